From an optimization exercise on the open Yosys and OpenROAD flow, aimed at small area, a short achievable clock period and few clock cycles per item; shortcuts taken in it are not production practice.
The RTL was checked by simulation tests, not by an equivalence proof against the original design.
Runs are listed by start time; runs that overlapped did not see each other's results, and the first one shown may already differ from the original design.
Some runs may be left out. An edit can pass the tests and still lose a function that they never use.
Power figures rest on the tool's default switching activity, not on a simulated workload.

**flow/design.v**
```verilog
`timescale 1ns / 1ps
module mmult(
  input  clk,                  
  input  reset_n,              
  input  enable,               
  input  [0:9*8-1] A_mat,      
  input  [0:9*8-1] B_mat,      
  output valid,                
  output reg [0:9*17-1] C_mat  
);
reg [1:0] row;    
reg       done;
wire busy = enable & ~done;
always @(posedge clk or negedge reset_n)
begin
    if (!reset_n) begin
        row  <= 2'd0;
        done <= 1'b0;
    end else if (busy) begin
        row  <= row + 2'd1;
        if (row == 2'd2) done <= 1'b1;
    end
end
wire [0:23] a_row = (row == 2'd0) ? A_mat[0:23] :
                    (row == 2'd1) ? A_mat[24:47] : A_mat[48:71];
reg [16:0] c_row [0:2];
integer c, k;
always @(*) begin
    for (c = 0; c < 3; c = c + 1) begin
        c_row[c] = 17'd0;
        for (k = 0; k < 3; k = k + 1)
            c_row[c] = c_row[c] + a_row[8*k +: 8] * B_mat[24*k + 8*c +: 8];
    end
end
integer r, j;
always @(posedge clk)
begin
    for (r = 0; r < 3; r = r + 1)
        if (busy && row == r)
            for (j = 0; j < 3; j = j + 1)
                C_mat[51*r + 17*j +: 17] <= c_row[j];
end
assign valid = done;
endmodule
```
**flow/config.mk**
```make
export PLATFORM = sky130hd
export DESIGN_NAME = mmult
export DESIGN_NICKNAME = mmult
export VERILOG_FILES = /design/flow/design.v
export SDC_FILE = /design/flow/constraint.sdc
export NUM_CORES = 4
export LEC_CHECK = 0
export CAP_MARGIN = 20
export CORE_MARGIN = 2
export CORE_UTILIZATION = 20
export PLACE_DENSITY = 0.35
export SLEW_MARGIN = 20
```
**flow/run.sh**
```bash
#!/bin/bash
# synth_recipe.tcl (not shown) runs the flow's synth.tcl, then flattens the netlist and writes it again
# the make line also repeats each setting of config.mk as NAME=value (left out here)
make -C /OpenROAD-flow-scripts/flow DESIGN_CONFIG=/design/flow/config.mk WORK_HOME=/design/flow/orfs CLKGATE_MAP_FILE= SYNTH_SCRIPT=/design/flow/synth_recipe.tcl finish
```
**flow/constraint.sdc**
```tcl
create_clock -name core_clock -period 90.0 [get_ports {clk}]
set_input_delay 18.0000 -clock core_clock [delete_from_list [all_inputs] [get_ports {clk}]]
set_output_delay 18.0000 -clock core_clock [all_outputs]
set_load 0.01 [all_outputs]
```
==> results of run 1 <==
==> kinds of logic after synthesis <==
kind of cell	Yosys count	share of synthesized area, %
adders and majority gates	774	51.0
buffers and inverters	758	11.2
and+or+nand+nor	688	14.1
DFF	156	17.9
AOI/OAI and AO/OA	126	3.49
xor gates and xnor gates	38	1.28
muxes	26	1.00
==> final timing paths <==
kind	to	cells past startpoint	slack, ns	start
min	done	1	0.52	done
min in group asynchronous	row[0]	1	17.69	reset_n
max in group asynchronous	done	1	72.11	reset_n
max reg2reg	C_mat[86]	24	81.98	row[0]
max	C_mat[122]	21	65.25	A_mat[24]
min reg2reg	done	1	0.52	done
==> registers in the layout (all words and copies together), names as in the netlist <==
signal / flops
row: 2
done: 1
C_mat: 153
==> through the flow <==
step	area [um2]	setup slack (ns)
3_3_place_gp	31200	64.68
5_1_grt	31800	64.84
4_1_cts	31800	65.22
3_5_place_dp	31200	64.64
6_report	31800	65.25
2_1_floorplan	26000	66.15
==> Yosys cell counts, types with 2 or more instances <==
cell type	n
nor2_1	22
a211o_1	2
ha_1	294
edfxtp_1	153
o221a_2	2
a311oi_1	2
o21ai_2	20
and2_1	334
o21bai_1	2
a21boi_0	3
a221o_1	2
fa_1	480
or2_2	3
dfrtp_1	3
a2111oi_0	4
nand3_1	7
nand2_1	238
buf_1	4
mux2i_1	26
nor3_1	7
nand2b_1	11
o211ai_1	6
o2111ai_1	3
a31oi_1	5
o21ai_0	12
nor2b_1	53
or3_1	2
a211oi_1	3
inv_1	692
xor2_1	9
o21a_1	7
a21oi_1	27
xnor2_1	29
a21oi_2	3
o21ai_1	3
buf_2	26
clkbuf_1	31
buf_6	4
nor4b_1	3
a21o_1	9
o31a_1	2
==> metal layers <==
layer,wire (um),vias to the layer above,global-route usage (%)
met3,4230,43,2.51
met2,39500,370,21.7
met1,39600,8986,18.2
li1,-,8235,-
met5,64,-,0
met4,912,10,2.80
==> cell type report <==
class                   instances  share of cell area [%]
multi-input cells            1652                    58.3
flip-flops and latches        156                    14.7
repair buffers                325                    10.0
inverters                     692                    8.18
well taps                    1742                    6.86
clock buffers                  17                    1.34
clock inverters                15                   0.532
diodes                          4                  0.0315
==> summary.txt, run 1 <==
Status
  • Status: finished clean

GRT
  • First-pass GRT wire length: 129000 um
  • Number of global-route vias before repair: 19.6k
  • Largest net degree at the start of global routing: 50
  • Initial antenna violation count: 15
  • Grt ovf: 0
  • Overall routing resource usage: 13.3%

Layout
  • Most common cell after layout, fill and taps aside: inv_1
  • Nets: 3765
  • Commonest non-fill, non-tap cells in the layout: inv_1 (692), fa_1 (480), and2_1 (331)
  • Util after Layout: 24.6%
  • Final cell count without fillers: 4603
  • Area growth from synthesis to layout: 22.0%
  • Share of post-route cells with drive strength above 1: 3.36%
  • Multi-input logic area: 18500 um2
  • Filler cells: 14.1k
  • Storage cell area: 4670 um2

CTS
  • Clock latency (worst-skew pair): 0.53 ns
  • Hold buffers post-CTS: 0
  • Clock-pin slew on the worst setup and hold paths: 0.07 ns
  • Clock Path Buffers: 2
  • Setup bufs post-CTS: 0
  • Clk sinks: 156
  • Root Buffer: clkbuf_16
  • Post-CTS sizing: 0
  • TritonCTS Buffers: 17
  • H-tree depth: 4
  • CTS tree: done

Worst setup path
  • Critical Path End Type: flip-flop
  • CP max stage delay: 0.80 ns
  • Critical Path Source Type: primary input
  • CP top delay family: adder cells
  • CP bufs+invs: 5
  • CP dominant cell by count: fa_1
  • Max FO, Critical Path: 24
  • Req. time, crit path: 90.23 ns
  • Kind of critical path: primary input to flip-flop
  • Critical path's slowest cell: o21ai_4
  • Critical path, cell by cell: clkdlybuf4s50_1 > mux2i_1 > o21ai_4 > and2_1 > fa_1 > fa_1 > inv_1 > fa_1 > fa_1 > inv_1 > fa_1 > fa_1 > inv_1 > fa_1 > inv_1 > ha_1 > o21a_1 > o31a_1 > o221a_2 > nor2_1 > o311ai_0
  • Crit path DAT: 24.98 ns

Placed design
  • Placed cell count: 4567
  • Port Buf Inserts: 300
  • DPL Wire Length: 68500 um
  • GPL Wtd Cong: 0.772

Detailed routing
  • Initial DRC count: 684
  • DRC viols: 0
  • Vias: 17.6k
  • Vias per cell: 3.83
  • Antenna-violating nets left: 0
  • DRT Pass-1 Iters: 5
  • Total Wirelength: 84400 um
  • Average wire per standard cell: 18.3 um

Floorplan
  • I/O pin cnt: 301
  • Core Region: 129000 um2
  • DIE HEIGHT: 365 um
  • Full die area: 133000 um2
  • # rows: 132
  • DIE WIDTH: 365 um
  • Starting density of the core: 20.1%

Timing
  • Final slew viol count: 0
  • Max-slew headroom: 32.0%
  • Setup TNS Final: 0 ns
  • Final setup skew: 0.0184 ns
  • Final Hold Fails: 0
  • Final setup viols: 0
  • Worst-margin pin slew: 1.02 ns
  • Fin crit share: 27.5%
  • RSZ-0062 raised after global routing: no
  • Hold_ws: 0.516 ns
  • Final Critical Period: 24.75 ns
  • FMAX: 40.4 MHz

Logic synthesis
  • Yosys reg bits: 156
  • Top cells by area, synth: fa_1 (37%), edfxtp_1 (18%), ha_1 (14%), inv_1 (10%), and2_1 (8.0%)
  • Async S/R FF share, synth: 1.92%
  • EDFF count, synth: 153
  • Main synth FF type: edfxtp_1
  • Post-Syn Instances: 2566
  • Area leader, netlist: fa_1
  • YS warnings: 2
  • Mapped Area: 26000 um2
  • Post-synth top area share: 36.9%
  • Post-synthesis cell type count: 59
  • Sequential share of the synthesized area: 17.9%
  • Syn avg cell area: 10.1 um2

Worst hold path
  • Worst min path class: flip-flop to flip-flop

Run
  • Max-cap violations: 0
Testbench counts, summed over its fixed seeds: cycles 1,600, mults 320.
Power of run 1 is not shown: default switching activity piles up to over one toggle a cycle in this logic, so the estimate is an artifact.
## Run 2: large edit since run 1, in outline
flow/design.v: 44 -> 1654 lines; modules unchanged: 0
  mmult: edited, 43 -> 1649 lines, shown in part
  fa: new, 4 lines
==> module mmult, changes in run 2, first 54 of 1643 lines <==
@@ -22,22 +22,1628 @@
 end
 wire [0:23] a_row = (row == 2'd0) ? A_mat[0:23] :
                     (row == 2'd1) ? A_mat[24:47] : A_mat[48:71];
-reg [16:0] c_row [0:2];
-integer c, k;
-always @(*) begin
-    for (c = 0; c < 3; c = c + 1) begin
-        c_row[c] = 17'd0;
-        for (k = 0; k < 3; k = k + 1)
-            c_row[c] = c_row[c] + a_row[8*k +: 8] * B_mat[24*k + 8*c +: 8];
-    end
-end
-integer r, j;
+wire [7:0] a0 = a_row[0:7];
+wire [7:0] b00 = B_mat[0:7];
+wire [7:0] b01 = B_mat[8:15];
+wire [7:0] b02 = B_mat[16:23];
+wire [7:0] a1 = a_row[8:15];
+wire [7:0] b10 = B_mat[24:31];
+wire [7:0] b11 = B_mat[32:39];
+wire [7:0] b12 = B_mat[40:47];
+wire [7:0] a2 = a_row[16:23];
+wire [7:0] b20 = B_mat[48:55];
+wire [7:0] b21 = B_mat[56:63];
+wire [7:0] b22 = B_mat[64:71];
+wire p0_0_0_0 = ~(a0[0] & b00[0]);
+wire p0_0_0_1 = ~(a0[0] & b00[1]);
+wire p0_0_0_2 = ~(a0[0] & b00[2]);
+wire p0_0_0_3 = ~(a0[0] & b00[3]);
+wire p0_0_0_4 = ~(a0[0] & b00[4]);
+wire p0_0_0_5 = ~(a0[0] & b00[5]);
+wire p0_0_0_6 = ~(a0[0] & b00[6]);
+wire p0_0_0_7 = ~(a0[0] & b00[7]);
+wire p0_0_1_0 = ~(a0[1] & b00[0]);
+wire p0_0_1_1 = ~(a0[1] & b00[1]);
+wire p0_0_1_2 = ~(a0[1] & b00[2]);
+wire p0_0_1_3 = ~(a0[1] & b00[3]);
+wire p0_0_1_4 = ~(a0[1] & b00[4]);
+wire p0_0_1_5 = ~(a0[1] & b00[5]);
+wire p0_0_1_6 = ~(a0[1] & b00[6]);
+wire p0_0_1_7 = ~(a0[1] & b00[7]);
+wire p0_0_2_0 = ~(a0[2] & b00[0]);
+wire p0_0_2_1 = ~(a0[2] & b00[1]);
+wire p0_0_2_2 = ~(a0[2] & b00[2]);
+wire p0_0_2_3 = ~(a0[2] & b00[3]);
+wire p0_0_2_4 = ~(a0[2] & b00[4]);
+wire p0_0_2_5 = ~(a0[2] & b00[5]);
+wire p0_0_2_6 = ~(a0[2] & b00[6]);
+wire p0_0_2_7 = ~(a0[2] & b00[7]);
+wire p0_0_3_0 = ~(a0[3] & b00[0]);
+wire p0_0_3_1 = ~(a0[3] & b00[1]);
+wire p0_0_3_2 = ~(a0[3] & b00[2]);
+wire p0_0_3_3 = ~(a0[3] & b00[3]);
==> module fa as of run 2 <==
module fa(input a, input b, input c, output s, output co);
assign s  = a ^ b ^ c;
assign co = (a & b) | (a & c) | (b & c);
endmodule
--- a/flow/config.mk
+++ b/flow/config.mk
@@ -10,3 +10,5 @@
 export CORE_UTILIZATION = 20
 export PLACE_DENSITY = 0.35
 export SLEW_MARGIN = 20
+export SYNTH_HIERARCHICAL = 1
+export SYNTH_MINIMUM_KEEP_SIZE = 0
==> run 2 against run 1 <==
Against the previous run: cell area down 19%; highest routed layer unchanged; still clean; cell count down 26%; register-to-register slack worse by 0.13 ns.
==> summary.txt, run 2 <==
Timing
  • FMAX: 40.6 MHz
  • Final setup margin: 65.35 ns
  • Max-slew headroom: 29.8%
  • Setup TNS Final: 0 ns
  • Worst-margin pin slew: 1.05 ns
  • Final slew viol count: 0
  • RSZ-0062 raised after global routing: no
  • Final setup viols: 0
  • Final Critical Period: 24.65 ns
  • Final setup skew: 0.0227 ns
  • Final Hold Fails: 0
  • Fin crit share: 27.4%

GRT
  • First-pass GRT wire length: 111000 um
  • Number of global-route vias before repair: 16.6k
  • Initial antenna violation count: 14
  • Grt ovf: 0
  • Largest net degree at the start of global routing: 53
  • Overall routing resource usage: 14.9%

Worst setup path
  • CP bufs+invs: 2
  • Critical path's slowest cell: fa_1
  • CP top delay family: adder cells
  • Req. time, crit path: 90.29 ns
  • Critical Path End Type: flip-flop
  • CP dominant cell by count: fa_1
  • Kind of critical path: primary input to flip-flop
  • Reg2reg setup slack: 81.85 ns
  • CP max stage delay: 0.60 ns
  • Crit path DAT: 24.94 ns
  • Critical path, cell by cell: clkdlybuf4s50_1 > mux2i_1 > o21ai_2 > buf_4 > nand2_1 > fa_1 > fa_1 > fa_1 > fa_1 > fa_1 > fa_1 > fa_1 > ha_1 > nand2_1 > a2bb2oi_1 > nor2b_1 > a2bb2oi_1 > o311ai_1 > a21oi_1 > xor2_1
  • RR Endpoint: C_mat[120]
  • FF-to-FF Start: row[1]
  • Max FO, Critical Path: 24
  • Critical Path Source Type: primary input
  • R2R depth: 22

Logic synthesis
  • Top cells by area, synth: fa_1 (50%), edfxtp_1 (22%), nand2_1 (11%), ha_1 (3.1%), buf_1 (1.4%)
  • Yosys reg bits: 156
  • Main synth FF type: edfxtp_1
  • Most common cell in the netlist: nand2_1
  • YS warnings: 7
  • Area leader, netlist: fa_1
  • Syn avg cell area: 11.6 um2
  • Commonest cells post-synth: nand2_1 (625), fa_1 (513), edfxtp_1 (153), buf_1 (75), ha_1 (51)
  • Mapped Area: 20400 um2
  • Post-synth top area share: 50.3%
  • Sequential share of the synthesized area: 22.9%
  • EDFF count, synth: 153
  • Post-Syn Instances: 1765
  • Async S/R FF share, synth: 1.92%
  • Post-synthesis cell type count: 57

Layout
  • Util after Layout: 25.2%
  • Nets: 2725
  • Most flops, register: C_mat
  • Share of post-route cells with drive strength above 1: 4.89%
  • Commonest non-fill, non-tap cells in the layout: nand2_1 (625), fa_1 (513), clkdlybuf4s50_1 (300)
  • Max reg flops: 153
  • Regs by FF count: C_mat x153, row x2, done x1
  • Area growth from synthesis to layout: 25.5%
  • Most common cell after layout, fill and taps aside: nand2_1

Floorplan
  • # rows: 117
  • Core Region: 102000 um2
  • Starting density of the core: 20.1%
  • DIE WIDTH: 324 um
  • I/O pin cnt: 301
  • DIE HEIGHT: 324 um
  • Full die area: 105000 um2

Detailed routing
  • DRT Pass-1 Iters: 5
  • Total Wirelength: 75500 um
  • Initial DRC count: 682
  • Average wire per standard cell: 22.2 um
  • Vias per cell: 4.19
  • Antenna-violating nets left: 0
  • DRC viols: 0
  • Vias: 14.2k

CTS
  • TritonCTS Buffers: 17
  • Setup bufs post-CTS: 0
  • Clock-pin slew on the worst setup and hold paths: 0.07 ns
  • Clk sinks: 156
  • Clock Path Buffers: 2
  • Clock latency (worst-skew pair): 0.51 ns
  • Post-CTS sizing: 0
  • H-tree depth: 4
  • Hold buffers post-CTS: 0
  • CTS tree: done
  • Root Buffer: clkbuf_16

Run
  • Max-cap violations: 0

Placed design
  • DP Worst Slack: 64.84 ns
  • GPL Wtd Cong: 0.800
  • Port Buf Inserts: 300
  • DPL Wire Length: 59100 um

Worst hold path
  • Worst min path class: flip-flop to flip-flop
  • Hold path start: done
  • WHS Endpoint: done
  • Worst hold path cell count: 1

Status
  • Status: finished clean
## run 2: logic make-up (layout without fill, tap and decap cells)
family | after synthesis | in the layout | synth area share [%]
flops | 156 | 156 | 22.9
simple gates | 705 | 705 | 13.7
other cells | 1 | 34 | 0.0184
fa+ha+maj | 564 | 564 | 53.4
compound gates | 126 | 126 | 4.11
buf+inv | 149 | 378 | 2.99
mux | 25 | 25 | 1.23
xor+xnor | 39 | 39 | 1.67
## run 2: Yosys stat by module (local to each module, per instance)
| module | cell area [um2] | cells inside | flops+latches |
|---|---|---|---|
| mmult | 10200 | 1255 | 156 |
| fa | 20.0 | 1 | 0 |
## run 2: worst max-delay path by stage
stage / from / endpoint / slack, ns / cells after the start
2_1_floorplan: A_mat[24] / C_mat[105] / 65.94 / 18
3_3_place_gp: A_mat[53] / C_mat[120] / 64.92 / 20
3_5_place_dp: A_mat[53] / C_mat[120] / 64.84 / 20
4_1_cts: A_mat[53] / C_mat[120] / 65.36 / 20
5_1_grt: A_mat[53] / C_mat[120] / 64.98 / 20
6_report: A_mat[53] / C_mat[120] / 65.35 / 20
## run 2: stage by stage
step	hold WS, ns	std cells	cell area, um2
floorplan	0.533	1797	20500
global route	0.549	3395	25600
CTS	0.529	3394	25600
global placement	0.495	3363	25000
finish	0.525	3395	25600
detailed placement	0.498	3363	25000
## run 2: layout make-up
cell class              count  area [um2]
well taps                1368        1710
diodes                      1        2.50
repair buffers            328        3210
clock inverters            14         168
fillers                 10800       76000
inverters                  19        71.3
multi-input cells        1492       15400
flip-flops and latches    156        4670
clock buffers              17         425
## run 2: metal layers
layer | track usage (%) | routed length, um | up-vias | share of wire [%]
met5 | 0 | 88 | - | 0.12
met4 | 4.25 | 1450 | 16 | 1.9
met3 | 3.32 | 4570 | 89 | 6.1
met2 | 26.1 | 38400 | 480 | 51
met1 | 18.3 | 30900 | 7584 | 41
li1 | - | - | 6071 | -
Testbench counts for the RTL of run 2, summed over its fixed seeds: cycles 1,600, mults 320.
Power of run 2 is left out for the same reason.
==> run 3, diff against run 2 <==
==> flow/config.mk (replaced) <==
export PLATFORM = sky130hd
export DESIGN_NAME = mmult
export DESIGN_NICKNAME = mmult
export VERILOG_FILES = /design/flow/design.v
export SDC_FILE = /design/flow/constraint.sdc
export NUM_CORES = 4
export LEC_CHECK = 0
export CAP_MARGIN = 5
export CORE_MARGIN = 2
export CORE_UTILIZATION = 55
export PLACE_DENSITY = 0.7
export SLEW_MARGIN = 5
export SYNTH_HIERARCHICAL = 1
export SYNTH_MINIMUM_KEEP_SIZE = 0
==> run 3 against run 2 <==
Against the previous run: die area is 63% lower; critical path depth stayed put; via count is 4.2% higher; critical path type unchanged; critical endpoint unchanged; largest cell class unchanged.
==> summary.txt, run 3 <==
Logic synthesis
  • Area leader, netlist: fa_1
  • Sequential share of the synthesized area: 22.9%
  • EDFF count, synth: 153
  • Top cells by area, synth: fa_1 (50%), edfxtp_1 (22%), nand2_1 (11%), ha_1 (3.1%), buf_1 (1.4%)
  • Most common cell in the netlist: nand2_1
  • Yosys reg bits: 156
  • Syn avg cell area: 11.6 um2
  • Post-synthesis cell type count: 57
  • Post-Syn Instances: 1765
  • Main synth FF type: edfxtp_1
  • Commonest cells post-synth: nand2_1 (625), fa_1 (513), edfxtp_1 (153), buf_1 (75), ha_1 (51)
  • Mapped Area: 20400 um2
  • Post-synth top area share: 50.3%
  • Async S/R FF share, synth: 1.92%
  • YS warnings: 7

Worst setup path
  • Critical path's slowest cell: fa_1
  • CP dominant cell by count: fa_1
  • Worst setup endpoint: C_mat[120]
  • Reg2reg setup slack: 82.11 ns
  • Critical path, cell by cell: clkdlybuf4s50_1 > mux2i_1 > o21ai_2 > buf_4 > nand2_1 > fa_1 > fa_1 > fa_1 > fa_1 > fa_1 > fa_1 > fa_1 > ha_1 > nand2_1 > a2bb2oi_1 > nor2b_1 > a2bb2oi_1 > o311ai_1 > a21oi_1 > xor2_1
  • Max FO, Critical Path: 24
  • Critical path depth: 20
  • Kind of critical path: primary input to flip-flop
  • CP max stage delay: 0.58 ns
  • Crit path DAT: 24.72 ns
  • Critical Path End Type: flip-flop
  • RR Endpoint: C_mat[120]
  • R2R depth: 22
  • Critical Path Source Type: primary input
  • Req. time, crit path: 90.20 ns
  • CP bufs+invs: 2
  • FF-to-FF Start: row[1]
  • CP top delay family: adder cells
  • Critical Path Source: A_mat[38]

Detailed routing
  • Met3 WL: 4840 um
  • Total Wirelength: 57800 um
  • Average wire per standard cell: 23.1 um
  • DRT Pass-1 Iters: 5
  • WL met2: 29200 um
  • Initial DRC count: 1155
  • Antenna-violating nets left: 0
  • Vias per cell: 5.94
  • Wire length on met1: 21000 um
  • Top layer in use: met4
  • DRC viols: 0
  • Vias: 14.8k

Timing
  • Max-slew headroom: 51.3%
  • RSZ-0062 raised after global routing: no
  • Final setup skew: 0.0187 ns
  • Final setup viols: 0
  • Final Hold Fails: 0
  • Setup TNS Final: 0 ns
  • Worst-margin pin slew: 0.730 ns
  • Final slew viol count: 0
  • Fin crit share: 27.2%
  • FMAX: 40.8 MHz
  • Final Critical Period: 24.52 ns

CTS
  • Post-CTS sizing: 0
  • Clock latency (worst-skew pair): 0.46 ns
  • Clock-pin slew on the worst setup and hold paths: 0.08 ns
  • Setup bufs post-CTS: 0
  • Hold buffers post-CTS: 0
  • H-tree depth: 4
  • Clk sinks: 156
  • TritonCTS Buffers: 17
  • Root Buffer: clkbuf_16
  • CTS tree: done
  • Clock Path Buffers: 2

Floorplan
  • DIE HEIGHT: 197 um
  • Full die area: 38700 um2
  • I/O pin cnt: 301
  • Core Region: 36600 um2
  • # rows: 70
  • Starting density of the core: 55.8%
  • DIE WIDTH: 197 um

GRT
  • Grt ovf: 0
  • Number of global-route vias before repair: 16.4k
  • Initial antenna violation count: 5
  • Overall routing resource usage: 31.2%
  • Largest net degree at the start of global routing: 49
  • First-pass GRT wire length: 89700 um

Layout
  • Regs by FF count: C_mat x153, row x2, done x1
  • Share of post-route cells with drive strength above 1: 4.93%
  • Area growth from synthesis to layout: 19.9%
  • Commonest non-fill, non-tap cells in the layout: nand2_1 (625), fa_1 (513), clkdlybuf4s50_1 (300)
  • Nets: 2726
  • Max reg flops: 153
  • Most flops, register: C_mat
  • Most common cell after layout, fill and taps aside: nand2_1

Placed design
  • Port Buf Inserts: 300
  • DPL Wire Length: 44100 um
  • GPL Wtd Cong: 0.914

Run
  • Max-cap violations: 0

Worst hold path
  • Worst min path class: flip-flop to flip-flop

Status
  • Status: finished clean
## run 3: cell counts after synthesis
Identical to the previous run, type by type.
## run 3: how the worst min path moves through the flow
| stage | startpoint | endpoint | slack [ns] | depth (start not counted) |
|---|---|---|---|---|
| 2_1_floorplan | done | done | 0.53 | 1 |
| 3_3_place_gp | done | done | 0.48 | 1 |
| 3_5_place_dp | done | done | 0.50 | 1 |
| 4_1_cts | done | done | 0.52 | 1 |
| 5_1_grt | done | done | 0.55 | 1 |
| 6_report | done | done | 0.53 | 1 |
## run 3: metal layers
layer	global-route usage, %	vias up
met5	0	-
met4	15.5	0
met3	6.26	181
met2	53.7	931
met1	38.0	7648
li1	-	6081
## run 3: modules after synthesis, one instance, submodules excluded
module	cell area [um2]	copies in the design
mmult	10200	1
fa	20.0	510
## run 3: logic make-up after synthesis
| group | count (synthesis) | share of synthesized area, % |
|---|---|---|
| AOI/OAI and AO/OA | 126 | 4.11 |
| xor gates and xnor gates | 39 | 1.67 |
| adders and majority gates | 564 | 53.4 |
| buffers and inverters | 149 | 2.99 |
| DFF | 156 | 22.9 |
| muxes | 25 | 1.23 |
| other | 1 | 0.0184 |
| and+or+nand+nor | 705 | 13.7 |
## run 3: layout make-up
| cell class | instances | area, um2 |
|---|---|---|
| clock inverters | 14 | 144 |
| well taps | 468 | 586 |
| multi-input cells | 1492 | 15400 |
| repair buffers | 329 | 3220 |
| fillers | 2777 | 12100 |
| clock buffers | 17 | 425 |
| diodes | 5 | 12.5 |
| flip-flops and latches | 156 | 4670 |
| inverters | 19 | 71.3 |
## run 3: metrics by stage
| step | setup slack, ns | hold WS, ns | cells | utilization, % | cell area, um2 |
|---|---|---|---|---|---|
| after floorplan | 65.94 | 0.533 | 1797 | - | 20500 |
| after global placement | 65.17 | 0.481 | 2464 | 65.3 | 23900 |
| after detailed placement | 65.06 | 0.499 | 2464 | 65.3 | 23900 |
| after CTS | 65.51 | 0.521 | 2495 | 66.9 | 24500 |
| after global routing | 65.14 | 0.551 | 2500 | 66.9 | 24500 |
| final | 65.48 | 0.528 | 2500 | 66.9 | 24500 |
Power of run 3 is left out for the same reason.
==> run 4, diff against run 3 <==
==> flow/flow/run.sh (new file) <==
#!/bin/bash
# The standard layout, with the smallest buffer on each port.
set -euo pipefail
bash standard.sh BUFFER_PORTS_ARGS="-buffer_cell sky130_fd_sc_hd__buf_1" finish > standard.log 2>&1
==> flow/standard.sh (new file) <==
#!/bin/bash
# synth_recipe.tcl (not shown) runs the flow's synth.tcl, then flattens the netlist and writes it again
# the make line also repeats each setting of config.mk as NAME=value (left out here)
make -C /OpenROAD-flow-scripts/flow DESIGN_CONFIG=/design/flow/config.mk WORK_HOME=/design/flow/orfs CLKGATE_MAP_FILE= SYNTH_SCRIPT=/design/flow/synth_recipe.tcl "${@:-finish}"
removed: flow/run.sh
==> run 4 against run 3 <==
Against the previous run: synthesized cell count stayed put; register-to-register slack lost 0.02 ns; wire length fell by 1.3%; still clean on timing, DRC and antenna; largest cell class unchanged.
==> summary.txt, run 4 <==
Timing
  • Final Critical Period: 24.14 ns
  • Final Hold Fails: 0
  • Fin crit share: 26.8%
  • RSZ-0062 raised after global routing: no
  • Worst-margin pin slew: 0.909 ns
  • Final setup skew: 0.0176 ns
  • Max-slew headroom: 39.2%
  • Final setup viols: 0
  • Final slew viol count: 0
  • Final setup margin: 65.86 ns
  • FMAX: 41.4 MHz
  • Setup TNS Final: 0 ns

Worst hold path
  • Worst hold path cell count: 1
  • Worst min path class: flip-flop to flip-flop

GRT
  • Met2 Use GR: 50.3%
  • Met1 usage: 38.3%
  • Grt ovf: 0
  • Overall routing resource usage: 30.7%
  • Met3 Usage GRT: 7.44%
  • First-pass GRT wire length: 87700 um
  • Busiest grt layer: met2
  • Number of global-route vias before repair: 16.3k
  • Largest net degree at the start of global routing: 52
  • Initial antenna violation count: 4

Detailed routing
  • DRC viols: 0
  • Initial DRC count: 1330
  • Average wire per standard cell: 22.8 um
  • Vias: 15.0k
  • Antenna-violating nets left: 0
  • Vias per cell: 5.98
  • Total Wirelength: 57000 um
  • DRT Pass-1 Iters: 6

Placed design
  • Placed cell count: 2463
  • DPL Wire Length: 43700 um
  • GPL Wtd Cong: 0.938
  • DP Worst Slack: 65.46 ns
  • Port Buf Inserts: 300

CTS
  • TritonCTS Buffers: 17
  • Setup bufs post-CTS: 0
  • Clock-pin slew on the worst setup and hold paths: 0.07 ns
  • Post-CTS sizing: 0
  • CTS tree: done
  • H-tree depth: 4
  • Clk sinks: 156
  • Root Buffer: clkbuf_16
  • Clock latency (worst-skew pair): 0.47 ns
  • Hold buffers post-CTS: 0
  • Clock Path Buffers: 2

Floorplan
  • # rows: 70
  • DIE HEIGHT: 197 um
  • Full die area: 38700 um2
  • Starting density of the core: 55.8%
  • Core Region: 36600 um2
  • I/O pin cnt: 301
  • DIE WIDTH: 197 um

Layout
  • Most common cell after layout, fill and taps aside: nand2_1
  • Commonest non-fill, non-tap cells in the layout: nand2_1 (625), fa_1 (513), buf_1 (300)
  • Final cell count without fillers: 2502
  • Filler cells: 2958
  • Regs by FF count: C_mat x153, row x2, done x1
  • Most flops, register: C_mat
  • Area growth from synthesis to layout: 10.6%
  • Nets: 2725
  • Share of post-route cells with drive strength above 1: 4.94%
  • Max reg flops: 153

Worst setup path
  • Worst setup endpoint: C_mat[86]
  • RR Endpoint: C_mat[86]
  • Req. time, crit path: 90.28 ns
  • Critical Path Source Type: primary input
  • Critical Path Source: A_mat[24]
  • Critical Path End Type: flip-flop
  • R2R depth: 22
  • Max FO, Critical Path: 24
  • Crit path DAT: 24.42 ns
  • Reg2reg setup slack: 82.09 ns
  • FF-to-FF Start: row[0]
  • Kind of critical path: primary input to flip-flop

Logic synthesis
  • Async S/R FF share, synth: 1.92%
  • Main synth FF type: edfxtp_1
  • Top cells by area, synth: fa_1 (50%), edfxtp_1 (22%), nand2_1 (11%), ha_1 (3.1%), buf_1 (1.4%)
  • Most common cell in the netlist: nand2_1
  • Syn avg cell area: 11.6 um2
  • YS warnings: 7
  • Post-Syn Instances: 1765
  • Yosys reg bits: 156
  • Post-synthesis cell type count: 57
  • Mapped Area: 20400 um2
  • Sequential share of the synthesized area: 22.9%
  • Area leader, netlist: fa_1
  • EDFF count, synth: 153
  • Post-synth top area share: 50.3%
  • Commonest cells post-synth: nand2_1 (625), fa_1 (513), edfxtp_1 (153), buf_1 (75), ha_1 (51)

Status
  • Status: finished clean

Run
  • Max-cap violations: 0
run 4: how the worst min path moves through the flow:
stage / start / end / slack (ns)
6_report: done / done / 0.52
5_1_grt: done / done / 0.54
4_1_cts: done / done / 0.51
3_5_place_dp: done / done / 0.50
3_3_place_gp: done / done / 0.49
2_1_floorplan: done / done / 0.53
run 4: area by class of cell:
class	count	area, um2	share of cell area, %
Antenna cell	8	20.0	0.0886
Clock buffer	18	429	1.90
Clock inverter	13	111	0.493
Inverter	19	71.3	0.316
Multi-Input combinational cell	1492	15400	68.0
Sequential cell	156	4670	20.7
Tap cell	468	586	2.59
Timing Repair Buffer	328	1340	5.91
run 4: metrics by stage:
step                cell area (um2)  util, %  hold WS (ns)
detailed placement            22000     60.2         0.495
finish                        22600     61.7         0.520
global placement              22000     60.2         0.494
floorplan                     20500        -         0.533
global route                  22600     61.7         0.538
CTS                           22600     61.7         0.512
run 4: per-module statistics from Yosys, one instance, submodules excluded:
module,copies in the design,flip-flops and latches,area [um2]
mmult,1,156,10200
fa,510,0,20.0
run 4: critical path, cell delays in order:
cell and delay (ns):
buf_1 0.08, mux2i_1 0.08, o21ai_2 0.15, buf_4 0.36, nand2_1 0.15, fa_1 0.54, fa_1 0.54, fa_1 0.54
fa_1 0.58, fa_1 0.47, fa_1 0.58, fa_1 0.42, ha_1 0.36, a21oi_1 0.26, nor2_1 0.08, a211oi_1 0.30
o21ai_0 0.16, a21o_1 0.22, a221oi_2 0.25, xor2_1 0.28
run 4: cells by family after synthesis:
group                    Yosys count  synth area share, %
other                              1               0.0184
buffers and inverters            149                 2.99
AND/OR/NAND/NOR                  705                 13.7
flip-flops                       156                 22.9
adder cells (fa/ha/maj)          564                 53.4
XOR/XNOR                          39                 1.67
multiplexers                      25                 1.23
AO/OA/AOI/OAI                    126                 4.11
run 4: layer usage:
| metal | routed length [um] | vias up |
|---|---|---|
| met5 | 9 | - |
| met4 | 2740 | 2 |
| met3 | 5480 | 193 |
| met2 | 28000 | 1005 |
| met1 | 20800 | 7662 |
| li1 | - | 6089 |
Power of run 4 is left out for the same reason.
## Run 5: large edit since run 4, in outline
flow/design.v: 1654 -> 2038 lines; modules unchanged: 1
  mmult: edited, 1649 -> 2033 lines, shown in part
==> module mmult as of run 5, first 58 of 2033 lines <==
module mmult(
  input  clk,                  
  input  reset_n,              
  input  enable,               
  input  [0:9*8-1] A_mat,      
  input  [0:9*8-1] B_mat,      
  output valid,                
  output reg [0:9*17-1] C_mat  
);
reg [1:0] row;    
reg       done;
wire busy = enable & ~done;
always @(posedge clk or negedge reset_n)
begin
    if (!reset_n) begin
        row  <= 2'd0;
        done <= 1'b0;
    end else if (busy) begin
        row  <= row + 2'd1;
        if (row == 2'd2) done <= 1'b1;
    end
end
wire [0:23] a_row = (row == 2'd0) ? A_mat[0:23] :
                    (row == 2'd1) ? A_mat[24:47] : A_mat[48:71];
wire [7:0] a0 = a_row[0:7];
wire [7:0] b00 = B_mat[0:7];
wire [7:0] b01 = B_mat[8:15];
wire [7:0] b02 = B_mat[16:23];
wire [7:0] a1 = a_row[8:15];
wire [7:0] b10 = B_mat[24:31];
wire [7:0] b11 = B_mat[32:39];
wire [7:0] b12 = B_mat[40:47];
wire [7:0] a2 = a_row[16:23];
wire [7:0] b20 = B_mat[48:55];
wire [7:0] b21 = B_mat[56:63];
wire [7:0] b22 = B_mat[64:71];
wire n0_0_0_0 = ~(a0[0] & b00[0]);
wire n0_0_0_1 = ~(a0[0] & b00[1]);
wire n0_0_0_2 = ~(a0[0] & b00[2]);
wire n0_0_0_3 = ~(a0[0] & b00[3]);
wire n0_0_0_4 = ~(a0[0] & b00[4]);
wire n0_0_0_5 = ~(a0[0] & b00[5]);
wire n0_0_0_6 = ~(a0[0] & b00[6]);
wire n0_0_0_7 = ~(a0[0] & b00[7]);
wire n0_0_1_0 = ~(a0[1] & b00[0]);
wire n0_0_1_1 = ~(a0[1] & b00[1]);
wire n0_0_1_2 = ~(a0[1] & b00[2]);
wire n0_0_1_3 = ~(a0[1] & b00[3]);
wire n0_0_1_4 = ~(a0[1] & b00[4]);
wire n0_0_1_5 = ~(a0[1] & b00[5]);
wire n0_0_1_6 = ~(a0[1] & b00[6]);
wire n0_0_1_7 = ~(a0[1] & b00[7]);
wire n0_0_2_0 = ~(a0[2] & b00[0]);
wire n0_0_2_1 = ~(a0[2] & b00[1]);
wire n0_0_2_2 = ~(a0[2] & b00[2]);
wire n0_0_2_3 = ~(a0[2] & b00[3]);
wire n0_0_2_4 = ~(a0[2] & b00[4]);
wire n0_0_2_5 = ~(a0[2] & b00[5]);
==> run 5 against run 4 <==
Against the previous run: die area decreased by 4.4%; clock skew is 0.0022 ns lower; global-route usage shrank 1.3 points; still clean on timing, DRC and antenna; via count fell by 9.6%; cell count fell by 6.6%; utilization decreased by 0.13 points; register-to-register slack better by 0.19 ns; first-iteration DRC count decreased by 17%; sequential share of layout area increased by 1.2 points; critical endpoint is now C_mat[85].
==> summary.txt, run 5 <==
Status
  • Status: finished clean

Timing
  • Final Critical Period: 23.83 ns
  • Final setup margin: 66.17 ns
  • Final slew viol count: 0
  • Worst-margin pin slew: 1.09 ns
  • Fin crit share: 26.5%
  • Final Hold Fails: 0
  • RSZ-0062 raised after global routing: no
  • Final setup skew: 0.0154 ns
  • Max-slew headroom: 27.2%
  • Hold_ws: 0.520 ns
  • Final setup viols: 0
  • Setup TNS Final: 0 ns
  • FMAX: 42.0 MHz

Layout
  • Commonest non-fill, non-tap cells in the layout: nand2_1 (609), fa_1 (504), buf_1 (300)
  • Most flops, register: C_mat
  • Most common cell after layout, fill and taps aside: nand2_1
  • Share of post-route cells with drive strength above 1: 4.90%
  • Nets: 2545
  • Area growth from synthesis to layout: 9.59%
  • Max reg flops: 153
  • Regs by FF count: C_mat x153, row x2, done x1
  • Finished Cell Area: 21400 um2

Worst setup path
  • Worst setup endpoint: C_mat[85]
  • CP max stage delay: 0.55 ns
  • Req. time, crit path: 90.28 ns
  • Critical Path End Type: flip-flop
  • R2R depth: 21
  • Crit path DAT: 24.11 ns
  • Critical path depth: 20
  • Critical path, cell by cell: buf_1 > mux2i_1 > o21ai_2 > buf_4 > nand2_1 > fa_1 > fa_1 > fa_1 > fa_1 > fa_1 > fa_1 > fa_1 > fa_1 > fa_1 > inv_1 > ha_1 > a41oi_1 > o21bai_1 > a21oi_1 > xor2_1
  • CP bufs+invs: 3
  • FF-to-FF Start: row[0]
  • Reg2reg setup slack: 82.28 ns
  • Critical Path Source: A_mat[39]
  • CP top delay family: adder cells
  • Critical path's slowest cell: fa_1
  • CP dominant cell by count: fa_1
  • Max FO, Critical Path: 24
  • Kind of critical path: primary input to flip-flop
  • RR Endpoint: C_mat[85]
  • Critical Path Source Type: primary input

Logic synthesis
  • Area share of fa/ha/maj cells after synthesis: 53.5%
  • XOR/XNOR Fraction of Synth Area: 1.80%
  • Main synth FF type: edfxtp_1
  • Post-synthesis compound-gate area fraction: 2.43%
  • Commonest cells post-synth: nand2_1 (609), fa_1 (504), edfxtp_1 (153), buf_1 (72), inv_1 (53)
  • Yosys reg bits: 156
  • Syn avg cell area: 11.8 um2
  • Most common cell in the netlist: nand2_1
  • Post-synth top area share: 51.7%
  • Top cells by area, synth: fa_1 (52%), edfxtp_1 (24%), nand2_1 (12%), ha_1 (1.7%), buf_1 (1.4%)
  • Post-synthesis simple-gate area fraction: 13.0%
  • Post-Syn Instances: 1648
  • Sequential share of the synthesized area: 23.9%
  • Main combinational cell family by area after synthesis: adder cells
  • EDFF count, synth: 153
  • Area leader, netlist: fa_1
  • Mux cell area share after synthesis: 1.23%
  • Mapped Area: 19500 um2
  • Post-synthesis cell type count: 42
  • YS warnings: 7
  • Async S/R FF share, synth: 1.92%

CTS
  • Clock latency (worst-skew pair): 0.45 ns
  • Setup bufs post-CTS: 0
  • Hold buffers post-CTS: 0
  • CTS tree: done
  • Root Buffer: clkbuf_16
  • Clock-pin slew on the worst setup and hold paths: 0.07 ns
  • TritonCTS Buffers: 17
  • Post-CTS sizing: 0
  • Clk sinks: 156
  • H-tree depth: 4
  • Clock Path Buffers: 2

Floorplan
  • DIE WIDTH: 192 um
  • Full die area: 37000 um2
  • # rows: 68
  • Core Region: 34700 um2
  • DIE HEIGHT: 192 um
  • I/O pin cnt: 301
  • Starting density of the core: 56.2%

Placed design
  • DPL Wire Length: 39900 um
  • DP Area: 20800 um2
  • DP Worst Slack: 65.72 ns
  • GPL Wtd Cong: 0.909
  • Port Buf Inserts: 300

GRT
  • Overall routing resource usage: 29.4%
  • First-pass GRT wire length: 80000 um
  • Number of global-route vias before repair: 15.0k
  • Grt ovf: 0
  • Initial antenna violation count: 4
  • Largest net degree at the start of global routing: 50

Detailed routing
  • Vias: 13.5k
  • DRC viols: 0
  • Vias per cell: 5.78
  • Total Wirelength: 51000 um
  • Average wire per standard cell: 21.8 um
  • Antenna-violating nets left: 0
  • DRT Pass-1 Iters: 7
  • Initial DRC count: 1105

Run
  • Max-cap violations: 0

Worst hold path
  • Worst min path class: flip-flop to flip-flop
## run 5: cell types whose count changed after synthesis, sizes merged, moves of 5 or more
cell    before  now
ha          51   27
o21ai       50   33
nand2b      13    2
nor2        20   12
a21o        11    5
or3          5    0
a21oi       22   10
nor2b       11    5
nand2      625  609
buf        116  127
fa         513  504
clkbuf      14    1
inv         19   53
## run 5: cells by family (layout without fill, tap and decap cells)
logic type	after synthesis	in the layout
other cells	0	4
buf+inv	181	412
mux	24	24
compound gates	65	65
flops	156	156
xor+xnor	40	40
fa+ha+maj	531	531
simple gates	651	651
## run 5: final cells by class
type,count,area [um2]
multi-input combinational,1311,14000
fill,2840,13300
sequential,156,4670
timing repair buffer,328,1340
tap,455,569
clock buffer,19,433
inverter,53,199
clock inverter,12,115
antenna,4,10.0
## run 5: worst min path at each step
stage                     slack (ns)  cells after the start  endpoint  start
after floorplan                 0.53                      1      done   done
after global placement          0.50                      1      done   done
after detailed placement        0.50                      1      done   done
after CTS                       0.52                      1      done   done
after global routing            0.52                      1      done   done
final                           0.52                      1      done   done
## run 5: routing by layer
layer | GRT usage (%) | part of all wire, % | vias up
met4 | 13.4 | 4.2 | 2
met5 | 0 | 0.025 | -
met1 | 37.9 | 37 | 6948
li1 | - | - | 5541
met3 | 6.04 | 8.8 | 176
met2 | 48.3 | 50 | 844
## run 5: stage by stage
stage               utilization (%)  std cells
floorplan                         -       1648
global placement               60.0       2303
detailed placement             60.0       2303
CTS                            61.6       2334
global route                   61.6       2337
finish                         61.6       2338
## run 5: modules after synthesis, one instance, submodules excluded
module,times used,flops+latches,area [um2]
mmult,1,156,9420
fa,504,0,20.0
Testbench counts for the RTL of run 5, summed over its fixed seeds: cycles 1,600, mults 320.
Power of run 5 is left out for the same reason.
==> run 6, diff against run 5 <==
==> flow/flow/run.sh (replaced) <==
#!/bin/bash
# The standard layout, with the smallest buffer on each port and a clock tree
# without dummy loads.
set -euo pipefail
bash standard.sh BUFFER_PORTS_ARGS="-buffer_cell sky130_fd_sc_hd__buf_1" \
  CTS_ARGS="-sink_clustering_enable -repair_clock_nets -dont_use_dummy_load -buf_list sky130_fd_sc_hd__clkbuf_8" \
  finish > standard.log 2>&1
==> run 6 against run 5 <==
Against the previous run: still clean; fmax up 0.31%; global-route usage fell by 0.22 points; synthesized cell count is the same; first-iteration DRC count shrank 4.4%; via count grew 0.11%; setup slack improved by 0.074 ns; critical path depth stayed put; wire length fell by 0.65%; sequential share of layout area is 0.32 points higher; largest cell class unchanged.
==> summary.txt, run 6 <==
Status
  • Status: finished clean

Detailed routing
  • Vias: 13.5k
  • Average wire per standard cell: 21.8 um
  • Vias per cell: 5.82
  • Initial DRC count: 1056
  • DRT Pass-1 Iters: 8
  • DRC viols: 0
  • Antenna-violating nets left: 0
  • Total Wirelength: 50700 um

Placed design
  • DPL Wire Length: 39900 um
  • Placed cell count: 2303
  • DP Area: 20800 um2
  • GPL Wtd Cong: 0.909
  • Port Buf Inserts: 300

Layout
  • Regs by FF count: C_mat x153, row x2, done x1
  • Most common cell after layout, fill and taps aside: nand2_1
  • Filler cells: 2878
  • Storage cell area: 4670 um2
  • Util after Layout: 60.7%
  • Nets: 2545
  • Most flops, register: C_mat
  • Multi-input logic area: 14000 um2
  • Commonest non-fill, non-tap cells in the layout: nand2_1 (609), fa_1 (504), buf_1 (300)
  • Final cell count without fillers: 2325
  • Area growth from synthesis to layout: 8.00%
  • Max reg flops: 153
  • Finished Cell Area: 21100 um2
  • Share of post-route cells with drive strength above 1: 4.34%

Logic synthesis
  • Commonest cells post-synth: nand2_1 (609), fa_1 (504), edfxtp_1 (153), buf_1 (72), inv_1 (53)
  • EDFF count, synth: 153
  • Post-synthesis simple-gate area fraction: 13.0%
  • Mapped Area: 19500 um2
  • Top cells by area, synth: fa_1 (52%), edfxtp_1 (24%), nand2_1 (12%), ha_1 (1.7%), buf_1 (1.4%)
  • Post-synthesis cell type count: 42
  • Mux cell area share after synthesis: 1.23%
  • Post-Syn Instances: 1648
  • Main combinational cell family by area after synthesis: adder cells
  • XOR/XNOR Fraction of Synth Area: 1.80%
  • Post-synthesis compound-gate area fraction: 2.43%
  • YS warnings: 7
  • Area share of fa/ha/maj cells after synthesis: 53.5%
  • Sequential share of the synthesized area: 23.9%
  • Area leader, netlist: fa_1
  • Main synth FF type: edfxtp_1
  • Yosys reg bits: 156
  • Async S/R FF share, synth: 1.92%
  • Post-synth top area share: 51.7%
  • Syn avg cell area: 11.8 um2
  • Most common cell in the netlist: nand2_1

Worst setup path
  • Critical path's slowest cell: fa_1
  • Max FO, Critical Path: 24
  • Critical Path Source Type: primary input
  • RR Endpoint: C_mat[85]
  • Reg2reg setup slack: 82.33 ns
  • Critical path, cell by cell: buf_1 > mux2i_1 > o21ai_2 > buf_4 > nand2_1 > fa_1 > fa_1 > fa_1 > fa_1 > fa_1 > fa_1 > fa_1 > fa_1 > fa_1 > inv_1 > ha_1 > a41oi_1 > o21bai_1 > a21oi_1 > xor2_1
  • CP bufs+invs: 3
  • FF-to-FF Start: row[0]
  • Critical Path End Type: flip-flop
  • CP top delay family: adder cells
  • CP dominant cell by count: fa_1
  • Kind of critical path: primary input to flip-flop
  • Critical path depth: 20
  • Req. time, crit path: 90.31 ns
  • Crit path DAT: 24.07 ns
  • R2R depth: 21
  • CP max stage delay: 0.55 ns

Worst hold path
  • Worst min path class: flip-flop to flip-flop
  • Hold path start: done
  • Worst hold path cell count: 1
  • WHS Endpoint: done

Run
  • Max-cap violations: 0

GRT
  • First-pass GRT wire length: 79400 um
  • Number of global-route vias before repair: 14.9k
  • Initial antenna violation count: 5
  • Grt ovf: 0
  • Largest net degree at the start of global routing: 50
  • Overall routing resource usage: 29.1%

CTS
  • Clock Path Buffers: 2
  • TritonCTS Buffers: 17
  • Clock latency (worst-skew pair): 0.48 ns
  • H-tree depth: 4
  • CTS tree: done
  • Root Buffer: clkbuf_8
  • Clk sinks: 156
  • Post-CTS sizing: 0
  • Clock-pin slew on the worst setup and hold paths: 0.07 ns
  • Hold buffers post-CTS: 0
  • Setup bufs post-CTS: 0

Floorplan
  • DIE WIDTH: 192 um
  • DIE HEIGHT: 192 um
  • # rows: 68
  • Full die area: 37000 um2
  • Core Region: 34700 um2
  • Starting density of the core: 56.2%
  • I/O pin cnt: 301

Timing
  • Final Hold Fails: 0
  • FMAX: 42.1 MHz
  • Setup TNS Final: 0 ns
  • Final setup viols: 0
  • Final setup skew: 0.0181 ns
  • Final slew viol count: 0
  • Max-slew headroom: 27.5%
  • Final Critical Period: 23.76 ns
  • Fin crit share: 26.4%
  • RSZ-0062 raised after global routing: no
  • Worst-margin pin slew: 1.09 ns
[run 6: cell counts after synthesis]
Identical to the previous run, type by type.
[run 6: per-module statistics from Yosys, one instance, submodules excluded]
module  cells  flip-flops and latches  area (um2)  times used
fa          1                       0        20.0         504
mmult    1144                     156        9420           1
[run 6: per-stage QoR]
stage               hold WS, ns  setup slack, ns
floorplan                 0.533            66.43
global placement          0.499            65.92
detailed placement        0.500            65.72
CTS                       0.519            66.26
global route              0.523            65.98
finish                    0.522            66.24
[run 6: area by class of cell]
type | instances | share of cell area [%]
Timing Repair Buffer | 328 | 6.34
Inverter | 53 | 0.944
Sequential cell | 156 | 22.2
Multi-Input combinational cell | 1311 | 66.7
Tap cell | 455 | 2.70
Clock buffer | 17 | 1.11
Antenna cell | 5 | 0.0594
[run 6: worst max-delay path by stage]
stage / to / start / slack (ns)
global placement: C_mat[136] / A_mat[31] / 65.92
finish: C_mat[85] / A_mat[39] / 66.24
floorplan: C_mat[119] / A_mat[31] / 66.43
detailed placement: C_mat[136] / A_mat[39] / 65.72
global route: C_mat[136] / A_mat[39] / 65.98
CTS: C_mat[136] / A_mat[39] / 66.26
[run 6: cell families (layout without fill, tap and decap cells)]
| logic type | Yosys count | in the layout |
|---|---|---|
| other | 0 | 5 |
| AND/OR/NAND/NOR | 651 | 651 |
| flip-flops | 156 | 156 |
| adder cells (fa/ha/maj) | 531 | 531 |
| AO/OA/AOI/OAI | 65 | 65 |
| buffers and inverters | 181 | 398 |
| XOR/XNOR | 40 | 40 |
| multiplexers | 24 | 24 |
[run 6: per-layer routing]
layer / wire, um / global-route usage, % / vias up / part of all wire [%]
met3: 4770 / 5.91 / 177 / 9.4
li1: - / - / 5528 / -
met2: 25100 / 48.0 / 863 / 49
met1: 18500 / 37.4 / 6958 / 37
met5: 0 / 0 / - / 0
met4: 2330 / 13.8 / 0 / 4.6
[run 6: worst reg2reg max path, cell delays in order, from the launching register on]
cell      delay [ns]
dfrtp_1         0.38
inv_1           0.12
ha_2            0.93
nand2_1         0.20
o21ai_2         0.12
buf_4           0.34
nand2_1         0.19
fa_1            0.50
fa_1            0.55
fa_1            0.43
fa_1            0.40
fa_1            0.42
fa_1            0.41
fa_1            0.39
fa_1            0.39
fa_1            0.37
inv_1           0.06
ha_1            0.26
a41oi_1         0.40
o21bai_1        0.19
a21oi_1         0.23
xor2_1          0.22
Power of run 6 is left out for the same reason.
==> run 7, diff against run 6 <==
--- a/flow/config.mk
+++ b/flow/config.mk
@@ -7,8 +7,8 @@
 export LEC_CHECK = 0
 export CAP_MARGIN = 5
 export CORE_MARGIN = 2
-export CORE_UTILIZATION = 55
-export PLACE_DENSITY = 0.7
+export CORE_UTILIZATION = 70
+export PLACE_DENSITY = 0.85
 export SLEW_MARGIN = 5
 export SYNTH_HIERARCHICAL = 1
 export SYNTH_MINIMUM_KEEP_SIZE = 0
==> run 7 against run 6 <==
Against the previous run: still clean on timing, DRC and antenna; synthesized area is the same; clock-buffer cell count is the same; critical path depth is the same; first-iteration DRC count grew 30%; cell count shrank 3.4%; setup slack lost 0.022 ns; via count grew 3.9%; critical path type unchanged; highest routed layer is now met5.
==> summary.txt, run 7 <==
CTS
  • Setup bufs post-CTS: 0
  • Root Buffer: clkbuf_8
  • Post-CTS sizing: 0
  • H-tree depth: 4
  • Hold buffers post-CTS: 0
  • TritonCTS Buffers: 17
  • Clk sinks: 156
  • Clock Path Buffers: 2
  • Clock latency (worst-skew pair): 0.47 ns
  • CTS tree: done
  • Clock-pin slew on the worst setup and hold paths: 0.08 ns

Detailed routing
  • Average wire per standard cell: 22.5 um
  • Vias: 14.1k
  • WL met2: 24800 um
  • Antenna-violating nets left: 0
  • Total Wirelength: 50500 um
  • Met3 WL: 5970 um
  • Top layer in use: met5
  • Wire length on met1: 16400 um
  • Vias per cell: 6.25
  • DRT Pass-1 Iters: 6
  • DRC viols: 0
  • Initial DRC count: 1372

GRT
  • Number of global-route vias before repair: 15.6k
  • Overall routing resource usage: 36.6%
  • Largest net degree at the start of global routing: 50
  • First-pass GRT wire length: 79000 um
  • Initial antenna violation count: 2
  • Grt ovf: 0

Layout
  • Multi-input logic area: 14000 um2
  • Most flops, register: C_mat
  • Commonest non-fill, non-tap cells in the layout: nand2_1 (609), fa_1 (504), buf_1 (300)
  • Most common cell after layout, fill and taps aside: nand2_1
  • Final cell count without fillers: 2247
  • Max reg flops: 153
  • Regs by FF count: C_mat x153, row x2, done x1
  • Nets: 2546
  • Share of post-route cells with drive strength above 1: 4.39%
  • Storage cell area: 4670 um2
  • Area growth from synthesis to layout: 7.52%
  • Filler cells: 1816

Logic synthesis
  • Async S/R FF share, synth: 1.92%
  • EDFF count, synth: 153
  • Area leader, netlist: fa_1
  • Commonest cells post-synth: nand2_1 (609), fa_1 (504), edfxtp_1 (153), buf_1 (72), inv_1 (53)
  • Top cells by area, synth: fa_1 (52%), edfxtp_1 (24%), nand2_1 (12%), ha_1 (1.7%), buf_1 (1.4%)
  • Sequential share of the synthesized area: 23.9%
  • Mapped Area: 19500 um2
  • Most common cell in the netlist: nand2_1
  • Yosys reg bits: 156
  • Syn avg cell area: 11.8 um2
  • Post-Syn Instances: 1648
  • Main synth FF type: edfxtp_1
  • YS warnings: 7
  • Post-synthesis cell type count: 42
  • Post-synth top area share: 51.7%

Floorplan
  • Core Region: 27600 um2
  • DIE WIDTH: 171 um
  • DIE HEIGHT: 171 um
  • # rows: 61
  • I/O pin cnt: 301
  • Full die area: 29200 um2
  • Starting density of the core: 70.6%

Worst setup path
  • Kind of critical path: primary input to flip-flop
  • Critical Path Source Type: primary input
  • Max FO, Critical Path: 24
  • RR Endpoint: C_mat[85]
  • Reg2reg setup slack: 82.61 ns
  • Critical Path End Type: flip-flop
  • Crit path DAT: 24.06 ns
  • Critical Path Source: A_mat[38]
  • Req. time, crit path: 90.28 ns
  • R2R depth: 22
  • FF-to-FF Start: row[0]

Timing
  • Fin crit share: 26.4%
  • RSZ-0062 raised after global routing: no
  • FMAX: 42.0 MHz
  • Worst-margin pin slew: 0.755 ns
  • Final Hold Fails: 0
  • Final setup viols: 0
  • Max-slew headroom: 49.7%
  • Final Critical Period: 23.78 ns
  • Final slew viol count: 0
  • Hold_ws: 0.518 ns
  • Final setup skew: 0.0225 ns
  • Setup TNS Final: 0 ns

Placed design
  • DPL Wire Length: 39100 um
  • GPL Wtd Cong: 0.946
  • Placed cell count: 2227
  • Port Buf Inserts: 300

Worst hold path
  • Hold path start: done
  • WHS Endpoint: done
  • Worst hold path cell count: 1
  • Worst min path class: flip-flop to flip-flop

Run
  • Max-cap violations: 0

Status
  • Status: finished clean
[run 7: kinds of logic after synthesis]
kind of cell,synth area share (%)
adders and majority gates,53.5
muxes,1.23
AOI/OAI and AO/OA,2.43
xor gates and xnor gates,1.80
and+or+nand+nor,13.0
buffers and inverters,4.18
DFF,23.9
[run 7: layer usage]
metal  vias to the layer above  global-route usage (%)
met5                         -                       0
met4                         2                    20.7
met3                       294                    9.18
met2                      1223                    60.4
met1                      7006                    44.7
li1                       5529                       -
[run 7: worst max-delay path by stage]
stage | to | slack (ns) | cells after the start
detailed placement | C_mat[119] | 65.77 | 20
global placement | C_mat[136] | 65.99 | 20
finish | C_mat[17] | 66.22 | 20
floorplan | C_mat[119] | 66.43 | 19
global route | C_mat[119] | 65.98 | 20
CTS | C_mat[119] | 66.28 | 20
[run 7: critical path: stages]
cell and delay, ns:
buf_1 0.07, mux2i_1 0.08, o21ai_2 0.16, buf_4 0.35, nand2_1 0.16, fa_1 0.50, fa_1 0.58, fa_1 0.45
fa_1 0.41, fa_1 0.43, fa_1 0.42, fa_1 0.40, fa_1 0.39, fa_1 0.37, inv_1 0.06, ha_1 0.27
a41oi_2 0.25, o21bai_2 0.14, a221oi_2 0.29, xor2_1 0.26
[run 7: modules after synthesis, one instance, submodules excluded]
module | flops+latches | area (um2)
fa | 0 | 20.0
mmult | 156 | 9420
[run 7: final cells by class]
type,instances,share of cell area (%)
multi-input combinational,1311,67.0
sequential,156,22.3
timing repair buffer,329,6.41
tap,378,2.25
clock buffer,17,1.12
inverter,53,0.948
antenna,3,0.0358
[run 7: metrics by stage]
step                      util, %  worst slack (ns)  area, um2
final                        75.9             66.22      21000
after global routing         75.9             65.98      21000
after CTS                    75.9             66.28      21000
after detailed placement     75.0             65.77      20700
after global placement       75.0             65.99      20700
after floorplan                 -             66.43      19500
Power of run 7 is left out for the same reason.
==> run 8, diff against run 7 <==
--- a/flow/design.v
+++ b/flow/design.v
@@ -8,21 +8,22 @@
   output valid,                
   output reg [0:9*17-1] C_mat  
 );
-reg [1:0] row;    
+reg [0:2] row;    
 reg       done;
 wire busy = enable & ~done;
 always @(posedge clk or negedge reset_n)
 begin
     if (!reset_n) begin
-        row  <= 2'd0;
+        row  <= 3'b100;
         done <= 1'b0;
     end else if (busy) begin
-        row  <= row + 2'd1;
-        if (row == 2'd2) done <= 1'b1;
+        row  <= {1'b0, row[0:1]};
+        if (row[2]) done <= 1'b1;
     end
 end
-wire [0:23] a_row = (row == 2'd0) ? A_mat[0:23] :
-                    (row == 2'd1) ? A_mat[24:47] : A_mat[48:71];
+wire [0:23] a_row = ({24{row[0]}} & A_mat[0:23]) |
+                    ({24{row[1]}} & A_mat[24:47]) |
+                    ({24{row[2]}} & A_mat[48:71]);
 wire [7:0] a0 = a_row[0:7];
 wire [7:0] b00 = B_mat[0:7];
 wire [7:0] b01 = B_mat[8:15];
@@ -306,11 +307,11 @@
 wire t0_s38, t0_c38;
 fa u38 (.a(t0_c23), .b(t0_c24), .c(t0_s34), .s(t0_s38), .co(t0_c38));
 wire t0_s39, t0_c39;
-fa u39 (.a(t0_s35), .b(t0_s36), .c(t0_c25), .s(t0_s39), .co(t0_c39));
+fa u39 (.a(t0_s35), .b(t0_s36), .c(t0_s37), .s(t0_s39), .co(t0_c39));
 wire t0_s40, t0_c40;
-fa u40 (.a(t0_s37), .b(t0_s38), .c(t0_c26), .s(t0_s40), .co(t0_c40));
+fa u40 (.a(t0_c25), .b(t0_s38), .c(t0_c26), .s(t0_s40), .co(t0_c40));
 wire t0_s41, t0_c41;
-fa u41 (.a(t0_s39), .b(t0_c27), .c(t0_s40), .s(t0_s41), .co(t0_c41));
+fa u41 (.a(t0_s39), .b(t0_s40), .c(t0_c27), .s(t0_s41), .co(t0_c41));
 wire t0_s42, t0_c42;
 fa u42 (.a(n0_0_0_6), .b(n0_0_1_5), .c(n0_0_2_4), .s(t0_s42), .co(t0_c42));
 wire t0_s43, t0_c43;
@@ -418,7 +419,7 @@
 wire t0_s94, t0_c94;
 fa u94 (.a(t0_s90), .b(t0_c72), .c(t0_c73), .s(t0_s94), .co(t0_c94));
 wire t0_s95, t0_c95;
-fa u95 (.a(t0_c74), .b(t0_s91), .c(t0_s92), .s(t0_s95), .co(t0_c95));
+fa u95 (.a(t0_s91), .b(t0_c74), .c(t0_s92), .s(t0_s95), .co(t0_c95));
 wire t0_s96, t0_c96;
 fa u96 (.a(t0_s93), .b(t0_c75), .c(t0_s94), .s(t0_s96), .co(t0_c96));
 wire t0_s97, t0_c97;
@@ -452,15 +453,15 @@
 wire t0_s111, t0_c111;
 fa u111 (.a(t0_s105), .b(t0_s106), .c(t0_s107), .s(t0_s111), .co(t0_c111));
 wire t0_s112, t0_c112;
-fa u112 (.a(t0_s108), .b(t0_c91), .c(t0_c92), .s(t0_s112), .co(t0_c112));
+fa u112 (.a(t0_s108), .b(t0_c91), .c(t0_s109), .s(t0_s112), .co(t0_c112));
 wire t0_s113, t0_c113;
-fa u113 (.a(t0_s109), .b(t0_c93), .c(t0_s110), .s(t0_s113), .co(t0_c113));
+fa u113 (.a(t0_c92), .b(t0_c93), .c(t0_s110), .s(t0_s113), .co(t0_c113));
 wire t0_s114, t0_c114;
-fa u114 (.a(t0_s111), .b(t0_c94), .c(t0_c95), .s(t0_s114), .co(t0_c114));
+fa u114 (.a(t0_s111), .b(t0_c94), .c(t0_s112), .s(t0_s114), .co(t0_c114));
 wire t0_s115, t0_c115;
-fa u115 (.a(t0_s112), .b(t0_s113), .c(t0_c96), .s(t0_s115), .co(t0_c115));
+fa u115 (.a(t0_c95), .b(t0_s113), .c(t0_c96), .s(t0_s115), .co(t0_c115));
 wire t0_s116, t0_c116;
-fa u116 (.a(t0_s114), .b(t0_c97), .c(t0_s115), .s(t0_s116), .co(t0_c116));
+fa u116 (.a(t0_s114), .b(t0_s115), .c(t0_c97), .s(t0_s116), .co(t0_c116));
 wire t0_s117, t0_c117;
 fa u117 (.a(n0_0_3_7), .b(n0_0_4_6), .c(n0_0_5_5), .s(t0_s117), .co(t0_c117));
 wire t0_s118, t0_c118;
@@ -484,11 +485,11 @@
 wire t0_s127, t0_c127;
 fa u127 (.a(t0_s122), .b(t0_s123), .c(t0_s124), .s(t0_s127), .co(t0_c127));
 wire t0_s128, t0_c128;
-fa u128 (.a(t0_c109), .b(t0_c110), .c(t0_s125), .s(t0_s128), .co(t0_c128));
+fa u128 (.a(t0_c109), .b(t0_s125), .c(t0_c110), .s(t0_s128), .co(t0_c128));
 wire t0_s129, t0_c129;
 fa u129 (.a(t0_c111), .b(t0_s126), .c(t0_s127), .s(t0_s129), .co(t0_c129));
 wire t0_s130, t0_c130;
-fa u130 (.a(t0_c112), .b(t0_c113), .c(t0_s128), .s(t0_s130), .co(t0_c130));
+fa u130 (.a(t0_c112), .b(t0_s128), .c(t0_c113), .s(t0_s130), .co(t0_c130));
 wire t0_s131, t0_c131;
 fa u131 (.a(t0_s129), .b(t0_c114), .c(t0_s130), .s(t0_s131), .co(t0_c131));
 wire t0_s132, t0_c132;
@@ -516,9 +517,9 @@
 wire t0_s143, t0_c143;
 fa u143 (.a(t0_s140), .b(t0_s141), .c(t0_c128), .s(t0_s143), .co(t0_c143));
 wire t0_s144, t0_c144;
-fa u144 (.a(t0_c129), .b(t0_s142), .c(t0_c130), .s(t0_s144), .co(t0_c144));
+fa u144 (.a(t0_s142), .b(t0_c129), .c(t0_s143), .s(t0_s144), .co(t0_c144));
 wire t0_s145, t0_c145;
-fa u145 (.a(t0_s143), .b(t0_c131), .c(t0_s144), .s(t0_s145), .co(t0_c145));
+fa u145 (.a(t0_c130), .b(t0_s144), .c(t0_c131), .s(t0_s145), .co(t0_c145));
 wire t0_s146, t0_c146;
 fa u146 (.a(n0_0_5_7), .b(n0_0_6_6), .c(n0_0_7_5), .s(t0_s146), .co(t0_c146));
 wire t0_s147, t0_c147;
@@ -534,7 +535,7 @@
 wire t0_s152, t0_c152;
 fa u152 (.a(t0_c139), .b(t0_s149), .c(t0_s150), .s(t0_s152), .co(t0_c152));
 wire t0_s153, t0_c153;
-fa u153 (.a(t0_c140), .b(t0_c141), .c(t0_s151), .s(t0_s153), .co(t0_c153));
+fa u153 (.a(t0_c140), .b(t0_s151), .c(t0_c141), .s(t0_s153), .co(t0_c153));
 wire t0_s154, t0_c154;
 fa u154 (.a(t0_s152), .b(t0_c142), .c(t0_s153), .s(t0_s154), .co(t0_c154));
 wire t0_s155, t0_c155;
@@ -550,9 +551,9 @@
 wire t0_s160, t0_c160;
 fa u160 (.a(t0_c150), .b(t0_s158), .c(t0_c151), .s(t0_s160), .co(t0_c160));
 wire t0_s161, t0_c161;
-fa u161 (.a(t0_s159), .b(t0_c152), .c(t0_c153), .s(t0_s161), .co(t0_c161));
+fa u161 (.a(t0_s159), .b(t0_c152), .c(t0_s160), .s(t0_s161), .co(t0_c161));
 wire t0_s162, t0_c162;
-fa u162 (.a(t0_s160), .b(t0_c154), .c(t0_s161), .s(t0_s162), .co(t0_c162));
+fa u162 (.a(t0_c153), .b(t0_s161), .c(t0_c154), .s(t0_s162), .co(t0_c162));
 wire t0_s163, t0_c163;
 fa u163 (.a(n0_0_7_7), .b(n0_1_7_7), .c(n0_2_7_7), .s(t0_s163), .co(t0_c163));
 wire t0_s164, t0_c164;
@@ -563,8 +564,8 @@
 fa u166 (.a(t0_c160), .b(t0_s165), .c(t0_c161), .s(t0_s166), .co(t0_c166));
 wire t0_s167, t0_c167;
 fa u167 (.a(t0_c163), .b(t0_c164), .c(t0_c165), .s(t0_s167), .co(t0_c167));
-wire [16:0] x0 = {t0_c167, t0_s167, t0_c162, t0_s162, t0_c145, t0_s145, t0_s132, t0_s116, t0_s98, t0_s78, t0_s58, t0_s41, t0_s27, t0_s16, t0_s7, t0_s3, t0_s0};
-wire [16:0] y0 = {1'b1, t0_c166, t0_s166, t0_c155, t0_s155, t0_c132, 1'b1, t0_c98, 1'b1, 1'b1, 1'b1, 1'b1, 1'b1, 1'b1, t0_s8, 1'b1, 1'b1};
+wire [16:0] x0 = {t0_c167, t0_s167, t0_s166, t0_s162, t0_s155, t0_s145, t0_s132, t0_s116, t0_s98, t0_s78, t0_s58, t0_s41, t0_s27, t0_s16, t0_s7, t0_s3, t0_s0};
+wire [16:0] y0 = {1'b1, t0_c166, t0_c162, t0_c155, t0_c145, t0_c132, 1'b1, t0_c98, 1'b1, 1'b1, 1'b1, 1'b1, 1'b1, 1'b1, t0_s8, 1'b1, 1'b1};
 wire p0_0 = t0_s0 ^ 1'b1;
 wire g0_0 = ~(t0_s0 | 1'b1);
 wire p0_1 = t0_s3 ^ 1'b1;
@@ -589,12 +590,12 @@
 wire g0_10 = ~(t0_s132 | 1'b1);
 wire p0_11 = t0_s145 ^ t0_c132;
 wire g0_11 = ~(t0_s145 | t0_c132);
-wire p0_12 = t0_c145 ^ t0_s155;
-wire g0_12 = ~(t0_c145 | t0_s155);
+wire p0_12 = t0_s155 ^ t0_c145;
+wire g0_12 = ~(t0_s155 | t0_c145);
 wire p0_13 = t0_s162 ^ t0_c155;
 wire g0_13 = ~(t0_s162 | t0_c155);
-wire p0_14 = t0_c162 ^ t0_s166;
-wire g0_14 = ~(t0_c162 | t0_s166);
+wire p0_14 = t0_s166 ^ t0_c162;
+wire g0_14 = ~(t0_s166 | t0_c162);
 wire p0_15 = t0_s167 ^ t0_c166;
 wire g0_15 = ~(t0_s167 | t0_c166);
 wire p0_16 = t0_c167 ^ 1'b1;
@@ -969,11 +970,11 @@
 wire t1_s206, t1_c206;
 fa u206 (.a(t1_c191), .b(t1_c192), .c(t1_s202), .s(t1_s206), .co(t1_c206));
 wire t1_s207, t1_c207;
-fa u207 (.a(t1_s203), .b(t1_s204), .c(t1_c193), .s(t1_s207), .co(t1_c207));
+fa u207 (.a(t1_s203), .b(t1_s204), .c(t1_s205), .s(t1_s207), .co(t1_c207));
 wire t1_s208, t1_c208;
-fa u208 (.a(t1_s205), .b(t1_s206), .c(t1_c194), .s(t1_s208), .co(t1_c208));
+fa u208 (.a(t1_c193), .b(t1_s206), .c(t1_c194), .s(t1_s208), .co(t1_c208));
 wire t1_s209, t1_c209;
-fa u209 (.a(t1_s207), .b(t1_c195), .c(t1_s208), .s(t1_s209), .co(t1_c209));
+fa u209 (.a(t1_s207), .b(t1_s208), .c(t1_c195), .s(t1_s209), .co(t1_c209));
 wire t1_s210, t1_c210;
 fa u210 (.a(n1_0_0_6), .b(n1_0_1_5), .c(n1_0_2_4), .s(t1_s210), .co(t1_c210));
 wire t1_s211, t1_c211;
@@ -1081,7 +1082,7 @@
 wire t1_s262, t1_c262;
 fa u262 (.a(t1_s258), .b(t1_c240), .c(t1_c241), .s(t1_s262), .co(t1_c262));
 wire t1_s263, t1_c263;
-fa u263 (.a(t1_c242), .b(t1_s259), .c(t1_s260), .s(t1_s263), .co(t1_c263));
+fa u263 (.a(t1_s259), .b(t1_c242), .c(t1_s260), .s(t1_s263), .co(t1_c263));
 wire t1_s264, t1_c264;
 fa u264 (.a(t1_s261), .b(t1_c243), .c(t1_s262), .s(t1_s264), .co(t1_c264));
 wire t1_s265, t1_c265;
@@ -1115,15 +1116,15 @@
 wire t1_s279, t1_c279;
 fa u279 (.a(t1_s273), .b(t1_s274), .c(t1_s275), .s(t1_s279), .co(t1_c279));
 wire t1_s280, t1_c280;
-fa u280 (.a(t1_s276), .b(t1_c259), .c(t1_c260), .s(t1_s280), .co(t1_c280));
+fa u280 (.a(t1_s276), .b(t1_c259), .c(t1_s277), .s(t1_s280), .co(t1_c280));
 wire t1_s281, t1_c281;
-fa u281 (.a(t1_s277), .b(t1_c261), .c(t1_s278), .s(t1_s281), .co(t1_c281));
+fa u281 (.a(t1_c260), .b(t1_c261), .c(t1_s278), .s(t1_s281), .co(t1_c281));
 wire t1_s282, t1_c282;
-fa u282 (.a(t1_s279), .b(t1_c262), .c(t1_c263), .s(t1_s282), .co(t1_c282));
+fa u282 (.a(t1_s279), .b(t1_c262), .c(t1_s280), .s(t1_s282), .co(t1_c282));
 wire t1_s283, t1_c283;
-fa u283 (.a(t1_s280), .b(t1_s281), .c(t1_c264), .s(t1_s283), .co(t1_c283));
+fa u283 (.a(t1_c263), .b(t1_s281), .c(t1_c264), .s(t1_s283), .co(t1_c283));
 wire t1_s284, t1_c284;
-fa u284 (.a(t1_s282), .b(t1_c265), .c(t1_s283), .s(t1_s284), .co(t1_c284));
+fa u284 (.a(t1_s282), .b(t1_s283), .c(t1_c265), .s(t1_s284), .co(t1_c284));
 wire t1_s285, t1_c285;
 fa u285 (.a(n1_0_3_7), .b(n1_0_4_6), .c(n1_0_5_5), .s(t1_s285), .co(t1_c285));
 wire t1_s286, t1_c286;
@@ -1147,11 +1148,11 @@
 wire t1_s295, t1_c295;
 fa u295 (.a(t1_s290), .b(t1_s291), .c(t1_s292), .s(t1_s295), .co(t1_c295));
 wire t1_s296, t1_c296;
-fa u296 (.a(t1_c277), .b(t1_c278), .c(t1_s293), .s(t1_s296), .co(t1_c296));
+fa u296 (.a(t1_c277), .b(t1_s293), .c(t1_c278), .s(t1_s296), .co(t1_c296));
 wire t1_s297, t1_c297;
 fa u297 (.a(t1_c279), .b(t1_s294), .c(t1_s295), .s(t1_s297), .co(t1_c297));
 wire t1_s298, t1_c298;
-fa u298 (.a(t1_c280), .b(t1_c281), .c(t1_s296), .s(t1_s298), .co(t1_c298));
+fa u298 (.a(t1_c280), .b(t1_s296), .c(t1_c281), .s(t1_s298), .co(t1_c298));
 wire t1_s299, t1_c299;
 fa u299 (.a(t1_s297), .b(t1_c282), .c(t1_s298), .s(t1_s299), .co(t1_c299));
 wire t1_s300, t1_c300;
@@ -1179,9 +1180,9 @@
 wire t1_s311, t1_c311;
 fa u311 (.a(t1_s308), .b(t1_s309), .c(t1_c296), .s(t1_s311), .co(t1_c311));
 wire t1_s312, t1_c312;
-fa u312 (.a(t1_c297), .b(t1_s310), .c(t1_c298), .s(t1_s312), .co(t1_c312));
+fa u312 (.a(t1_s310), .b(t1_c297), .c(t1_s311), .s(t1_s312), .co(t1_c312));
 wire t1_s313, t1_c313;
-fa u313 (.a(t1_s311), .b(t1_c299), .c(t1_s312), .s(t1_s313), .co(t1_c313));
+fa u313 (.a(t1_c298), .b(t1_s312), .c(t1_c299), .s(t1_s313), .co(t1_c313));
 wire t1_s314, t1_c314;
 fa u314 (.a(n1_0_5_7), .b(n1_0_6_6), .c(n1_0_7_5), .s(t1_s314), .co(t1_c314));
 wire t1_s315, t1_c315;
@@ -1197,7 +1198,7 @@
 wire t1_s320, t1_c320;
 fa u320 (.a(t1_c307), .b(t1_s317), .c(t1_s318), .s(t1_s320), .co(t1_c320));
 wire t1_s321, t1_c321;
-fa u321 (.a(t1_c308), .b(t1_c309), .c(t1_s319), .s(t1_s321), .co(t1_c321));
+fa u321 (.a(t1_c308), .b(t1_s319), .c(t1_c309), .s(t1_s321), .co(t1_c321));
 wire t1_s322, t1_c322;
 fa u322 (.a(t1_s320), .b(t1_c310), .c(t1_s321), .s(t1_s322), .co(t1_c322));
 wire t1_s323, t1_c323;
@@ -1213,9 +1214,9 @@
 wire t1_s328, t1_c328;
 fa u328 (.a(t1_c318), .b(t1_s326), .c(t1_c319), .s(t1_s328), .co(t1_c328));
 wire t1_s329, t1_c329;
-fa u329 (.a(t1_s327), .b(t1_c320), .c(t1_c321), .s(t1_s329), .co(t1_c329));
+fa u329 (.a(t1_s327), .b(t1_c320), .c(t1_s328), .s(t1_s329), .co(t1_c329));
 wire t1_s330, t1_c330;
-fa u330 (.a(t1_s328), .b(t1_c322), .c(t1_s329), .s(t1_s330), .co(t1_c330));
+fa u330 (.a(t1_c321), .b(t1_s329), .c(t1_c322), .s(t1_s330), .co(t1_c330));
 wire t1_s331, t1_c331;
 fa u331 (.a(n1_0_7_7), .b(n1_1_7_7), .c(n1_2_7_7), .s(t1_s331), .co(t1_c331));
 wire t1_s332, t1_c332;
@@ -1226,8 +1227,8 @@
 fa u334 (.a(t1_c328), .b(t1_s333), .c(t1_c329), .s(t1_s334), .co(t1_c334));
 wire t1_s335, t1_c335;
 fa u335 (.a(t1_c331), .b(t1_c332), .c(t1_c333), .s(t1_s335), .co(t1_c335));
-wire [16:0] x1 = {t1_c335, t1_s335, t1_c330, t1_s330, t1_c313, t1_s313, t1_s300, t1_s284, t1_s266, t1_s246, t1_s226, t1_s209, t1_s195, t1_s184, t1_s175, t1_s171, t1_s168};
-wire [16:0] y1 = {1'b1, t1_c334, t1_s334, t1_c323, t1_s323, t1_c300, 1'b1, t1_c266, 1'b1, 1'b1, 1'b1, 1'b1, 1'b1, 1'b1, t1_s176, 1'b1, 1'b1};
+wire [16:0] x1 = {t1_c335, t1_s335, t1_s334, t1_s330, t1_s323, t1_s313, t1_s300, t1_s284, t1_s266, t1_s246, t1_s226, t1_s209, t1_s195, t1_s184, t1_s175, t1_s171, t1_s168};
+wire [16:0] y1 = {1'b1, t1_c334, t1_c330, t1_c323, t1_c313, t1_c300, 1'b1, t1_c266, 1'b1, 1'b1, 1'b1, 1'b1, 1'b1, 1'b1, t1_s176, 1'b1, 1'b1};
 wire p1_0 = t1_s168 ^ 1'b1;
 wire g1_0 = ~(t1_s168 | 1'b1);
 wire p1_1 = t1_s171 ^ 1'b1;
@@ -1252,12 +1253,12 @@
 wire g1_10 = ~(t1_s300 | 1'b1);
 wire p1_11 = t1_s313 ^ t1_c300;
 wire g1_11 = ~(t1_s313 | t1_c300);
-wire p1_12 = t1_c313 ^ t1_s323;
-wire g1_12 = ~(t1_c313 | t1_s323);
+wire p1_12 = t1_s323 ^ t1_c313;
+wire g1_12 = ~(t1_s323 | t1_c313);
 wire p1_13 = t1_s330 ^ t1_c323;
 wire g1_13 = ~(t1_s330 | t1_c323);
-wire p1_14 = t1_c330 ^ t1_s334;
-wire g1_14 = ~(t1_c330 | t1_s334);
+wire p1_14 = t1_s334 ^ t1_c330;
+wire g1_14 = ~(t1_s334 | t1_c330);
 wire p1_15 = t1_s335 ^ t1_c334;
 wire g1_15 = ~(t1_s335 | t1_c334);
 wire p1_16 = t1_c335 ^ 1'b1;
@@ -1632,11 +1633,11 @@
 wire t2_s374, t2_c374;
 fa u374 (.a(t2_c359), .b(t2_c360), .c(t2_s370), .s(t2_s374), .co(t2_c374));
 wire t2_s375, t2_c375;
-fa u375 (.a(t2_s371), .b(t2_s372), .c(t2_c361), .s(t2_s375), .co(t2_c375));
+fa u375 (.a(t2_s371), .b(t2_s372), .c(t2_s373), .s(t2_s375), .co(t2_c375));
 wire t2_s376, t2_c376;
-fa u376 (.a(t2_s373), .b(t2_s374), .c(t2_c362), .s(t2_s376), .co(t2_c376));
+fa u376 (.a(t2_c361), .b(t2_s374), .c(t2_c362), .s(t2_s376), .co(t2_c376));
 wire t2_s377, t2_c377;
-fa u377 (.a(t2_s375), .b(t2_c363), .c(t2_s376), .s(t2_s377), .co(t2_c377));
+fa u377 (.a(t2_s375), .b(t2_s376), .c(t2_c363), .s(t2_s377), .co(t2_c377));
 wire t2_s378, t2_c378;
 fa u378 (.a(n2_0_0_6), .b(n2_0_1_5), .c(n2_0_2_4), .s(t2_s378), .co(t2_c378));
 wire t2_s379, t2_c379;
@@ -1744,7 +1745,7 @@
 wire t2_s430, t2_c430;
 fa u430 (.a(t2_s426), .b(t2_c408), .c(t2_c409), .s(t2_s430), .co(t2_c430));
 wire t2_s431, t2_c431;
-fa u431 (.a(t2_c410), .b(t2_s427), .c(t2_s428), .s(t2_s431), .co(t2_c431));
+fa u431 (.a(t2_s427), .b(t2_c410), .c(t2_s428), .s(t2_s431), .co(t2_c431));
 wire t2_s432, t2_c432;
 fa u432 (.a(t2_s429), .b(t2_c411), .c(t2_s430), .s(t2_s432), .co(t2_c432));
 wire t2_s433, t2_c433;
@@ -1778,15 +1779,15 @@
 wire t2_s447, t2_c447;
 fa u447 (.a(t2_s441), .b(t2_s442), .c(t2_s443), .s(t2_s447), .co(t2_c447));
 wire t2_s448, t2_c448;
-fa u448 (.a(t2_s444), .b(t2_c427), .c(t2_c428), .s(t2_s448), .co(t2_c448));
+fa u448 (.a(t2_s444), .b(t2_c427), .c(t2_s445), .s(t2_s448), .co(t2_c448));
 wire t2_s449, t2_c449;
-fa u449 (.a(t2_s445), .b(t2_c429), .c(t2_s446), .s(t2_s449), .co(t2_c449));
+fa u449 (.a(t2_c428), .b(t2_c429), .c(t2_s446), .s(t2_s449), .co(t2_c449));
 wire t2_s450, t2_c450;
-fa u450 (.a(t2_s447), .b(t2_c430), .c(t2_c431), .s(t2_s450), .co(t2_c450));
+fa u450 (.a(t2_s447), .b(t2_c430), .c(t2_s448), .s(t2_s450), .co(t2_c450));
 wire t2_s451, t2_c451;
-fa u451 (.a(t2_s448), .b(t2_s449), .c(t2_c432), .s(t2_s451), .co(t2_c451));
+fa u451 (.a(t2_c431), .b(t2_s449), .c(t2_c432), .s(t2_s451), .co(t2_c451));
 wire t2_s452, t2_c452;
-fa u452 (.a(t2_s450), .b(t2_c433), .c(t2_s451), .s(t2_s452), .co(t2_c452));
+fa u452 (.a(t2_s450), .b(t2_s451), .c(t2_c433), .s(t2_s452), .co(t2_c452));
 wire t2_s453, t2_c453;
 fa u453 (.a(n2_0_3_7), .b(n2_0_4_6), .c(n2_0_5_5), .s(t2_s453), .co(t2_c453));
 wire t2_s454, t2_c454;
@@ -1810,11 +1811,11 @@
 wire t2_s463, t2_c463;
 fa u463 (.a(t2_s458), .b(t2_s459), .c(t2_s460), .s(t2_s463), .co(t2_c463));
 wire t2_s464, t2_c464;
-fa u464 (.a(t2_c445), .b(t2_c446), .c(t2_s461), .s(t2_s464), .co(t2_c464));
+fa u464 (.a(t2_c445), .b(t2_s461), .c(t2_c446), .s(t2_s464), .co(t2_c464));
 wire t2_s465, t2_c465;
 fa u465 (.a(t2_c447), .b(t2_s462), .c(t2_s463), .s(t2_s465), .co(t2_c465));
 wire t2_s466, t2_c466;
-fa u466 (.a(t2_c448), .b(t2_c449), .c(t2_s464), .s(t2_s466), .co(t2_c466));
+fa u466 (.a(t2_c448), .b(t2_s464), .c(t2_c449), .s(t2_s466), .co(t2_c466));
 wire t2_s467, t2_c467;
 fa u467 (.a(t2_s465), .b(t2_c450), .c(t2_s466), .s(t2_s467), .co(t2_c467));
 wire t2_s468, t2_c468;
@@ -1842,9 +1843,9 @@
 wire t2_s479, t2_c479;
 fa u479 (.a(t2_s476), .b(t2_s477), .c(t2_c464), .s(t2_s479), .co(t2_c479));
 wire t2_s480, t2_c480;
-fa u480 (.a(t2_c465), .b(t2_s478), .c(t2_c466), .s(t2_s480), .co(t2_c480));
+fa u480 (.a(t2_s478), .b(t2_c465), .c(t2_s479), .s(t2_s480), .co(t2_c480));
 wire t2_s481, t2_c481;
-fa u481 (.a(t2_s479), .b(t2_c467), .c(t2_s480), .s(t2_s481), .co(t2_c481));
+fa u481 (.a(t2_c466), .b(t2_s480), .c(t2_c467), .s(t2_s481), .co(t2_c481));
 wire t2_s482, t2_c482;
 fa u482 (.a(n2_0_5_7), .b(n2_0_6_6), .c(n2_0_7_5), .s(t2_s482), .co(t2_c482));
 wire t2_s483, t2_c483;
@@ -1860,7 +1861,7 @@
 wire t2_s488, t2_c488;
 fa u488 (.a(t2_c475), .b(t2_s485), .c(t2_s486), .s(t2_s488), .co(t2_c488));
 wire t2_s489, t2_c489;
-fa u489 (.a(t2_c476), .b(t2_c477), .c(t2_s487), .s(t2_s489), .co(t2_c489));
+fa u489 (.a(t2_c476), .b(t2_s487), .c(t2_c477), .s(t2_s489), .co(t2_c489));
 wire t2_s490, t2_c490;
 fa u490 (.a(t2_s488), .b(t2_c478), .c(t2_s489), .s(t2_s490), .co(t2_c490));
 wire t2_s491, t2_c491;
@@ -1876,9 +1877,9 @@
 wire t2_s496, t2_c496;
 fa u496 (.a(t2_c486), .b(t2_s494), .c(t2_c487), .s(t2_s496), .co(t2_c496));
 wire t2_s497, t2_c497;
-fa u497 (.a(t2_s495), .b(t2_c488), .c(t2_c489), .s(t2_s497), .co(t2_c497));
+fa u497 (.a(t2_s495), .b(t2_c488), .c(t2_s496), .s(t2_s497), .co(t2_c497));
 wire t2_s498, t2_c498;
-fa u498 (.a(t2_s496), .b(t2_c490), .c(t2_s497), .s(t2_s498), .co(t2_c498));
+fa u498 (.a(t2_c489), .b(t2_s497), .c(t2_c490), .s(t2_s498), .co(t2_c498));
 wire t2_s499, t2_c499;
 fa u499 (.a(n2_0_7_7), .b(n2_1_7_7), .c(n2_2_7_7), .s(t2_s499), .co(t2_c499));
 wire t2_s500, t2_c500;
@@ -1889,8 +1890,8 @@
 fa u502 (.a(t2_c496), .b(t2_s501), .c(t2_c497), .s(t2_s502), .co(t2_c502));
 wire t2_s503, t2_c503;
 fa u503 (.a(t2_c499), .b(t2_c500), .c(t2_c501), .s(t2_s503), .co(t2_c503));
-wire [16:0] x2 = {t2_c503, t2_s503, t2_c498, t2_s498, t2_c481, t2_s481, t2_s468, t2_s452, t2_s434, t2_s414, t2_s394, t2_s377, t2_s363, t2_s352, t2_s343, t2_s339, t2_s336};
-wire [16:0] y2 = {1'b1, t2_c502, t2_s502, t2_c491, t2_s491, t2_c468, 1'b1, t2_c434, 1'b1, 1'b1, 1'b1, 1'b1, 1'b1, 1'b1, t2_s344, 1'b1, 1'b1};
+wire [16:0] x2 = {t2_c503, t2_s503, t2_s502, t2_s498, t2_s491, t2_s481, t2_s468, t2_s452, t2_s434, t2_s414, t2_s394, t2_s377, t2_s363, t2_s352, t2_s343, t2_s339, t2_s336};
+wire [16:0] y2 = {1'b1, t2_c502, t2_c498, t2_c491, t2_c481, t2_c468, 1'b1, t2_c434, 1'b1, 1'b1, 1'b1, 1'b1, 1'b1, 1'b1, t2_s344, 1'b1, 1'b1};
 wire p2_0 = t2_s336 ^ 1'b1;
 wire g2_0 = ~(t2_s336 | 1'b1);
 wire p2_1 = t2_s339 ^ 1'b1;
@@ -1915,12 +1916,12 @@
 wire g2_10 = ~(t2_s468 | 1'b1);
 wire p2_11 = t2_s481 ^ t2_c468;
 wire g2_11 = ~(t2_s481 | t2_c468);
-wire p2_12 = t2_c481 ^ t2_s491;
-wire g2_12 = ~(t2_c481 | t2_s491);
+wire p2_12 = t2_s491 ^ t2_c481;
+wire g2_12 = ~(t2_s491 | t2_c481);
 wire p2_13 = t2_s498 ^ t2_c491;
 wire g2_13 = ~(t2_s498 | t2_c491);
-wire p2_14 = t2_c498 ^ t2_s502;
-wire g2_14 = ~(t2_c498 | t2_s502);
+wire p2_14 = t2_s502 ^ t2_c498;
+wire g2_14 = ~(t2_s502 | t2_c498);
 wire p2_15 = t2_s503 ^ t2_c502;
 wire g2_15 = ~(t2_s503 | t2_c502);
 wire p2_16 = t2_c503 ^ 1'b1;
@@ -2026,9 +2027,9 @@
 wire [16:0] c_row2 = {(p2_16 ^ G2_k8_15), (p2_15 ^ G2_k8_14), (p2_14 ^ G2_k8_13), (p2_13 ^ G2_k8_12), (p2_12 ^ G2_k8_11), (p2_11 ^ G2_k8_10), (p2_10 ^ G2_k8_9), (p2_9 ^ G2_k8_8), (p2_8 ^ G2_k4_7), (p2_7 ^ G2_k4_6), (p2_6 ^ G2_k4_5), (p2_5 ^ G2_k4_4), (p2_4 ^ G2_k2_3), (p2_3 ^ G2_k2_2), (p2_2 ^ G2_k1_1), (p2_1 ^ g2_0), p2_0};
 always @(posedge clk)
 begin
-    if (busy && row == 2'd0) C_mat[0:50]    <= {c_row0, c_row1, c_row2};
-    if (busy && row == 2'd1) C_mat[51:101]  <= {c_row0, c_row1, c_row2};
-    if (busy && row == 2'd2) C_mat[102:152] <= {c_row0, c_row1, c_row2};
+    if (busy && row[0]) C_mat[0:50]    <= {c_row0, c_row1, c_row2};
+    if (busy && row[1]) C_mat[51:101]  <= {c_row0, c_row1, c_row2};
+    if (busy && row[2]) C_mat[102:152] <= {c_row0, c_row1, c_row2};
 end
 assign valid = done;
 endmodule
--- a/flow/config.mk
+++ b/flow/config.mk
@@ -7,8 +7,8 @@
 export LEC_CHECK = 0
 export CAP_MARGIN = 5
 export CORE_MARGIN = 2
-export CORE_UTILIZATION = 70
-export PLACE_DENSITY = 0.85
+export CORE_UTILIZATION = 55
+export PLACE_DENSITY = 0.7
 export SLEW_MARGIN = 5
 export SYNTH_HIERARCHICAL = 1
 export SYNTH_MINIMUM_KEEP_SIZE = 0
==> run 8 against run 7 <==
Against the previous run: still clean on timing, DRC and antenna; synthesized cell count decreased by 0.42%; fmax decreased by 1.7%; utilization decreased by 15 points; clock-buffer cell count did not move; non-clock buffer count down 3.
==> summary.txt, run 8 <==
Status
  • Status: finished clean

Pwr
  • Seq pwr share: 61.7%
  • Clk pwr share: 32.2%
  • Power Density: 6.12 nW/um2
  • Psw: 0.0307 mW
  • Static leakage: 4.00 nW
  • Power Total: 0.128 mW
  • Gate power share: 6.1%
  • Worst VDD drop: 8.46 uV
  • Internal power: 0.0973 mW
  • Switching part of the total: 24.0%

Layout
  • Commonest non-fill, non-tap cells in the layout: nand2_1 (630), fa_1 (504), buf_1 (300)
  • Final cell count without fillers: 2315
  • Most common cell after layout, fill and taps aside: nand2_1
  • Most flops, register: C_mat
  • Area growth from synthesis to layout: 8.31%
  • Regs by FF count: C_mat x153, row x3, done x1
  • Finished Cell Area: 20900 um2
  • Share of post-route cells with drive strength above 1: 3.50%
  • Nets: 2532
  • Max reg flops: 153

GRT
  • First-pass GRT wire length: 80600 um
  • Initial antenna violation count: 6
  • Grt ovf: 0
  • Largest net degree at the start of global routing: 30
  • Number of global-route vias before repair: 15.0k
  • Overall routing resource usage: 29.9%

Floorplan
  • Full die area: 36600 um2
  • # rows: 68
  • Starting density of the core: 55.9%
  • Core Region: 34500 um2
  • DIE HEIGHT: 191 um
  • DIE WIDTH: 191 um
  • I/O pin cnt: 301

Worst setup path
  • Crit path DAT: 24.47 ns
  • CP dominant cell by count: fa_1
  • Critical Path End Type: flip-flop
  • Critical path, cell by cell: buf_1 > a22oi_1 > nand2_1 > nand2_1 > fa_1 > fa_1 > fa_1 > fa_1 > fa_1 > fa_1 > fa_1 > fa_1 > fa_1 > inv_1 > ha_1 > a31oi_2 > o21bai_2 > a221oi_2 > xor2_1
  • CP max stage delay: 0.96 ns
  • Critical path's slowest cell: nand2_1
  • Kind of critical path: primary input to flip-flop
  • Max FO, Critical Path: 24
  • Critical Path Source Type: primary input
  • Req. time, crit path: 90.28 ns

Logic synthesis
  • Top cells by area, synth: fa_1 (52%), edfxtp_1 (24%), nand2_1 (12%), ha_1 (1.6%), buf_1 (1.4%)
  • YS warnings: 7
  • EDFF count, synth: 153
  • Mapped Area: 19300 um2
  • Post-synth top area share: 52.3%
  • Sequential share of the synthesized area: 24.3%
  • Most common cell in the netlist: nand2_1
  • Commonest cells post-synth: nand2_1 (630), fa_1 (504), edfxtp_1 (153), buf_1 (72), inv_1 (57)
  • Main synth FF type: edfxtp_1
  • Post-Syn Instances: 1641
  • Async S/R FF share, synth: 2.55%
  • Yosys reg bits: 157
  • Area leader, netlist: fa_1
  • Post-synthesis cell type count: 34
  • Syn avg cell area: 11.8 um2

Timing
  • Final setup viols: 0
  • FMAX: 41.3 MHz
  • Fin crit share: 26.9%
  • Final Hold Fails: 0
  • Worst-margin pin slew: 1.28 ns
  • Setup TNS Final: 0 ns
  • RSZ-0062 raised after global routing: no
  • Final setup margin: 65.81 ns
  • Final slew viol count: 0
  • Final setup skew: 0.0289 ns
  • Max-slew headroom: 14.3%
  • Final Critical Period: 24.19 ns

Detailed routing
  • Vias: 13.4k
  • DRT Pass-1 Iters: 9
  • Total Wirelength: 51700 um
  • Average wire per standard cell: 22.3 um
  • DRC viols: 0
  • Vias per cell: 5.80
  • Initial DRC count: 979
  • Antenna-violating nets left: 0

CTS
  • Clock latency (worst-skew pair): 0.49 ns
  • TritonCTS Buffers: 17
  • Clk sinks: 157
  • Clock-pin slew on the worst setup and hold paths: 0.10 ns
  • Setup bufs post-CTS: 0
  • H-tree depth: 4
  • Clock Path Buffers: 2
  • Hold buffers post-CTS: 0
  • Post-CTS sizing: 0
  • Root Buffer: clkbuf_8
  • CTS tree: done

Placed design
  • Port Buf Inserts: 300
  • DP Area: 20700 um2
  • Placed cell count: 2293
  • DP Worst Slack: 65.38 ns
  • GPL Wtd Cong: 0.882
  • DPL Wire Length: 39700 um

Run
  • Max-cap violations: 0

Worst hold path
  • Worst min path class: flip-flop to flip-flop
[run 8: cell types whose count changed after synthesis, moves of 14 or more]
cell	change
mux2i_1	-24
a22oi_1	+24
clkbuf_1	+14
o21ai_2	-19
nand2_1	+21
buf_4	-22
[run 8: Yosys stat by module (local to each module, per instance)]
| module | flip-flops and latches | cells | cell area (um2) |
|---|---|---|---|
| fa | 0 | 1 | 20.0 |
| mmult | 157 | 1137 | 9210 |
[run 8: layout make-up]
cell class	count	area (um2)
Antenna cell	5	12.5
Clock buffer	17	234
Inverter	57	214
Sequential cell	157	4700
Tap cell	455	569
Fill cell	2933	13600
Timing Repair Buffer	326	1320
Multi-Input combinational cell	1298	13900
[run 8: final timing paths]
path	startpoint	to	slack, ns	cells after the start
min	done	done	0.51	1
min in group asynchronous	reset_n	done	17.33	1
min reg2reg	done	done	0.51	1
max in group asynchronous	reset_n	row[0]	72.42	1
max	A_mat[14]	C_mat[51]	65.81	19
max reg2reg	row[0]	C_mat[51]	82.46	18
[run 8: stage by stage]
step | hold WS [ns] | util (%)
final | 0.514 | 60.5
after global routing | 0.525 | 60.5
after CTS | 0.512 | 60.5
after detailed placement | 0.489 | 59.8
after global placement | 0.483 | 59.8
after floorplan | 0.533 | -
[run 8: layer usage]
layer / vias up / part of all wire, % / global-route usage [%]
met3: 157 / 10 / 6.77
met4: 2 / 4.3 / 13.5
met5: - / 0.023 / 0
li1: 5502 / - / -
met1: 6914 / 35 / 37.4
met2: 844 / 50 / 50.1
[run 8: power groups by stage]
stage | combinational (mW) | sequential [mW] | clock (mW)
after floorplan | 0.00352 | 0.0805 | 0
after global placement | 0.00749 | 0.0805 | 0
after detailed placement | 0.00751 | 0.0805 | 0
after CTS | 0.00754 | 0.0789 | 0.0427
after global routing | 0.00818 | 0.0789 | 0.0451
final | 0.00779 | 0.0789 | 0.0413
[run 8: critical path: cells and delay by family]
family,cells,cell delay [ns]
XOR/XNOR,1,0.27
buffers and inverters,2,0.14
AO/OA/AOI/OAI,4,0.72
adder cells (fa/ha/maj),10,4.15
AND/OR/NAND/NOR,2,1.17
[run 8: cells by family (layout without fill, tap and decap cells)]
group,Yosys count,after routing,share of synthesized area [%]
AND/OR/NAND/NOR,669,669,13.6
adder cells (fa/ha/maj),528,528,53.8
buffers and inverters,186,400,3.89
flip-flops,157,157,24.3
AO/OA/AOI/OAI,63,63,2.59
XOR/XNOR,36,36,1.63
multiplexers,2,2,0.117
other,0,5,0
Testbench counts for the RTL of run 8, summed over its fixed seeds: cycles 1,600, mults 320.
==> run 9, diff against run 8 <==
==> flow/design.v: back to that of run 5 <==
==> flow/flow/run.sh (replaced) <==
#!/bin/bash
# The standard layout, with the smallest buffer on each port, a clock tree
# without dummy loads, and timing repair that aims for 66 ns of setup slack
# (a period near 24 ns) instead of stopping at any positive slack.
set -euo pipefail
bash standard.sh BUFFER_PORTS_ARGS="-buffer_cell sky130_fd_sc_hd__buf_1" \
  CTS_ARGS="-sink_clustering_enable -repair_clock_nets -dont_use_dummy_load -buf_list sky130_fd_sc_hd__clkbuf_8" \
  SETUP_SLACK_MARGIN=66 \
  finish > standard.log 2>&1
==> run 9 against run 8 <==
Against the previous run: die area grew 1.1%; cell area grew 0.84%; critical endpoint is now C_mat[85]; largest cell class unchanged; critical path type unchanged; first-iteration DRC count grew 1.1%; non-clock buffer count grew 2; cell count grew 0.43%; still clean on timing, DRC and antenna; fmax grew 2.2%.
==> summary.txt, run 9 <==
Status
  • Status: finished clean

Layout
  • Most flops, register: C_mat
  • Most common cell after layout, fill and taps aside: nand2_1
  • Nets: 2545
  • Max reg flops: 153
  • Regs by FF count: C_mat x153, row x2, done x1
  • Commonest non-fill, non-tap cells in the layout: nand2_1 (609), fa_1 (504), buf_1 (300)
  • Area growth from synthesis to layout: 8.04%
  • Share of post-route cells with drive strength above 1: 4.40%
  • Util after Layout: 60.7%

Detailed routing
  • Vias: 13.5k
  • Initial DRC count: 990
  • DRT Pass-1 Iters: 8
  • Antenna-violating nets left: 0
  • Total Wirelength: 50800 um
  • DRC viols: 0
  • Average wire per standard cell: 21.9 um
  • Vias per cell: 5.79

Worst setup path
  • Kind of critical path: primary input to flip-flop
  • CP dominant cell by count: fa_1
  • Req. time, crit path: 90.22 ns
  • CP max stage delay: 0.54 ns
  • Max FO, Critical Path: 24
  • Critical Path End Type: flip-flop
  • Critical path, cell by cell: buf_1 > mux2i_1 > o21ai_2 > buf_4 > nand2_1 > fa_1 > fa_1 > fa_1 > fa_1 > fa_1 > fa_1 > fa_1 > fa_1 > fa_1 > nor2_1 > a41oi_2 > o21bai_1 > a21oi_1 > xor2_1
  • Critical Path Source Type: primary input
  • Crit path DAT: 23.90 ns
  • Critical path's slowest cell: fa_1

Logic synthesis
  • Syn avg cell area: 11.8 um2
  • Mapped Area: 19500 um2
  • Post-Syn Instances: 1648
  • Main synth FF type: edfxtp_1
  • Commonest cells post-synth: nand2_1 (609), fa_1 (504), edfxtp_1 (153), buf_1 (72), inv_1 (53)
  • EDFF count, synth: 153
  • Area leader, netlist: fa_1
  • Async S/R FF share, synth: 1.92%
  • Post-synth top area share: 51.7%
  • Post-synthesis cell type count: 42
  • Top cells by area, synth: fa_1 (52%), edfxtp_1 (24%), nand2_1 (12%), ha_1 (1.7%), buf_1 (1.4%)
  • Sequential share of the synthesized area: 23.9%
  • YS warnings: 7
  • Yosys reg bits: 156
  • Most common cell in the netlist: nand2_1

Floorplan
  • Full die area: 37000 um2
  • I/O pin cnt: 301
  • # rows: 68
  • DIE HEIGHT: 192 um
  • Core Region: 34700 um2
  • DIE WIDTH: 192 um
  • Starting density of the core: 56.2%

CTS
  • Clock-pin slew on the worst setup and hold paths: 0.07 ns
  • Root Buffer: clkbuf_8
  • Hold buffers post-CTS: 0
  • Clk sinks: 156
  • TritonCTS Buffers: 17
  • H-tree depth: 4
  • CTS tree: done
  • Clock Path Buffers: 2
  • Clock latency (worst-skew pair): 0.48 ns

Timing
  • Final setup skew: 0.0179 ns
  • Setup TNS Final: 0 ns
  • Fin crit share: 26.3%
  • FMAX: 42.2 MHz
  • Final Hold Fails: 0
  • Final slew viol count: 0
  • Max-slew headroom: 27.6%
  • Final setup viols: 0
  • RSZ-0062 raised after global routing: no
  • Worst-margin pin slew: 1.09 ns
  • Final Critical Period: 23.68 ns

GRT
  • Overall routing resource usage: 29.1%
  • Number of global-route vias before repair: 14.9k
  • First-pass GRT wire length: 79400 um
  • Grt ovf: 0
  • Initial antenna violation count: 5
  • Largest net degree at the start of global routing: 50

Placed design
  • GPL Wtd Cong: 0.909
  • Port Buf Inserts: 300
  • DPL Wire Length: 39900 um

Worst hold path
  • Worst min path class: flip-flop to flip-flop

Run
  • Max-cap violations: 0
-- run 9: cell count changes after synthesis, sizes merged, moves of 5 or more --
cell	previous run	this run
buf	114	127
nand2	630	609
o21ai	6	33
mux2i	0	24
nor4b	6	1
a22oi	24	0
clkbuf	15	1
xor2	15	20
-- run 9: final cells by class --
| class | instances | area [um2] |
|---|---|---|
| flip-flops and latches | 156 | 4670 |
| fillers | 2882 | 13600 |
| inverters | 53 | 199 |
| well taps | 455 | 569 |
| diodes | 5 | 12.5 |
| repair buffers | 328 | 1340 |
| clock buffers | 17 | 234 |
| multi-input cells | 1311 | 14100 |
-- run 9: stage by stage --
step	cell area, um2	setup WS [ns]	hold WS [ns]	cells
5_1_grt	21100	66.12	0.523	2323
6_report	21100	66.32	0.520	2325
3_3_place_gp	20800	65.92	0.499	2303
3_5_place_dp	20800	65.72	0.500	2303
2_1_floorplan	19500	66.43	0.533	1648
4_1_cts	21100	66.26	0.519	2320
-- run 9: final timing paths --
| path | depth (start not counted) | slack, ns | to | from |
|---|---|---|---|---|
| max in group asynchronous | 1 | 72.51 | row[1] | reset_n |
| max | 19 | 66.32 | C_mat[85] | A_mat[39] |
| min in group asynchronous | 1 | 17.32 | done | reset_n |
| min reg2reg | 1 | 0.52 | done | done |
| min | 1 | 0.52 | done | done |
| max reg2reg | 20 | 82.40 | C_mat[85] | row[0] |
-- run 9: per-module statistics from Yosys (local to each module, per instance) --
module	cells	copies in the design
fa	1	504
mmult	1144	1
-- run 9: timing repair --
item / CTS / global route
resized for setup: 0 / 1
endpoints found under the setup margin: 0 / 3
setup buffers: 0 / 0
-- run 9: logic make-up after synthesis --
kind of cell | share of synthesized area [%]
buffers and inverters | 4.18
multiplexers | 1.23
AND/OR/NAND/NOR | 13.0
XOR/XNOR | 1.80
flip-flops | 23.9
AO/OA/AOI/OAI | 2.43
adder cells (fa/ha/maj) | 53.5
-- run 9: worst max-delay path: cells and delay by family --
family          cells  cell delay, ns
buf+inv             2            0.41
xor+xnor            1            0.17
compound gates      4            0.82
mux                 1            0.09
fa+ha+maj           9            3.96
simple gates        2            0.42
-- run 9: routing by layer --
layer	global-route usage, %	share of wire (%)	up-vias
li1	-	-	5526
met1	37.4	37	6894
met2	48.0	50	885
met3	5.91	9.4	159
met4	13.8	4.3	0
met5	0	0	-
Testbench counts for the RTL of run 9, summed over its fixed seeds: cycles 1,600, mults 320.
Power of run 9 is not shown: default switching activity piles up to over one toggle a cycle in this logic, so the estimate is an artifact.
==> run 10, diff against run 9 <==
==> flow/flow/run.sh (replaced) <==
#!/bin/bash
# The standard layout, with the smallest buffer on each port, a clock tree
# without dummy loads, and timing repair that aims for 67 ns of setup slack
# (a period near 23 ns) instead of stopping at any positive slack.
set -euo pipefail
bash standard.sh BUFFER_PORTS_ARGS="-buffer_cell sky130_fd_sc_hd__buf_1" \
  CTS_ARGS="-sink_clustering_enable -repair_clock_nets -dont_use_dummy_load -buf_list sky130_fd_sc_hd__clkbuf_8" \
  SETUP_SLACK_MARGIN=67 \
  finish > standard.log 2>&1
==> run 10 against run 9 <==
Against the previous run: sequential share of layout area decreased by 1.3 points; synthesized cell count is the same; hold slack lost 0.015 ns; critical path type unchanged.
==> summary.txt, run 10 <==
Status
  • Status: finished clean

GRT
  • First-pass GRT wire length: 81100 um
  • Initial antenna violation count: 2
  • Overall routing resource usage: 29.8%
  • Number of global-route vias before repair: 15.3k
  • Grt ovf: 0
  • Largest net degree at the start of global routing: 50

Logic synthesis
  • XOR/XNOR Fraction of Synth Area: 1.80%
  • Sequential share of the synthesized area: 23.9%
  • Mapped Area: 19500 um2
  • YS warnings: 7
  • Commonest cells post-synth: nand2_1 (609), fa_1 (504), edfxtp_1 (153), buf_1 (72), inv_1 (53)
  • Post-synthesis cell type count: 42
  • Async S/R FF share, synth: 1.92%
  • Syn avg cell area: 11.8 um2
  • Post-synthesis simple-gate area fraction: 13.0%
  • Main synth FF type: edfxtp_1
  • Area leader, netlist: fa_1
  • Area share of fa/ha/maj cells after synthesis: 53.5%
  • Post-Syn Instances: 1648
  • Top cells by area, synth: fa_1 (52%), edfxtp_1 (24%), nand2_1 (12%), ha_1 (1.7%), buf_1 (1.4%)
  • Main combinational cell family by area after synthesis: adder cells
  • Post-synth top area share: 51.7%
  • Post-synthesis compound-gate area fraction: 2.43%
  • Yosys reg bits: 156
  • Mux cell area share after synthesis: 1.23%
  • EDFF count, synth: 153
  • Most common cell in the netlist: nand2_1

Detailed routing
  • DRT Pass-1 Iters: 7
  • Vias: 13.8k
  • Average wire per standard cell: 23.1 um
  • Total Wirelength: 54200 um
  • DRC viols: 0
  • Initial DRC count: 1088
  • Antenna-violating nets left: 0
  • Vias per cell: 5.87

Timing
  • Final setup margin: 66.88 ns
  • Final setup skew: 0.0291 ns
  • Setup TNS Final: 0 ns
  • Final Critical Period: 23.12 ns
  • Fin crit share: 25.7%
  • Worst-margin pin slew: 1.16 ns
  • Final Hold Fails: 0
  • Final setup viols: 0
  • Max-slew headroom: 22.9%
  • FMAX: 43.2 MHz
  • RSZ-0062 raised after global routing: yes
  • Hold_ws: 0.505 ns
  • Final slew viol count: 0

Worst setup path
  • R2R depth: 20
  • Crit path DAT: 23.42 ns
  • Critical path's slowest cell: fa_1
  • Max FO, Critical Path: 24
  • CP max stage delay: 0.53 ns
  • Req. time, crit path: 90.30 ns
  • Critical Path End Type: flip-flop
  • Kind of critical path: primary input to flip-flop
  • Critical path, cell by cell: buf_1 > mux2i_1 > o21ai_2 > buf_8 > nand2_1 > fa_1 > fa_1 > fa_1 > fa_1 > fa_1 > fa_2 > fa_2 > fa_2 > inv_2 > ha_4 > a41oi_4 > o21bai_2 > a221oi_2 > xor2_1
  • Critical Path Source Type: primary input
  • CP dominant cell by count: fa_1

CTS
  • CTS tree: done
  • Clock Path Buffers: 2
  • Hold buffers post-CTS: 0
  • H-tree depth: 4
  • Clock latency (worst-skew pair): 0.48 ns
  • TritonCTS Buffers: 17
  • Clock-pin slew on the worst setup and hold paths: 0.08 ns
  • Root Buffer: clkbuf_8
  • Clk sinks: 156

Layout
  • Most flops, register: C_mat
  • Share of post-route cells with drive strength above 1: 13.1%
  • Commonest non-fill, non-tap cells in the layout: nand2_1 (603), fa_1 (415), buf_1 (299)
  • Filler cells: 2703
  • Most common cell after layout, fill and taps aside: nand2_1
  • Regs by FF count: C_mat x153, row x2, done x1
  • Area growth from synthesis to layout: 14.5%
  • Nets: 2574
  • Max reg flops: 153

Floorplan
  • # rows: 68
  • DIE HEIGHT: 192 um
  • I/O pin cnt: 301
  • Full die area: 37000 um2
  • Starting density of the core: 56.2%
  • Core Region: 34700 um2
  • DIE WIDTH: 192 um

Placed design
  • Port Buf Inserts: 300
  • GPL Wtd Cong: 0.884
  • DP Worst Slack: 66.08 ns
  • DPL Wire Length: 40500 um

Worst hold path
  • Worst hold path cell count: 1
  • Worst min path class: flip-flop to flip-flop

Run
  • Max-cap violations: 0
==> run 10: cell counts after synthesis <==
No cell type changed its count.
==> run 10: worst max-delay path, delay by kind of cell <==
kind,cells,cell delay [ns]
AND/OR/NAND/NOR,1,0.13
adder cells (fa/ha/maj),9,3.63
AO/OA/AOI/OAI,4,0.82
multiplexers,1,0.11
buffers and inverters,3,0.45
XOR/XNOR,1,0.25
==> run 10: final timing paths <==
check | slack [ns] | from | to
setup / recovery | 66.88 | A_mat[43] | C_mat[119]
hold / removal | 0.50 | done | done
setup reg to reg | 82.86 | row[0] | C_mat[34]
hold reg to reg | 0.50 | done | done
max in group asynchronous | 72.54 | reset_n | row[0]
min in group asynchronous | 17.31 | reset_n | done
==> run 10: cell type report <==
class                           instances  area (um2)  share of cell area, %
Clock buffer                           17         234                   1.05
Tap cell                              455         569                   2.55
Inverter                               53         199                  0.890
Antenna cell                            1        2.50                 0.0112
Sequential cell                       156        4670                   20.9
Timing Repair Buffer                  357        2010                   8.99
Multi-Input combinational cell       1311       14700                   65.6
==> run 10: routing by layer <==
| layer | GRT usage [%] | up-vias | part of all wire (%) |
|---|---|---|---|
| met5 | 0.412 | - | 0.017 |
| met4 | 12.3 | 2 | 4.5 |
| met3 | 5.33 | 183 | 9.3 |
| met2 | 51.5 | 880 | 50 |
| met1 | 37.5 | 7156 | 36 |
| li1 | - | 5576 | - |
==> run 10: timing repair <==
item,4_1_cts,5_1_grt
setup endpoints to repair,54,63
cloned,5,5
resized for setup,93,51
setup buffers,9,10
pin swaps,37,22
==> run 10: cell families after synthesis <==
| family | Yosys count |
|---|---|
| muxes | 24 |
| adders and majority gates | 531 |
| AOI/OAI and AO/OA | 65 |
| and+or+nand+nor | 651 |
| DFF | 156 |
| buffers and inverters | 181 |
| xor gates and xnor gates | 40 |
==> run 10: modules after synthesis, one instance, submodules excluded <==
module,cells inside,flops+latches
fa,1,0
mmult,1144,156
==> run 10: through the flow <==
step	util [%]	std cells	area (um2)
floorplan	-	1648	19800
global placement	60.7	2303	21100
detailed placement	60.7	2303	21100
CTS	63.1	2334	21900
global route	64.4	2350	22300
finish	64.4	2350	22300
Power of run 10 is left out for the same reason.
--- run 11: outline of the changes from run 10 ---
flow/design.v: 2038 -> 1823 lines; modules unchanged: 1
  mmult: edited, 2033 -> 1809 lines, shown in part
  mul3: new, 3 lines
  sel2: new, 3 lines
  sel3: new, 3 lines
==> module mmult, changes in run 11, first 59 of 3116 lines <==
@@ -7,597 +7,525 @@
   output valid,                
   output reg [0:9*17-1] C_mat  
 );
-reg [1:0] row;    
-reg       done;
-wire busy = enable & ~done;
+reg [0:2] row;    
+wire done = ~|row;
+wire busy = enable;   
 always @(posedge clk or negedge reset_n)
 begin
-    if (!reset_n) begin
-        row  <= 2'd0;
-        done <= 1'b0;
-    end else if (busy) begin
-        row  <= row + 2'd1;
-        if (row == 2'd2) done <= 1'b1;
-    end
+    if (!reset_n)
+        row <= 3'b100;
+    else if (enable)
+        row <= {1'b0, row[0:1]};
 end
-wire [0:23] a_row = (row == 2'd0) ? A_mat[0:23] :
-                    (row == 2'd1) ? A_mat[24:47] : A_mat[48:71];
+wire [0:23] a_row = ({24{row[0]}} & A_mat[0:23]) |
+                    ({24{row[1]}} & A_mat[24:47]) |
+                    ({24{row[2]}} & A_mat[48:71]);
 wire [7:0] a0 = a_row[0:7];
+wire [9:0] t0;
+mul3 m0 (.a(a0), .t(t0));   
 wire [7:0] b00 = B_mat[0:7];
 wire [7:0] b01 = B_mat[8:15];
 wire [7:0] b02 = B_mat[16:23];
 wire [7:0] a1 = a_row[8:15];
+wire [9:0] t1;
+mul3 m1 (.a(a1), .t(t1));   
 wire [7:0] b10 = B_mat[24:31];
 wire [7:0] b11 = B_mat[32:39];
 wire [7:0] b12 = B_mat[40:47];
 wire [7:0] a2 = a_row[16:23];
+wire [9:0] t2;
+mul3 m2 (.a(a2), .t(t2));   
 wire [7:0] b20 = B_mat[48:55];
 wire [7:0] b21 = B_mat[56:63];
 wire [7:0] b22 = B_mat[64:71];
-wire n0_0_0_0 = ~(a0[0] & b00[0]);
-wire n0_0_0_1 = ~(a0[0] & b00[1]);
-wire n0_0_0_2 = ~(a0[0] & b00[2]);
-wire n0_0_0_3 = ~(a0[0] & b00[3]);
-wire n0_0_0_4 = ~(a0[0] & b00[4]);
-wire n0_0_0_5 = ~(a0[0] & b00[5]);
-wire n0_0_0_6 = ~(a0[0] & b00[6]);
-wire n0_0_0_7 = ~(a0[0] & b00[7]);
-wire n0_0_1_0 = ~(a0[1] & b00[0]);
-wire n0_0_1_1 = ~(a0[1] & b00[1]);
-wire n0_0_1_2 = ~(a0[1] & b00[2]);
-wire n0_0_1_3 = ~(a0[1] & b00[3]);
==> module mul3 as of run 11 <==
module mul3(input [7:0] a, output [9:0] t);
assign t = {2'b00, a} + {1'b0, a, 1'b0};
endmodule
==> module sel2 as of run 11 <==
module sel2(input s0, input d0, input s1, input d1, output n);
assign n = ~((s0 & d0) | (s1 & d1));
endmodule
==> module sel3 as of run 11 <==
module sel3(input s0, input d0, input s1, input d1, input s2, input d2, output n);
assign n = ~((s0 & d0) | (s1 & d1) | (s2 & d2));
endmodule
==> flow/flow/run.sh (replaced) <==
#!/bin/bash
# The standard layout, with the smallest buffer on each port and a clock tree
# without dummy loads.
set -euo pipefail
bash standard.sh BUFFER_PORTS_ARGS="-buffer_cell sky130_fd_sc_hd__buf_1" \
  CTS_ARGS="-sink_clustering_enable -repair_clock_nets -dont_use_dummy_load -buf_list sky130_fd_sc_hd__clkbuf_8" \
  finish > standard.log 2>&1
==> run 11 against run 10 <==
Against the previous run: clock-buffer cell count unchanged; first-iteration DRC count rose to 4.3 times the previous value; synthesized cell count down 19%; sequential share of layout area up 2.8 points; hold slack better by 0.20 ns; synthesized area down 9.6%; cell count down 12%; clock skew up 0.0046 ns; critical endpoint is now C_mat[136]; largest cell class unchanged.
==> summary.txt, run 11 <==
CTS
  • CTS tree: done
  • Clock Path Buffers: 2
  • H-tree depth: 4
  • Clk sinks: 156
  • Root Buffer: clkbuf_8
  • Setup bufs post-CTS: 0
  • Hold buffers post-CTS: 0
  • Clock latency (worst-skew pair): 0.50 ns
  • TritonCTS Buffers: 17
  • Clock-pin slew on the worst setup and hold paths: 0.09 ns
  • Post-CTS sizing: 0

Logic synthesis
  • Most common cell in the netlist: fa_1
  • Async S/R FF share, synth: 1.92%
  • Area leader, netlist: fa_1
  • Sequential share of the synthesized area: 26.5%
  • EDFF count, synth: 153
  • Mapped Area: 17600 um2
  • Top cells by area, synth: fa_1 (32%), edfxtp_1 (26%), a222oi_1 (16%), a22oi_2 (5.1%), ha_1 (3.8%)
  • Main synth FF type: edfxtp_1
  • Post-Syn Instances: 1336
  • Commonest cells post-synth: fa_1 (285), a222oi_1 (276), edfxtp_1 (153), inv_1 (94), nor2b_1 (74)
  • Post-synthesis cell type count: 51
  • YS warnings: 7
  • Post-synth top area share: 32.4%
  • Syn avg cell area: 13.2 um2
  • Yosys reg bits: 156

Layout
  • Finished Cell Area: 19700 um2
  • Util after Layout: 62.5%
  • Regs by FF count: C_mat x153, row x3
  • Max reg flops: 153
  • Area growth from synthesis to layout: 11.9%
  • Most common cell after layout, fill and taps aside: buf_1
  • Final cell count without fillers: 2078
  • Commonest non-fill, non-tap cells in the layout: buf_1 (300), fa_1 (285), a222oi_1 (276)
  • Share of post-route cells with drive strength above 1: 8.97%
  • Nets: 2161
  • Most flops, register: C_mat

Detailed routing
  • Total Wirelength: 56100 um
  • Initial DRC count: 4656
  • Vias: 15.3k
  • Antenna-violating nets left: 0
  • DRT Pass-1 Iters: 20
  • DRC viols: 0
  • Vias per cell: 7.39
  • Average wire per standard cell: 27.0 um

Pwr
  • Power Total: 0.132 mW
  • Power Density: 6.70 nW/um2
  • Worst VDD drop: 9.12 uV
  • Static leakage: 4.84 nW

Timing
  • Final setup margin: 64.66 ns
  • Worst-margin pin slew: 1.17 ns
  • Setup TNS Final: 0 ns
  • Hold_ws: 0.708 ns
  • RSZ-0062 raised after global routing: no
  • Final setup skew: 0.0337 ns
  • Final Critical Period: 25.34 ns
  • Max-slew headroom: 22.1%
  • Final slew viol count: 0
  • FMAX: 39.5 MHz
  • Final Hold Fails: 0
  • Final setup viols: 0
  • Fin crit share: 28.2%

Floorplan
  • Starting density of the core: 55.9%
  • Core Region: 31600 um2
  • # rows: 65
  • Full die area: 33500 um2
  • I/O pin cnt: 301
  • DIE HEIGHT: 183 um
  • DIE WIDTH: 183 um

Worst hold path
  • WHS Endpoint: row[0]
  • Hold path start: row[0]
  • Worst min path class: flip-flop to flip-flop
  • Worst hold path cell count: 1

Run
  • Max-cap violations: 0

Worst setup path
  • CP max stage delay: 1.00 ns
  • RR Endpoint: C_mat[136]
  • Critical Path End Type: flip-flop
  • Req. time, crit path: 90.25 ns
  • Critical path's slowest cell: fa_1
  • Critical path, cell by cell: buf_1 > a222oi_1 > inv_1 > ha_1 > fa_1 > a222oi_1 > fa_1 > fa_1 > fa_1 > fa_1 > fa_1 > fa_1 > fa_1 > inv_1 > ha_1 > nor4b_1 > a31oi_1 > o21ba_2 > a311oi_1
  • CP dominant cell by count: fa_1
  • Max FO, Critical Path: 27
  • Reg2reg setup slack: 81.67 ns
  • Crit path DAT: 25.60 ns
  • FF-to-FF Start: row[1]
  • R2R depth: 19
  • Critical Path Source Type: primary input
  • Kind of critical path: primary input to flip-flop
  • Critical Path Source: A_mat[22]

GRT
  • Largest net degree at the start of global routing: 52
  • Overall routing resource usage: 33.9%
  • Grt ovf: 0
  • First-pass GRT wire length: 86300 um
  • Number of global-route vias before repair: 15.6k
  • Initial antenna violation count: 3

Placed design
  • Placed cell count: 2058
  • GPL Wtd Cong: 0.970
  • Port Buf Inserts: 300
  • DP Area: 19500 um2
  • DP Worst Slack: 64.46 ns
  • DPL Wire Length: 39700 um

Status
  • Status: finished clean
[run 11: cell types whose count changed in the layout (fill, tap and decap cells not counted), sizes merged, moves of 27 or more]
cell,before,now
nand2,609,51
a22oi,0,72
fa,504,285
and2,4,39
nor2b,5,74
a222oi,0,276
ha,27,54
inv,53,94
[run 11: worst max-delay path by stage]
stage                 end  slack (ns)
2_1_floorplan  C_mat[136]       65.42
3_3_place_gp   C_mat[136]       64.59
3_5_place_dp   C_mat[136]       64.46
4_1_cts        C_mat[136]       64.94
5_1_grt        C_mat[136]       64.22
6_report       C_mat[136]       64.66
[run 11: area by class of cell]
type	instances	area [um2]
multi-input combinational	1071	12600
fill	2521	11800
sequential	156	4670
timing repair buffer	335	1390
tap	402	503
inverter	94	353
clock buffer	17	234
antenna	3	7.51
[run 11: routing by layer]
layer,GRT usage (%),vias up,wire length (um)
met5,0,-,0
met4,17.1,0,3320
met3,8.94,257,7750
met2,51.9,1462,25100
met1,44.9,7364,19900
li1,-,6264,-
[run 11: kinds of logic after synthesis]
group / share of synthesized area (%)
compound gates: 24.8
mux: 0.128
xor+xnor: 2.63
fa+ha+maj: 36.2
simple gates: 7.36
buf+inv: 2.38
flops: 26.5
[run 11: modules after synthesis (local to each module, per instance)]
module,area (um2),flip-flops and latches
fa,20.0,0
mul3,353,0
mmult,7510,156
sel2,12.5,0
sel3,10.0,0
[run 11: where the power goes]
part / internal, mW / switching, mW
logic: 0.00266 / 0.00980
registers: 0.0784 / 0
clock network: 0.0167 / 0.0246
total: 0.0978 / 0.0344
[run 11: critical path: cells and delay by family]
kind / cells / cell delay (ns)
buffers and inverters: 3 / 0.78
AO/OA/AOI/OAI: 5 / 1.70
AND/OR/NAND/NOR: 1 / 0.46
adder cells (fa/ha/maj): 10 / 4.64
Testbench counts for the RTL of run 11, summed over its fixed seeds: cycles 1,600, mults 320.
==> run 12, diff against run 11 <==
==> flow/flow/run.sh (replaced) <==
#!/bin/bash
# The standard layout, with the smallest buffer on each port, a clock tree
# without dummy loads, and timing repair that aims for 65 ns of setup slack
# (a period near 25 ns) instead of stopping at any positive slack.
set -euo pipefail
bash standard.sh BUFFER_PORTS_ARGS="-buffer_cell sky130_fd_sc_hd__buf_1" \
  CTS_ARGS="-sink_clustering_enable -repair_clock_nets -dont_use_dummy_load -buf_list sky130_fd_sc_hd__clkbuf_8" \
  SETUP_SLACK_MARGIN=65 \
  finish > standard.log 2>&1
==> run 12 against run 11 <==
Against the previous run: critical path type unchanged; clock-buffer cell count did not move; sequential share of layout area fell by 0.18 points; critical path depth fell by 1; utilization rose by 0.48 points.
==> summary.txt, run 12 <==
Logic synthesis
  • EDFF count, synth: 153
  • Async S/R FF share, synth: 1.92%
  • YS warnings: 7
  • Area leader, netlist: fa_1
  • Yosys reg bits: 156
  • Sequential share of the synthesized area: 26.5%
  • Main synth FF type: edfxtp_1
  • Top cells by area, synth: fa_1 (32%), edfxtp_1 (26%), a222oi_1 (16%), a22oi_2 (5.1%), ha_1 (3.8%)
  • Post-synthesis cell type count: 51
  • Mapped Area: 17600 um2
  • Post-synth top area share: 32.4%
  • Commonest cells post-synth: fa_1 (285), a222oi_1 (276), edfxtp_1 (153), inv_1 (94), nor2b_1 (74)
  • Most common cell in the netlist: fa_1
  • Post-Syn Instances: 1336
  • Syn avg cell area: 13.2 um2

Placed design
  • DPL Wire Length: 39700 um
  • Port Buf Inserts: 300
  • DP Worst Slack: 64.46 ns
  • Placed cell count: 2058
  • DP Area: 19500 um2
  • GPL Wtd Cong: 0.970

Layout
  • Commonest non-fill, non-tap cells in the layout: buf_1 (300), fa_1 (284), a222oi_1 (276)
  • Share of post-route cells with drive strength above 1: 10.5%
  • Regs by FF count: C_mat x153, row x3
  • Max reg flops: 153
  • Area growth from synthesis to layout: 12.8%
  • Finished Cell Area: 19900 um2
  • Most flops, register: C_mat
  • Final cell count without fillers: 2090
  • Filler cells: 2516
  • Most common cell after layout, fill and taps aside: buf_1
  • Storage cell area: 4670 um2
  • Nets: 2173
  • Multi-input logic area: 12600 um2

Floorplan
  • Full die area: 33500 um2
  • DIE HEIGHT: 183 um
  • # rows: 65
  • Core Region: 31600 um2
  • DIE WIDTH: 183 um
  • Starting density of the core: 55.9%
  • I/O pin cnt: 301

Timing
  • Final Critical Period: 24.69 ns
  • Final setup skew: 0.0302 ns
  • Setup TNS Final: 0 ns
  • Final setup viols: 0
  • Final slew viol count: 0
  • Final Hold Fails: 0
  • Fin crit share: 27.4%
  • FMAX: 40.5 MHz
  • RSZ-0062 raised after global routing: no
  • Final setup margin: 65.31 ns
  • Max-slew headroom: 26.8%
  • Worst-margin pin slew: 1.10 ns

Pwr
  • Worst VDD drop: 9.12 uV
  • Static leakage: 4.86 nW
  • Power Total: 0.132 mW
  • Power Density: 6.63 nW/um2

Worst hold path
  • Worst min path class: flip-flop to flip-flop

Detailed routing
  • Average wire per standard cell: 27.2 um
  • Initial DRC count: 4686
  • Vias per cell: 7.36
  • Total Wirelength: 56800 um
  • DRT Pass-1 Iters: 22
  • Antenna-violating nets left: 0
  • Vias: 15.4k
  • DRC viols: 0

CTS
  • CTS tree: done
  • Clk sinks: 156
  • Root Buffer: clkbuf_8
  • Clock latency (worst-skew pair): 0.49 ns
  • Clock Path Buffers: 2
  • Clock-pin slew on the worst setup and hold paths: 0.07 ns
  • TritonCTS Buffers: 17
  • Hold buffers post-CTS: 0
  • H-tree depth: 4

GRT
  • First-pass GRT wire length: 86600 um
  • Number of global-route vias before repair: 15.6k
  • Grt ovf: 0
  • Overall routing resource usage: 34.0%
  • Largest net degree at the start of global routing: 52
  • Initial antenna violation count: 3

Worst setup path
  • CP dominant cell by count: fa_1
  • Kind of critical path: primary input to flip-flop
  • Critical Path Source Type: primary input
  • CP max stage delay: 1.01 ns
  • Critical Path End Type: flip-flop
  • Critical path's slowest cell: fa_1
  • Critical path, cell by cell: buf_1 > a222oi_1 > bufinv_8 > ha_1 > fa_1 > a222oi_1 > fa_1 > fa_1 > fa_1 > fa_1 > fa_1 > fa_1 > fa_1 > or3_1 > o31ai_4 > a21oi_1 > o221ai_1 > a311oi_1
  • Max FO, Critical Path: 27
  • Crit path DAT: 24.85 ns
  • Req. time, crit path: 90.16 ns

Status
  • Status: finished clean

Run
  • Max-cap violations: 0
run 12: cell counts after synthesis:
Identical to the previous run, type by type.
run 12: worst paths after layout:
kind,startpoint,end,slack (ns),depth (start not counted)
worst max-delay path,A_mat[22],C_mat[119],65.31,18
worst min-delay path,row[0],row[0],0.71,1
worst max register to register,row[0],C_mat[119],82.25,19
worst min register to register,row[0],row[0],0.71,1
max in group asynchronous,reset_n,row[0],72.44,1
min in group asynchronous,reset_n,row[1],17.33,1
run 12: worst max-delay path, delay by kind of cell:
family	cells	cell delay, ns
buffers and inverters	2	0.43
adders and majority gates	9	4.32
and+or+nand+nor	1	0.41
AOI/OAI and AO/OA	6	1.67
run 12: timing repair:
action	CTS	global route
buffers inserted	2	7
hold endpoints to repair	0	0
gates cloned	1	2
endpoints found under the setup margin	3	37
pin swaps	1	4
resized for setup	2	16
run 12: power by group:
group / leakage (nW) / internal (mW) / total [mW] / switching [mW]
sequential: 1.09 / 0.0784 / 0.0784 / 0
combinational: 3.65 / 0.00266 / 0.0124 / 0.00978
clock: 0.122 / 0.0167 / 0.0410 / 0.0244
run 12: layout make-up:
| class | instances | area share (%) |
|---|---|---|
| Inverter | 94 | 1.90 |
| Multi-Input combinational cell | 1071 | 63.5 |
| Clock buffer | 17 | 1.18 |
| Sequential cell | 156 | 23.5 |
| Timing Repair inverter | 3 | 0.0755 |
| Timing Repair Buffer | 344 | 7.32 |
| Antenna cell | 3 | 0.0378 |
| Tap cell | 402 | 2.53 |
run 12: cell families (layout without fill, tap and decap cells):
| group | Yosys count | count (layout) | share of synthesized area [%] |
|---|---|---|---|
| AO/OA/AOI/OAI | 447 | 447 | 24.8 |
| XOR/XNOR | 53 | 53 | 2.63 |
| adder cells (fa/ha/maj) | 339 | 339 | 36.2 |
| buffers and inverters | 109 | 458 | 2.38 |
| flip-flops | 156 | 156 | 26.5 |
| multiplexers | 2 | 2 | 0.128 |
| other | 0 | 3 | 0 |
| AND/OR/NAND/NOR | 230 | 230 | 7.36 |
run 12: layer usage:
metal / wire [um] / track usage [%]
met5: 0 / 0
met4: 3370 / 18.5
met3: 8230 / 9.11
met2: 25200 / 51.7
met1: 19900 / 44.9
run 12: Yosys stat by module, one instance, submodules excluded:
| module | flops+latches | cells | copies in the design | area [um2] |
|---|---|---|---|---|
| fa | 0 | 1 | 282 | 20.0 |
| mmult | 156 | 601 | 1 | 7510 |
| mul3 | 0 | 43 | 3 | 353 |
| sel2 | 0 | 1 | 72 | 12.5 |
| sel3 | 0 | 1 | 252 | 10.0 |
run 12: metrics by stage:
stage	utilization, %	hold WS (ns)
final	63.0	0.705
after global routing	63.0	0.742
after CTS	62.6	0.699
after detailed placement	61.8	0.695
after global placement	61.8	0.671
after floorplan	-	0.751
==> run 13, diff against run 12 <==
==> flow/flow/run.sh (replaced) <==
#!/bin/bash
# The standard layout, with the smallest buffer on each port and a clock tree
# without dummy loads.
set -euo pipefail
bash standard.sh BUFFER_PORTS_ARGS="-buffer_cell sky130_fd_sc_hd__buf_1" \
  CTS_ARGS="-sink_clustering_enable -repair_clock_nets -dont_use_dummy_load -buf_list sky130_fd_sc_hd__clkbuf_8" \
  finish > standard.log 2>&1
--- a/flow/config.mk
+++ b/flow/config.mk
@@ -7,8 +7,8 @@
 export LEC_CHECK = 0
 export CAP_MARGIN = 5
 export CORE_MARGIN = 2
-export CORE_UTILIZATION = 55
-export PLACE_DENSITY = 0.7
+export CORE_UTILIZATION = 35
+export PLACE_DENSITY = 0.45
 export SLEW_MARGIN = 5
 export SYNTH_HIERARCHICAL = 1
 export SYNTH_MINIMUM_KEEP_SIZE = 0
==> run 13 against run 12 <==
Against the previous run: hold slack better by 0.026 ns; cell count up 12%; flip-flop and latch count unchanged; sequential share of layout area down 0.26 points; largest power group unchanged; power down 0.21%; combinational power about the same; largest cell class unchanged; critical path type unchanged; critical endpoint is now C_mat[136]; critical path depth up 2; utilization down 23 points; highest routed layer unchanged; fmax down 1.4%; register-to-register slack worse by 0.72 ns.
==> summary.txt, run 13 <==
Logic synthesis
  • Most common cell in the netlist: fa_1
  • Area leader, netlist: fa_1
  • Top cells by area, synth: fa_1 (32%), edfxtp_1 (26%), a222oi_1 (16%), a22oi_2 (5.1%), ha_1 (3.8%)
  • Yosys reg bits: 156
  • Post-synthesis cell type count: 51
  • Post-Syn Instances: 1336
  • Post-synth top area share: 32.4%
  • Async S/R FF share, synth: 1.92%
  • Syn avg cell area: 13.2 um2
  • EDFF count, synth: 153
  • YS warnings: 7
  • Mapped Area: 17600 um2
  • Main synth FF type: edfxtp_1
  • Commonest cells post-synth: fa_1 (285), a222oi_1 (276), edfxtp_1 (153), inv_1 (94), nor2b_1 (74)
  • Sequential share of the synthesized area: 26.5%

Floorplan
  • Full die area: 52200 um2
  • I/O pin cnt: 301
  • Core Region: 50000 um2
  • Starting density of the core: 35.3%
  • DIE HEIGHT: 228 um
  • DIE WIDTH: 228 um
  • # rows: 82

Detailed routing
  • Total Wirelength: 64300 um
  • Antenna-violating nets left: 0
  • Vias per cell: 6.29
  • DRC viols: 0
  • Initial DRC count: 3356
  • Vias: 14.8k
  • Average wire per standard cell: 27.4 um
  • DRT Pass-1 Iters: 15

Layout
  • Max reg flops: 153
  • Multi-input logic area: 12600 um2
  • Most common cell after layout, fill and taps aside: buf_1
  • Area growth from synthesis to layout: 14.0%
  • Final cell count without fillers: 2349
  • Filler cells: 4847
  • Nets: 2165
  • Most flops, register: C_mat
  • # diodes: 0
  • Regs by FF count: C_mat x153, row x3
  • Finished Cell Area: 20100 um2
  • Storage cell area: 4670 um2
  • Commonest non-fill, non-tap cells in the layout: buf_1 (300), fa_1 (285), a222oi_1 (276)
  • Share of post-route cells with drive strength above 1: 9.30%

Pwr
  • Seq pwr share: 59.6%
  • Gate power share: 9.5%
  • Internal power: 0.0977 mW
  • Power Density: 6.55 nW/um2
  • Psw: 0.0339 mW
  • Worst VDD drop: 6.19 uV
  • Static leakage: 4.87 nW
  • Power Total: 0.132 mW
  • Switching part of the total: 25.8%
  • Clk pwr share: 30.9%

Timing
  • Fin crit share: 27.8%
  • Setup TNS Final: 0 ns
  • RSZ-0062 raised after global routing: no
  • Final Hold Fails: 0
  • Final Critical Period: 25.04 ns
  • Final slew viol count: 0
  • FMAX: 39.9 MHz
  • Worst-margin pin slew: 1.14 ns
  • Final setup viols: 0
  • Final setup skew: 0.0346 ns
  • Max-slew headroom: 23.9%

CTS
  • H-tree depth: 4
  • Setup bufs post-CTS: 0
  • Root Buffer: clkbuf_8
  • TritonCTS Buffers: 17
  • Clock-pin slew on the worst setup and hold paths: 0.09 ns
  • CTS tree: done
  • Hold buffers post-CTS: 0
  • Clock latency (worst-skew pair): 0.54 ns
  • Post-CTS sizing: 0
  • Clk sinks: 156
  • Clock Path Buffers: 2

GRT
  • Largest net degree at the start of global routing: 38
  • Number of global-route vias before repair: 15.3k
  • Overall routing resource usage: 24.8%
  • Grt ovf: 0
  • First-pass GRT wire length: 96200 um
  • Initial antenna violation count: 0

Worst setup path
  • Critical Path End Type: flip-flop
  • Critical Path Source Type: primary input
  • FF-to-FF Start: row[1]
  • Critical Path Source: A_mat[3]
  • Crit path DAT: 25.36 ns
  • Max FO, Critical Path: 26
  • Req. time, crit path: 90.32 ns
  • Kind of critical path: primary input to flip-flop

Placed design
  • Port Buf Inserts: 300
  • DPL Wire Length: 47300 um
  • DP Area: 19900 um2
  • Placed cell count: 2332
  • GPL Wtd Cong: 0.846

Status
  • Status: finished clean

Worst hold path
  • Worst min path class: flip-flop to flip-flop
  • Hold path start: row[0]

Run
  • Max-cap violations: 0
run 13: changes by cell type in the layout (fill, tap and decap cells not counted), sizes merged:
cell	previous run	this run
inv	90	94
buf	344	339
bufinv	1	0
diode	3	0
clkinvlp	6	0
run 13: worst max-delay path: stages:
cell and delay, ns:
buf_1 0.07, a222oi_1 0.33, inv_1 0.56, ha_1 0.59, a21o_1 0.22, a21oi_2 0.18, o21ai_1 0.15, xnor2_2 0.81
a222oi_1 0.31, fa_1 0.64, fa_1 0.43, fa_1 0.39, fa_1 0.47, fa_1 0.52, inv_1 0.04, ha_1 0.30
nor4b_1 0.44, a31oi_1 0.27, o21ba_2 0.30, a311oi_1 0.33
run 13: cell type report:
cell class	instances	area share (%)
clock buffer	17	1.16
inverter	94	1.75
multi-input combinational	1071	62.6
sequential	156	23.2
tap	672	4.18
timing repair buffer	339	7.06
run 13: Yosys stat by module, one instance, submodules excluded:
| module | cells | flip-flops and latches | times used | area, um2 |
|---|---|---|---|---|
| fa | 1 | 0 | 282 | 20.0 |
| sel2 | 1 | 0 | 72 | 12.5 |
| sel3 | 1 | 0 | 252 | 10.0 |
| mmult | 601 | 156 | 1 | 7510 |
| mul3 | 43 | 0 | 3 | 353 |
run 13: per-layer routing:
layer	routed length (um)	vias up	GRT usage, %
met5	0	-	0.368
met4	1600	0	6.66
met3	7050	89	6.44
met2	30700	1003	39.6
met1	25000	7412	33.6
li1	-	6269	-
run 13: power by group through the flow:
| stage | clock network (mW) | registers [mW] | logic, mW |
|---|---|---|---|
| 6_report | 0.0407 | 0.0785 | 0.0125 |
| 5_1_grt | 0.0455 | 0.0784 | 0.0133 |
| 4_1_cts | 0.0433 | 0.0784 | 0.0118 |
| 3_5_place_dp | 0 | 0.0801 | 0.0118 |
| 3_3_place_gp | 0 | 0.0801 | 0.0118 |
| 2_1_floorplan | 0 | 0.0801 | 0.00599 |
run 13: final timing paths:
kind	to	cells past startpoint	slack (ns)
min in group asynchronous	row[1]	1	17.29
max	C_mat[136]	20	64.96
max in group asynchronous	row[0]	1	72.48
max reg2reg	C_mat[136]	19	81.53
min reg2reg	row[0]	1	0.73
min	row[0]	1	0.73
run 13: metrics by stage:
stage                     utilization, %  hold WS, ns  worst slack [ns]
after global routing                40.2        0.772             64.57
final                               40.2        0.732             64.96
after global placement              39.8        0.708             64.57
after floorplan                        -        0.751             65.42
after detailed placement            39.8        0.727             64.51
after CTS                           40.2        0.738             65.13
run 13: cells by family (layout without fill, tap and decap cells):
kind of cell | count (synthesis) | after routing | synth area share [%]
flip-flops | 156 | 156 | 26.5
XOR/XNOR | 53 | 53 | 2.63
buffers and inverters | 109 | 450 | 2.38
multiplexers | 2 | 2 | 0.128
AND/OR/NAND/NOR | 230 | 230 | 7.36
AO/OA/AOI/OAI | 447 | 447 | 24.8
adder cells (fa/ha/maj) | 339 | 339 | 36.2
==> run 14, diff against run 13 <==
--- a/flow/design.v
+++ b/flow/design.v
@@ -384,7 +384,7 @@
 wire t0_s39, t0_c39;
 fa u39 (.a(t0_c28), .b(t0_s37), .c(t0_s38), .s(t0_s39), .co(t0_c39));
 wire t0_s40, t0_c40;
-fa u40 (.a(t0_c29), .b(t0_s39), .c(t0_c30), .s(t0_s40), .co(t0_c40));
+fa u40 (.a(t0_c29), .b(t0_s39), .c(1'b1), .s(t0_s40), .co(t0_c40));
 wire t0_s41, t0_c41;
 fa u41 (.a(n0_0_0_8), .b(n0_0_1_6), .c(n0_0_2_4), .s(t0_s41), .co(t0_c41));
 wire t0_s42, t0_c42;
@@ -491,8 +491,8 @@
 fa u92 (.a(n0_0_3_9), .b(n0_1_3_9), .c(n0_2_3_9), .s(t0_s92), .co(t0_c92));
 wire t0_s93, t0_c93;
 fa u93 (.a(t0_c89), .b(t0_s92), .c(t0_c90), .s(t0_s93), .co(t0_c93));
-wire [16:0] x0 = {t0_c92, t0_s93, t0_s91, t0_s88, t0_s83, t0_s77, t0_s69, t0_c50, t0_s50, t0_s40, t0_s30, t0_s21, t0_s14, t0_s8, t0_s4, t0_c0, t0_s0};
-wire [16:0] y0 = {t0_c93, t0_c91, t0_c88, t0_c83, t0_c77, t0_c69, 1'b1, t0_s60, t0_c40, 1'b1, 1'b1, 1'b1, 1'b1, 1'b1, 1'b1, t0_s1, 1'b1};
+wire [16:0] x0 = {t0_c92, t0_s93, t0_s91, t0_s88, t0_s83, t0_s77, t0_s69, t0_c50, t0_c40, t0_s40, t0_s30, t0_s21, t0_s14, t0_s8, t0_s4, t0_c0, t0_s0};
+wire [16:0] y0 = {t0_c93, t0_c91, t0_c88, t0_c83, t0_c77, t0_c69, 1'b1, t0_s60, t0_s50, t0_c30, 1'b1, 1'b1, 1'b1, 1'b1, 1'b1, t0_s1, 1'b1};
 wire p0_0 = t0_s0 ^ 1'b1;
 wire g0_0 = ~(t0_s0 | 1'b1);
 wire p0_1 = t0_c0 ^ t0_s1;
@@ -507,10 +507,10 @@
 wire g0_5 = ~(t0_s21 | 1'b1);
 wire p0_6 = t0_s30 ^ 1'b1;
 wire g0_6 = ~(t0_s30 | 1'b1);
-wire p0_7 = t0_s40 ^ 1'b1;
-wire g0_7 = ~(t0_s40 | 1'b1);
-wire p0_8 = t0_s50 ^ t0_c40;
-wire g0_8 = ~(t0_s50 | t0_c40);
+wire p0_7 = t0_s40 ^ t0_c30;
+wire g0_7 = ~(t0_s40 | t0_c30);
+wire p0_8 = t0_c40 ^ t0_s50;
+wire g0_8 = ~(t0_c40 | t0_s50);
 wire p0_9 = t0_c50 ^ t0_s60;
 wire g0_9 = ~(t0_c50 | t0_s60);
 wire p0_10 = t0_s69 ^ 1'b1;
@@ -971,7 +971,7 @@
 wire t1_s133, t1_c133;
 fa u133 (.a(t1_c122), .b(t1_s131), .c(t1_s132), .s(t1_s133), .co(t1_c133));
 wire t1_s134, t1_c134;
-fa u134 (.a(t1_c123), .b(t1_s133), .c(t1_c124), .s(t1_s134), .co(t1_c134));
+fa u134 (.a(t1_c123), .b(t1_s133), .c(1'b1), .s(t1_s134), .co(t1_c134));
 wire t1_s135, t1_c135;
 fa u135 (.a(n1_0_0_8), .b(n1_0_1_6), .c(n1_0_2_4), .s(t1_s135), .co(t1_c135));
 wire t1_s136, t1_c136;
@@ -1078,8 +1078,8 @@
 fa u186 (.a(n1_0_3_9), .b(n1_1_3_9), .c(n1_2_3_9), .s(t1_s186), .co(t1_c186));
 wire t1_s187, t1_c187;
 fa u187 (.a(t1_c183), .b(t1_s186), .c(t1_c184), .s(t1_s187), .co(t1_c187));
-wire [16:0] x1 = {t1_c186, t1_s187, t1_s185, t1_s182, t1_s177, t1_s171, t1_s163, t1_c144, t1_s144, t1_s134, t1_s124, t1_s115, t1_s108, t1_s102, t1_s98, t1_c94, t1_s94};
-wire [16:0] y1 = {t1_c187, t1_c185, t1_c182, t1_c177, t1_c171, t1_c163, 1'b1, t1_s154, t1_c134, 1'b1, 1'b1, 1'b1, 1'b1, 1'b1, 1'b1, t1_s95, 1'b1};
+wire [16:0] x1 = {t1_c186, t1_s187, t1_s185, t1_s182, t1_s177, t1_s171, t1_s163, t1_c144, t1_c134, t1_s134, t1_s124, t1_s115, t1_s108, t1_s102, t1_s98, t1_c94, t1_s94};
+wire [16:0] y1 = {t1_c187, t1_c185, t1_c182, t1_c177, t1_c171, t1_c163, 1'b1, t1_s154, t1_s144, t1_c124, 1'b1, 1'b1, 1'b1, 1'b1, 1'b1, t1_s95, 1'b1};
 wire p1_0 = t1_s94 ^ 1'b1;
 wire g1_0 = ~(t1_s94 | 1'b1);
 wire p1_1 = t1_c94 ^ t1_s95;
@@ -1094,10 +1094,10 @@
 wire g1_5 = ~(t1_s115 | 1'b1);
 wire p1_6 = t1_s124 ^ 1'b1;
 wire g1_6 = ~(t1_s124 | 1'b1);
-wire p1_7 = t1_s134 ^ 1'b1;
-wire g1_7 = ~(t1_s134 | 1'b1);
-wire p1_8 = t1_s144 ^ t1_c134;
-wire g1_8 = ~(t1_s144 | t1_c134);
+wire p1_7 = t1_s134 ^ t1_c124;
+wire g1_7 = ~(t1_s134 | t1_c124);
+wire p1_8 = t1_c134 ^ t1_s144;
+wire g1_8 = ~(t1_c134 | t1_s144);
 wire p1_9 = t1_c144 ^ t1_s154;
 wire g1_9 = ~(t1_c144 | t1_s154);
 wire p1_10 = t1_s163 ^ 1'b1;
@@ -1558,7 +1558,7 @@
 wire t2_s227, t2_c227;
 fa u227 (.a(t2_c216), .b(t2_s225), .c(t2_s226), .s(t2_s227), .co(t2_c227));
 wire t2_s228, t2_c228;
-fa u228 (.a(t2_c217), .b(t2_s227), .c(t2_c218), .s(t2_s228), .co(t2_c228));
+fa u228 (.a(t2_c217), .b(t2_s227), .c(1'b1), .s(t2_s228), .co(t2_c228));
 wire t2_s229, t2_c229;
 fa u229 (.a(n2_0_0_8), .b(n2_0_1_6), .c(n2_0_2_4), .s(t2_s229), .co(t2_c229));
 wire t2_s230, t2_c230;
@@ -1665,8 +1665,8 @@
 fa u280 (.a(n2_0_3_9), .b(n2_1_3_9), .c(n2_2_3_9), .s(t2_s280), .co(t2_c280));
 wire t2_s281, t2_c281;
 fa u281 (.a(t2_c277), .b(t2_s280), .c(t2_c278), .s(t2_s281), .co(t2_c281));
-wire [16:0] x2 = {t2_c280, t2_s281, t2_s279, t2_s276, t2_s271, t2_s265, t2_s257, t2_c238, t2_s238, t2_s228, t2_s218, t2_s209, t2_s202, t2_s196, t2_s192, t2_c188, t2_s188};
-wire [16:0] y2 = {t2_c281, t2_c279, t2_c276, t2_c271, t2_c265, t2_c257, 1'b1, t2_s248, t2_c228, 1'b1, 1'b1, 1'b1, 1'b1, 1'b1, 1'b1, t2_s189, 1'b1};
+wire [16:0] x2 = {t2_c280, t2_s281, t2_s279, t2_s276, t2_s271, t2_s265, t2_s257, t2_c238, t2_c228, t2_s228, t2_s218, t2_s209, t2_s202, t2_s196, t2_s192, t2_c188, t2_s188};
+wire [16:0] y2 = {t2_c281, t2_c279, t2_c276, t2_c271, t2_c265, t2_c257, 1'b1, t2_s248, t2_s238, t2_c218, 1'b1, 1'b1, 1'b1, 1'b1, 1'b1, t2_s189, 1'b1};
 wire p2_0 = t2_s188 ^ 1'b1;
 wire g2_0 = ~(t2_s188 | 1'b1);
 wire p2_1 = t2_c188 ^ t2_s189;
@@ -1681,10 +1681,10 @@
 wire g2_5 = ~(t2_s209 | 1'b1);
 wire p2_6 = t2_s218 ^ 1'b1;
 wire g2_6 = ~(t2_s218 | 1'b1);
-wire p2_7 = t2_s228 ^ 1'b1;
-wire g2_7 = ~(t2_s228 | 1'b1);
-wire p2_8 = t2_s238 ^ t2_c228;
-wire g2_8 = ~(t2_s238 | t2_c228);
+wire p2_7 = t2_s228 ^ t2_c218;
+wire g2_7 = ~(t2_s228 | t2_c218);
+wire p2_8 = t2_c228 ^ t2_s238;
+wire g2_8 = ~(t2_c228 | t2_s238);
 wire p2_9 = t2_c238 ^ t2_s248;
 wire g2_9 = ~(t2_c238 | t2_s248);
 wire p2_10 = t2_s257 ^ 1'b1;
==> flow/flow/run.sh (replaced) <==
#!/bin/bash
# The standard layout, with the smallest buffer on each port, a clock tree
# without dummy loads, and timing repair that aims for 65.5 ns of setup slack
# (a period near 24.5 ns) instead of stopping at any positive slack.
set -euo pipefail
bash standard.sh BUFFER_PORTS_ARGS="-buffer_cell sky130_fd_sc_hd__buf_1" \
  CTS_ARGS="-sink_clustering_enable -repair_clock_nets -dont_use_dummy_load -buf_list sky130_fd_sc_hd__clkbuf_8" \
  SETUP_SLACK_MARGIN=65.5 \
  finish > standard.log 2>&1
==> run 14 against run 13 <==
Against the previous run: synthesized cell count increased by 6.7%; fmax increased by 2.7%; first-iteration DRC count increased by 1.1%; via count increased by 10%; cell area increased by 9.7%; clock power decreased by 1%; non-clock buffer count increased by 59; critical path depth increased by 2; cell count increased by 7.2%; register-to-register slack improved by 0.77 ns; sequential power about the same; largest power group unchanged.
==> summary.txt, run 14 <==
Floorplan
  • DIE HEIGHT: 232 um
  • DIE WIDTH: 232 um
  • I/O pin cnt: 301
  • Starting density of the core: 35.5%
  • Core Region: 51400 um2
  • # rows: 83
  • Full die area: 53900 um2

Pwr
  • Worst VDD drop: 5.84 uV
  • Static leakage: 5.51 nW
  • Power Density: 5.97 nW/um2
  • Power Total: 0.132 mW

Worst setup path
  • CP max stage delay: 0.54 ns
  • FF-to-FF Start: row[1]
  • Critical Path Source: A_mat[9]
  • Max FO, Critical Path: 14
  • Kind of critical path: primary input to flip-flop
  • CP dominant cell by count: fa_1
  • RR Endpoint: C_mat[121]
  • Req. time, crit path: 90.31 ns
  • Reg2reg setup slack: 82.30 ns
  • R2R depth: 20
  • Critical Path Source Type: primary input
  • Critical path's slowest cell: fa_1
  • Critical path, cell by cell: buf_1 > a222oi_1 > inv_2 > buf_12 > ha_2 > nor3b_1 > a31oi_1 > o21ai_0 > a311o_2 > buf_4 > a222oi_1 > fa_1 > fa_2 > fa_1 > fa_1 > fa_1 > inv_1 > ha_4 > nor4b_2 > a211oi_2 > o31ai_1 > xor2_1
  • Critical Path End Type: flip-flop
  • Crit path DAT: 24.70 ns

CTS
  • Clock latency (worst-skew pair): 0.53 ns
  • H-tree depth: 4
  • Clk sinks: 156
  • TritonCTS Buffers: 17
  • Hold buffers post-CTS: 0
  • Clock Path Buffers: 2
  • Root Buffer: clkbuf_8
  • Clock-pin slew on the worst setup and hold paths: 0.08 ns
  • CTS tree: done

Logic synthesis
  • YS warnings: 7
  • Commonest cells post-synth: fa_1 (285), a222oi_1 (276), edfxtp_1 (153), inv_1 (108), nor2b_1 (78)
  • Post-synthesis cell type count: 69
  • Mapped Area: 18200 um2
  • Yosys reg bits: 156
  • Async S/R FF share, synth: 1.92%
  • Post-Syn Instances: 1425
  • Syn avg cell area: 12.8 um2
  • Top cells by area, synth: fa_1 (31%), edfxtp_1 (25%), a222oi_1 (15%), a22oi_2 (4.9%), ha_1 (3.9%)
  • Sequential share of the synthesized area: 25.6%
  • Post-synth top area share: 31.3%
  • Area leader, netlist: fa_1
  • EDFF count, synth: 153
  • Main synth FF type: edfxtp_1
  • Most common cell in the netlist: fa_1

Placed design
  • DPL Wire Length: 50300 um
  • Port Buf Inserts: 300
  • Placed cell count: 2405
  • GPL Wtd Cong: 0.885

Layout
  • Filler cells: 4934
  • Area growth from synthesis to layout: 21.1%
  • Regs by FF count: C_mat x153, row x3
  • Max reg flops: 153
  • Most common cell after layout, fill and taps aside: buf_1
  • Nets: 2328
  • Share of post-route cells with drive strength above 1: 16.9%
  • Most flops, register: C_mat
  • Util after Layout: 42.9%
  • Commonest non-fill, non-tap cells in the layout: buf_1 (300), a222oi_1 (276), fa_1 (275)
  • Final cell count without fillers: 2519

Timing
  • Final slew viol count: 0
  • Setup TNS Final: 0 ns
  • Final Critical Period: 24.39 ns
  • Worst-margin pin slew: 1.19 ns
  • Fin crit share: 27.1%
  • RSZ-0062 raised after global routing: yes
  • FMAX: 41.0 MHz
  • Final Hold Fails: 0
  • Max-slew headroom: 19.9%
  • Hold_ws: 0.730 ns
  • Final setup skew: 0.0174 ns
  • Final setup viols: 0

Detailed routing
  • DRT Pass-1 Iters: 11
  • Vias: 16.3k
  • Vias per cell: 6.46
  • Antenna-violating nets left: 0
  • Initial DRC count: 3393
  • Average wire per standard cell: 29.6 um
  • DRC viols: 0
  • Total Wirelength: 74500 um

Run
  • Max-cap violations: 0

GRT
  • Grt ovf: 0
  • Overall routing resource usage: 27.3%
  • Largest net degree at the start of global routing: 38
  • Initial antenna violation count: 2
  • First-pass GRT wire length: 108000 um
  • Number of global-route vias before repair: 16.8k

Worst hold path
  • WHS Endpoint: row[0]
  • Hold path start: row[0]
  • Worst min path class: flip-flop to flip-flop
  • Worst hold path cell count: 1

Status
  • Status: finished clean
run 14: cell types whose count changed in the layout (fill, tap and decap cells not counted), sizes merged, moves of 5 or more:
| cell | before | now |
|---|---|---|
| clkinvlp | 0 | 12 |
| buf | 339 | 397 |
| a21oi | 29 | 36 |
| inv | 94 | 104 |
| o21ai | 10 | 15 |
| o21a | 0 | 5 |
run 14: critical path: cells and delay by family:
kind	cells	cell delay (ns)
xor+xnor	1	0.39
buf+inv	5	0.62
simple gates	2	0.58
fa+ha+maj	7	2.92
compound gates	7	2.17
run 14: logic make-up after synthesis:
group / Yosys count / synth area share [%]
AO/OA/AOI/OAI: 472 / 25.0
AND/OR/NAND/NOR: 268 / 8.61
other: 1 / 0.0206
multiplexers: 8 / 0.480
XOR/XNOR: 50 / 2.40
adder cells (fa/ha/maj): 342 / 35.2
flip-flops: 156 / 25.6
buffers and inverters: 128 / 2.70
run 14: routing by layer:
layer | track usage, % | share of wire (%) | wire length [um]
met5 | 0 | 0 | 0
met4 | 11.5 | 3.7 | 2790
met3 | 7.63 | 12 | 8790
met2 | 42.6 | 46 | 34000
met1 | 35.7 | 39 | 28900
run 14: what timing repair did:
item                       CTS  global route
setup endpoints to repair   81            56
resized for setup           57            75
cloned                      14             2
buffers inserted            56            23
pin swaps                   28            52
run 14: how the worst max path moves through the flow:
stage                            end  slack [ns]  cells past startpoint
after floorplan           C_mat[120]       65.50                     19
after detailed placement  C_mat[119]       63.85                     20
after global placement    C_mat[119]       63.98                     20
after CTS                 C_mat[120]       65.51                     21
after global routing      C_mat[121]       65.46                     21
final                     C_mat[121]       65.61                     22
run 14: power by group:
part           internal, mW  switching, mW
logic               0.00288         0.0102
clock network        0.0165         0.0237
registers            0.0785              0
total                0.0979         0.0339
run 14: cell type report:
class,count,area [um2],area share (%)
multi-input cells,1145,13700,62.2
repair inverters,13,72.6,0.329
flip-flops and latches,156,4670,21.2
inverters,108,500,2.27
diodes,2,5.00,0.0227
clock buffers,17,234,1.06
repair buffers,398,2010,9.13
well taps,680,851,3.86
run 14: through the flow:
step | setup WS (ns) | instance area, um2
after floorplan | 65.50 | 18300
after global routing | 65.46 | 22100
after detailed placement | 63.85 | 20300
final | 65.61 | 22100
after CTS | 65.51 | 21500
after global placement | 63.98 | 20300
run 14: per-module statistics from Yosys (local to each module, per instance):
| module | copies in the design | cells inside | flops+latches | cell area (um2) |
|---|---|---|---|---|
| fa | 282 | 1 | 0 | 20.0 |
| sel3 | 252 | 1 | 0 | 10.0 |
| sel2 | 72 | 1 | 0 | 12.5 |
| mmult | 1 | 690 | 156 | 8100 |
| mul3 | 3 | 43 | 0 | 353 |
Testbench counts for the RTL of run 14, summed over its fixed seeds: cycles 1,600, mults 320.
==> run 15, diff against run 14 <==
--- a/flow/design.v
+++ b/flow/design.v
@@ -308,161 +308,161 @@
 wire t0_s1, t0_c1;
 fa u1 (.a(n0_0_0_1), .b(n0_1_0_1), .c(n0_2_0_1), .s(t0_s1), .co(t0_c1));
 wire t0_s2, t0_c2;
-fa u2 (.a(n0_0_0_2), .b(n0_0_1_0), .c(n0_1_0_2), .s(t0_s2), .co(t0_c2));
+fa u2 (.a(n0_0_1_0), .b(n0_1_1_0), .c(n0_2_1_0), .s(t0_s2), .co(t0_c2));
 wire t0_s3, t0_c3;
-fa u3 (.a(n0_1_1_0), .b(n0_2_0_2), .c(n0_2_1_0), .s(t0_s3), .co(t0_c3));
+fa u3 (.a(n0_0_0_2), .b(n0_1_0_2), .c(n0_2_0_2), .s(t0_s3), .co(t0_c3));
 wire t0_s4, t0_c4;
-fa u4 (.a(t0_c1), .b(t0_s2), .c(t0_s3), .s(t0_s4), .co(t0_c4));
+fa u4 (.a(t0_s2), .b(t0_c1), .c(t0_s3), .s(t0_s4), .co(t0_c4));
 wire t0_s5, t0_c5;
-fa u5 (.a(n0_0_0_3), .b(n0_0_1_1), .c(n0_1_0_3), .s(t0_s5), .co(t0_c5));
+fa u5 (.a(n0_0_1_1), .b(n0_1_1_1), .c(n0_2_1_1), .s(t0_s5), .co(t0_c5));
 wire t0_s6, t0_c6;
-fa u6 (.a(n0_1_1_1), .b(n0_2_0_3), .c(n0_2_1_1), .s(t0_s6), .co(t0_c6));
+fa u6 (.a(t0_c2), .b(n0_0_0_3), .c(n0_1_0_3), .s(t0_s6), .co(t0_c6));
 wire t0_s7, t0_c7;
-fa u7 (.a(t0_c2), .b(t0_c3), .c(t0_s5), .s(t0_s7), .co(t0_c7));
+fa u7 (.a(n0_2_0_3), .b(t0_s5), .c(t0_c3), .s(t0_s7), .co(t0_c7));
 wire t0_s8, t0_c8;
 fa u8 (.a(t0_s6), .b(t0_c4), .c(t0_s7), .s(t0_s8), .co(t0_c8));
 wire t0_s9, t0_c9;
-fa u9 (.a(n0_0_0_4), .b(n0_0_1_2), .c(n0_0_2_0), .s(t0_s9), .co(t0_c9));
+fa u9 (.a(n0_0_2_0), .b(n0_1_2_0), .c(n0_2_2_0), .s(t0_s9), .co(t0_c9));
 wire t0_s10, t0_c10;
-fa u10 (.a(n0_1_0_4), .b(n0_1_1_2), .c(n0_1_2_0), .s(t0_s10), .co(t0_c10));
+fa u10 (.a(n0_0_1_2), .b(n0_1_1_2), .c(n0_2_1_2), .s(t0_s10), .co(t0_c10));
 wire t0_s11, t0_c11;
-fa u11 (.a(n0_2_0_4), .b(n0_2_1_2), .c(n0_2_2_0), .s(t0_s11), .co(t0_c11));
+fa u11 (.a(t0_s9), .b(t0_c5), .c(n0_0_0_4), .s(t0_s11), .co(t0_c11));
 wire t0_s12, t0_c12;
-fa u12 (.a(t0_c5), .b(t0_c6), .c(t0_s10), .s(t0_s12), .co(t0_c12));
+fa u12 (.a(n0_1_0_4), .b(n0_2_0_4), .c(t0_s10), .s(t0_s12), .co(t0_c12));
 wire t0_s13, t0_c13;
-fa u13 (.a(t0_s11), .b(t0_s9), .c(t0_c7), .s(t0_s13), .co(t0_c13));
+fa u13 (.a(t0_c6), .b(t0_s11), .c(t0_c7), .s(t0_s13), .co(t0_c13));
 wire t0_s14, t0_c14;
 fa u14 (.a(t0_s12), .b(t0_s13), .c(t0_c8), .s(t0_s14), .co(t0_c14));
 wire t0_s15, t0_c15;
-fa u15 (.a(n0_0_0_5), .b(n0_0_1_3), .c(n0_0_2_1), .s(t0_s15), .co(t0_c15));
+fa u15 (.a(n0_0_2_1), .b(n0_1_2_1), .c(n0_2_2_1), .s(t0_s15), .co(t0_c15));
 wire t0_s16, t0_c16;
-fa u16 (.a(n0_1_0_5), .b(n0_1_1_3), .c(n0_1_2_1), .s(t0_s16), .co(t0_c16));
+fa u16 (.a(t0_c9), .b(n0_0_1_3), .c(n0_1_1_3), .s(t0_s16), .co(t0_c16));
 wire t0_s17, t0_c17;
-fa u17 (.a(n0_2_0_5), .b(n0_2_1_3), .c(n0_2_2_1), .s(t0_s17), .co(t0_c17));
+fa u17 (.a(n0_2_1_3), .b(t0_s15), .c(n0_0_0_5), .s(t0_s17), .co(t0_c17));
 wire t0_s18, t0_c18;
-fa u18 (.a(t0_c10), .b(t0_c11), .c(t0_c9), .s(t0_s18), .co(t0_c18));
+fa u18 (.a(n0_1_0_5), .b(n0_2_0_5), .c(t0_c10), .s(t0_s18), .co(t0_c18));
 wire t0_s19, t0_c19;
-fa u19 (.a(t0_s15), .b(t0_s16), .c(t0_s17), .s(t0_s19), .co(t0_c19));
+fa u19 (.a(t0_c11), .b(t0_s16), .c(t0_s17), .s(t0_s19), .co(t0_c19));
 wire t0_s20, t0_c20;
-fa u20 (.a(t0_c12), .b(t0_s18), .c(t0_s19), .s(t0_s20), .co(t0_c20));
+fa u20 (.a(t0_c12), .b(t0_s18), .c(t0_c13), .s(t0_s20), .co(t0_c20));
 wire t0_s21, t0_c21;
-fa u21 (.a(t0_c13), .b(t0_s20), .c(t0_c14), .s(t0_s21), .co(t0_c21));
+fa u21 (.a(t0_s19), .b(t0_s20), .c(t0_c14), .s(t0_s21), .co(t0_c21));
 wire t0_s22, t0_c22;
-fa u22 (.a(n0_0_0_6), .b(n0_0_1_4), .c(n0_0_2_2), .s(t0_s22), .co(t0_c22));
+fa u22 (.a(n0_0_3_0), .b(n0_1_3_0), .c(n0_2_3_0), .s(t0_s22), .co(t0_c22));
 wire t0_s23, t0_c23;
-fa u23 (.a(n0_0_3_0), .b(n0_1_0_6), .c(n0_1_1_4), .s(t0_s23), .co(t0_c23));
+fa u23 (.a(n0_0_2_2), .b(n0_1_2_2), .c(n0_2_2_2), .s(t0_s23), .co(t0_c23));
 wire t0_s24, t0_c24;
-fa u24 (.a(n0_1_2_2), .b(n0_1_3_0), .c(n0_2_0_6), .s(t0_s24), .co(t0_c24));
+fa u24 (.a(t0_s22), .b(t0_c15), .c(n0_0_1_4), .s(t0_s24), .co(t0_c24));
 wire t0_s25, t0_c25;
-fa u25 (.a(n0_2_1_4), .b(n0_2_2_2), .c(n0_2_3_0), .s(t0_s25), .co(t0_c25));
+fa u25 (.a(n0_1_1_4), .b(n0_2_1_4), .c(n0_0_0_6), .s(t0_s25), .co(t0_c25));
 wire t0_s26, t0_c26;
-fa u26 (.a(t0_c15), .b(t0_c16), .c(t0_c17), .s(t0_s26), .co(t0_c26));
+fa u26 (.a(n0_1_0_6), .b(n0_2_0_6), .c(t0_s23), .s(t0_s26), .co(t0_c26));
 wire t0_s27, t0_c27;
-fa u27 (.a(t0_s22), .b(t0_s23), .c(t0_s24), .s(t0_s27), .co(t0_c27));
+fa u27 (.a(t0_c16), .b(t0_s24), .c(t0_c17), .s(t0_s27), .co(t0_c27));
 wire t0_s28, t0_c28;
-fa u28 (.a(t0_s25), .b(t0_c18), .c(t0_c19), .s(t0_s28), .co(t0_c28));
+fa u28 (.a(t0_c18), .b(t0_s25), .c(t0_s26), .s(t0_s28), .co(t0_c28));
 wire t0_s29, t0_c29;
-fa u29 (.a(t0_s26), .b(t0_s27), .c(t0_c20), .s(t0_s29), .co(t0_c29));
+fa u29 (.a(t0_c19), .b(t0_s27), .c(t0_s28), .s(t0_s29), .co(t0_c29));
 wire t0_s30, t0_c30;
-fa u30 (.a(t0_s28), .b(t0_s29), .c(t0_c21), .s(t0_s30), .co(t0_c30));
+fa u30 (.a(t0_c20), .b(t0_s29), .c(t0_c21), .s(t0_s30), .co(t0_c30));
 wire t0_s31, t0_c31;
-fa u31 (.a(n0_0_0_7), .b(n0_0_1_5), .c(n0_0_2_3), .s(t0_s31), .co(t0_c31));
+fa u31 (.a(n0_0_3_1), .b(n0_1_3_1), .c(n0_2_3_1), .s(t0_s31), .co(t0_c31));
 wire t0_s32, t0_c32;
-fa u32 (.a(n0_0_3_1), .b(n0_1_0_7), .c(n0_1_1_5), .s(t0_s32), .co(t0_c32));
+fa u32 (.a(t0_c22), .b(n0_0_2_3), .c(n0_1_2_3), .s(t0_s32), .co(t0_c32));
 wire t0_s33, t0_c33;
-fa u33 (.a(n0_1_2_3), .b(n0_1_3_1), .c(n0_2_0_7), .s(t0_s33), .co(t0_c33));
+fa u33 (.a(n0_2_2_3), .b(t0_s31), .c(n0_0_1_5), .s(t0_s33), .co(t0_c33));
 wire t0_s34, t0_c34;
-fa u34 (.a(n0_2_1_5), .b(n0_2_2_3), .c(n0_2_3_1), .s(t0_s34), .co(t0_c34));
+fa u34 (.a(n0_1_1_5), .b(n0_2_1_5), .c(t0_c23), .s(t0_s34), .co(t0_c34));
 wire t0_s35, t0_c35;
-fa u35 (.a(t0_c22), .b(t0_c23), .c(t0_c24), .s(t0_s35), .co(t0_c35));
+fa u35 (.a(n0_0_0_7), .b(n0_1_0_7), .c(n0_2_0_7), .s(t0_s35), .co(t0_c35));
 wire t0_s36, t0_c36;
-fa u36 (.a(t0_c25), .b(t0_s31), .c(t0_s32), .s(t0_s36), .co(t0_c36));
+fa u36 (.a(t0_c24), .b(t0_s32), .c(t0_c25), .s(t0_s36), .co(t0_c36));
 wire t0_s37, t0_c37;
-fa u37 (.a(t0_s33), .b(t0_s34), .c(t0_c26), .s(t0_s37), .co(t0_c37));
+fa u37 (.a(t0_s33), .b(t0_c26), .c(t0_s34), .s(t0_s37), .co(t0_c37));
 wire t0_s38, t0_c38;
-fa u38 (.a(t0_c27), .b(t0_s35), .c(t0_s36), .s(t0_s38), .co(t0_c38));
+fa u38 (.a(t0_s35), .b(t0_c27), .c(t0_s36), .s(t0_s38), .co(t0_c38));
 wire t0_s39, t0_c39;
 fa u39 (.a(t0_c28), .b(t0_s37), .c(t0_s38), .s(t0_s39), .co(t0_c39));
 wire t0_s40, t0_c40;
-fa u40 (.a(t0_c29), .b(t0_s39), .c(1'b1), .s(t0_s40), .co(t0_c40));
+fa u40 (.a(t0_c29), .b(t0_s39), .c(t0_c30), .s(t0_s40), .co(t0_c40));
 wire t0_s41, t0_c41;
-fa u41 (.a(n0_0_0_8), .b(n0_0_1_6), .c(n0_0_2_4), .s(t0_s41), .co(t0_c41));
+fa u41 (.a(n0_0_3_2), .b(n0_1_3_2), .c(n0_2_3_2), .s(t0_s41), .co(t0_c41));
 wire t0_s42, t0_c42;
-fa u42 (.a(n0_0_3_2), .b(n0_1_0_8), .c(n0_1_1_6), .s(t0_s42), .co(t0_c42));
+fa u42 (.a(t0_c31), .b(n0_0_2_4), .c(n0_1_2_4), .s(t0_s42), .co(t0_c42));
 wire t0_s43, t0_c43;
-fa u43 (.a(n0_1_2_4), .b(n0_1_3_2), .c(n0_2_0_8), .s(t0_s43), .co(t0_c43));
+fa u43 (.a(n0_2_2_4), .b(n0_0_1_6), .c(n0_1_1_6), .s(t0_s43), .co(t0_c43));
 wire t0_s44, t0_c44;
-fa u44 (.a(n0_2_1_6), .b(n0_2_2_4), .c(n0_2_3_2), .s(t0_s44), .co(t0_c44));
+fa u44 (.a(n0_2_1_6), .b(t0_s41), .c(n0_0_0_8), .s(t0_s44), .co(t0_c44));
 wire t0_s45, t0_c45;
-fa u45 (.a(t0_c31), .b(t0_c32), .c(t0_c33), .s(t0_s45), .co(t0_c45));
+fa u45 (.a(n0_1_0_8), .b(n0_2_0_8), .c(t0_c32), .s(t0_s45), .co(t0_c45));
 wire t0_s46, t0_c46;
-fa u46 (.a(t0_c34), .b(t0_s41), .c(t0_s42), .s(t0_s46), .co(t0_c46));
+fa u46 (.a(t0_c33), .b(t0_s42), .c(t0_c34), .s(t0_s46), .co(t0_c46));
 wire t0_s47, t0_c47;
-fa u47 (.a(t0_s43), .b(t0_s44), .c(t0_c35), .s(t0_s47), .co(t0_c47));
+fa u47 (.a(t0_c35), .b(t0_s43), .c(t0_s44), .s(t0_s47), .co(t0_c47));
 wire t0_s48, t0_c48;
-fa u48 (.a(t0_c36), .b(t0_s45), .c(t0_s46), .s(t0_s48), .co(t0_c48));
+fa u48 (.a(t0_s45), .b(t0_c36), .c(t0_s46), .s(t0_s48), .co(t0_c48));
 wire t0_s49, t0_c49;
 fa u49 (.a(t0_c37), .b(t0_s47), .c(t0_c38), .s(t0_s49), .co(t0_c49));
 wire t0_s50, t0_c50;
-fa u50 (.a(t0_s48), .b(t0_s49), .c(t0_c39), .s(t0_s50), .co(t0_c50));
+fa u50 (.a(t0_s48), .b(t0_c39), .c(t0_s49), .s(t0_s50), .co(t0_c50));
 wire t0_s51, t0_c51;
-fa u51 (.a(n0_0_0_9), .b(n0_0_1_7), .c(n0_0_2_5), .s(t0_s51), .co(t0_c51));
+fa u51 (.a(n0_0_3_3), .b(n0_1_3_3), .c(n0_2_3_3), .s(t0_s51), .co(t0_c51));
 wire t0_s52, t0_c52;
-fa u52 (.a(n0_0_3_3), .b(n0_1_0_9), .c(n0_1_1_7), .s(t0_s52), .co(t0_c52));
+fa u52 (.a(n0_0_2_5), .b(n0_1_2_5), .c(n0_2_2_5), .s(t0_s52), .co(t0_c52));
 wire t0_s53, t0_c53;
-fa u53 (.a(n0_1_2_5), .b(n0_1_3_3), .c(n0_2_0_9), .s(t0_s53), .co(t0_c53));
+fa u53 (.a(t0_c41), .b(n0_0_0_9), .c(n0_0_1_7), .s(t0_s53), .co(t0_c53));
 wire t0_s54, t0_c54;
-fa u54 (.a(n0_2_1_7), .b(n0_2_2_5), .c(n0_2_3_3), .s(t0_s54), .co(t0_c54));
+fa u54 (.a(n0_1_0_9), .b(n0_1_1_7), .c(n0_2_0_9), .s(t0_s54), .co(t0_c54));
 wire t0_s55, t0_c55;
-fa u55 (.a(t0_c41), .b(t0_c42), .c(t0_c43), .s(t0_s55), .co(t0_c55));
+fa u55 (.a(n0_2_1_7), .b(t0_c42), .c(t0_s51), .s(t0_s55), .co(t0_c55));
 wire t0_s56, t0_c56;
-fa u56 (.a(t0_c44), .b(t0_s51), .c(t0_s52), .s(t0_s56), .co(t0_c56));
+fa u56 (.a(t0_c43), .b(t0_s52), .c(t0_c44), .s(t0_s56), .co(t0_c56));
 wire t0_s57, t0_c57;
-fa u57 (.a(t0_s53), .b(t0_s54), .c(t0_c45), .s(t0_s57), .co(t0_c57));
+fa u57 (.a(t0_c45), .b(t0_s53), .c(t0_s54), .s(t0_s57), .co(t0_c57));
 wire t0_s58, t0_c58;
-fa u58 (.a(t0_c46), .b(t0_s55), .c(t0_s56), .s(t0_s58), .co(t0_c58));
+fa u58 (.a(t0_s55), .b(t0_c46), .c(t0_c47), .s(t0_s58), .co(t0_c58));
 wire t0_s59, t0_c59;
-fa u59 (.a(t0_c47), .b(t0_s57), .c(t0_c48), .s(t0_s59), .co(t0_c59));
+fa u59 (.a(t0_s56), .b(t0_s57), .c(t0_c48), .s(t0_s59), .co(t0_c59));
 wire t0_s60, t0_c60;
 fa u60 (.a(t0_s58), .b(t0_c49), .c(t0_s59), .s(t0_s60), .co(t0_c60));
 wire t0_s61, t0_c61;
-fa u61 (.a(n0_0_1_8), .b(n0_0_2_6), .c(n0_0_3_4), .s(t0_s61), .co(t0_c61));
+fa u61 (.a(n0_0_3_4), .b(n0_1_3_4), .c(n0_2_3_4), .s(t0_s61), .co(t0_c61));
 wire t0_s62, t0_c62;
-fa u62 (.a(n0_1_1_8), .b(n0_1_2_6), .c(n0_1_3_4), .s(t0_s62), .co(t0_c62));
+fa u62 (.a(n0_0_2_6), .b(n0_1_2_6), .c(n0_2_2_6), .s(t0_s62), .co(t0_c62));
 wire t0_s63, t0_c63;
-fa u63 (.a(n0_2_1_8), .b(n0_2_2_6), .c(n0_2_3_4), .s(t0_s63), .co(t0_c63));
+fa u63 (.a(n0_0_1_8), .b(n0_1_1_8), .c(n0_2_1_8), .s(t0_s63), .co(t0_c63));
 wire t0_s64, t0_c64;
-fa u64 (.a(t0_c51), .b(t0_c52), .c(t0_c53), .s(t0_s64), .co(t0_c64));
+fa u64 (.a(t0_c51), .b(t0_s61), .c(t0_c52), .s(t0_s64), .co(t0_c64));
 wire t0_s65, t0_c65;
-fa u65 (.a(t0_c54), .b(t0_s61), .c(t0_s62), .s(t0_s65), .co(t0_c65));
+fa u65 (.a(t0_c53), .b(t0_c54), .c(t0_s62), .s(t0_s65), .co(t0_c65));
 wire t0_s66, t0_c66;
-fa u66 (.a(t0_s63), .b(t0_c55), .c(t0_c56), .s(t0_s66), .co(t0_c66));
+fa u66 (.a(t0_s63), .b(t0_c55), .c(t0_s64), .s(t0_s66), .co(t0_c66));
 wire t0_s67, t0_c67;
-fa u67 (.a(t0_s64), .b(t0_s65), .c(t0_c57), .s(t0_s67), .co(t0_c67));
+fa u67 (.a(t0_c56), .b(t0_c57), .c(t0_s65), .s(t0_s67), .co(t0_c67));
 wire t0_s68, t0_c68;
-fa u68 (.a(t0_c58), .b(t0_s66), .c(t0_s67), .s(t0_s68), .co(t0_c68));
+fa u68 (.a(t0_s66), .b(t0_c58), .c(t0_s67), .s(t0_s68), .co(t0_c68));
 wire t0_s69, t0_c69;
 fa u69 (.a(t0_c59), .b(t0_s68), .c(t0_c60), .s(t0_s69), .co(t0_c69));
 wire t0_s70, t0_c70;
-fa u70 (.a(n0_0_1_9), .b(n0_0_2_7), .c(n0_0_3_5), .s(t0_s70), .co(t0_c70));
+fa u70 (.a(n0_0_3_5), .b(n0_1_3_5), .c(n0_2_3_5), .s(t0_s70), .co(t0_c70));
 wire t0_s71, t0_c71;
-fa u71 (.a(n0_1_1_9), .b(n0_1_2_7), .c(n0_1_3_5), .s(t0_s71), .co(t0_c71));
+fa u71 (.a(n0_0_1_9), .b(n0_0_2_7), .c(n0_1_1_9), .s(t0_s71), .co(t0_c71));
 wire t0_s72, t0_c72;
-fa u72 (.a(n0_2_1_9), .b(n0_2_2_7), .c(n0_2_3_5), .s(t0_s72), .co(t0_c72));
+fa u72 (.a(n0_1_2_7), .b(n0_2_1_9), .c(n0_2_2_7), .s(t0_s72), .co(t0_c72));
 wire t0_s73, t0_c73;
-fa u73 (.a(t0_c61), .b(t0_c62), .c(t0_c63), .s(t0_s73), .co(t0_c73));
+fa u73 (.a(t0_c61), .b(t0_c62), .c(t0_s70), .s(t0_s73), .co(t0_c73));
 wire t0_s74, t0_c74;
-fa u74 (.a(t0_s70), .b(t0_s71), .c(t0_s72), .s(t0_s74), .co(t0_c74));
+fa u74 (.a(t0_c63), .b(t0_s71), .c(t0_s72), .s(t0_s74), .co(t0_c74));
 wire t0_s75, t0_c75;
 fa u75 (.a(t0_c64), .b(t0_c65), .c(t0_s73), .s(t0_s75), .co(t0_c75));
 wire t0_s76, t0_c76;
-fa u76 (.a(t0_s74), .b(t0_c66), .c(t0_s75), .s(t0_s76), .co(t0_c76));
+fa u76 (.a(t0_s74), .b(t0_c66), .c(t0_c67), .s(t0_s76), .co(t0_c76));
 wire t0_s77, t0_c77;
-fa u77 (.a(t0_c67), .b(t0_s76), .c(t0_c68), .s(t0_s77), .co(t0_c77));
+fa u77 (.a(t0_s75), .b(t0_s76), .c(t0_c68), .s(t0_s77), .co(t0_c77));
 wire t0_s78, t0_c78;
-fa u78 (.a(n0_0_2_8), .b(n0_0_3_6), .c(n0_1_2_8), .s(t0_s78), .co(t0_c78));
+fa u78 (.a(n0_0_3_6), .b(n0_1_3_6), .c(n0_2_3_6), .s(t0_s78), .co(t0_c78));
 wire t0_s79, t0_c79;
-fa u79 (.a(n0_1_3_6), .b(n0_2_2_8), .c(n0_2_3_6), .s(t0_s79), .co(t0_c79));
+fa u79 (.a(n0_0_2_8), .b(n0_1_2_8), .c(n0_2_2_8), .s(t0_s79), .co(t0_c79));
 wire t0_s80, t0_c80;
 fa u80 (.a(t0_c70), .b(t0_c71), .c(t0_c72), .s(t0_s80), .co(t0_c80));
 wire t0_s81, t0_c81;
@@ -491,8 +491,8 @@
 fa u92 (.a(n0_0_3_9), .b(n0_1_3_9), .c(n0_2_3_9), .s(t0_s92), .co(t0_c92));
 wire t0_s93, t0_c93;
 fa u93 (.a(t0_c89), .b(t0_s92), .c(t0_c90), .s(t0_s93), .co(t0_c93));
-wire [16:0] x0 = {t0_c92, t0_s93, t0_s91, t0_s88, t0_s83, t0_s77, t0_s69, t0_c50, t0_c40, t0_s40, t0_s30, t0_s21, t0_s14, t0_s8, t0_s4, t0_c0, t0_s0};
-wire [16:0] y0 = {t0_c93, t0_c91, t0_c88, t0_c83, t0_c77, t0_c69, 1'b1, t0_s60, t0_s50, t0_c30, 1'b1, 1'b1, 1'b1, 1'b1, 1'b1, t0_s1, 1'b1};
+wire [16:0] x0 = {t0_c92, t0_s93, t0_s91, t0_s88, t0_s83, t0_s77, t0_s69, t0_c50, t0_s50, t0_s40, t0_s30, t0_s21, t0_s14, t0_s8, t0_s4, t0_c0, t0_s0};
+wire [16:0] y0 = {t0_c93, t0_c91, t0_c88, t0_c83, t0_c77, t0_c69, 1'b1, t0_s60, t0_c40, 1'b1, 1'b1, 1'b1, 1'b1, 1'b1, 1'b1, t0_s1, 1'b1};
 wire p0_0 = t0_s0 ^ 1'b1;
 wire g0_0 = ~(t0_s0 | 1'b1);
 wire p0_1 = t0_c0 ^ t0_s1;
@@ -507,10 +507,10 @@
 wire g0_5 = ~(t0_s21 | 1'b1);
 wire p0_6 = t0_s30 ^ 1'b1;
 wire g0_6 = ~(t0_s30 | 1'b1);
-wire p0_7 = t0_s40 ^ t0_c30;
-wire g0_7 = ~(t0_s40 | t0_c30);
-wire p0_8 = t0_c40 ^ t0_s50;
-wire g0_8 = ~(t0_c40 | t0_s50);
+wire p0_7 = t0_s40 ^ 1'b1;
+wire g0_7 = ~(t0_s40 | 1'b1);
+wire p0_8 = t0_s50 ^ t0_c40;
+wire g0_8 = ~(t0_s50 | t0_c40);
 wire p0_9 = t0_c50 ^ t0_s60;
 wire g0_9 = ~(t0_c50 | t0_s60);
 wire p0_10 = t0_s69 ^ 1'b1;
@@ -895,161 +895,161 @@
 wire t1_s95, t1_c95;
 fa u95 (.a(n1_0_0_1), .b(n1_1_0_1), .c(n1_2_0_1), .s(t1_s95), .co(t1_c95));
 wire t1_s96, t1_c96;
-fa u96 (.a(n1_0_0_2), .b(n1_0_1_0), .c(n1_1_0_2), .s(t1_s96), .co(t1_c96));
+fa u96 (.a(n1_0_1_0), .b(n1_1_1_0), .c(n1_2_1_0), .s(t1_s96), .co(t1_c96));
 wire t1_s97, t1_c97;
-fa u97 (.a(n1_1_1_0), .b(n1_2_0_2), .c(n1_2_1_0), .s(t1_s97), .co(t1_c97));
+fa u97 (.a(n1_0_0_2), .b(n1_1_0_2), .c(n1_2_0_2), .s(t1_s97), .co(t1_c97));
 wire t1_s98, t1_c98;
-fa u98 (.a(t1_c95), .b(t1_s96), .c(t1_s97), .s(t1_s98), .co(t1_c98));
+fa u98 (.a(t1_s96), .b(t1_c95), .c(t1_s97), .s(t1_s98), .co(t1_c98));
 wire t1_s99, t1_c99;
-fa u99 (.a(n1_0_0_3), .b(n1_0_1_1), .c(n1_1_0_3), .s(t1_s99), .co(t1_c99));
+fa u99 (.a(n1_0_1_1), .b(n1_1_1_1), .c(n1_2_1_1), .s(t1_s99), .co(t1_c99));
 wire t1_s100, t1_c100;
-fa u100 (.a(n1_1_1_1), .b(n1_2_0_3), .c(n1_2_1_1), .s(t1_s100), .co(t1_c100));
+fa u100 (.a(t1_c96), .b(n1_0_0_3), .c(n1_1_0_3), .s(t1_s100), .co(t1_c100));
 wire t1_s101, t1_c101;
-fa u101 (.a(t1_c96), .b(t1_c97), .c(t1_s100), .s(t1_s101), .co(t1_c101));
+fa u101 (.a(n1_2_0_3), .b(t1_s99), .c(t1_c97), .s(t1_s101), .co(t1_c101));
 wire t1_s102, t1_c102;
-fa u102 (.a(t1_s99), .b(t1_c98), .c(t1_s101), .s(t1_s102), .co(t1_c102));
+fa u102 (.a(t1_s100), .b(t1_c98), .c(t1_s101), .s(t1_s102), .co(t1_c102));
 wire t1_s103, t1_c103;
-fa u103 (.a(n1_0_0_4), .b(n1_0_1_2), .c(n1_0_2_0), .s(t1_s103), .co(t1_c103));
+fa u103 (.a(n1_0_2_0), .b(n1_1_2_0), .c(n1_2_2_0), .s(t1_s103), .co(t1_c103));
 wire t1_s104, t1_c104;
-fa u104 (.a(n1_1_0_4), .b(n1_1_1_2), .c(n1_1_2_0), .s(t1_s104), .co(t1_c104));
+fa u104 (.a(n1_0_1_2), .b(n1_1_1_2), .c(n1_2_1_2), .s(t1_s104), .co(t1_c104));
 wire t1_s105, t1_c105;
-fa u105 (.a(n1_2_0_4), .b(n1_2_1_2), .c(n1_2_2_0), .s(t1_s105), .co(t1_c105));
+fa u105 (.a(t1_s103), .b(t1_c99), .c(n1_0_0_4), .s(t1_s105), .co(t1_c105));
 wire t1_s106, t1_c106;
-fa u106 (.a(t1_c100), .b(t1_c99), .c(t1_s103), .s(t1_s106), .co(t1_c106));
+fa u106 (.a(n1_1_0_4), .b(n1_2_0_4), .c(t1_s104), .s(t1_s106), .co(t1_c106));
 wire t1_s107, t1_c107;
-fa u107 (.a(t1_s104), .b(t1_s105), .c(t1_c101), .s(t1_s107), .co(t1_c107));
+fa u107 (.a(t1_c100), .b(t1_s105), .c(t1_c101), .s(t1_s107), .co(t1_c107));
 wire t1_s108, t1_c108;
 fa u108 (.a(t1_s106), .b(t1_s107), .c(t1_c102), .s(t1_s108), .co(t1_c108));
 wire t1_s109, t1_c109;
-fa u109 (.a(n1_0_0_5), .b(n1_0_1_3), .c(n1_0_2_1), .s(t1_s109), .co(t1_c109));
+fa u109 (.a(n1_0_2_1), .b(n1_1_2_1), .c(n1_2_2_1), .s(t1_s109), .co(t1_c109));
 wire t1_s110, t1_c110;
-fa u110 (.a(n1_1_0_5), .b(n1_1_1_3), .c(n1_1_2_1), .s(t1_s110), .co(t1_c110));
+fa u110 (.a(t1_c103), .b(n1_0_1_3), .c(n1_1_1_3), .s(t1_s110), .co(t1_c110));
 wire t1_s111, t1_c111;
-fa u111 (.a(n1_2_0_5), .b(n1_2_1_3), .c(n1_2_2_1), .s(t1_s111), .co(t1_c111));
+fa u111 (.a(n1_2_1_3), .b(t1_s109), .c(n1_0_0_5), .s(t1_s111), .co(t1_c111));
 wire t1_s112, t1_c112;
-fa u112 (.a(t1_c103), .b(t1_c104), .c(t1_c105), .s(t1_s112), .co(t1_c112));
+fa u112 (.a(n1_1_0_5), .b(n1_2_0_5), .c(t1_c104), .s(t1_s112), .co(t1_c112));
 wire t1_s113, t1_c113;
-fa u113 (.a(t1_s109), .b(t1_s110), .c(t1_s111), .s(t1_s113), .co(t1_c113));
+fa u113 (.a(t1_c105), .b(t1_s110), .c(t1_s111), .s(t1_s113), .co(t1_c113));
 wire t1_s114, t1_c114;
-fa u114 (.a(t1_c106), .b(t1_s112), .c(t1_s113), .s(t1_s114), .co(t1_c114));
+fa u114 (.a(t1_c106), .b(t1_s112), .c(t1_c107), .s(t1_s114), .co(t1_c114));
 wire t1_s115, t1_c115;
-fa u115 (.a(t1_c107), .b(t1_s114), .c(t1_c108), .s(t1_s115), .co(t1_c115));
+fa u115 (.a(t1_s113), .b(t1_s114), .c(t1_c108), .s(t1_s115), .co(t1_c115));
 wire t1_s116, t1_c116;
-fa u116 (.a(n1_0_0_6), .b(n1_0_1_4), .c(n1_0_2_2), .s(t1_s116), .co(t1_c116));
+fa u116 (.a(n1_0_3_0), .b(n1_1_3_0), .c(n1_2_3_0), .s(t1_s116), .co(t1_c116));
 wire t1_s117, t1_c117;
-fa u117 (.a(n1_0_3_0), .b(n1_1_0_6), .c(n1_1_1_4), .s(t1_s117), .co(t1_c117));
+fa u117 (.a(n1_0_2_2), .b(n1_1_2_2), .c(n1_2_2_2), .s(t1_s117), .co(t1_c117));
 wire t1_s118, t1_c118;
-fa u118 (.a(n1_1_2_2), .b(n1_1_3_0), .c(n1_2_0_6), .s(t1_s118), .co(t1_c118));
+fa u118 (.a(t1_s116), .b(t1_c109), .c(n1_0_1_4), .s(t1_s118), .co(t1_c118));
 wire t1_s119, t1_c119;
-fa u119 (.a(n1_2_1_4), .b(n1_2_2_2), .c(n1_2_3_0), .s(t1_s119), .co(t1_c119));
+fa u119 (.a(n1_1_1_4), .b(n1_2_1_4), .c(n1_0_0_6), .s(t1_s119), .co(t1_c119));
 wire t1_s120, t1_c120;
-fa u120 (.a(t1_c109), .b(t1_c110), .c(t1_c111), .s(t1_s120), .co(t1_c120));
+fa u120 (.a(n1_1_0_6), .b(n1_2_0_6), .c(t1_s117), .s(t1_s120), .co(t1_c120));
 wire t1_s121, t1_c121;
-fa u121 (.a(t1_s116), .b(t1_s117), .c(t1_s118), .s(t1_s121), .co(t1_c121));
+fa u121 (.a(t1_c110), .b(t1_s118), .c(t1_c111), .s(t1_s121), .co(t1_c121));
 wire t1_s122, t1_c122;
-fa u122 (.a(t1_s119), .b(t1_c112), .c(t1_c113), .s(t1_s122), .co(t1_c122));
+fa u122 (.a(t1_c112), .b(t1_s119), .c(t1_s120), .s(t1_s122), .co(t1_c122));
 wire t1_s123, t1_c123;
-fa u123 (.a(t1_s120), .b(t1_s121), .c(t1_c114), .s(t1_s123), .co(t1_c123));
+fa u123 (.a(t1_c113), .b(t1_s121), .c(t1_s122), .s(t1_s123), .co(t1_c123));
 wire t1_s124, t1_c124;
-fa u124 (.a(t1_s122), .b(t1_s123), .c(t1_c115), .s(t1_s124), .co(t1_c124));
+fa u124 (.a(t1_c114), .b(t1_s123), .c(t1_c115), .s(t1_s124), .co(t1_c124));
 wire t1_s125, t1_c125;
-fa u125 (.a(n1_0_0_7), .b(n1_0_1_5), .c(n1_0_2_3), .s(t1_s125), .co(t1_c125));
+fa u125 (.a(n1_0_3_1), .b(n1_1_3_1), .c(n1_2_3_1), .s(t1_s125), .co(t1_c125));
 wire t1_s126, t1_c126;
-fa u126 (.a(n1_0_3_1), .b(n1_1_0_7), .c(n1_1_1_5), .s(t1_s126), .co(t1_c126));
+fa u126 (.a(t1_c116), .b(n1_0_2_3), .c(n1_1_2_3), .s(t1_s126), .co(t1_c126));
 wire t1_s127, t1_c127;
-fa u127 (.a(n1_1_2_3), .b(n1_1_3_1), .c(n1_2_0_7), .s(t1_s127), .co(t1_c127));
+fa u127 (.a(n1_2_2_3), .b(t1_s125), .c(n1_0_1_5), .s(t1_s127), .co(t1_c127));
 wire t1_s128, t1_c128;
-fa u128 (.a(n1_2_1_5), .b(n1_2_2_3), .c(n1_2_3_1), .s(t1_s128), .co(t1_c128));
+fa u128 (.a(n1_1_1_5), .b(n1_2_1_5), .c(t1_c117), .s(t1_s128), .co(t1_c128));
 wire t1_s129, t1_c129;
-fa u129 (.a(t1_c116), .b(t1_c117), .c(t1_c118), .s(t1_s129), .co(t1_c129));
+fa u129 (.a(n1_0_0_7), .b(n1_1_0_7), .c(n1_2_0_7), .s(t1_s129), .co(t1_c129));
 wire t1_s130, t1_c130;
-fa u130 (.a(t1_c119), .b(t1_s125), .c(t1_s126), .s(t1_s130), .co(t1_c130));
+fa u130 (.a(t1_c118), .b(t1_s126), .c(t1_c119), .s(t1_s130), .co(t1_c130));
 wire t1_s131, t1_c131;
-fa u131 (.a(t1_s127), .b(t1_s128), .c(t1_c120), .s(t1_s131), .co(t1_c131));
+fa u131 (.a(t1_s127), .b(t1_c120), .c(t1_s128), .s(t1_s131), .co(t1_c131));
 wire t1_s132, t1_c132;
-fa u132 (.a(t1_c121), .b(t1_s129), .c(t1_s130), .s(t1_s132), .co(t1_c132));
+fa u132 (.a(t1_s129), .b(t1_c121), .c(t1_s130), .s(t1_s132), .co(t1_c132));
 wire t1_s133, t1_c133;
 fa u133 (.a(t1_c122), .b(t1_s131), .c(t1_s132), .s(t1_s133), .co(t1_c133));
 wire t1_s134, t1_c134;
-fa u134 (.a(t1_c123), .b(t1_s133), .c(1'b1), .s(t1_s134), .co(t1_c134));
+fa u134 (.a(t1_c123), .b(t1_s133), .c(t1_c124), .s(t1_s134), .co(t1_c134));
 wire t1_s135, t1_c135;
-fa u135 (.a(n1_0_0_8), .b(n1_0_1_6), .c(n1_0_2_4), .s(t1_s135), .co(t1_c135));
+fa u135 (.a(n1_0_3_2), .b(n1_1_3_2), .c(n1_2_3_2), .s(t1_s135), .co(t1_c135));
 wire t1_s136, t1_c136;
-fa u136 (.a(n1_0_3_2), .b(n1_1_0_8), .c(n1_1_1_6), .s(t1_s136), .co(t1_c136));
+fa u136 (.a(t1_c125), .b(n1_0_2_4), .c(n1_1_2_4), .s(t1_s136), .co(t1_c136));
 wire t1_s137, t1_c137;
-fa u137 (.a(n1_1_2_4), .b(n1_1_3_2), .c(n1_2_0_8), .s(t1_s137), .co(t1_c137));
+fa u137 (.a(n1_2_2_4), .b(n1_0_1_6), .c(n1_1_1_6), .s(t1_s137), .co(t1_c137));
 wire t1_s138, t1_c138;
-fa u138 (.a(n1_2_1_6), .b(n1_2_2_4), .c(n1_2_3_2), .s(t1_s138), .co(t1_c138));
+fa u138 (.a(n1_2_1_6), .b(t1_s135), .c(n1_0_0_8), .s(t1_s138), .co(t1_c138));
 wire t1_s139, t1_c139;
-fa u139 (.a(t1_c125), .b(t1_c126), .c(t1_c127), .s(t1_s139), .co(t1_c139));
+fa u139 (.a(n1_1_0_8), .b(n1_2_0_8), .c(t1_c126), .s(t1_s139), .co(t1_c139));
 wire t1_s140, t1_c140;
-fa u140 (.a(t1_c128), .b(t1_s135), .c(t1_s136), .s(t1_s140), .co(t1_c140));
+fa u140 (.a(t1_c127), .b(t1_s136), .c(t1_c128), .s(t1_s140), .co(t1_c140));
 wire t1_s141, t1_c141;
-fa u141 (.a(t1_s137), .b(t1_s138), .c(t1_c129), .s(t1_s141), .co(t1_c141));
+fa u141 (.a(t1_c129), .b(t1_s137), .c(t1_s138), .s(t1_s141), .co(t1_c141));
 wire t1_s142, t1_c142;
-fa u142 (.a(t1_c130), .b(t1_s139), .c(t1_s140), .s(t1_s142), .co(t1_c142));
+fa u142 (.a(t1_s139), .b(t1_c130), .c(t1_s140), .s(t1_s142), .co(t1_c142));
 wire t1_s143, t1_c143;
 fa u143 (.a(t1_c131), .b(t1_s141), .c(t1_c132), .s(t1_s143), .co(t1_c143));
 wire t1_s144, t1_c144;
-fa u144 (.a(t1_s142), .b(t1_s143), .c(t1_c133), .s(t1_s144), .co(t1_c144));
+fa u144 (.a(t1_s142), .b(t1_c133), .c(t1_s143), .s(t1_s144), .co(t1_c144));
 wire t1_s145, t1_c145;
-fa u145 (.a(n1_0_0_9), .b(n1_0_1_7), .c(n1_0_2_5), .s(t1_s145), .co(t1_c145));
+fa u145 (.a(n1_0_3_3), .b(n1_1_3_3), .c(n1_2_3_3), .s(t1_s145), .co(t1_c145));
 wire t1_s146, t1_c146;
-fa u146 (.a(n1_0_3_3), .b(n1_1_0_9), .c(n1_1_1_7), .s(t1_s146), .co(t1_c146));
+fa u146 (.a(n1_0_2_5), .b(n1_1_2_5), .c(n1_2_2_5), .s(t1_s146), .co(t1_c146));
 wire t1_s147, t1_c147;
-fa u147 (.a(n1_1_2_5), .b(n1_1_3_3), .c(n1_2_0_9), .s(t1_s147), .co(t1_c147));
+fa u147 (.a(t1_c135), .b(n1_0_0_9), .c(n1_0_1_7), .s(t1_s147), .co(t1_c147));
 wire t1_s148, t1_c148;
-fa u148 (.a(n1_2_1_7), .b(n1_2_2_5), .c(n1_2_3_3), .s(t1_s148), .co(t1_c148));
+fa u148 (.a(n1_1_0_9), .b(n1_1_1_7), .c(n1_2_0_9), .s(t1_s148), .co(t1_c148));
 wire t1_s149, t1_c149;
-fa u149 (.a(t1_c135), .b(t1_c136), .c(t1_c137), .s(t1_s149), .co(t1_c149));
+fa u149 (.a(n1_2_1_7), .b(t1_c136), .c(t1_s145), .s(t1_s149), .co(t1_c149));
 wire t1_s150, t1_c150;
-fa u150 (.a(t1_c138), .b(t1_s145), .c(t1_s146), .s(t1_s150), .co(t1_c150));
+fa u150 (.a(t1_c137), .b(t1_s146), .c(t1_c138), .s(t1_s150), .co(t1_c150));
 wire t1_s151, t1_c151;
-fa u151 (.a(t1_s147), .b(t1_s148), .c(t1_c139), .s(t1_s151), .co(t1_c151));
+fa u151 (.a(t1_c139), .b(t1_s147), .c(t1_s148), .s(t1_s151), .co(t1_c151));
 wire t1_s152, t1_c152;
-fa u152 (.a(t1_c140), .b(t1_s149), .c(t1_s150), .s(t1_s152), .co(t1_c152));
+fa u152 (.a(t1_s149), .b(t1_c140), .c(t1_c141), .s(t1_s152), .co(t1_c152));
 wire t1_s153, t1_c153;
-fa u153 (.a(t1_c141), .b(t1_s151), .c(t1_c142), .s(t1_s153), .co(t1_c153));
+fa u153 (.a(t1_s150), .b(t1_s151), .c(t1_c142), .s(t1_s153), .co(t1_c153));
 wire t1_s154, t1_c154;
 fa u154 (.a(t1_s152), .b(t1_c143), .c(t1_s153), .s(t1_s154), .co(t1_c154));
 wire t1_s155, t1_c155;
-fa u155 (.a(n1_0_1_8), .b(n1_0_2_6), .c(n1_0_3_4), .s(t1_s155), .co(t1_c155));
+fa u155 (.a(n1_0_3_4), .b(n1_1_3_4), .c(n1_2_3_4), .s(t1_s155), .co(t1_c155));
 wire t1_s156, t1_c156;
-fa u156 (.a(n1_1_1_8), .b(n1_1_2_6), .c(n1_1_3_4), .s(t1_s156), .co(t1_c156));
+fa u156 (.a(n1_0_2_6), .b(n1_1_2_6), .c(n1_2_2_6), .s(t1_s156), .co(t1_c156));
 wire t1_s157, t1_c157;
-fa u157 (.a(n1_2_1_8), .b(n1_2_2_6), .c(n1_2_3_4), .s(t1_s157), .co(t1_c157));
+fa u157 (.a(n1_0_1_8), .b(n1_1_1_8), .c(n1_2_1_8), .s(t1_s157), .co(t1_c157));
 wire t1_s158, t1_c158;
-fa u158 (.a(t1_c145), .b(t1_c146), .c(t1_c147), .s(t1_s158), .co(t1_c158));
+fa u158 (.a(t1_c145), .b(t1_s155), .c(t1_c146), .s(t1_s158), .co(t1_c158));
 wire t1_s159, t1_c159;
-fa u159 (.a(t1_c148), .b(t1_s155), .c(t1_s156), .s(t1_s159), .co(t1_c159));
+fa u159 (.a(t1_c147), .b(t1_c148), .c(t1_s156), .s(t1_s159), .co(t1_c159));
 wire t1_s160, t1_c160;
-fa u160 (.a(t1_s157), .b(t1_c149), .c(t1_c150), .s(t1_s160), .co(t1_c160));
+fa u160 (.a(t1_s157), .b(t1_c149), .c(t1_s158), .s(t1_s160), .co(t1_c160));
 wire t1_s161, t1_c161;
-fa u161 (.a(t1_s158), .b(t1_s159), .c(t1_c151), .s(t1_s161), .co(t1_c161));
+fa u161 (.a(t1_c150), .b(t1_c151), .c(t1_s159), .s(t1_s161), .co(t1_c161));
 wire t1_s162, t1_c162;
-fa u162 (.a(t1_c152), .b(t1_s160), .c(t1_s161), .s(t1_s162), .co(t1_c162));
+fa u162 (.a(t1_s160), .b(t1_c152), .c(t1_s161), .s(t1_s162), .co(t1_c162));
 wire t1_s163, t1_c163;
 fa u163 (.a(t1_c153), .b(t1_s162), .c(t1_c154), .s(t1_s163), .co(t1_c163));
 wire t1_s164, t1_c164;
-fa u164 (.a(n1_0_1_9), .b(n1_0_2_7), .c(n1_0_3_5), .s(t1_s164), .co(t1_c164));
+fa u164 (.a(n1_0_3_5), .b(n1_1_3_5), .c(n1_2_3_5), .s(t1_s164), .co(t1_c164));
 wire t1_s165, t1_c165;
-fa u165 (.a(n1_1_1_9), .b(n1_1_2_7), .c(n1_1_3_5), .s(t1_s165), .co(t1_c165));
+fa u165 (.a(n1_0_1_9), .b(n1_0_2_7), .c(n1_1_1_9), .s(t1_s165), .co(t1_c165));
 wire t1_s166, t1_c166;
-fa u166 (.a(n1_2_1_9), .b(n1_2_2_7), .c(n1_2_3_5), .s(t1_s166), .co(t1_c166));
+fa u166 (.a(n1_1_2_7), .b(n1_2_1_9), .c(n1_2_2_7), .s(t1_s166), .co(t1_c166));
 wire t1_s167, t1_c167;
-fa u167 (.a(t1_c155), .b(t1_c156), .c(t1_c157), .s(t1_s167), .co(t1_c167));
+fa u167 (.a(t1_c155), .b(t1_c156), .c(t1_s164), .s(t1_s167), .co(t1_c167));
 wire t1_s168, t1_c168;
-fa u168 (.a(t1_s164), .b(t1_s165), .c(t1_s166), .s(t1_s168), .co(t1_c168));
+fa u168 (.a(t1_c157), .b(t1_s165), .c(t1_s166), .s(t1_s168), .co(t1_c168));
 wire t1_s169, t1_c169;
 fa u169 (.a(t1_c158), .b(t1_c159), .c(t1_s167), .s(t1_s169), .co(t1_c169));
 wire t1_s170, t1_c170;
-fa u170 (.a(t1_s168), .b(t1_c160), .c(t1_s169), .s(t1_s170), .co(t1_c170));
+fa u170 (.a(t1_s168), .b(t1_c160), .c(t1_c161), .s(t1_s170), .co(t1_c170));
 wire t1_s171, t1_c171;
-fa u171 (.a(t1_c161), .b(t1_s170), .c(t1_c162), .s(t1_s171), .co(t1_c171));
+fa u171 (.a(t1_s169), .b(t1_s170), .c(t1_c162), .s(t1_s171), .co(t1_c171));
 wire t1_s172, t1_c172;
-fa u172 (.a(n1_0_2_8), .b(n1_0_3_6), .c(n1_1_2_8), .s(t1_s172), .co(t1_c172));
+fa u172 (.a(n1_0_3_6), .b(n1_1_3_6), .c(n1_2_3_6), .s(t1_s172), .co(t1_c172));
 wire t1_s173, t1_c173;
-fa u173 (.a(n1_1_3_6), .b(n1_2_2_8), .c(n1_2_3_6), .s(t1_s173), .co(t1_c173));
+fa u173 (.a(n1_0_2_8), .b(n1_1_2_8), .c(n1_2_2_8), .s(t1_s173), .co(t1_c173));
 wire t1_s174, t1_c174;
 fa u174 (.a(t1_c164), .b(t1_c165), .c(t1_c166), .s(t1_s174), .co(t1_c174));
 wire t1_s175, t1_c175;
@@ -1078,8 +1078,8 @@
 fa u186 (.a(n1_0_3_9), .b(n1_1_3_9), .c(n1_2_3_9), .s(t1_s186), .co(t1_c186));
 wire t1_s187, t1_c187;
 fa u187 (.a(t1_c183), .b(t1_s186), .c(t1_c184), .s(t1_s187), .co(t1_c187));
-wire [16:0] x1 = {t1_c186, t1_s187, t1_s185, t1_s182, t1_s177, t1_s171, t1_s163, t1_c144, t1_c134, t1_s134, t1_s124, t1_s115, t1_s108, t1_s102, t1_s98, t1_c94, t1_s94};
-wire [16:0] y1 = {t1_c187, t1_c185, t1_c182, t1_c177, t1_c171, t1_c163, 1'b1, t1_s154, t1_s144, t1_c124, 1'b1, 1'b1, 1'b1, 1'b1, 1'b1, t1_s95, 1'b1};
+wire [16:0] x1 = {t1_c186, t1_s187, t1_s185, t1_s182, t1_s177, t1_s171, t1_s163, t1_c144, t1_s144, t1_s134, t1_s124, t1_s115, t1_s108, t1_s102, t1_s98, t1_c94, t1_s94};
+wire [16:0] y1 = {t1_c187, t1_c185, t1_c182, t1_c177, t1_c171, t1_c163, 1'b1, t1_s154, t1_c134, 1'b1, 1'b1, 1'b1, 1'b1, 1'b1, 1'b1, t1_s95, 1'b1};
 wire p1_0 = t1_s94 ^ 1'b1;
 wire g1_0 = ~(t1_s94 | 1'b1);
 wire p1_1 = t1_c94 ^ t1_s95;
@@ -1094,10 +1094,10 @@
 wire g1_5 = ~(t1_s115 | 1'b1);
 wire p1_6 = t1_s124 ^ 1'b1;
 wire g1_6 = ~(t1_s124 | 1'b1);
-wire p1_7 = t1_s134 ^ t1_c124;
-wire g1_7 = ~(t1_s134 | t1_c124);
-wire p1_8 = t1_c134 ^ t1_s144;
-wire g1_8 = ~(t1_c134 | t1_s144);
+wire p1_7 = t1_s134 ^ 1'b1;
+wire g1_7 = ~(t1_s134 | 1'b1);
+wire p1_8 = t1_s144 ^ t1_c134;
+wire g1_8 = ~(t1_s144 | t1_c134);
 wire p1_9 = t1_c144 ^ t1_s154;
 wire g1_9 = ~(t1_c144 | t1_s154);
 wire p1_10 = t1_s163 ^ 1'b1;
@@ -1482,161 +1482,161 @@
 wire t2_s189, t2_c189;
 fa u189 (.a(n2_0_0_1), .b(n2_1_0_1), .c(n2_2_0_1), .s(t2_s189), .co(t2_c189));
 wire t2_s190, t2_c190;
-fa u190 (.a(n2_0_0_2), .b(n2_0_1_0), .c(n2_1_0_2), .s(t2_s190), .co(t2_c190));
+fa u190 (.a(n2_0_1_0), .b(n2_1_1_0), .c(n2_2_1_0), .s(t2_s190), .co(t2_c190));
 wire t2_s191, t2_c191;
-fa u191 (.a(n2_1_1_0), .b(n2_2_0_2), .c(n2_2_1_0), .s(t2_s191), .co(t2_c191));
+fa u191 (.a(n2_0_0_2), .b(n2_1_0_2), .c(n2_2_0_2), .s(t2_s191), .co(t2_c191));
 wire t2_s192, t2_c192;
-fa u192 (.a(t2_c189), .b(t2_s190), .c(t2_s191), .s(t2_s192), .co(t2_c192));
+fa u192 (.a(t2_s190), .b(t2_c189), .c(t2_s191), .s(t2_s192), .co(t2_c192));
 wire t2_s193, t2_c193;
-fa u193 (.a(n2_0_0_3), .b(n2_0_1_1), .c(n2_1_0_3), .s(t2_s193), .co(t2_c193));
+fa u193 (.a(n2_0_1_1), .b(n2_1_1_1), .c(n2_2_1_1), .s(t2_s193), .co(t2_c193));
 wire t2_s194, t2_c194;
-fa u194 (.a(n2_1_1_1), .b(n2_2_0_3), .c(n2_2_1_1), .s(t2_s194), .co(t2_c194));
+fa u194 (.a(t2_c190), .b(n2_0_0_3), .c(n2_1_0_3), .s(t2_s194), .co(t2_c194));
 wire t2_s195, t2_c195;
-fa u195 (.a(t2_c190), .b(t2_c191), .c(t2_s193), .s(t2_s195), .co(t2_c195));
+fa u195 (.a(n2_2_0_3), .b(t2_s193), .c(t2_c191), .s(t2_s195), .co(t2_c195));
 wire t2_s196, t2_c196;
 fa u196 (.a(t2_s194), .b(t2_c192), .c(t2_s195), .s(t2_s196), .co(t2_c196));
 wire t2_s197, t2_c197;
-fa u197 (.a(n2_0_0_4), .b(n2_0_1_2), .c(n2_0_2_0), .s(t2_s197), .co(t2_c197));
+fa u197 (.a(n2_0_2_0), .b(n2_1_2_0), .c(n2_2_2_0), .s(t2_s197), .co(t2_c197));
 wire t2_s198, t2_c198;
-fa u198 (.a(n2_1_0_4), .b(n2_1_1_2), .c(n2_1_2_0), .s(t2_s198), .co(t2_c198));
+fa u198 (.a(n2_0_1_2), .b(n2_1_1_2), .c(n2_2_1_2), .s(t2_s198), .co(t2_c198));
 wire t2_s199, t2_c199;
-fa u199 (.a(n2_2_0_4), .b(n2_2_1_2), .c(n2_2_2_0), .s(t2_s199), .co(t2_c199));
+fa u199 (.a(t2_s197), .b(t2_c193), .c(n2_0_0_4), .s(t2_s199), .co(t2_c199));
 wire t2_s200, t2_c200;
-fa u200 (.a(t2_c193), .b(t2_c194), .c(t2_s197), .s(t2_s200), .co(t2_c200));
+fa u200 (.a(n2_1_0_4), .b(n2_2_0_4), .c(t2_s198), .s(t2_s200), .co(t2_c200));
 wire t2_s201, t2_c201;
-fa u201 (.a(t2_s198), .b(t2_s199), .c(t2_c195), .s(t2_s201), .co(t2_c201));
+fa u201 (.a(t2_c194), .b(t2_s199), .c(t2_c195), .s(t2_s201), .co(t2_c201));
 wire t2_s202, t2_c202;
 fa u202 (.a(t2_s200), .b(t2_s201), .c(t2_c196), .s(t2_s202), .co(t2_c202));
 wire t2_s203, t2_c203;
-fa u203 (.a(n2_0_0_5), .b(n2_0_1_3), .c(n2_0_2_1), .s(t2_s203), .co(t2_c203));
+fa u203 (.a(n2_0_2_1), .b(n2_1_2_1), .c(n2_2_2_1), .s(t2_s203), .co(t2_c203));
 wire t2_s204, t2_c204;
-fa u204 (.a(n2_1_0_5), .b(n2_1_1_3), .c(n2_1_2_1), .s(t2_s204), .co(t2_c204));
+fa u204 (.a(t2_c197), .b(n2_0_1_3), .c(n2_1_1_3), .s(t2_s204), .co(t2_c204));
 wire t2_s205, t2_c205;
-fa u205 (.a(n2_2_0_5), .b(n2_2_1_3), .c(n2_2_2_1), .s(t2_s205), .co(t2_c205));
+fa u205 (.a(n2_2_1_3), .b(t2_s203), .c(n2_0_0_5), .s(t2_s205), .co(t2_c205));
 wire t2_s206, t2_c206;
-fa u206 (.a(t2_c197), .b(t2_c198), .c(t2_c199), .s(t2_s206), .co(t2_c206));
+fa u206 (.a(n2_1_0_5), .b(n2_2_0_5), .c(t2_c198), .s(t2_s206), .co(t2_c206));
 wire t2_s207, t2_c207;
-fa u207 (.a(t2_s203), .b(t2_s204), .c(t2_s205), .s(t2_s207), .co(t2_c207));
+fa u207 (.a(t2_c199), .b(t2_s204), .c(t2_s205), .s(t2_s207), .co(t2_c207));
 wire t2_s208, t2_c208;
-fa u208 (.a(t2_c200), .b(t2_s206), .c(t2_s207), .s(t2_s208), .co(t2_c208));
+fa u208 (.a(t2_c200), .b(t2_s206), .c(t2_c201), .s(t2_s208), .co(t2_c208));
 wire t2_s209, t2_c209;
-fa u209 (.a(t2_c201), .b(t2_s208), .c(t2_c202), .s(t2_s209), .co(t2_c209));
+fa u209 (.a(t2_s207), .b(t2_s208), .c(t2_c202), .s(t2_s209), .co(t2_c209));
 wire t2_s210, t2_c210;
-fa u210 (.a(n2_0_0_6), .b(n2_0_1_4), .c(n2_0_2_2), .s(t2_s210), .co(t2_c210));
+fa u210 (.a(n2_0_3_0), .b(n2_1_3_0), .c(n2_2_3_0), .s(t2_s210), .co(t2_c210));
 wire t2_s211, t2_c211;
-fa u211 (.a(n2_0_3_0), .b(n2_1_0_6), .c(n2_1_1_4), .s(t2_s211), .co(t2_c211));
+fa u211 (.a(n2_0_2_2), .b(n2_1_2_2), .c(n2_2_2_2), .s(t2_s211), .co(t2_c211));
 wire t2_s212, t2_c212;
-fa u212 (.a(n2_1_2_2), .b(n2_1_3_0), .c(n2_2_0_6), .s(t2_s212), .co(t2_c212));
+fa u212 (.a(t2_s210), .b(t2_c203), .c(n2_0_1_4), .s(t2_s212), .co(t2_c212));
 wire t2_s213, t2_c213;
-fa u213 (.a(n2_2_1_4), .b(n2_2_2_2), .c(n2_2_3_0), .s(t2_s213), .co(t2_c213));
+fa u213 (.a(n2_1_1_4), .b(n2_2_1_4), .c(n2_0_0_6), .s(t2_s213), .co(t2_c213));
 wire t2_s214, t2_c214;
-fa u214 (.a(t2_c203), .b(t2_c204), .c(t2_c205), .s(t2_s214), .co(t2_c214));
+fa u214 (.a(n2_1_0_6), .b(n2_2_0_6), .c(t2_s211), .s(t2_s214), .co(t2_c214));
 wire t2_s215, t2_c215;
-fa u215 (.a(t2_s210), .b(t2_s211), .c(t2_s212), .s(t2_s215), .co(t2_c215));
+fa u215 (.a(t2_c204), .b(t2_s212), .c(t2_c205), .s(t2_s215), .co(t2_c215));
 wire t2_s216, t2_c216;
-fa u216 (.a(t2_s213), .b(t2_c206), .c(t2_c207), .s(t2_s216), .co(t2_c216));
+fa u216 (.a(t2_c206), .b(t2_s213), .c(t2_s214), .s(t2_s216), .co(t2_c216));
 wire t2_s217, t2_c217;
-fa u217 (.a(t2_s214), .b(t2_s215), .c(t2_c208), .s(t2_s217), .co(t2_c217));
+fa u217 (.a(t2_c207), .b(t2_s215), .c(t2_s216), .s(t2_s217), .co(t2_c217));
 wire t2_s218, t2_c218;
-fa u218 (.a(t2_s216), .b(t2_s217), .c(t2_c209), .s(t2_s218), .co(t2_c218));
+fa u218 (.a(t2_c208), .b(t2_s217), .c(t2_c209), .s(t2_s218), .co(t2_c218));
 wire t2_s219, t2_c219;
-fa u219 (.a(n2_0_0_7), .b(n2_0_1_5), .c(n2_0_2_3), .s(t2_s219), .co(t2_c219));
+fa u219 (.a(n2_0_3_1), .b(n2_1_3_1), .c(n2_2_3_1), .s(t2_s219), .co(t2_c219));
 wire t2_s220, t2_c220;
-fa u220 (.a(n2_0_3_1), .b(n2_1_0_7), .c(n2_1_1_5), .s(t2_s220), .co(t2_c220));
+fa u220 (.a(t2_c210), .b(n2_0_2_3), .c(n2_1_2_3), .s(t2_s220), .co(t2_c220));
 wire t2_s221, t2_c221;
-fa u221 (.a(n2_1_2_3), .b(n2_1_3_1), .c(n2_2_0_7), .s(t2_s221), .co(t2_c221));
+fa u221 (.a(n2_2_2_3), .b(t2_s219), .c(n2_0_1_5), .s(t2_s221), .co(t2_c221));
 wire t2_s222, t2_c222;
-fa u222 (.a(n2_2_1_5), .b(n2_2_2_3), .c(n2_2_3_1), .s(t2_s222), .co(t2_c222));
+fa u222 (.a(n2_1_1_5), .b(n2_2_1_5), .c(t2_c211), .s(t2_s222), .co(t2_c222));
 wire t2_s223, t2_c223;
-fa u223 (.a(t2_c210), .b(t2_c211), .c(t2_c212), .s(t2_s223), .co(t2_c223));
+fa u223 (.a(n2_0_0_7), .b(n2_1_0_7), .c(n2_2_0_7), .s(t2_s223), .co(t2_c223));
 wire t2_s224, t2_c224;
-fa u224 (.a(t2_c213), .b(t2_s219), .c(t2_s220), .s(t2_s224), .co(t2_c224));
+fa u224 (.a(t2_c212), .b(t2_s220), .c(t2_c213), .s(t2_s224), .co(t2_c224));
 wire t2_s225, t2_c225;
-fa u225 (.a(t2_s221), .b(t2_s222), .c(t2_c214), .s(t2_s225), .co(t2_c225));
+fa u225 (.a(t2_s221), .b(t2_c214), .c(t2_s222), .s(t2_s225), .co(t2_c225));
 wire t2_s226, t2_c226;
-fa u226 (.a(t2_c215), .b(t2_s223), .c(t2_s224), .s(t2_s226), .co(t2_c226));
+fa u226 (.a(t2_s223), .b(t2_c215), .c(t2_s224), .s(t2_s226), .co(t2_c226));
 wire t2_s227, t2_c227;
 fa u227 (.a(t2_c216), .b(t2_s225), .c(t2_s226), .s(t2_s227), .co(t2_c227));
 wire t2_s228, t2_c228;
-fa u228 (.a(t2_c217), .b(t2_s227), .c(1'b1), .s(t2_s228), .co(t2_c228));
+fa u228 (.a(t2_c217), .b(t2_s227), .c(t2_c218), .s(t2_s228), .co(t2_c228));
 wire t2_s229, t2_c229;
-fa u229 (.a(n2_0_0_8), .b(n2_0_1_6), .c(n2_0_2_4), .s(t2_s229), .co(t2_c229));
+fa u229 (.a(n2_0_3_2), .b(n2_1_3_2), .c(n2_2_3_2), .s(t2_s229), .co(t2_c229));
 wire t2_s230, t2_c230;
-fa u230 (.a(n2_0_3_2), .b(n2_1_0_8), .c(n2_1_1_6), .s(t2_s230), .co(t2_c230));
+fa u230 (.a(t2_c219), .b(n2_0_2_4), .c(n2_1_2_4), .s(t2_s230), .co(t2_c230));
 wire t2_s231, t2_c231;
-fa u231 (.a(n2_1_2_4), .b(n2_1_3_2), .c(n2_2_0_8), .s(t2_s231), .co(t2_c231));
+fa u231 (.a(n2_2_2_4), .b(n2_0_1_6), .c(n2_1_1_6), .s(t2_s231), .co(t2_c231));
 wire t2_s232, t2_c232;
-fa u232 (.a(n2_2_1_6), .b(n2_2_2_4), .c(n2_2_3_2), .s(t2_s232), .co(t2_c232));
+fa u232 (.a(n2_2_1_6), .b(t2_s229), .c(n2_0_0_8), .s(t2_s232), .co(t2_c232));
 wire t2_s233, t2_c233;
-fa u233 (.a(t2_c219), .b(t2_c220), .c(t2_c221), .s(t2_s233), .co(t2_c233));
+fa u233 (.a(n2_1_0_8), .b(n2_2_0_8), .c(t2_c220), .s(t2_s233), .co(t2_c233));
 wire t2_s234, t2_c234;
-fa u234 (.a(t2_c222), .b(t2_s229), .c(t2_s230), .s(t2_s234), .co(t2_c234));
+fa u234 (.a(t2_c221), .b(t2_s230), .c(t2_c222), .s(t2_s234), .co(t2_c234));
 wire t2_s235, t2_c235;
-fa u235 (.a(t2_s231), .b(t2_s232), .c(t2_c223), .s(t2_s235), .co(t2_c235));
+fa u235 (.a(t2_c223), .b(t2_s231), .c(t2_s232), .s(t2_s235), .co(t2_c235));
 wire t2_s236, t2_c236;
-fa u236 (.a(t2_c224), .b(t2_s233), .c(t2_s234), .s(t2_s236), .co(t2_c236));
+fa u236 (.a(t2_s233), .b(t2_c224), .c(t2_s234), .s(t2_s236), .co(t2_c236));
 wire t2_s237, t2_c237;
 fa u237 (.a(t2_c225), .b(t2_s235), .c(t2_c226), .s(t2_s237), .co(t2_c237));
 wire t2_s238, t2_c238;
-fa u238 (.a(t2_s236), .b(t2_s237), .c(t2_c227), .s(t2_s238), .co(t2_c238));
+fa u238 (.a(t2_s236), .b(t2_c227), .c(t2_s237), .s(t2_s238), .co(t2_c238));
 wire t2_s239, t2_c239;
-fa u239 (.a(n2_0_0_9), .b(n2_0_1_7), .c(n2_0_2_5), .s(t2_s239), .co(t2_c239));
+fa u239 (.a(n2_0_3_3), .b(n2_1_3_3), .c(n2_2_3_3), .s(t2_s239), .co(t2_c239));
 wire t2_s240, t2_c240;
-fa u240 (.a(n2_0_3_3), .b(n2_1_0_9), .c(n2_1_1_7), .s(t2_s240), .co(t2_c240));
+fa u240 (.a(n2_0_2_5), .b(n2_1_2_5), .c(n2_2_2_5), .s(t2_s240), .co(t2_c240));
 wire t2_s241, t2_c241;
-fa u241 (.a(n2_1_2_5), .b(n2_1_3_3), .c(n2_2_0_9), .s(t2_s241), .co(t2_c241));
+fa u241 (.a(t2_c229), .b(n2_0_0_9), .c(n2_0_1_7), .s(t2_s241), .co(t2_c241));
 wire t2_s242, t2_c242;
-fa u242 (.a(n2_2_1_7), .b(n2_2_2_5), .c(n2_2_3_3), .s(t2_s242), .co(t2_c242));
+fa u242 (.a(n2_1_0_9), .b(n2_1_1_7), .c(n2_2_0_9), .s(t2_s242), .co(t2_c242));
 wire t2_s243, t2_c243;
-fa u243 (.a(t2_c229), .b(t2_c230), .c(t2_c231), .s(t2_s243), .co(t2_c243));
+fa u243 (.a(n2_2_1_7), .b(t2_c230), .c(t2_s239), .s(t2_s243), .co(t2_c243));
 wire t2_s244, t2_c244;
-fa u244 (.a(t2_c232), .b(t2_s239), .c(t2_s240), .s(t2_s244), .co(t2_c244));
+fa u244 (.a(t2_c231), .b(t2_s240), .c(t2_c232), .s(t2_s244), .co(t2_c244));
 wire t2_s245, t2_c245;
-fa u245 (.a(t2_s241), .b(t2_s242), .c(t2_c233), .s(t2_s245), .co(t2_c245));
+fa u245 (.a(t2_c233), .b(t2_s241), .c(t2_s242), .s(t2_s245), .co(t2_c245));
 wire t2_s246, t2_c246;
-fa u246 (.a(t2_c234), .b(t2_s243), .c(t2_s244), .s(t2_s246), .co(t2_c246));
+fa u246 (.a(t2_s243), .b(t2_c234), .c(t2_c235), .s(t2_s246), .co(t2_c246));
 wire t2_s247, t2_c247;
-fa u247 (.a(t2_c235), .b(t2_s245), .c(t2_c236), .s(t2_s247), .co(t2_c247));
+fa u247 (.a(t2_s244), .b(t2_s245), .c(t2_c236), .s(t2_s247), .co(t2_c247));
 wire t2_s248, t2_c248;
 fa u248 (.a(t2_s246), .b(t2_c237), .c(t2_s247), .s(t2_s248), .co(t2_c248));
 wire t2_s249, t2_c249;
-fa u249 (.a(n2_0_1_8), .b(n2_0_2_6), .c(n2_0_3_4), .s(t2_s249), .co(t2_c249));
+fa u249 (.a(n2_0_3_4), .b(n2_1_3_4), .c(n2_2_3_4), .s(t2_s249), .co(t2_c249));
 wire t2_s250, t2_c250;
-fa u250 (.a(n2_1_1_8), .b(n2_1_2_6), .c(n2_1_3_4), .s(t2_s250), .co(t2_c250));
+fa u250 (.a(n2_0_2_6), .b(n2_1_2_6), .c(n2_2_2_6), .s(t2_s250), .co(t2_c250));
 wire t2_s251, t2_c251;
-fa u251 (.a(n2_2_1_8), .b(n2_2_2_6), .c(n2_2_3_4), .s(t2_s251), .co(t2_c251));
+fa u251 (.a(n2_0_1_8), .b(n2_1_1_8), .c(n2_2_1_8), .s(t2_s251), .co(t2_c251));
 wire t2_s252, t2_c252;
-fa u252 (.a(t2_c239), .b(t2_c240), .c(t2_c241), .s(t2_s252), .co(t2_c252));
+fa u252 (.a(t2_c239), .b(t2_s249), .c(t2_c240), .s(t2_s252), .co(t2_c252));
 wire t2_s253, t2_c253;
-fa u253 (.a(t2_c242), .b(t2_s249), .c(t2_s250), .s(t2_s253), .co(t2_c253));
+fa u253 (.a(t2_c241), .b(t2_c242), .c(t2_s250), .s(t2_s253), .co(t2_c253));
 wire t2_s254, t2_c254;
-fa u254 (.a(t2_s251), .b(t2_c243), .c(t2_c244), .s(t2_s254), .co(t2_c254));
+fa u254 (.a(t2_s251), .b(t2_c243), .c(t2_s252), .s(t2_s254), .co(t2_c254));
 wire t2_s255, t2_c255;
-fa u255 (.a(t2_s252), .b(t2_s253), .c(t2_c245), .s(t2_s255), .co(t2_c255));
+fa u255 (.a(t2_c244), .b(t2_c245), .c(t2_s253), .s(t2_s255), .co(t2_c255));
 wire t2_s256, t2_c256;
-fa u256 (.a(t2_c246), .b(t2_s254), .c(t2_s255), .s(t2_s256), .co(t2_c256));
+fa u256 (.a(t2_s254), .b(t2_c246), .c(t2_s255), .s(t2_s256), .co(t2_c256));
 wire t2_s257, t2_c257;
 fa u257 (.a(t2_c247), .b(t2_s256), .c(t2_c248), .s(t2_s257), .co(t2_c257));
 wire t2_s258, t2_c258;
-fa u258 (.a(n2_0_1_9), .b(n2_0_2_7), .c(n2_0_3_5), .s(t2_s258), .co(t2_c258));
+fa u258 (.a(n2_0_3_5), .b(n2_1_3_5), .c(n2_2_3_5), .s(t2_s258), .co(t2_c258));
 wire t2_s259, t2_c259;
-fa u259 (.a(n2_1_1_9), .b(n2_1_2_7), .c(n2_1_3_5), .s(t2_s259), .co(t2_c259));
+fa u259 (.a(n2_0_1_9), .b(n2_0_2_7), .c(n2_1_1_9), .s(t2_s259), .co(t2_c259));
 wire t2_s260, t2_c260;
-fa u260 (.a(n2_2_1_9), .b(n2_2_2_7), .c(n2_2_3_5), .s(t2_s260), .co(t2_c260));
+fa u260 (.a(n2_1_2_7), .b(n2_2_1_9), .c(n2_2_2_7), .s(t2_s260), .co(t2_c260));
 wire t2_s261, t2_c261;
-fa u261 (.a(t2_c249), .b(t2_c250), .c(t2_c251), .s(t2_s261), .co(t2_c261));
+fa u261 (.a(t2_c249), .b(t2_c250), .c(t2_s258), .s(t2_s261), .co(t2_c261));
 wire t2_s262, t2_c262;
-fa u262 (.a(t2_s258), .b(t2_s259), .c(t2_s260), .s(t2_s262), .co(t2_c262));
+fa u262 (.a(t2_c251), .b(t2_s259), .c(t2_s260), .s(t2_s262), .co(t2_c262));
 wire t2_s263, t2_c263;
 fa u263 (.a(t2_c252), .b(t2_c253), .c(t2_s261), .s(t2_s263), .co(t2_c263));
 wire t2_s264, t2_c264;
-fa u264 (.a(t2_s262), .b(t2_c254), .c(t2_s263), .s(t2_s264), .co(t2_c264));
+fa u264 (.a(t2_s262), .b(t2_c254), .c(t2_c255), .s(t2_s264), .co(t2_c264));
 wire t2_s265, t2_c265;
-fa u265 (.a(t2_c255), .b(t2_s264), .c(t2_c256), .s(t2_s265), .co(t2_c265));
+fa u265 (.a(t2_s263), .b(t2_s264), .c(t2_c256), .s(t2_s265), .co(t2_c265));
 wire t2_s266, t2_c266;
-fa u266 (.a(n2_0_2_8), .b(n2_0_3_6), .c(n2_1_2_8), .s(t2_s266), .co(t2_c266));
+fa u266 (.a(n2_0_3_6), .b(n2_1_3_6), .c(n2_2_3_6), .s(t2_s266), .co(t2_c266));
 wire t2_s267, t2_c267;
-fa u267 (.a(n2_1_3_6), .b(n2_2_2_8), .c(n2_2_3_6), .s(t2_s267), .co(t2_c267));
+fa u267 (.a(n2_0_2_8), .b(n2_1_2_8), .c(n2_2_2_8), .s(t2_s267), .co(t2_c267));
 wire t2_s268, t2_c268;
 fa u268 (.a(t2_c258), .b(t2_c259), .c(t2_c260), .s(t2_s268), .co(t2_c268));
 wire t2_s269, t2_c269;
@@ -1665,8 +1665,8 @@
 fa u280 (.a(n2_0_3_9), .b(n2_1_3_9), .c(n2_2_3_9), .s(t2_s280), .co(t2_c280));
 wire t2_s281, t2_c281;
 fa u281 (.a(t2_c277), .b(t2_s280), .c(t2_c278), .s(t2_s281), .co(t2_c281));
-wire [16:0] x2 = {t2_c280, t2_s281, t2_s279, t2_s276, t2_s271, t2_s265, t2_s257, t2_c238, t2_c228, t2_s228, t2_s218, t2_s209, t2_s202, t2_s196, t2_s192, t2_c188, t2_s188};
-wire [16:0] y2 = {t2_c281, t2_c279, t2_c276, t2_c271, t2_c265, t2_c257, 1'b1, t2_s248, t2_s238, t2_c218, 1'b1, 1'b1, 1'b1, 1'b1, 1'b1, t2_s189, 1'b1};
+wire [16:0] x2 = {t2_c280, t2_s281, t2_s279, t2_s276, t2_s271, t2_s265, t2_s257, t2_c238, t2_s238, t2_s228, t2_s218, t2_s209, t2_s202, t2_s196, t2_s192, t2_c188, t2_s188};
+wire [16:0] y2 = {t2_c281, t2_c279, t2_c276, t2_c271, t2_c265, t2_c257, 1'b1, t2_s248, t2_c228, 1'b1, 1'b1, 1'b1, 1'b1, 1'b1, 1'b1, t2_s189, 1'b1};
 wire p2_0 = t2_s188 ^ 1'b1;
 wire g2_0 = ~(t2_s188 | 1'b1);
 wire p2_1 = t2_c188 ^ t2_s189;
@@ -1681,10 +1681,10 @@
 wire g2_5 = ~(t2_s209 | 1'b1);
 wire p2_6 = t2_s218 ^ 1'b1;
 wire g2_6 = ~(t2_s218 | 1'b1);
-wire p2_7 = t2_s228 ^ t2_c218;
-wire g2_7 = ~(t2_s228 | t2_c218);
-wire p2_8 = t2_c228 ^ t2_s238;
-wire g2_8 = ~(t2_c228 | t2_s238);
+wire p2_7 = t2_s228 ^ 1'b1;
+wire g2_7 = ~(t2_s228 | 1'b1);
+wire p2_8 = t2_s238 ^ t2_c228;
+wire g2_8 = ~(t2_s238 | t2_c228);
 wire p2_9 = t2_c238 ^ t2_s248;
 wire g2_9 = ~(t2_c238 | t2_s248);
 wire p2_10 = t2_s257 ^ 1'b1;
==> flow/flow/run.sh (replaced) <==
#!/bin/bash
# The standard layout, with the smallest buffer on each port, a clock tree
# without dummy loads, and timing repair that aims for 65 ns of setup slack
# (a period near 25 ns) instead of stopping at any positive slack.
set -euo pipefail
bash standard.sh BUFFER_PORTS_ARGS="-buffer_cell sky130_fd_sc_hd__buf_1" \
  CTS_ARGS="-sink_clustering_enable -repair_clock_nets -dont_use_dummy_load -buf_list sky130_fd_sc_hd__clkbuf_8" \
  SETUP_SLACK_MARGIN=65 \
  finish > standard.log 2>&1
--- a/flow/config.mk
+++ b/flow/config.mk
@@ -7,8 +7,8 @@
 export LEC_CHECK = 0
 export CAP_MARGIN = 5
 export CORE_MARGIN = 2
-export CORE_UTILIZATION = 35
-export PLACE_DENSITY = 0.45
+export CORE_UTILIZATION = 55
+export PLACE_DENSITY = 0.7
 export SLEW_MARGIN = 5
 export SYNTH_HIERARCHICAL = 1
 export SYNTH_MINIMUM_KEEP_SIZE = 0
==> run 15 against run 14 <==
Against the previous run: sequential power about the same; still clean; hold slack got worse by 0.023 ns; largest power group unchanged; clock skew increased by 0.012 ns; synthesized area decreased by 3.3%; die area decreased by 38%; synthesized cell count decreased by 6.2%; clock power about the same.
==> summary.txt, run 15 <==
Logic synthesis
  • Post-synth top area share: 32.4%
  • YS warnings: 7
  • Post-synthesis cell type count: 51
  • Syn avg cell area: 13.2 um2
  • Async S/R FF share, synth: 1.92%
  • Most common cell in the netlist: fa_1
  • Mapped Area: 17600 um2
  • Area leader, netlist: fa_1
  • Sequential share of the synthesized area: 26.5%
  • Commonest cells post-synth: fa_1 (285), a222oi_1 (276), edfxtp_1 (153), inv_1 (94), nor2b_1 (74)
  • Yosys reg bits: 156
  • Main synth FF type: edfxtp_1
  • EDFF count, synth: 153
  • Post-Syn Instances: 1336
  • Top cells by area, synth: fa_1 (32%), edfxtp_1 (26%), a222oi_1 (16%), a22oi_2 (5.1%), ha_1 (3.8%)

GRT
  • Largest net degree at the start of global routing: 52
  • Overall routing resource usage: 35.7%
  • First-pass GRT wire length: 90700 um
  • Number of global-route vias before repair: 16.2k
  • Initial antenna violation count: 0
  • Grt ovf: 0

Detailed routing
  • Initial DRC count: 4542
  • Top layer in use: met4
  • DRT Pass-1 Iters: 20
  • DRC viols: 0
  • WL met2: 27000 um
  • Vias per cell: 7.53
  • Average wire per standard cell: 29.2 um
  • Total Wirelength: 61200 um
  • Vias: 15.8k
  • Wire length on met1: 21400 um
  • Met3 WL: 9060 um
  • Antenna-violating nets left: 0

Pwr
  • Internal power: 0.0978 mW
  • Worst VDD drop: 8.25 uV
  • Seq pwr share: 59.8%
  • Clk pwr share: 30.6%
  • Switching part of the total: 25.4%
  • Psw: 0.0333 mW
  • Gate power share: 9.6%
  • Power Density: 6.57 nW/um2
  • Static leakage: 4.88 nW

Worst setup path
  • CP dominant cell by count: fa_1
  • Reg2reg setup slack: 82.18 ns
  • Critical Path End Type: flip-flop
  • Critical path, cell by cell: buf_1 > a222oi_1 > buf_4 > clkinvlp_4 > ha_1 > nand3_2 > a21oi_1 > nor4_1 > a311o_2 > a222oi_1 > fa_1 > fa_1 > fa_1 > fa_1 > fa_1 > inv_1 > ha_1 > a41oi_1 > o21ba_2 > o221ai_1 > a311oi_1
  • Critical path's slowest cell: a311o_2
  • Kind of critical path: primary input to flip-flop
  • Max FO, Critical Path: 14
  • Critical Path Source Type: primary input
  • Crit path DAT: 24.83 ns
  • Req. time, crit path: 90.20 ns
  • CP max stage delay: 0.60 ns

Timing
  • Hold_ws: 0.707 ns
  • Final slew viol count: 0
  • Final Critical Period: 24.63 ns
  • Fin crit share: 27.4%
  • Final Hold Fails: 0
  • Final setup viols: 0
  • FMAX: 40.6 MHz
  • RSZ-0062 raised after global routing: no
  • Setup TNS Final: 0 ns
  • Final setup skew: 0.0290 ns
  • Max-slew headroom: 26.6%
  • Worst-margin pin slew: 1.10 ns

Layout
  • Area growth from synthesis to layout: 13.2%
  • Commonest non-fill, non-tap cells in the layout: buf_1 (300), fa_1 (283), a222oi_1 (276)
  • Most flops, register: C_mat
  • Max reg flops: 153
  • Share of post-route cells with drive strength above 1: 11.0%
  • Nets: 2182
  • # diodes: 0
  • Regs by FF count: C_mat x153, row x3
  • Final cell count without fillers: 2096
  • Most common cell after layout, fill and taps aside: buf_1
  • Util after Layout: 63.2%

Placed design
  • Port Buf Inserts: 300
  • Placed cell count: 2061
  • GPL Wtd Cong: 0.978
  • DPL Wire Length: 41600 um

CTS
  • H-tree depth: 4
  • TritonCTS Buffers: 17
  • Root Buffer: clkbuf_8
  • CTS tree: done
  • Clock Path Buffers: 2
  • Clock-pin slew on the worst setup and hold paths: 0.07 ns
  • Clock latency (worst-skew pair): 0.47 ns
  • Clk sinks: 156

Floorplan
  • DIE WIDTH: 183 um
  • I/O pin cnt: 301
  • Core Region: 31600 um2
  • DIE HEIGHT: 183 um
  • Full die area: 33500 um2
  • # rows: 65
  • Starting density of the core: 55.9%

Worst hold path
  • Worst min path class: flip-flop to flip-flop

Status
  • Status: finished clean

Run
  • Max-cap violations: 0
==> run 15: what timing repair did <==
action	in CTS	in global routing
cloned	1	4
endpoints found under the hold margin	0	0
endpoints found under the setup margin	6	45
gates resized for setup	2	13
hold buffers	0	0
setup buffers	2	11
pin swaps	1	6
==> run 15: stage by stage <==
| step | power, mW | setup slack (ns) | area (um2) |
|---|---|---|---|
| finish | 0.131 | 65.37 | 20000 |
| global route | 0.136 | 65.05 | 20000 |
| CTS | 0.132 | 65.09 | 19800 |
| detailed placement | 0.0919 | 64.49 | 19500 |
| global placement | 0.0918 | 64.32 | 19500 |
| floorplan | 0.0860 | 65.68 | 17600 |
==> run 15: final timing paths <==
| kind | from | to | cells past startpoint |
|---|---|---|---|
| setup / recovery | A_mat[21] | C_mat[102] | 21 |
| hold / removal | row[0] | row[0] | 1 |
| setup reg to reg | row[0] | C_mat[102] | 19 |
| hold reg to reg | row[0] | row[0] | 1 |
| max in group asynchronous | reset_n | row[0] | 1 |
| min in group asynchronous | reset_n | row[1] | 1 |
==> run 15: per-module statistics from Yosys, one instance, submodules excluded <==
module | flops+latches | copies in the design | cells inside | area [um2]
mul3 | 0 | 3 | 43 | 353
mmult | 156 | 1 | 601 | 7510
fa | 0 | 282 | 1 | 20.0
sel2 | 0 | 72 | 1 | 12.5
sel3 | 0 | 252 | 1 | 10.0
==> run 15: layer usage <==
metal,GRT usage [%],vias to the layer above
met5,0,-
met4,17.9,0
met3,11.1,353
met2,55.5,1534
met1,45.7,7612
li1,-,6288
==> run 15: kinds of logic (layout without fill, tap and decap cells) <==
family,Yosys count,after routing,share of synthesized area (%)
simple gates,230,230,7.36
buf+inv,109,467,2.38
xor+xnor,53,53,2.63
fa+ha+maj,339,339,36.2
flops,156,156,26.5
mux,2,2,0.128
compound gates,447,447,24.8
==> run 15: power by group through the flow <==
stage	Combinational, mW	Sequential (mW)	Clock (mW)
2_1_floorplan	0.00599	0.0801	0
3_3_place_gp	0.0117	0.0801	0
4_1_cts	0.0119	0.0784	0.0414
6_report	0.0126	0.0784	0.0401
3_5_place_dp	0.0118	0.0801	0
5_1_grt	0.0131	0.0784	0.0442
==> run 15: worst max-delay path: cells and delay by family <==
| kind | cells | cell delay [ns] |
|---|---|---|
| adders and majority gates | 7 | 3.12 |
| AOI/OAI and AO/OA | 8 | 2.77 |
| buffers and inverters | 4 | 0.71 |
| and+or+nand+nor | 2 | 0.23 |
==> run 15: final cells by class <==
type | instances | area (um2)
repair buffers | 351 | 1510
multi-input cells | 1071 | 12600
fillers | 2511 | 11600
repair inverters | 5 | 25.0
flip-flops and latches | 156 | 4670
clock buffers | 17 | 234
well taps | 402 | 503
inverters | 94 | 368
Testbench counts for the RTL of run 15, summed over its fixed seeds: cycles 1,600, mults 320.
==> run 16, diff against run 15 <==
--- a/flow/config.mk
+++ b/flow/config.mk
@@ -7,8 +7,8 @@
 export LEC_CHECK = 0
 export CAP_MARGIN = 5
 export CORE_MARGIN = 2
-export CORE_UTILIZATION = 55
-export PLACE_DENSITY = 0.7
+export CORE_UTILIZATION = 50
+export PLACE_DENSITY = 0.6
 export SLEW_MARGIN = 5
 export SYNTH_HIERARCHICAL = 1
 export SYNTH_MINIMUM_KEEP_SIZE = 0
==> run 16 against run 15 <==
Against the previous run: die area rose by 9.8%; critical path type unchanged; critical path depth did not move; combinational power barely moved; setup slack got worse by 0.15 ns; fmax fell by 0.62%; highest routed layer unchanged; non-clock buffer count fell by 5; largest cell class unchanged; flip-flop and latch count did not move; synthesized cell count did not move; wire length rose by 2.8%.
==> summary.txt, run 16 <==
Status
  • Status: finished clean

Pwr
  • Clk pwr share: 30.0%
  • Switching part of the total: 24.9%
  • Static leakage: 4.84 nW
  • Power Density: 6.51 nW/um2
  • Psw: 0.0325 mW
  • Gate power share: 9.8%
  • Internal power: 0.0977 mW
  • Worst VDD drop: 9.02 uV
  • Seq pwr share: 60.3%

Logic synthesis
  • Mapped Area: 17600 um2
  • Main synth FF type: edfxtp_1
  • Yosys reg bits: 156
  • EDFF count, synth: 153
  • Sequential share of the synthesized area: 26.5%
  • Commonest cells post-synth: fa_1 (285), a222oi_1 (276), edfxtp_1 (153), inv_1 (94), nor2b_1 (74)
  • Most common cell in the netlist: fa_1
  • Area leader, netlist: fa_1
  • Post-synthesis cell type count: 51
  • Top cells by area, synth: fa_1 (32%), edfxtp_1 (26%), a222oi_1 (16%), a22oi_2 (5.1%), ha_1 (3.8%)
  • Async S/R FF share, synth: 1.92%
  • Syn avg cell area: 13.2 um2
  • Post-Syn Instances: 1336
  • Post-synth top area share: 32.4%
  • YS warnings: 7

Floorplan
  • # rows: 68
  • Core Region: 34600 um2
  • Full die area: 36800 um2
  • Starting density of the core: 50.9%
  • DIE WIDTH: 192 um
  • DIE HEIGHT: 192 um
  • I/O pin cnt: 301

Detailed routing
  • Vias: 15.6k
  • Average wire per standard cell: 29.3 um
  • DRC viols: 0
  • DRT Pass-1 Iters: 15
  • Vias per cell: 7.26
  • Antenna-violating nets left: 0
  • Initial DRC count: 3877
  • Total Wirelength: 62900 um

Layout
  • Regs by FF count: C_mat x153, row x3
  • Most flops, register: C_mat
  • Filler cells: 2948
  • Finished Cell Area: 20000 um2
  • Area growth from synthesis to layout: 13.5%
  • Most common cell after layout, fill and taps aside: buf_1
  • Final cell count without fillers: 2144
  • # diodes: 0
  • Commonest non-fill, non-tap cells in the layout: buf_1 (300), fa_1 (282), a222oi_1 (276)
  • Nets: 2177
  • Max reg flops: 153
  • Share of post-route cells with drive strength above 1: 10.8%

CTS
  • Clock-pin slew on the worst setup and hold paths: 0.08 ns
  • TritonCTS Buffers: 17
  • Clock Path Buffers: 2
  • CTS tree: done
  • Root Buffer: clkbuf_8
  • H-tree depth: 4
  • Clock latency (worst-skew pair): 0.48 ns
  • Clk sinks: 156

Worst setup path
  • Crit path DAT: 25.04 ns
  • Max FO, Critical Path: 14
  • Critical Path End Type: flip-flop
  • Critical path, cell by cell: buf_1 > a222oi_1 > buf_4 > clkinvlp_4 > ha_1 > fa_2 > xor2_2 > a222oi_1 > fa_1 > fa_1 > fa_1 > fa_1 > fa_1 > fa_1 > inv_1 > ha_1 > nor4b_2 > a31oi_1 > o21ba_2 > o221ai_1 > a311oi_1
  • CP max stage delay: 0.91 ns
  • CP dominant cell by count: fa_1
  • Req. time, crit path: 90.26 ns
  • Kind of critical path: primary input to flip-flop
  • Critical path's slowest cell: xor2_2
  • Critical Path Source Type: primary input

Run
  • Max-cap violations: 0

Placed design
  • GPL Wtd Cong: 0.927
  • Placed cell count: 2109
  • Port Buf Inserts: 300
  • DPL Wire Length: 43000 um
  • DP Area: 19600 um2
  • DP Worst Slack: 64.41 ns

Timing
  • Final slew viol count: 0
  • FMAX: 40.3 MHz
  • RSZ-0062 raised after global routing: no
  • Final setup margin: 65.21 ns
  • Setup TNS Final: 0 ns
  • Final Critical Period: 24.79 ns
  • Final setup skew: 0.0278 ns
  • Final Hold Fails: 0
  • Max-slew headroom: 18.7%
  • Fin crit share: 27.5%
  • Hold_ws: 0.713 ns
  • Final setup viols: 0
  • Worst-margin pin slew: 1.22 ns

GRT
  • Largest net degree at the start of global routing: 38
  • Number of global-route vias before repair: 15.7k
  • Overall routing resource usage: 33.7%
  • Initial antenna violation count: 0
  • Grt ovf: 0
  • First-pass GRT wire length: 91500 um

Worst hold path
  • Worst min path class: flip-flop to flip-flop
[run 16: path summary, 6_finish.rpt]
path                               to  cells past startpoint  startpoint  slack, ns
hold / removal                 row[0]                      1      row[0]       0.71
hold reg to reg                row[0]                      1      row[0]       0.71
setup reg to reg           C_mat[119]                     20      row[1]      81.96
max in group asynchronous      row[0]                      1     reset_n      72.47
min in group asynchronous      row[2]                      1     reset_n      17.31
setup / recovery            C_mat[34]                     21    A_mat[6]      65.21
[run 16: per-module statistics from Yosys (local to each module, per instance)]
module | area (um2) | flip-flops and latches | copies in the design
sel2 | 12.5 | 0 | 72
mul3 | 353 | 0 | 3
fa | 20.0 | 0 | 282
sel3 | 10.0 | 0 | 252
mmult | 7510 | 156 | 1
[run 16: routing by layer]
metal,up-vias,global-route usage (%),share of wire (%)
li1,6283,-,-
met1,7659,44.0,36
met2,1395,51.6,44
met3,227,10.8,15
met4,0,15.0,4.8
met5,-,0,0
[run 16: cell type report]
| class | instances | area (um2) | share of cell area (%) |
|---|---|---|---|
| inverter | 94 | 372 | 1.86 |
| clock buffer | 17 | 234 | 1.17 |
| timing repair inverter | 5 | 25.0 | 0.125 |
| multi-input combinational | 1071 | 12700 | 63.3 |
| tap | 455 | 569 | 2.84 |
| sequential | 156 | 4670 | 23.3 |
| timing repair buffer | 346 | 1470 | 7.35 |
[run 16: kinds of logic after synthesis]
| family | count (synthesis) | synth area share (%) |
|---|---|---|
| compound gates | 447 | 24.8 |
| fa+ha+maj | 339 | 36.2 |
| simple gates | 230 | 7.36 |
| flops | 156 | 26.5 |
| buf+inv | 109 | 2.38 |
| xor+xnor | 53 | 2.63 |
| mux | 2 | 0.128 |
[run 16: stage by stage]
step	util, %	power, mW
final	57.8	0.130
after global routing	57.8	0.135
after CTS	57.3	0.131
after detailed placement	56.5	0.0920
after global placement	56.5	0.0920
after floorplan	-	0.0860
[run 16: power groups by stage]
stage               logic [mW]  clock network, mW  registers (mW)
floorplan              0.00599                  0          0.0801
finish                  0.0127             0.0390          0.0785
global route            0.0132             0.0432          0.0784
global placement        0.0119                  0          0.0801
CTS                     0.0120             0.0405          0.0784
detailed placement      0.0120                  0          0.0801
[run 16: critical path, delay by kind of cell]
| family | cells | cell delay, ns |
|---|---|---|
| XOR/XNOR | 1 | 0.91 |
| AND/OR/NAND/NOR | 1 | 0.19 |
| buffers and inverters | 4 | 0.65 |
| adder cells (fa/ha/maj) | 9 | 3.62 |
| AO/OA/AOI/OAI | 6 | 1.67 |
[run 16: what timing repair did]
| action | CTS | global route |
|---|---|---|
| cloned | 1 | 4 |
| hold buffers | 0 | 0 |
| setup endpoints to repair | 6 | 57 |
| buffers inserted | 2 | 11 |
| pin swaps | 1 | 6 |
| resized for setup | 3 | 13 |
==> run 17, diff against run 16 <==
--- a/flow/design.v
+++ b/flow/design.v
@@ -42,8 +42,7 @@
 wire z00_01 = ~b00[1] & b00[0];
 wire z00_02 = b00[1] & ~b00[0];
 wire z00_03 = b00[1] & b00[0];
-wire n0_0_0_0;
-sel2 v0_0_0_0 (.s0(z00_01), .d0(a0[0]), .s1(z00_03), .d1(t0[0]), .n(n0_0_0_0));
+wire n0_0_0_0 = ~(b00[0] & a0[0]);
 wire n0_0_0_1;
 sel3 v0_0_0_1 (.s0(z00_01), .d0(a0[1]), .s1(z00_02), .d1(a0[0]), .s2(z00_03), .d2(t0[1]), .n(n0_0_0_1));
 wire n0_0_0_2;
@@ -64,8 +63,7 @@
 wire z00_11 = ~b00[3] & b00[2];
 wire z00_12 = b00[3] & ~b00[2];
 wire z00_13 = b00[3] & b00[2];
-wire n0_0_1_0;
-sel2 v0_0_1_0 (.s0(z00_11), .d0(a0[0]), .s1(z00_13), .d1(t0[0]), .n(n0_0_1_0));
+wire n0_0_1_0 = ~(b00[2] & a0[0]);
 wire n0_0_1_1;
 sel3 v0_0_1_1 (.s0(z00_11), .d0(a0[1]), .s1(z00_12), .d1(a0[0]), .s2(z00_13), .d2(t0[1]), .n(n0_0_1_1));
 wire n0_0_1_2;
@@ -86,8 +84,7 @@
 wire z00_21 = ~b00[5] & b00[4];
 wire z00_22 = b00[5] & ~b00[4];
 wire z00_23 = b00[5] & b00[4];
-wire n0_0_2_0;
-sel2 v0_0_2_0 (.s0(z00_21), .d0(a0[0]), .s1(z00_23), .d1(t0[0]), .n(n0_0_2_0));
+wire n0_0_2_0 = ~(b00[4] & a0[0]);
 wire n0_0_2_1;
 sel3 v0_0_2_1 (.s0(z00_21), .d0(a0[1]), .s1(z00_22), .d1(a0[0]), .s2(z00_23), .d2(t0[1]), .n(n0_0_2_1));
 wire n0_0_2_2;
@@ -108,8 +105,7 @@
 wire z00_31 = ~b00[7] & b00[6];
 wire z00_32 = b00[7] & ~b00[6];
 wire z00_33 = b00[7] & b00[6];
-wire n0_0_3_0;
-sel2 v0_0_3_0 (.s0(z00_31), .d0(a0[0]), .s1(z00_33), .d1(t0[0]), .n(n0_0_3_0));
+wire n0_0_3_0 = ~(b00[6] & a0[0]);
 wire n0_0_3_1;
 sel3 v0_0_3_1 (.s0(z00_31), .d0(a0[1]), .s1(z00_32), .d1(a0[0]), .s2(z00_33), .d2(t0[1]), .n(n0_0_3_1));
 wire n0_0_3_2;
@@ -130,8 +126,7 @@
 wire z10_01 = ~b10[1] & b10[0];
 wire z10_02 = b10[1] & ~b10[0];
 wire z10_03 = b10[1] & b10[0];
-wire n0_1_0_0;
-sel2 v0_1_0_0 (.s0(z10_01), .d0(a1[0]), .s1(z10_03), .d1(t1[0]), .n(n0_1_0_0));
+wire n0_1_0_0 = ~(b10[0] & a1[0]);
 wire n0_1_0_1;
 sel3 v0_1_0_1 (.s0(z10_01), .d0(a1[1]), .s1(z10_02), .d1(a1[0]), .s2(z10_03), .d2(t1[1]), .n(n0_1_0_1));
 wire n0_1_0_2;
@@ -152,8 +147,7 @@
 wire z10_11 = ~b10[3] & b10[2];
 wire z10_12 = b10[3] & ~b10[2];
 wire z10_13 = b10[3] & b10[2];
-wire n0_1_1_0;
-sel2 v0_1_1_0 (.s0(z10_11), .d0(a1[0]), .s1(z10_13), .d1(t1[0]), .n(n0_1_1_0));
+wire n0_1_1_0 = ~(b10[2] & a1[0]);
 wire n0_1_1_1;
 sel3 v0_1_1_1 (.s0(z10_11), .d0(a1[1]), .s1(z10_12), .d1(a1[0]), .s2(z10_13), .d2(t1[1]), .n(n0_1_1_1));
 wire n0_1_1_2;
@@ -174,8 +168,7 @@
 wire z10_21 = ~b10[5] & b10[4];
 wire z10_22 = b10[5] & ~b10[4];
 wire z10_23 = b10[5] & b10[4];
-wire n0_1_2_0;
-sel2 v0_1_2_0 (.s0(z10_21), .d0(a1[0]), .s1(z10_23), .d1(t1[0]), .n(n0_1_2_0));
+wire n0_1_2_0 = ~(b10[4] & a1[0]);
 wire n0_1_2_1;
 sel3 v0_1_2_1 (.s0(z10_21), .d0(a1[1]), .s1(z10_22), .d1(a1[0]), .s2(z10_23), .d2(t1[1]), .n(n0_1_2_1));
 wire n0_1_2_2;
@@ -196,8 +189,7 @@
 wire z10_31 = ~b10[7] & b10[6];
 wire z10_32 = b10[7] & ~b10[6];
 wire z10_33 = b10[7] & b10[6];
-wire n0_1_3_0;
-sel2 v0_1_3_0 (.s0(z10_31), .d0(a1[0]), .s1(z10_33), .d1(t1[0]), .n(n0_1_3_0));
+wire n0_1_3_0 = ~(b10[6] & a1[0]);
 wire n0_1_3_1;
 sel3 v0_1_3_1 (.s0(z10_31), .d0(a1[1]), .s1(z10_32), .d1(a1[0]), .s2(z10_33), .d2(t1[1]), .n(n0_1_3_1));
 wire n0_1_3_2;
@@ -218,8 +210,7 @@
 wire z20_01 = ~b20[1] & b20[0];
 wire z20_02 = b20[1] & ~b20[0];
 wire z20_03 = b20[1] & b20[0];
-wire n0_2_0_0;
-sel2 v0_2_0_0 (.s0(z20_01), .d0(a2[0]), .s1(z20_03), .d1(t2[0]), .n(n0_2_0_0));
+wire n0_2_0_0 = ~(b20[0] & a2[0]);
 wire n0_2_0_1;
 sel3 v0_2_0_1 (.s0(z20_01), .d0(a2[1]), .s1(z20_02), .d1(a2[0]), .s2(z20_03), .d2(t2[1]), .n(n0_2_0_1));
 wire n0_2_0_2;
@@ -240,8 +231,7 @@
 wire z20_11 = ~b20[3] & b20[2];
 wire z20_12 = b20[3] & ~b20[2];
 wire z20_13 = b20[3] & b20[2];
-wire n0_2_1_0;
-sel2 v0_2_1_0 (.s0(z20_11), .d0(a2[0]), .s1(z20_13), .d1(t2[0]), .n(n0_2_1_0));
+wire n0_2_1_0 = ~(b20[2] & a2[0]);
 wire n0_2_1_1;
 sel3 v0_2_1_1 (.s0(z20_11), .d0(a2[1]), .s1(z20_12), .d1(a2[0]), .s2(z20_13), .d2(t2[1]), .n(n0_2_1_1));
 wire n0_2_1_2;
@@ -262,8 +252,7 @@
 wire z20_21 = ~b20[5] & b20[4];
 wire z20_22 = b20[5] & ~b20[4];
 wire z20_23 = b20[5] & b20[4];
-wire n0_2_2_0;
-sel2 v0_2_2_0 (.s0(z20_21), .d0(a2[0]), .s1(z20_23), .d1(t2[0]), .n(n0_2_2_0));
+wire n0_2_2_0 = ~(b20[4] & a2[0]);
 wire n0_2_2_1;
 sel3 v0_2_2_1 (.s0(z20_21), .d0(a2[1]), .s1(z20_22), .d1(a2[0]), .s2(z20_23), .d2(t2[1]), .n(n0_2_2_1));
 wire n0_2_2_2;
@@ -284,8 +273,7 @@
 wire z20_31 = ~b20[7] & b20[6];
 wire z20_32 = b20[7] & ~b20[6];
 wire z20_33 = b20[7] & b20[6];
-wire n0_2_3_0;
-sel2 v0_2_3_0 (.s0(z20_31), .d0(a2[0]), .s1(z20_33), .d1(t2[0]), .n(n0_2_3_0));
+wire n0_2_3_0 = ~(b20[6] & a2[0]);
 wire n0_2_3_1;
 sel3 v0_2_3_1 (.s0(z20_31), .d0(a2[1]), .s1(z20_32), .d1(a2[0]), .s2(z20_33), .d2(t2[1]), .n(n0_2_3_1));
 wire n0_2_3_2;
@@ -629,8 +617,7 @@
 wire z01_01 = ~b01[1] & b01[0];
 wire z01_02 = b01[1] & ~b01[0];
 wire z01_03 = b01[1] & b01[0];
-wire n1_0_0_0;
-sel2 v1_0_0_0 (.s0(z01_01), .d0(a0[0]), .s1(z01_03), .d1(t0[0]), .n(n1_0_0_0));
+wire n1_0_0_0 = ~(b01[0] & a0[0]);
 wire n1_0_0_1;
 sel3 v1_0_0_1 (.s0(z01_01), .d0(a0[1]), .s1(z01_02), .d1(a0[0]), .s2(z01_03), .d2(t0[1]), .n(n1_0_0_1));
 wire n1_0_0_2;
@@ -651,8 +638,7 @@
 wire z01_11 = ~b01[3] & b01[2];
 wire z01_12 = b01[3] & ~b01[2];
 wire z01_13 = b01[3] & b01[2];
-wire n1_0_1_0;
-sel2 v1_0_1_0 (.s0(z01_11), .d0(a0[0]), .s1(z01_13), .d1(t0[0]), .n(n1_0_1_0));
+wire n1_0_1_0 = ~(b01[2] & a0[0]);
 wire n1_0_1_1;
 sel3 v1_0_1_1 (.s0(z01_11), .d0(a0[1]), .s1(z01_12), .d1(a0[0]), .s2(z01_13), .d2(t0[1]), .n(n1_0_1_1));
 wire n1_0_1_2;
@@ -673,8 +659,7 @@
 wire z01_21 = ~b01[5] & b01[4];
 wire z01_22 = b01[5] & ~b01[4];
 wire z01_23 = b01[5] & b01[4];
-wire n1_0_2_0;
-sel2 v1_0_2_0 (.s0(z01_21), .d0(a0[0]), .s1(z01_23), .d1(t0[0]), .n(n1_0_2_0));
+wire n1_0_2_0 = ~(b01[4] & a0[0]);
 wire n1_0_2_1;
 sel3 v1_0_2_1 (.s0(z01_21), .d0(a0[1]), .s1(z01_22), .d1(a0[0]), .s2(z01_23), .d2(t0[1]), .n(n1_0_2_1));
 wire n1_0_2_2;
@@ -695,8 +680,7 @@
 wire z01_31 = ~b01[7] & b01[6];
 wire z01_32 = b01[7] & ~b01[6];
 wire z01_33 = b01[7] & b01[6];
-wire n1_0_3_0;
-sel2 v1_0_3_0 (.s0(z01_31), .d0(a0[0]), .s1(z01_33), .d1(t0[0]), .n(n1_0_3_0));
+wire n1_0_3_0 = ~(b01[6] & a0[0]);
 wire n1_0_3_1;
 sel3 v1_0_3_1 (.s0(z01_31), .d0(a0[1]), .s1(z01_32), .d1(a0[0]), .s2(z01_33), .d2(t0[1]), .n(n1_0_3_1));
 wire n1_0_3_2;
@@ -717,8 +701,7 @@
 wire z11_01 = ~b11[1] & b11[0];
 wire z11_02 = b11[1] & ~b11[0];
 wire z11_03 = b11[1] & b11[0];
-wire n1_1_0_0;
-sel2 v1_1_0_0 (.s0(z11_01), .d0(a1[0]), .s1(z11_03), .d1(t1[0]), .n(n1_1_0_0));
+wire n1_1_0_0 = ~(b11[0] & a1[0]);
 wire n1_1_0_1;
 sel3 v1_1_0_1 (.s0(z11_01), .d0(a1[1]), .s1(z11_02), .d1(a1[0]), .s2(z11_03), .d2(t1[1]), .n(n1_1_0_1));
 wire n1_1_0_2;
@@ -739,8 +722,7 @@
 wire z11_11 = ~b11[3] & b11[2];
 wire z11_12 = b11[3] & ~b11[2];
 wire z11_13 = b11[3] & b11[2];
-wire n1_1_1_0;
-sel2 v1_1_1_0 (.s0(z11_11), .d0(a1[0]), .s1(z11_13), .d1(t1[0]), .n(n1_1_1_0));
+wire n1_1_1_0 = ~(b11[2] & a1[0]);
 wire n1_1_1_1;
 sel3 v1_1_1_1 (.s0(z11_11), .d0(a1[1]), .s1(z11_12), .d1(a1[0]), .s2(z11_13), .d2(t1[1]), .n(n1_1_1_1));
 wire n1_1_1_2;
@@ -761,8 +743,7 @@
 wire z11_21 = ~b11[5] & b11[4];
 wire z11_22 = b11[5] & ~b11[4];
 wire z11_23 = b11[5] & b11[4];
-wire n1_1_2_0;
-sel2 v1_1_2_0 (.s0(z11_21), .d0(a1[0]), .s1(z11_23), .d1(t1[0]), .n(n1_1_2_0));
+wire n1_1_2_0 = ~(b11[4] & a1[0]);
 wire n1_1_2_1;
 sel3 v1_1_2_1 (.s0(z11_21), .d0(a1[1]), .s1(z11_22), .d1(a1[0]), .s2(z11_23), .d2(t1[1]), .n(n1_1_2_1));
 wire n1_1_2_2;
@@ -783,8 +764,7 @@
 wire z11_31 = ~b11[7] & b11[6];
 wire z11_32 = b11[7] & ~b11[6];
 wire z11_33 = b11[7] & b11[6];
-wire n1_1_3_0;
-sel2 v1_1_3_0 (.s0(z11_31), .d0(a1[0]), .s1(z11_33), .d1(t1[0]), .n(n1_1_3_0));
+wire n1_1_3_0 = ~(b11[6] & a1[0]);
 wire n1_1_3_1;
 sel3 v1_1_3_1 (.s0(z11_31), .d0(a1[1]), .s1(z11_32), .d1(a1[0]), .s2(z11_33), .d2(t1[1]), .n(n1_1_3_1));
 wire n1_1_3_2;
@@ -805,8 +785,7 @@
 wire z21_01 = ~b21[1] & b21[0];
 wire z21_02 = b21[1] & ~b21[0];
 wire z21_03 = b21[1] & b21[0];
-wire n1_2_0_0;
-sel2 v1_2_0_0 (.s0(z21_01), .d0(a2[0]), .s1(z21_03), .d1(t2[0]), .n(n1_2_0_0));
+wire n1_2_0_0 = ~(b21[0] & a2[0]);
 wire n1_2_0_1;
 sel3 v1_2_0_1 (.s0(z21_01), .d0(a2[1]), .s1(z21_02), .d1(a2[0]), .s2(z21_03), .d2(t2[1]), .n(n1_2_0_1));
 wire n1_2_0_2;
@@ -827,8 +806,7 @@
 wire z21_11 = ~b21[3] & b21[2];
 wire z21_12 = b21[3] & ~b21[2];
 wire z21_13 = b21[3] & b21[2];
-wire n1_2_1_0;
-sel2 v1_2_1_0 (.s0(z21_11), .d0(a2[0]), .s1(z21_13), .d1(t2[0]), .n(n1_2_1_0));
+wire n1_2_1_0 = ~(b21[2] & a2[0]);
 wire n1_2_1_1;
 sel3 v1_2_1_1 (.s0(z21_11), .d0(a2[1]), .s1(z21_12), .d1(a2[0]), .s2(z21_13), .d2(t2[1]), .n(n1_2_1_1));
 wire n1_2_1_2;
@@ -849,8 +827,7 @@
 wire z21_21 = ~b21[5] & b21[4];
 wire z21_22 = b21[5] & ~b21[4];
 wire z21_23 = b21[5] & b21[4];
-wire n1_2_2_0;
-sel2 v1_2_2_0 (.s0(z21_21), .d0(a2[0]), .s1(z21_23), .d1(t2[0]), .n(n1_2_2_0));
+wire n1_2_2_0 = ~(b21[4] & a2[0]);
 wire n1_2_2_1;
 sel3 v1_2_2_1 (.s0(z21_21), .d0(a2[1]), .s1(z21_22), .d1(a2[0]), .s2(z21_23), .d2(t2[1]), .n(n1_2_2_1));
 wire n1_2_2_2;
@@ -871,8 +848,7 @@
 wire z21_31 = ~b21[7] & b21[6];
 wire z21_32 = b21[7] & ~b21[6];
 wire z21_33 = b21[7] & b21[6];
-wire n1_2_3_0;
-sel2 v1_2_3_0 (.s0(z21_31), .d0(a2[0]), .s1(z21_33), .d1(t2[0]), .n(n1_2_3_0));
+wire n1_2_3_0 = ~(b21[6] & a2[0]);
 wire n1_2_3_1;
 sel3 v1_2_3_1 (.s0(z21_31), .d0(a2[1]), .s1(z21_32), .d1(a2[0]), .s2(z21_33), .d2(t2[1]), .n(n1_2_3_1));
 wire n1_2_3_2;
@@ -1216,8 +1192,7 @@
 wire z02_01 = ~b02[1] & b02[0];
 wire z02_02 = b02[1] & ~b02[0];
 wire z02_03 = b02[1] & b02[0];
-wire n2_0_0_0;
-sel2 v2_0_0_0 (.s0(z02_01), .d0(a0[0]), .s1(z02_03), .d1(t0[0]), .n(n2_0_0_0));
+wire n2_0_0_0 = ~(b02[0] & a0[0]);
 wire n2_0_0_1;
 sel3 v2_0_0_1 (.s0(z02_01), .d0(a0[1]), .s1(z02_02), .d1(a0[0]), .s2(z02_03), .d2(t0[1]), .n(n2_0_0_1));
 wire n2_0_0_2;
@@ -1238,8 +1213,7 @@
 wire z02_11 = ~b02[3] & b02[2];
 wire z02_12 = b02[3] & ~b02[2];
 wire z02_13 = b02[3] & b02[2];
-wire n2_0_1_0;
-sel2 v2_0_1_0 (.s0(z02_11), .d0(a0[0]), .s1(z02_13), .d1(t0[0]), .n(n2_0_1_0));
+wire n2_0_1_0 = ~(b02[2] & a0[0]);
 wire n2_0_1_1;
 sel3 v2_0_1_1 (.s0(z02_11), .d0(a0[1]), .s1(z02_12), .d1(a0[0]), .s2(z02_13), .d2(t0[1]), .n(n2_0_1_1));
 wire n2_0_1_2;
@@ -1260,8 +1234,7 @@
 wire z02_21 = ~b02[5] & b02[4];
 wire z02_22 = b02[5] & ~b02[4];
 wire z02_23 = b02[5] & b02[4];
-wire n2_0_2_0;
-sel2 v2_0_2_0 (.s0(z02_21), .d0(a0[0]), .s1(z02_23), .d1(t0[0]), .n(n2_0_2_0));
+wire n2_0_2_0 = ~(b02[4] & a0[0]);
 wire n2_0_2_1;
 sel3 v2_0_2_1 (.s0(z02_21), .d0(a0[1]), .s1(z02_22), .d1(a0[0]), .s2(z02_23), .d2(t0[1]), .n(n2_0_2_1));
 wire n2_0_2_2;
@@ -1282,8 +1255,7 @@
 wire z02_31 = ~b02[7] & b02[6];
 wire z02_32 = b02[7] & ~b02[6];
 wire z02_33 = b02[7] & b02[6];
-wire n2_0_3_0;
-sel2 v2_0_3_0 (.s0(z02_31), .d0(a0[0]), .s1(z02_33), .d1(t0[0]), .n(n2_0_3_0));
+wire n2_0_3_0 = ~(b02[6] & a0[0]);
 wire n2_0_3_1;
 sel3 v2_0_3_1 (.s0(z02_31), .d0(a0[1]), .s1(z02_32), .d1(a0[0]), .s2(z02_33), .d2(t0[1]), .n(n2_0_3_1));
 wire n2_0_3_2;
@@ -1304,8 +1276,7 @@
 wire z12_01 = ~b12[1] & b12[0];
 wire z12_02 = b12[1] & ~b12[0];
 wire z12_03 = b12[1] & b12[0];
-wire n2_1_0_0;
-sel2 v2_1_0_0 (.s0(z12_01), .d0(a1[0]), .s1(z12_03), .d1(t1[0]), .n(n2_1_0_0));
+wire n2_1_0_0 = ~(b12[0] & a1[0]);
 wire n2_1_0_1;
 sel3 v2_1_0_1 (.s0(z12_01), .d0(a1[1]), .s1(z12_02), .d1(a1[0]), .s2(z12_03), .d2(t1[1]), .n(n2_1_0_1));
 wire n2_1_0_2;
@@ -1326,8 +1297,7 @@
 wire z12_11 = ~b12[3] & b12[2];
 wire z12_12 = b12[3] & ~b12[2];
 wire z12_13 = b12[3] & b12[2];
-wire n2_1_1_0;
-sel2 v2_1_1_0 (.s0(z12_11), .d0(a1[0]), .s1(z12_13), .d1(t1[0]), .n(n2_1_1_0));
+wire n2_1_1_0 = ~(b12[2] & a1[0]);
 wire n2_1_1_1;
 sel3 v2_1_1_1 (.s0(z12_11), .d0(a1[1]), .s1(z12_12), .d1(a1[0]), .s2(z12_13), .d2(t1[1]), .n(n2_1_1_1));
 wire n2_1_1_2;
@@ -1348,8 +1318,7 @@
 wire z12_21 = ~b12[5] & b12[4];
 wire z12_22 = b12[5] & ~b12[4];
 wire z12_23 = b12[5] & b12[4];
-wire n2_1_2_0;
-sel2 v2_1_2_0 (.s0(z12_21), .d0(a1[0]), .s1(z12_23), .d1(t1[0]), .n(n2_1_2_0));
+wire n2_1_2_0 = ~(b12[4] & a1[0]);
 wire n2_1_2_1;
 sel3 v2_1_2_1 (.s0(z12_21), .d0(a1[1]), .s1(z12_22), .d1(a1[0]), .s2(z12_23), .d2(t1[1]), .n(n2_1_2_1));
 wire n2_1_2_2;
@@ -1370,8 +1339,7 @@
 wire z12_31 = ~b12[7] & b12[6];
 wire z12_32 = b12[7] & ~b12[6];
 wire z12_33 = b12[7] & b12[6];
-wire n2_1_3_0;
-sel2 v2_1_3_0 (.s0(z12_31), .d0(a1[0]), .s1(z12_33), .d1(t1[0]), .n(n2_1_3_0));
+wire n2_1_3_0 = ~(b12[6] & a1[0]);
 wire n2_1_3_1;
 sel3 v2_1_3_1 (.s0(z12_31), .d0(a1[1]), .s1(z12_32), .d1(a1[0]), .s2(z12_33), .d2(t1[1]), .n(n2_1_3_1));
 wire n2_1_3_2;
@@ -1392,8 +1360,7 @@
 wire z22_01 = ~b22[1] & b22[0];
 wire z22_02 = b22[1] & ~b22[0];
 wire z22_03 = b22[1] & b22[0];
-wire n2_2_0_0;
-sel2 v2_2_0_0 (.s0(z22_01), .d0(a2[0]), .s1(z22_03), .d1(t2[0]), .n(n2_2_0_0));
+wire n2_2_0_0 = ~(b22[0] & a2[0]);
 wire n2_2_0_1;
 sel3 v2_2_0_1 (.s0(z22_01), .d0(a2[1]), .s1(z22_02), .d1(a2[0]), .s2(z22_03), .d2(t2[1]), .n(n2_2_0_1));
 wire n2_2_0_2;
@@ -1414,8 +1381,7 @@
 wire z22_11 = ~b22[3] & b22[2];
 wire z22_12 = b22[3] & ~b22[2];
 wire z22_13 = b22[3] & b22[2];
-wire n2_2_1_0;
-sel2 v2_2_1_0 (.s0(z22_11), .d0(a2[0]), .s1(z22_13), .d1(t2[0]), .n(n2_2_1_0));
+wire n2_2_1_0 = ~(b22[2] & a2[0]);
 wire n2_2_1_1;
 sel3 v2_2_1_1 (.s0(z22_11), .d0(a2[1]), .s1(z22_12), .d1(a2[0]), .s2(z22_13), .d2(t2[1]), .n(n2_2_1_1));
 wire n2_2_1_2;
@@ -1436,8 +1402,7 @@
 wire z22_21 = ~b22[5] & b22[4];
 wire z22_22 = b22[5] & ~b22[4];
 wire z22_23 = b22[5] & b22[4];
-wire n2_2_2_0;
-sel2 v2_2_2_0 (.s0(z22_21), .d0(a2[0]), .s1(z22_23), .d1(t2[0]), .n(n2_2_2_0));
+wire n2_2_2_0 = ~(b22[4] & a2[0]);
 wire n2_2_2_1;
 sel3 v2_2_2_1 (.s0(z22_21), .d0(a2[1]), .s1(z22_22), .d1(a2[0]), .s2(z22_23), .d2(t2[1]), .n(n2_2_2_1));
 wire n2_2_2_2;
@@ -1458,8 +1423,7 @@
 wire z22_31 = ~b22[7] & b22[6];
 wire z22_32 = b22[7] & ~b22[6];
 wire z22_33 = b22[7] & b22[6];
-wire n2_2_3_0;
-sel2 v2_2_3_0 (.s0(z22_31), .d0(a2[0]), .s1(z22_33), .d1(t2[0]), .n(n2_2_3_0));
+wire n2_2_3_0 = ~(b22[6] & a2[0]);
 wire n2_2_3_1;
 sel3 v2_2_3_1 (.s0(z22_31), .d0(a2[1]), .s1(z22_32), .d1(a2[0]), .s2(z22_33), .d2(t2[1]), .n(n2_2_3_1));
 wire n2_2_3_2;
==> run 17 against run 16 <==
Against the previous run: still clean; combinational power hardly changed; fmax is 0.30% lower; register-to-register slack worse by 0.05 ns; utilization is 0.38 points lower; hold slack hardly changed; wire length is 0.27% higher; cell area is 1.6% lower; die area is 1.8% lower; critical endpoint is now C_mat[119]; largest power group unchanged.
==> summary.txt, run 17 <==
Detailed routing
  • DRC viols: 0
  • Vias: 15.3k
  • Initial DRC count: 4725
  • DRT Pass-1 Iters: 14
  • Vias per cell: 7.13
  • Average wire per standard cell: 29.4 um
  • Antenna-violating nets left: 0
  • Total Wirelength: 63100 um

CTS
  • Clock Path Buffers: 2
  • H-tree depth: 4
  • TritonCTS Buffers: 17
  • Clk sinks: 156
  • Clock latency (worst-skew pair): 0.49 ns
  • Root Buffer: clkbuf_8
  • Clock-pin slew on the worst setup and hold paths: 0.08 ns
  • Hold buffers post-CTS: 0
  • CTS tree: done

Status
  • Status: finished clean

Worst setup path
  • Critical Path End Type: flip-flop
  • Crit path DAT: 25.11 ns
  • Reg2reg setup slack: 81.91 ns
  • Kind of critical path: primary input to flip-flop
  • R2R depth: 20
  • Max FO, Critical Path: 14
  • Critical Path Source Type: primary input
  • FF-to-FF Start: row[1]
  • RR Endpoint: C_mat[119]
  • Req. time, crit path: 90.25 ns

Pwr
  • Static leakage: 4.85 nW
  • Worst VDD drop: 7.81 uV
  • Power Density: 6.62 nW/um2

Layout
  • Max reg flops: 153
  • Area growth from synthesis to layout: 13.7%
  • Most flops, register: C_mat
  • Finished Cell Area: 19700 um2
  • Util after Layout: 57.4%
  • Share of post-route cells with drive strength above 1: 8.62%
  • Commonest non-fill, non-tap cells in the layout: buf_1 (300), fa_1 (283), a222oi_1 (273)
  • # diodes: 0
  • Nets: 2181
  • Regs by FF count: C_mat x153, row x3
  • Most common cell after layout, fill and taps aside: buf_1
  • Filler cells: 2955

Worst hold path
  • Hold path start: row[0]
  • Worst min path class: flip-flop to flip-flop
  • Worst hold path cell count: 1
  • WHS Endpoint: row[0]

Timing
  • RSZ-0062 raised after global routing: no
  • Hold_ws: 0.713 ns
  • Max-slew headroom: 14.7%
  • Fin crit share: 27.6%
  • Setup TNS Final: 0 ns
  • Final slew viol count: 0
  • Worst-margin pin slew: 1.27 ns
  • Final Hold Fails: 0
  • Final setup skew: 0.0293 ns
  • Final setup margin: 65.14 ns
  • FMAX: 40.2 MHz
  • Final Critical Period: 24.86 ns
  • Final setup viols: 0

Floorplan
  • # rows: 68
  • DIE WIDTH: 190 um
  • DIE HEIGHT: 190 um
  • Full die area: 36100 um2
  • I/O pin cnt: 301
  • Starting density of the core: 50.5%
  • Core Region: 34300 um2

Placed design
  • DP Worst Slack: 64.38 ns
  • DPL Wire Length: 43800 um
  • Port Buf Inserts: 300
  • DP Area: 19300 um2
  • GPL Wtd Cong: 0.944

GRT
  • Number of global-route vias before repair: 15.3k
  • Grt ovf: 0
  • First-pass GRT wire length: 91400 um
  • Largest net degree at the start of global routing: 35
  • Initial antenna violation count: 0
  • Overall routing resource usage: 34.1%

Logic synthesis
  • Mapped Area: 17300 um2
  • Syn avg cell area: 12.9 um2
  • YS warnings: 7
  • Post-Syn Instances: 1339

Run
  • Max-cap violations: 0
## run 17: per-layer routing
metal  GRT usage (%)  up-vias  wire, um
li1                -     6223         -
met5               0        -         0
met1            45.7     7429     22800
met4            13.5        0      3140
met3            10.1      258      9330
met2            52.5     1398     27800
## run 17: area by class of cell
cell class,count,area (um2),share of cell area [%]
Multi-Input combinational cell,1077,12400,62.7
Sequential cell,156,4670,23.7
Timing Repair Buffer,348,1490,7.55
Tap cell,455,569,2.89
Inverter,91,353,1.79
Clock buffer,17,234,1.19
Timing Repair inverter,4,20.0,0.102
## run 17: timing repair
item	4_1_cts	5_1_grt
resized for setup	4	10
buffers inserted	0	9
pin swaps	0	4
cloned	0	4
setup endpoints to repair	6	60
hold endpoints to repair	0	0
## run 17: critical path, stage by stage
cell,delay (ns)
buf_1,0.07
a222oi_1,0.31
buf_4,0.20
clkinvlp_4,0.37
ha_1,0.38
a21oi_2,0.21
nand2_1,0.12
xnor2_2,0.97
a222oi_1,0.27
fa_1,0.63
fa_1,0.44
fa_1,0.41
fa_1,0.48
fa_1,0.49
inv_1,0.04
ha_1,0.31
a21oi_1,0.31
o31ai_4,0.16
a21oi_1,0.36
o221ai_1,0.20
a311oi_1,0.38
## run 17: worst max-delay path by stage
stage,startpoint,end,slack [ns],cells after the start
6_report,A_mat[14],C_mat[119],65.14,21
5_1_grt,A_mat[21],C_mat[136],65.02,22
3_3_place_gp,A_mat[22],C_mat[136],64.56,20
4_1_cts,A_mat[4],C_mat[119],65.01,21
3_5_place_dp,A_mat[22],C_mat[119],64.38,21
2_1_floorplan,A_mat[15],C_mat[136],65.77,20
## run 17: power breakdown
part / internal, mW / total (mW) / switching [mW] / leakage [nW]
Clock: 0.0166 / 0.0393 / 0.0227 / 0.122
Sequential: 0.0785 / 0.0785 / 0 / 1.09
Combinational: 0.00273 / 0.0125 / 0.00974 / 3.64
Total: 0.0978 / 0.130 / 0.0324 / 4.85
## run 17: per-stage QoR
| stage | std cells | power (mW) |
|---|---|---|
| after floorplan | 1339 | 0.0855 |
| after global placement | 2118 | 0.0917 |
| after detailed placement | 2118 | 0.0917 |
| after CTS | 2135 | 0.131 |
| after global routing | 2148 | 0.135 |
| final | 2148 | 0.130 |
Testbench counts for the RTL of run 17, summed over its fixed seeds: cycles 1,600, mults 320.
==> run 18, diff against run 17 <==
--- a/flow/config.mk
+++ b/flow/config.mk
@@ -7,8 +7,8 @@
 export LEC_CHECK = 0
 export CAP_MARGIN = 5
 export CORE_MARGIN = 2
-export CORE_UTILIZATION = 50
-export PLACE_DENSITY = 0.6
+export CORE_UTILIZATION = 55
+export PLACE_DENSITY = 0.7
 export SLEW_MARGIN = 5
 export SYNTH_HIERARCHICAL = 1
 export SYNTH_MINIMUM_KEEP_SIZE = 0
==> run 18 against run 17 <==
Against the previous run: critical path depth grew 1; wire length shrank 1.4%; combinational power is essentially flat; utilization grew 6.4 points; clock-buffer cell count is the same; power is essentially flat; register-to-register slack gained 0.07 ns; flip-flop and latch count is the same; synthesized area is the same; critical path type unchanged; largest power group unchanged.
==> summary.txt, run 18 <==
Timing
  • Hold_ws: 0.700 ns
  • Setup TNS Final: 0 ns
  • Worst-margin pin slew: 1.26 ns
  • Final setup skew: 0.0217 ns
  • Final setup margin: 65.23 ns
  • Final setup viols: 0
  • Max-slew headroom: 15.7%
  • FMAX: 40.4 MHz
  • Final Critical Period: 24.77 ns
  • Final Hold Fails: 0
  • RSZ-0062 raised after global routing: no
  • Final slew viol count: 0
  • Fin crit share: 27.5%

Run
  • Max-cap violations: 0

Logic synthesis
  • Syn avg cell area: 12.9 um2
  • YS warnings: 7
  • Mapped Area: 17300 um2
  • Post-Syn Instances: 1339

Floorplan
  • DIE HEIGHT: 181 um
  • Full die area: 32900 um2
  • DIE WIDTH: 181 um
  • I/O pin cnt: 301
  • Core Region: 30800 um2
  • # rows: 64
  • Starting density of the core: 56.2%

Pwr
  • Switching part of the total: 24.9%
  • Power Density: 6.62 nW/um2
  • Static leakage: 4.85 nW
  • Worst VDD drop: 8.28 uV
  • Psw: 0.0324 mW
  • Clk pwr share: 30.4%
  • Internal power: 0.0977 mW
  • Seq pwr share: 60.3%
  • Gate power share: 9.4%

Detailed routing
  • Total Wirelength: 62200 um
  • Vias per cell: 7.45
  • Vias: 15.6k
  • Initial DRC count: 4540
  • DRC viols: 0
  • DRT Pass-1 Iters: 17
  • Antenna-violating nets left: 0
  • Average wire per standard cell: 29.8 um

CTS
  • Clock Path Buffers: 2
  • TritonCTS Buffers: 17
  • Clock latency (worst-skew pair): 0.52 ns
  • H-tree depth: 4
  • CTS tree: done
  • Clk sinks: 156
  • Clock-pin slew on the worst setup and hold paths: 0.06 ns
  • Root Buffer: clkbuf_8

Layout
  • Share of post-route cells with drive strength above 1: 8.63%
  • Most flops, register: C_mat
  • Most common cell after layout, fill and taps aside: buf_1
  • Max reg flops: 153
  • Util after Layout: 63.8%
  • Filler cells: 2460
  • Nets: 2180
  • Finished Cell Area: 19700 um2
  • Regs by FF count: C_mat x153, row x3
  • Commonest non-fill, non-tap cells in the layout: buf_1 (300), fa_1 (284), a222oi_1 (273)
  • Area growth from synthesis to layout: 13.6%

Placed design
  • GPL Wtd Cong: 0.962
  • DP Worst Slack: 64.17 ns
  • DP Area: 19200 um2
  • DPL Wire Length: 42400 um
  • Port Buf Inserts: 300

Worst setup path
  • Max FO, Critical Path: 27
  • Critical Path End Type: flip-flop
  • Crit path DAT: 25.04 ns
  • Critical Path Source Type: primary input
  • Req. time, crit path: 90.27 ns
  • Kind of critical path: primary input to flip-flop

Worst hold path
  • Worst min path class: flip-flop to flip-flop

GRT
  • Largest net degree at the start of global routing: 42
  • Number of global-route vias before repair: 16.1k
  • Overall routing resource usage: 37.3%
  • Grt ovf: 0
  • Initial antenna violation count: 1
  • First-pass GRT wire length: 92000 um

Status
  • Status: finished clean
run 18: changes by cell type in the layout (fill, tap and decap cells not counted), sizes merged:
cell / change
buf: -1
clkinv: -1
clkinvlp: +1
diode: +1
run 18: worst paths after layout:
check | from | slack, ns | depth (start not counted) | end
max | A_mat[6] | 65.23 | 22 | C_mat[68]
min | row[0] | 0.70 | 1 | row[0]
max reg2reg | row[1] | 81.98 | 21 | C_mat[68]
min reg2reg | row[0] | 0.70 | 1 | row[0]
max in group asynchronous | reset_n | 72.48 | 1 | row[0]
min in group asynchronous | reset_n | 17.29 | 1 | row[1]
run 18: repair_timing:
action	in CTS	in global routing
setup endpoints to repair	12	57
hold buffers	0	0
resized for setup	3	16
buffers inserted	0	12
hold endpoints to repair	0	0
gates cloned	0	4
pin swaps	0	5
run 18: power by group through the flow:
| stage | clock [mW] | combinational (mW) | sequential (mW) |
|---|---|---|---|
| 2_1_floorplan | 0 | 0.00541 | 0.0801 |
| 3_3_place_gp | 0 | 0.0112 | 0.0801 |
| 3_5_place_dp | 0 | 0.0113 | 0.0801 |
| 4_1_cts | 0.0403 | 0.0114 | 0.0785 |
| 5_1_grt | 0.0426 | 0.0126 | 0.0784 |
| 6_report | 0.0395 | 0.0122 | 0.0785 |
run 18: per-layer routing:
metal | global-route usage, % | wire [um] | vias up
met3 | 14.1 | 9700 | 341
met4 | 19.7 | 3900 | 0
met2 | 56.4 | 27100 | 1504
met1 | 47.1 | 21500 | 7496
met5 | 0 | 0 | -
li1 | - | - | 6221
run 18: critical path, cell delays in order:
cell	delay, ns
buf_1	0.07
a222oi_1	0.75
inv_4	0.30
ha_1	0.33
fa_2	0.41
a21oi_1	0.22
o21bai_1	0.17
xor2_4	0.37
buf_4	0.24
a222oi_1	0.11
fa_1	0.44
fa_1	0.53
fa_1	0.39
fa_1	0.45
fa_1	0.50
inv_1	0.05
ha_1	0.31
a21oi_1	0.34
o31ai_4	0.16
a21oi_1	0.34
o221ai_1	0.18
a311oi_1	0.34
run 18: final cells by class:
class | count | area [um2] | share of cell area [%]
antenna | 1 | 2.50 | 0.0127
clock buffer | 17 | 234 | 1.19
inverter | 91 | 359 | 1.83
multi-input combinational | 1077 | 12400 | 63.1
sequential | 156 | 4670 | 23.7
tap | 396 | 495 | 2.52
timing repair buffer | 347 | 1480 | 7.52
timing repair inverter | 4 | 20.0 | 0.102
run 18: through the flow:
stage	power [mW]	cells
floorplan	0.0855	1339
global placement	0.0912	2055
detailed placement	0.0914	2055
CTS	0.130	2072
global route	0.134	2089
finish	0.130	2089

what the ideal ports hide:
No port has a modelled driver above. Below, the same layouts with a new extraction and two added sets of constraints.
Step 1: set_driving_cell puts a clkbuf_16 on clk and a buf_2 on each other input, an assumption about the parent block.
Step 2 also shifts input and output timing later by t, the mid clock arrival at the registers, as if the neighbouring blocks saw the same clock.
a / b / c = ideal ports / drivers / drivers and shift; a / b = the first two.
run	t, ns	setup WS [ns]	worst hold slack (ns)	cell pins on the clock port's net
run 1	0.593	65.250 / 65.298 / 64.705	0.516 / 0.516 / 0.516	1
run 2	0.570	65.349 / 65.385 / 64.815	0.525 / 0.525 / 0.525	1
run 3	0.508	65.476 / 65.504 / 64.996	0.528 / 0.528 / 0.528	1
run 4	0.513	65.860 / 65.884 / 65.371	0.520 / 0.520 / 0.520	1
run 5	0.494	66.166 / 66.194 / 65.700	0.520 / 0.520 / 0.520	1
run 6	0.521	66.240 / 66.263 / 65.742	0.522 / 0.522 / 0.522	1
run 7	0.510	66.218 / 66.245 / 65.735	0.518 / 0.518 / 0.518	1
run 8	0.522	65.811 / 65.834 / 65.313	0.514 / 0.514 / 0.514	1
run 9	0.522	66.321 / 66.345 / 65.823	0.520 / 0.520 / 0.520	1
run 10	0.516	66.878 / 66.847 / 66.331	0.505 / 0.505 / 0.505	1
run 11	0.520	64.655 / 64.682 / 64.162	0.708 / 0.708 / 0.708	1
run 12	0.520	65.313 / 65.347 / 64.827	0.705 / 0.705 / 0.705	1
run 13	0.574	64.959 / 64.991 / 64.418	0.732 / 0.732 / 0.732	1
run 14	0.576	65.609 / 65.640 / 65.065	0.730 / 0.730 / 0.730	1
run 15	0.504	65.366 / 65.394 / 64.890	0.707 / 0.707 / 0.707	1
run 16	0.519	65.213 / 65.239 / 64.720	0.713 / 0.713 / 0.713	1
run 17	0.529	65.137 / 65.167 / 64.638	0.713 / 0.713 / 0.713	1
run 18	0.552	65.227 / 65.252 / 64.700	0.700 / 0.700 / 0.700	1
After both steps setup and hold are still met in every run listed. The setup slack of run 10, which loses most, moves by -0.031 ns with the drivers and by -0.547 ns with both steps.
